Background: an optimization exercise with open tools, aiming at small area, a short achievable clock period and few clock cycles. Do not read the settings as production practice.
Where RTL was checked, it was by simulation tests only, not by an equivalence proof against the original.
Order is by start time. A run may have started before the one above it ended, and the first run may already hold edits.
Not every run is shown, and edits may drop behaviour that the tests do not exercise.
Only the layout flow was run in runs 2 to 8, 15, 17 and 21; the RTL was not checked for function there.

**design/flow/design.v**
```verilog
module cordicMagPh
   #(parameter integer N        = 13,  
     parameter integer XY_WIDTH = 18)  
    (input  wire                           clk,
     input  wire                           reset,    
     input  wire                           st,       
     input  wire signed [XY_WIDTH - 1 : 0] xin,      
     input  wire signed [XY_WIDTH - 1 : 0] yin,      
     output reg                            rdy,      
     output wire        [XY_WIDTH - 1 : 0] mag,      
     output wire signed [XY_WIDTH + 1 : 0] ph);      
    localparam integer N_WIDTH = $clog2(N);
    reg signed [XY_WIDTH + 1 : 0] x, y, z;
    reg        [N_WIDTH  - 1 : 0] ni;       
    reg                           qrt;      
    wire signed [XY_WIDTH + 1 : 0] xShift, yShift;
    wire        [XY_WIDTH - 2 : 0] atan;
    reg  signed [XY_WIDTH + 1 : 0] zCnv;
    reg          [XY_WIDTH : 0] a;
    reg  [2 * XY_WIDTH - 1 : 0] r;
    localparam [1 : 0] ST0 = 2'd0, ST1 = 2'd1, ST2 = 2'd2, ST3 = 2'd3;
    reg [1 : 0] state;
    localparam integer PKG_WIDTH = XY_WIDTH + 1;
    function [63:0] atanLUTlong;
        input integer i;
        begin
            case (i)
                0: atanLUTlong = 64'd2305843009213693952;
                1: atanLUTlong = 64'd1361218612134873344;
                2: atanLUTlong = 64'd719230530580881024;
                3: atanLUTlong = 64'd365092647525521984;
                4: atanLUTlong = 64'd183254791493294816;
                5: atanLUTlong = 64'd91716730292036224;
                6: atanLUTlong = 64'd45869556482713136;
                7: atanLUTlong = 64'd22936177926750896;
                8: atanLUTlong = 64'd11468263948075832;
                9: atanLUTlong = 64'd5734153847876408;
                10: atanLUTlong = 64'd2867079658191484;
                11: atanLUTlong = 64'd1433540170878135;
                12: atanLUTlong = 64'd716770128161890;
                13: atanLUTlong = 64'd358385069421298;
                14: atanLUTlong = 64'd179192535378193;
                15: atanLUTlong = 64'd89596267772540;
                16: atanLUTlong = 64'd44798133896700;
                17: atanLUTlong = 64'd22399066949654;
                18: atanLUTlong = 64'd11199533474990;
                19: atanLUTlong = 64'd5599766737515;
                20: atanLUTlong = 64'd2799883368760;
                21: atanLUTlong = 64'd1399941684380;
                22: atanLUTlong = 64'd699970842190;
                23: atanLUTlong = 64'd349985421095;
                24: atanLUTlong = 64'd174992710548;
                25: atanLUTlong = 64'd87496355274;
                26: atanLUTlong = 64'd43748177637;
                27: atanLUTlong = 64'd21874088818;
                28: atanLUTlong = 64'd10937044409;
                29: atanLUTlong = 64'd5468522205;
                30: atanLUTlong = 64'd2734261102;
                31: atanLUTlong = 64'd1367130551;
                32: atanLUTlong = 64'd683565276;
                33: atanLUTlong = 64'd341782638;
                34: atanLUTlong = 64'd170891319;
                35: atanLUTlong = 64'd85445659;
                36: atanLUTlong = 64'd42722830;
                37: atanLUTlong = 64'd21361415;
                38: atanLUTlong = 64'd10680707;
                39: atanLUTlong = 64'd5340354;
                40: atanLUTlong = 64'd2670177;
                41: atanLUTlong = 64'd1335088;
                42: atanLUTlong = 64'd667544;
                43: atanLUTlong = 64'd333772;
                44: atanLUTlong = 64'd166886;
                45: atanLUTlong = 64'd83443;
                46: atanLUTlong = 64'd41722;
                47: atanLUTlong = 64'd20861;
                48: atanLUTlong = 64'd10430;
                49: atanLUTlong = 64'd5215;
                50: atanLUTlong = 64'd2608;
                51: atanLUTlong = 64'd1304;
                52: atanLUTlong = 64'd652;
                53: atanLUTlong = 64'd326;
                54: atanLUTlong = 64'd163;
                55: atanLUTlong = 64'd81;
                56: atanLUTlong = 64'd41;
                57: atanLUTlong = 64'd20;
                58: atanLUTlong = 64'd10;
                59: atanLUTlong = 64'd5;
                60: atanLUTlong = 64'd3;
                61: atanLUTlong = 64'd1;
                62: atanLUTlong = 64'd1;
                63: atanLUTlong = 64'd0;
                default: atanLUTlong = 64'd0;
            endcase
        end
    endfunction
    function [63:0] coefdLUTlong;
        input integer i;
        begin
            case (i)
                0: coefdLUTlong = 64'd3260954456333195264;
                1: coefdLUTlong = 64'd2916686334356757504;
                2: coefdLUTlong = 64'd2829601372552588288;
                3: coefdLUTlong = 64'd2807750841902562304;
                4: coefdLUTlong = 64'd2802282967498353152;
                5: coefdLUTlong = 64'd2800915666627739136;
                6: coefdLUTlong = 64'd2800573820569637376;
                7: coefdLUTlong = 64'd2800488357751430656;
                8: coefdLUTlong = 64'd2800466991965381120;
                9: coefdLUTlong = 64'd2800461650513774592;
                10: coefdLUTlong = 64'd2800460315150554624;
                11: coefdLUTlong = 64'd2800459981309729792;
                12: coefdLUTlong = 64'd2800459897849522176;
                13: coefdLUTlong = 64'd2800459876984470016;
                14: coefdLUTlong = 64'd2800459871768206848;
                15: coefdLUTlong = 64'd2800459870464141312;
                16: coefdLUTlong = 64'd2800459870138124800;
                17: coefdLUTlong = 64'd2800459870056620544;
                18: coefdLUTlong = 64'd2800459870036244480;
                19: coefdLUTlong = 64'd2800459870031150592;
                20: coefdLUTlong = 64'd2800459870029877248;
                21: coefdLUTlong = 64'd2800459870029558784;
                22: coefdLUTlong = 64'd2800459870029479424;
                23: coefdLUTlong = 64'd2800459870029459456;
                24: coefdLUTlong = 64'd2800459870029454336;
                25: coefdLUTlong = 64'd2800459870029453312;
                default: coefdLUTlong = 64'd0;
            endcase
        end
    endfunction
    localparam integer COEFD_LUT_LONG_SIZE = 26;
    function [PKG_WIDTH - 3 : 0] atanLUTshort;
        input integer i;
        reg [63 : 0] v;
        begin
            v = atanLUTlong(i);
            atanLUTshort = v[61 -: PKG_WIDTH - 2];
        end
    endfunction
    function [PKG_WIDTH - 3 : 0] coefdInit;
        input integer dummy;
        reg [63 : 0] v;
        begin
            if (N - 1 > COEFD_LUT_LONG_SIZE - 1)
                v = coefdLUTlong(COEFD_LUT_LONG_SIZE - 1);
            else
                v = coefdLUTlong(N - 1);
            coefdInit = v[61 -: PKG_WIDTH - 2];
        end
    endfunction
    localparam [PKG_WIDTH - 3 : 0] coefd = coefdInit(0);
    function [PKG_WIDTH - 1 : 0] signalSaturate;
        input [PKG_WIDTH - 1 : 0] x;
        begin
            if (x[PKG_WIDTH - 1 : PKG_WIDTH - 2] == 2'b01) begin
                signalSaturate = {2'b01, {(PKG_WIDTH - 2){1'b0}}};
            end else if (x[PKG_WIDTH - 1 : PKG_WIDTH - 2] == 2'b10) begin
                signalSaturate = {2'b11, {(PKG_WIDTH - 2){1'b0}}};
            end else begin
                signalSaturate = x;
            end
        end
    endfunction
    always @(posedge clk or posedge reset)
    if (reset) begin
        rdy   <= 1'b0;
        x     <= {(XY_WIDTH + 2){1'b0}};
        y     <= {(XY_WIDTH + 2){1'b0}};
        z     <= {(XY_WIDTH + 2){1'b0}};
        ni    <= {N_WIDTH{1'b0}};
        qrt   <= 1'b0;
        state <= ST0;
    end else begin
        if (st) begin  
            rdy <= 1'b0;
            ni  <= {N_WIDTH{1'b0}};  
            if (xin < 0) begin
                x   <= -xin;
                qrt <= 1'b1;
            end else begin  
                x   <= xin;
                qrt <= 1'b0;
            end
            y <= yin;
            state <= ST1;
        end else begin
            case (state)
                ST0: begin
                    rdy <= 1'b1;
                end
                ST1: begin
                    if (y == 0) begin  
                        rdy <= 1'b1;
                        if (~qrt) begin  
                            z <= {(XY_WIDTH + 2){1'b0}};
                        end else begin
                            z <= {2'b01, {XY_WIDTH{1'b0}}};  
                        end
                        state <= ST0;  
                    end else begin  
                        if (y < 0) begin
                            x <= x - y;
                            y <= y + x;
                            z <= -atan;
                        end else begin
                            x <= x + y;
                            y <= y - x;
                            z <= atan;
                        end
                        ni    <= ni + 1'd1;
                        state <= ST2;
                    end
                end
                ST2: begin
                    if (y < 0) begin
                        x <= x - yShift;
                        y <= y + xShift;
                        z <= z - atan;
                    end else begin  
                        x <= x + yShift;
                        y <= y - xShift;
                        z <= z + atan;
                    end
                    if (ni < N - 1) begin  
                        ni    <= ni + 1'd1;
                        state <= ST2;
                    end else begin
                        ni    <= {N_WIDTH{1'b0}};
                        state <= ST3;
                    end
                end
                ST3: begin
                    rdy   <= 1'b1;
                    x     <= {1'b0, r[2 * XY_WIDTH - 1 : XY_WIDTH - 1]};
                    z     <= zCnv;
                    state <= ST0;
                end
            endcase
        end
    end
    assign xShift = x >>> ni;
    assign yShift = y >>> ni;
    assign atan   = atanLUTshort(ni);
    always @(*) begin
        if (x >= 0) begin
            a = x[XY_WIDTH : 0];
        end else begin
            a = {(XY_WIDTH + 1){1'b0}};
        end
        r = a * coefd;
    end
    always @(*) begin
        zCnv = {z[XY_WIDTH + 1], signalSaturate(z[XY_WIDTH : 0])};
        if (~qrt) begin  
            zCnv = zCnv;
        end else begin     
            if (zCnv >= 0) begin
                zCnv = {2'b01, {XY_WIDTH{1'b0}}} - zCnv;  
            end else begin
                zCnv = {2'b11, {XY_WIDTH{1'b0}}} - zCnv;  
            end
        end
    end
    assign mag = x[XY_WIDTH - 1 : 0];
    assign ph  = z;
endmodule
```
**design/flow/run.sh**
```bash
#!/bin/bash
# synth_recipe.tcl (not shown) runs the flow's synth.tcl, then flattens the netlist and writes it again
# the make line also repeats each setting of config.mk as NAME=value (left out here)
make -C /OpenROAD-flow-scripts/flow DESIGN_CONFIG=/design/flow/config.mk WORK_HOME=/design/flow/orfs CLKGATE_MAP_FILE= SYNTH_SCRIPT=/design/flow/synth_recipe.tcl finish
```
**design/flow/config.mk**
```make
export PLATFORM = sky130hd
export DESIGN_NAME = cordicMagPh
export DESIGN_NICKNAME = cordicMagPh
export VERILOG_FILES = /design/flow/design.v
export SDC_FILE = /design/flow/constraint.sdc
export NUM_CORES = 4
export LEC_CHECK = 0
export CAP_MARGIN = 20
export CORE_MARGIN = 2
export CORE_UTILIZATION = 40
export SLEW_MARGIN = 20
```
**design/flow/constraint.sdc**
```tcl
create_clock -name core_clock -period 8.0 [get_ports {clk}]
set_input_delay 1.6000 -clock core_clock [delete_from_list [all_inputs] [get_ports {clk}]]
set_output_delay 1.6000 -clock core_clock [all_outputs]
set_load 0.01 [all_outputs]
```
==> results by group, run 1 <==
GRT
  • Met2 Use GR: between 40% and 50%
  • Grt peak-use layer: met2
  • GR Util met1: roughly 36%
  • Met3 usage: 4.944%
  • Initial antenna violation count: 1
  • Wire length of the first global-routing pass: ~110 mm
  • Number of global-route vias before repair: around 18000
  • GRT Overall Usage: between 20% and 30%
  • Total grt overflow: 0
  • Largest net degree at the start of global routing: 77

Route
  • TritonRoute pass-1 iters: 8
  • Vias per cell: between 5 and 6
  • DRC violations left: 0
  • Iter 0 DRT Violations: between 1500 and 2000
  • Drt wl/cell: around 22 um
  • Total wire length: approximately 70 mm
  • Antenna violation net count after detailed routing: 0
  • Via Count: about 19000

Synth
  • Count leader, synth: inv_1
  • Warnings from Yosys: 1
  • Yosys top cell by area: ha_1
  • Synth Instances: approximately 2500
  • Commonest cells post-synth: inv_1 (280), ha_1 (261), a21oi_1 (199)
  • Syn Std Cell Area: roughly 20000 sq um
  • Main flop type after synthesis: dfrtp_1
  • Sequential share of the synthesized area: 8.622%
  • Avg Synthesized Cell Area: between 7 and 8 sq um
  • Synth top area cells: ha_1 (17%), fa_1 (13%), dfrtp_1 (8.6%), inv_1 (5.3%), a21oi_1 (5.0%)
  • Synth Net Count: ~2900
  • Number of synthesized flops with an enable pin: 0
  • Distinct cells, synth: roughly 90
  • Yosys top cell area share: around 17%
  • Synth Register Bits: just under 70
  • Synth async-reset ratio: between 90% and 100%

Floorplanning
  • Die area: 51130 sq um
  • Die Height: between 200 and 250 um
  • Site Rows: slightly above 80
  • IO Pins: between 70 and 80
  • Total core area: around 49000 sq um
  • Starting Density: between 40% and 50%
  • Die Wd: approximately 230 um

Clock tree
  • Cts bufs inserted: 9
  • CTS root buf: clkbuf_16
  • Clock Pin Slew Worst Setup and Hold Paths: roughly 0.060 ns
  • CTS tree: yes
  • Clock tree sinks: 68
  • H-tree levels: 3
  • # hold bufs at CTS: 0
  • Clock Tree Buf Depth: 2
  • Clk latency of the worst-skew pair: 0.38 ns
  • Post-CTS Setup Bufs: 0
  • Post-CTS sizing: 0

Placement
  • DP Wirelength: roughly 54 mm
  • GP Congestion: 0.9447
  • I/O Buffers: 77

Final layout
  • FILL cells: 5000
  • Area Growth Syn to Fin: 8.000%
  • Number of nets in the layout: between 2000 and 3000
  • ANT cells: 0
  • Fin util: between 40 and 50%
  • Fraction of layout instances using a drive strength above 1: around 6.2%

STA
  • Slew margin rel.: 30.61%
  • Fmax: around 140 MHz
  • Setup TNS: 0 ns
  • Min cycle time layout: 7.222 ns
  • Final Cycle Share: between 90% and 100%
  • RSZ-0062 raised after global routing: no
  • Slew Limit Fails: 0
  • Final hold vios: 0
  • Layout Skew: between 0.01 and 0.015 ns
  • Measured slew at the worst slew-check pin: 1.041 ns
  • Final setup vio count: 0

Critical path
  • Worst Path Max Fanout: 28
  • CP Launch Type: flip-flop
  • Worst EP required: between 8 and 9 ns
  • Critical path endpoint category: flip-flop
  • Critical path arrival: between 7 and 8 ns
  • Critical path type: reg2reg

Status
  • Status: complete, no violations

Worst hold path
  • Hold Path Class: reg2reg

Flow run
  • Max cap viols: 0
==> sequential cells by signal, summed over array words and instances, names as in the netlist <==
name   cells
ni         4
qrt        1
rdy        1
state      2
x         20
y         20
z         20
==> layer usage <==
metal  vias up  routed length [um]
met2       729               31720
met5         -                   0
li1       8743                   -
met3       138                5128
met1      9198               30410
met4         0                2498
==> through the flow <==
step | setup slack [ns] | instances | cell area (sq um) | hold slack (ns)
finish | 0.7781 | 3135 | 21320 | 0.5379
global placement | 1.017 | 3118 | 20970 | 0.5222
detailed placement | 0.8608 | 3118 | 20970 | 0.5259
CTS | 0.8028 | 3134 | 21290 | 0.5407
floorplan | 0.9608 | 2477 | 19740 | 0.5513
global route | 0.3480 | 3135 | 21320 | 0.5476
==> critical path: stages, from the launching register on <==
cell and delay [ns]:
dfrtp_1 0.90, nand2b_1 0.44, inv_1 0.21, ha_1 0.36, inv_1 0.06, fa_1 0.53
inv_1 0.05, fa_1 0.46, fa_1 0.52, fa_1 0.54, inv_1 0.05, fa_1 0.52
inv_1 0.04, ha_1 0.33, nand2_1 0.10, or3_1 0.34, o21ai_0 0.17, buf_4 0.18
a21o_1 0.20, a31oi_1 0.22, o31ai_1 0.35, xnor2_1 0.16, a21oi_1 0.08, a221oi_1 0.28
==> kinds of logic after synthesis <==
| family | share of synthesized area (%) |
|---|---|
| buffers and inverters | 8.888 |
| AND/OR/NAND/NOR | 15.27 |
| flip-flops | 8.622 |
| adder cells (fa/ha/maj) | 29.43 |
| AO/OA/AOI/OAI | 23.17 |
| XOR/XNOR | 7.189 |
| multiplexers | 7.436 |
==> final cells by class <==
cell class / count / area, sq um / share of cell area [%]
well taps: 664 / 830.8 / 3.898
flip-flops and latches: 68 / 1713 / 8.036
inverters: 283 / 1064 / 4.989
clock buffers: 12 / 246.5 / 1.156
multi-input cells: 1985 / 16300 / 76.45
clock inverters: 4 / 73.82 / 0.3463
repair buffers: 119 / 1092 / 5.124
==> layout by cell type, fill, tap and decap left out, types with 27 or more instances in the layout <==
| cell | n |
|---|---|
| a21o_1 | 39 |
| mux2i_1 | 54 |
| ha_1 | 260 |
| inv_1 | 277 |
| a211oi_1 | 29 |
| nand2b_1 | 40 |
| mux4_2 | 27 |
| nor2b_1 | 30 |
| xor2_1 | 66 |
| xnor2_1 | 96 |
| fa_1 | 127 |
| o211ai_1 | 29 |
| nor3_1 | 45 |
| clkdlybuf4s50_1 | 76 |
| a21oi_1 | 198 |
| nand2_1 | 176 |
| dfrtp_1 | 63 |
| o21ai_0 | 148 |
| nand3_1 | 42 |
| nor2_1 | 191 |
| buf_4 | 40 |
==> path summary, 6_finish.rpt <==
path,startpoint,to,slack (ns),cells after the start
worst max-delay path,x[19],x[18],0.78,23
worst max register to register,x[19],x[18],0.78,23
worst min register to register,z[19],z[19],0.54,1
worst min-delay path,z[19],z[19],0.54,1
max in group asynchronous,reset,ni[0],5.68,3
min in group asynchronous,reset,z[16],1.75,3
Testbench counts, summed over its fixed seeds: cycles 240,000.
Power of run 1 is left out: the tool's default activity adds up to more than one toggle a clock period on the data nets, which glitch-free logic cannot reach.
==> run 2: changes to the inputs <==
==> design/flow/design.v (replaced) <==
module cordicMagPh
   #(parameter integer N        = 13,  
     parameter integer XY_WIDTH = 18)  
    (input  wire                           clk,
     input  wire                           reset,    
     input  wire                           st,       
     input  wire signed [XY_WIDTH - 1 : 0] xin,      
     input  wire signed [XY_WIDTH - 1 : 0] yin,      
     output reg                            rdy,      
     output wire        [XY_WIDTH - 1 : 0] mag,      
     output wire signed [XY_WIDTH + 1 : 0] ph);      
    localparam integer WW = 24;            
    localparam [16 : 0] COEFD = 17'd79593;  
    localparam [18 : 0] ATAN0 = 19'd65536;  
    reg         [18 : 0] x;      
    reg  signed [WW - 1 : 0] w;  
    reg  signed [18 : 0] z;
    reg         [3 : 0]  cnt;    
    reg                  busy;
    reg                  yzp;    
    reg                  qrt;    
    function [15 : 0] atanLUT;
        input [3 : 0] i;
        begin
            case (i)
                4'd1:  atanLUT = 16'd38688;
                4'd2:  atanLUT = 16'd20441;
                4'd3:  atanLUT = 16'd10376;
                4'd4:  atanLUT = 16'd5208;
                4'd5:  atanLUT = 16'd2606;
                4'd6:  atanLUT = 16'd1303;
                4'd7:  atanLUT = 16'd651;
                4'd8:  atanLUT = 16'd325;
                4'd9:  atanLUT = 16'd162;
                4'd10: atanLUT = 16'd81;
                4'd11: atanLUT = 16'd40;
                4'd12: atanLUT = 16'd20;
                default: atanLUT = 16'd0;
            endcase
        end
    endfunction
    wire sx = xin[XY_WIDTH - 1];
    wire sy = yin[XY_WIDTH - 1];
    wire yz = (yin == 0);
    wire [18 : 0] x1 = {1'b0, xin ^ {18{sx}}} + {1'b0, yin ^ {18{sy}}} + sx + sy;
    wire signed [18 : 0] y1 = (sx ^ sy) ? ({yin[17], yin} + {xin[17], xin})
                                        : ({yin[17], yin} - {xin[17], xin});
    wire signed [WW - 1 : 0] w1 = {{(WW - 20){y1[18]}}, y1, 1'b0};
    wire signed [18 : 0] z1 = yz ? 19'sd0 : (sy ? -ATAN0 : ATAN0);
    wire neg = w[WW - 1];                            
    wire pos = ~neg;
    wire signed [WW - 1 : 0] wsh = w >>> {cnt, 1'b0};  
    wire [18 : 0] xinc = wsh[18 : 0] ^ {19{neg}};
    wire [18 : 0] xn = x + xinc + neg;                
    wire [18 : 0] xm = x & ({19{1'b1}} << cnt);       
    wire signed [WW - 1 : 0] xmw = {{(WW - 19){1'b0}}, xm};
    wire signed [WW - 1 : 0] ws = w + (xmw ^ {WW{pos}}) + pos;  
    wire signed [WW - 1 : 0] wn = {ws[WW - 2 : 0], 1'b0};
    wire [15 : 0] at = atanLUT(cnt);
    wire signed [18 : 0] zn = z + ({3'b000, at} ^ {19{neg}}) + neg;
    wire [35 : 0] xe = {17'd0, x};
    wire [35 : 0] prod = (xe << 16) + (xe << 14) - (xe << 11) - (xe << 8) - (xe << 5)
                       + (xe << 3) + xe + (neg ? {19'd0, COEFD} : 36'd0);
    wire last = (cnt == 4'd12);
    always @(posedge clk or posedge reset)
    if (reset) begin
        rdy  <= 1'b0;
        busy <= 1'b0;
        yzp  <= 1'b0;
    end else begin
        if (st) begin
            rdy  <= 1'b0;
            busy <= ~yz;
            yzp  <= yz;
        end else begin
            yzp <= 1'b0;
            if (yzp | (busy & last))
                rdy <= 1'b1;
            if (last)
                busy <= 1'b0;
        end
    end
    always @(posedge clk) begin
        if (st) begin
            x   <= x1;
            w   <= w1;
            z   <= z1;
            cnt <= 4'd1;
            qrt <= sx;
        end else begin
            w   <= wn;
            cnt <= cnt + 4'd1;
            if (busy) begin
                z <= zn;
                x <= last ? {1'b0, prod[34 : 17]} : xn;
            end
        end
    end
    reg signed [19 : 0] zc;
    always @(*) begin
        if (z[18 : 17] == 2'b01)
            zc = {3'b001, 17'd0};
        else if (z[18 : 17] == 2'b10)
            zc = {3'b111, 17'd0};
        else
            zc = {z[18], z};
        if (qrt) begin
            if (zc >= 0)
                zc = {2'b01, 18'd0} - zc;
            else
                zc = {2'b11, 18'd0} - zc;
        end
    end
    assign mag = x[XY_WIDTH - 1 : 0];
    assign ph  = zc;
endmodule
==> run 2 against run 1 <==
Net effect: count of clock-buffer cells in the layout shrank 3; worst hold slack got worse by 0.055 ns; area after synthesis down 27%; critical path type is now in2reg.
==> results by group, run 2 <==
Clock tree
  • CTS root buf: clkbuf_16
  • Post-CTS sizing: 0 (unchanged)
  • Clock Pin Slew Worst Setup and Hold Paths: 0.07 ns (about the same)
  • Clock Tree Buf Depth: 2 (unchanged)
  • H-tree levels: 3 (unchanged)
  • Post-CTS Setup Bufs: 0 (unchanged)
  • Clock tree sinks: 85 (+25%)
  • # hold bufs at CTS: 0 (unchanged)
  • Clk latency of the worst-skew pair: 0.36 ns (-0.02 ns)
  • Cts bufs inserted: 9 (unchanged)
  • CTS tree: yes

Synth
  • Warnings from Yosys: 1 (unchanged)
  • Sequential share of the synthesized area: 14.62% (+6.0 points)
  • Yosys top cell area share: 18.93% (+2.4 points)
  • Synth async-reset ratio: 3.529% (-96 points)
  • Synth Net Count: 2049 (-29%)
  • Yosys top cell by area: ha_1
  • Count leader, synth: ha_1
  • Synth top area cells: ha_1 (19%), fa_1 (11%), edfxtp_1 (8.1%), xor2_1 (6.7%), dfxtp_1 (6.0%)
  • Syn Std Cell Area: 14410 sq um (-27%)
  • Main flop type after synthesis: dfxtp_1
  • Synth Register Bits: 85 (+25%)
  • Commonest cells post-synth: ha_1 (218), inv_1 (201), a21oi_1 (119)
  • Avg Synthesized Cell Area: 8.428 sq um (+5.8%)
  • Number of synthesized flops with an enable pin: 39 (+39)
  • Distinct cells, synth: 82 (-9.9%)
  • Synth Instances: 1710 (-31%)

Placement
  • GP Congestion: 0.9328 (-1.3%)
  • DP Wirelength: 30.69 mm (-43%)
  • I/O Buffers: 77 (unchanged)

STA
  • Slew margin rel.: 35.17% (+4.6 points)
  • Final hold vios: 0 (unchanged)
  • RSZ-0062 raised after global routing: no
  • Final Cycle Share: 74.86% (-15 points)
  • Fmax: 167.0 MHz (+21%)
  • Setup TNS: 0 ns (unchanged)
  • Slew Limit Fails: 0 (unchanged)
  • Layout Skew: 0.01579 ns (+0.005050 ns)
  • Min cycle time layout: 5.989 ns (-1.233 ns)
  • Measured slew at the worst slew-check pin: 0.9724 ns (-0.06836 ns)
  • Final setup vio count: 0 (unchanged)

Worst hold path
  • Min-Delay Endpoint: rdy
  • Hold Path Class: reg2reg
  • Hold Crit Start: yzp
  • Hold Path Stages: 2 (+1)

Route
  • DRC violations left: 0 (unchanged)
  • Antenna violation net count after detailed routing: 0 (unchanged)
  • TritonRoute pass-1 iters: 5 (-3)
  • Iter 0 DRT Violations: 694 (-61%)
  • Vias per cell: 5.448 (-9.2%)
  • Total wire length: 37.89 mm (-46%)
  • Via Count: 12000 (-36%)
  • Drt wl/cell: 17.21 um (-23%)

Critical path
  • Reg2reg setup slack: 2.25 ns (+1.47 ns)
  • Worst r2r dst: x[8]
  • Worst Path Max Fanout: 21 (-25%)
  • Worst EP required: 8.20 ns (-0.08 ns)
  • Critical path endpoint category: flip-flop
  • CP Launch Type: input port
  • Critical path arrival: 6.19 ns (-1.31 ns)
  • Worst r2r src: w[23]
  • Critical path type: in2reg
  • Reg2reg path depth: 20 (-13%)

Floorplanning
  • Die Height: 193.8 um (-14%)
  • IO Pins: 78 (unchanged)
  • Total core area: 35480 sq um (-27%)
  • Die area: 37560 sq um (-27%)
  • Die Wd: 193.8 um (-14%)
  • Starting Density: 40.61% (+0.21 points)
  • Site Rows: 69 (-15%)

Final layout
  • Area Growth Syn to Fin: 9.602%
  • Regs by FF count: w: 23 flops, x: 19 flops, z: 19 flops
  • Largest register FFs: 23
  • Most flops, register: w
  • Fraction of layout instances using a drive strength above 1: 3.676% (-2.5 points)
  • ANT cells: 0 (unchanged)
  • Most frequent cells in the layout: ha_1 (218), inv_1 (201), a21oi_1 (119), nand2_1 (116), nor2_1 (114)
  • Number of nets in the layout: 2075 (-28%)
  • Most common cell after layout, fill and taps aside: ha_1

Status
  • Status: complete, no violations

Flow run
  • Max cap viols: 0 (unchanged)

GRT
  • Wire length of the first global-routing pass: 61.13 mm (-43%)
  • Largest net degree at the start of global routing: 61 (-21%)
  • Initial antenna violation count: 0 (-1)
  • Number of global-route vias before repair: 11720 (-36%)
  • Total grt overflow: 0 (unchanged)
  • GRT Overall Usage: 20.01% (-7.3 points)
==> run 2: changes by cell type after synthesis, moves of 45 or more <==
| cell | change |
|---|---|
| nand2_1 | -60 |
| dfrtp_1 | -65 |
| inv_1 | -79 |
| o21ai_0 | -64 |
| clkbuf_1 | -51 |
| a21oi_1 | -80 |
| fa_1 | -45 |
| nor2_1 | -79 |
==> run 2: worst max-delay path, cell delays in order <==
cell and delay, ns:
clkdlybuf4s50_1 0.39, buf_4 0.23, xnor2_1 0.59, o21ai_0 0.30
fa_1 0.48, a21o_1 0.17, a21oi_1 0.22, nor2b_1 0.12
o41ai_2 0.37, o21ai_1 0.20, o41ai_2 0.33, o311a_1 0.28
mux2i_1 0.09, a311oi_1 0.61, o21ai_0 0.20
==> run 2: layout make-up <==
type / count / area [sq um]
multi-input cells: 1347 / 11180
clock inverters: 7 / 76.32
repair buffers: 90 / 863.3
inverters: 203 / 762.0
clock buffers: 9 / 225.2
flip-flops and latches: 85 / 2108
well taps: 461 / 576.8
fillers: 3493 / 19690
==> run 2: worst max path at each step <==
stage | from | to | slack [ns] | cells after the start
floorplan | w[23] | x[8] | 2.22 | 20
global placement | yin[17] | w[23] | 1.82 | 15
detailed placement | yin[17] | w[21] | 1.67 | 15
CTS | yin[17] | w[21] | 2.05 | 15
global route | yin[17] | w[21] | 1.63 | 15
finish | yin[17] | w[21] | 2.01 | 15
==> run 2: cells by family after synthesis <==
kind of cell               Yosys count  share of synthesized area [%]
AOI/OAI and AO/OA                  407                          18.27
and+or+nand+nor                    397                          13.13
adders and majority gates          300                          30.32
buffers and inverters              278                          7.779
xor gates and xnor gates           208                          12.64
DFF                                 85                          14.62
muxes                               35                          3.247
==> run 2: stage by stage <==
step / cell area [sq um] / setup slack [ns] / utilization, % / std cells / hold WS (ns)
4_1_cts: 15790 / 2.053 / 44.50 / 2201 / 0.4880
3_3_place_gp: 15490 / 1.816 / 43.65 / 2185 / 0.4577
6_report: 15800 / 2.011 / 44.52 / 2202 / 0.4832
2_1_floorplan: 14410 / 2.222 / - / 1710 / 0.4482
3_5_place_dp: 15490 / 1.675 / 43.65 / 2185 / 0.4715
5_1_grt: 15800 / 1.634 / 44.52 / 2202 / 0.5196
==> run 2: metal layers <==
layer  share of wire, %  global-route usage (%)
met3                4.0                   2.140
met4                1.9                   4.826
met2                 48                   34.38
met1                 47                   26.96
met5                  0                       0
Power of run 2 is left out for the same reason.
==> run 3: changes to the inputs <==
==> design/flow/design.v (replaced) <==
module cordicMagPh
   #(parameter integer N        = 13,  
     parameter integer XY_WIDTH = 18)  
    (input  wire                           clk,
     input  wire                           reset,    
     input  wire                           st,       
     input  wire signed [XY_WIDTH - 1 : 0] xin,      
     input  wire signed [XY_WIDTH - 1 : 0] yin,      
     output reg                            rdy,      
     output wire        [XY_WIDTH - 1 : 0] mag,      
     output wire signed [XY_WIDTH + 1 : 0] ph);      
    reg         [18 : 0] x;      
    reg         [20 : 0] w;      
    reg         [18 : 0] z;      
    reg         [3 : 0]  cnt;    
    reg                  busy;
    reg                  yzp;    
    reg                  qrt;    
    wire sx = xin[17];
    wire sy = yin[17];
    wire yz = (yin == 18'd0);
    wire [17 : 0] ax = xin ^ {18{sx}};
    wire [17 : 0] ay = yin ^ {18{sy}};
    wire [17 : 0] hs = ax ^ ay;
    wire [17 : 0] hc = ax & ay;
    wire [18 : 0] x1;
    cordicAdd #(19) addx1 (.a({1'b0, hs}), .b({hc, sx}), .cin(sy), .s(x1));
    wire sub1 = ~(sx ^ sy);
    wire [18 : 0] y1;
    cordicAdd #(19) addy1 (.a({yin[17], yin}), .b({xin[17], xin} ^ {19{sub1}}),
                           .cin(sub1), .s(y1));
    wire [18 : 0] z1 = yz ? 19'd0 : ((sx ^ sy) ? 19'h70000 : 19'h10000);
    wire neg = w[20];                       
    wire pos = ~neg;
    reg  [18 : 0] ysh;                      
    reg  [18 : 0] xmk;                      
    reg  [15 : 0] at;                       
    always @(*) begin
        case (cnt)
            4'd1: begin
                ysh = {w[20], w[19], w[18], w[17], w[16], w[15], w[14], w[13], w[12], w[11], w[10], w[9], w[8], w[7], w[6], w[5], w[4], w[3], w[2]};
                xmk = {{18{1'b1}}, 1'd0};
                at  = 16'd38688;
            end
            4'd2: begin
                ysh = {w[20], w[20], w[20], w[19], w[18], w[17], w[16], w[15], w[14], w[13], w[12], w[11], w[10], w[9], w[8], w[7], w[6], w[5], w[4]};
                xmk = {{17{1'b1}}, 2'd0};
                at  = 16'd20441;
            end
            4'd3: begin
                ysh = {w[20], w[20], w[20], w[20], w[20], w[19], w[18], w[17], w[16], w[15], w[14], w[13], w[12], w[11], w[10], w[9], w[8], w[7], w[6]};
                xmk = {{16{1'b1}}, 3'd0};
                at  = 16'd10376;
            end
            4'd4: begin
                ysh = {w[20], w[20], w[20], w[20], w[20], w[20], w[20], w[19], w[18], w[17], w[16], w[15], w[14], w[13], w[12], w[11], w[10], w[9], w[8]};
                xmk = {{15{1'b1}}, 4'd0};
                at  = 16'd5208;
            end
            4'd5: begin
                ysh = {w[20], w[20], w[20], w[20], w[20], w[20], w[20], w[20], w[20], w[19], w[18], w[17], w[16], w[15], w[14], w[13], w[12], w[11], w[10]};
                xmk = {{14{1'b1}}, 5'd0};
                at  = 16'd2606;
            end
            4'd6: begin
                ysh = {w[20], w[20], w[20], w[20], w[20], w[20], w[20], w[20], w[20], w[20], w[20], w[19], w[18], w[17], w[16], w[15], w[14], w[13], w[12]};
                xmk = {{13{1'b1}}, 6'd0};
                at  = 16'd1303;
            end
            4'd7: begin
                ysh = {w[20], w[20], w[20], w[20], w[20], w[20], w[20], w[20], w[20], w[20], w[20], w[20], w[20], w[19], w[18], w[17], w[16], w[15], w[14]};
                xmk = {{12{1'b1}}, 7'd0};
                at  = 16'd651;
            end
            4'd8: begin
                ysh = {w[20], w[20], w[20], w[20], w[20], w[20], w[20], w[20], w[20], w[20], w[20], w[20], w[20], w[20], w[20], w[19], w[18], w[17], w[16]};
                xmk = {{11{1'b1}}, 8'd0};
                at  = 16'd325;
            end
            4'd9: begin
                ysh = {w[20], w[20], w[20], w[20], w[20], w[20], w[20], w[20], w[20], w[20], w[20], w[20], w[20], w[20], w[20], w[20], w[20], w[19], w[18]};
                xmk = {{10{1'b1}}, 9'd0};
                at  = 16'd162;
            end
            default: begin
                ysh = 19'd0;
                xmk = 19'd0;
                at  = 16'd0;
            end
        endcase
    end
    wire [18 : 0] xn;
    cordicAdd #(19) addx (.a(x), .b(ysh ^ {19{neg}}), .cin(neg), .s(xn));
    wire [20 : 0] xm = {2'b00, x & xmk};
    wire [20 : 0] ws;
    cordicAdd #(21) addw (.a(w), .b(xm ^ {21{pos}}), .cin(pos), .s(ws));
    wire [20 : 0] wn = {ws[19 : 0], 1'b0};
    wire n10 = neg;
    wire [11 : 0] y10 = {w[20], w[20 : 10]};
    wire [11 : 0] a10 = {3'b000, x[18 : 10]};
    wire [11 : 0] y11;
    cordicAdd #(12) addy11 (.a(y10), .b(a10 ^ {12{~n10}}), .cin(~n10), .s(y11));
    wire n11 = y11[11];
    wire [11 : 0] a11 = {4'b0000, x[18 : 11]} + (n10 & (&x[10 : 0]));
    wire [11 : 0] y12;
    cordicAdd #(12) addy12 (.a(y11), .b(a11 ^ {12{~n11}}), .cin(~n11), .s(y12));
    wire n12 = y12[11];
    wire [1 : 0] s3 = {1'b0, n10} + {1'b0, n11} + {1'b0, n12};    
    wire [17 : 0] gmag;
    cordicGain gain (.x(x), .s(s3), .mag(gmag));
    reg [8 : 0] kt;
    always @(*) begin
        case ({qrt, n10, n11, n12})
            4'b0000: kt = 9'sd141;
            4'b0001: kt = 9'sd101;
            4'b0010: kt = 9'sd61;
            4'b0011: kt = 9'sd21;
            4'b0100: kt = -9'sd21;
            4'b0101: kt = -9'sd61;
            4'b0110: kt = -9'sd101;
            4'b0111: kt = -9'sd141;
            4'b1000: kt = -9'sd141;
            4'b1001: kt = -9'sd101;
            4'b1010: kt = -9'sd61;
            4'b1011: kt = -9'sd21;
            4'b1100: kt = 9'sd21;
            4'b1101: kt = 9'sd61;
            4'b1110: kt = 9'sd101;
            4'b1111: kt = 9'sd141;
        endcase
    end
    wire last = (cnt == 4'd10);
    wire zneg = neg ^ qrt;
    wire [18 : 0] zb = last ? {{10{kt[8]}}, kt} : ({3'b000, at} ^ {19{zneg}});
    wire [18 : 0] zn;
    cordicAdd #(19) addz (.a(z), .b(zb), .cin(~last & zneg), .s(zn));
    always @(posedge clk or posedge reset)
    if (reset) begin
        rdy  <= 1'b0;
        busy <= 1'b0;
        yzp  <= 1'b0;
    end else begin
        if (st) begin
            rdy  <= 1'b0;
            busy <= ~yz;
            yzp  <= yz;
        end else begin
            yzp <= 1'b0;
            if (yzp | (busy & last))
                rdy <= 1'b1;
            if (last)
                busy <= 1'b0;
        end
    end
    always @(posedge clk) begin
        if (st) begin
            x   <= x1;
            w   <= {y1[18], y1, 1'b0};
            z   <= z1;
            cnt <= 4'd1;
            qrt <= sx;
        end else begin
            w   <= wn;
            cnt <= cnt + 4'd1;
            if (busy) begin
                z <= zn;
                x <= last ? {1'b0, gmag} : xn;
            end
        end
    end
    wire [18 : 0] zs = (z[18 : 17] == 2'b01) ? 19'h20000 :
                       (z[18 : 17] == 2'b10) ? 19'h60000 : z;
    wire zs0 = (zs == 19'd0);
    wire [1 : 0] top = ~qrt ? {zs[18], zs[18]} : (zs0 ? 2'b01 : (zs[18] ? 2'b00 : 2'b11));
    assign ph  = {top, zs[17 : 0]};
    assign mag = x[17 : 0];
endmodule
module cordicGain (input wire [18 : 0] x, input wire [1 : 0] s, output wire [17 : 0] mag);
    wire m1 = x[16] ^ x[13];
    wire m2 = x[16] & x[13];
    wire m3 = x[17] ^ x[14] ^ ~x[12];
    wire m4 = (x[17] & x[14]) | (x[17] & ~x[12]) | (x[14] & ~x[12]);
    wire m5 = x[18] ^ x[15] ^ ~x[13];
    wire m6 = (x[18] & x[15]) | (x[18] & ~x[13]) | (x[15] & ~x[13]);
    wire m7 = x[16] ^ ~x[14];
    wire m8 = x[16] & ~x[14];
    wire m9 = x[17] ^ ~x[15];
    wire m10 = x[17] & ~x[15];
    wire m11 = x[18] ^ ~x[16];
    wire m12 = x[18] & ~x[16];
    wire m13 = x[11] ^ x[8];
    wire m14 = x[11] & x[8];
    wire m15 = x[12] ^ x[9] ^ ~x[7];
    wire m16 = (x[12] & x[9]) | (x[12] & ~x[7]) | (x[9] & ~x[7]);
    wire m17 = x[13] ^ x[10] ^ ~x[8];
    wire m18 = (x[13] & x[10]) | (x[13] & ~x[8]) | (x[10] & ~x[8]);
    wire m19 = x[14] ^ x[11] ^ ~x[9];
    wire m20 = (x[14] & x[11]) | (x[14] & ~x[9]) | (x[11] & ~x[9]);
    wire m21 = ~x[6] ^ ~x[3];
    wire m22 = ~x[6] & ~x[3];
    wire m23 = x[15] ^ x[12] ^ ~x[10];
    wire m24 = (x[15] & x[12]) | (x[15] & ~x[10]) | (x[12] & ~x[10]);
    wire m25 = ~x[7] ^ ~x[4] ^ x[1];
    wire m26 = (~x[7] & ~x[4]) | (~x[7] & x[1]) | (~x[4] & x[1]);
    wire m27 = ~x[11] ^ ~x[8] ^ ~x[5];
    wire m28 = (~x[11] & ~x[8]) | (~x[11] & ~x[5]) | (~x[8] & ~x[5]);
    wire m29 = x[2] ^ x[0] ^ m1;
    wire m30 = (x[2] & x[0]) | (x[2] & m1) | (x[0] & m1);
    wire m31 = ~x[9] ^ ~x[6] ^ x[3];
    wire m32 = (~x[9] & ~x[6]) | (~x[9] & x[3]) | (~x[6] & x[3]);
    wire m33 = x[1] ^ m3 ^ m2;
    wire m34 = (x[1] & m3) | (x[1] & m2) | (m3 & m2);
    wire m35 = ~x[10] ^ ~x[7] ^ x[4];
    wire m36 = (~x[10] & ~x[7]) | (~x[10] & x[4]) | (~x[7] & x[4]);
    wire m37 = x[2] ^ m5 ^ m4;
    wire m38 = (x[2] & m5) | (x[2] & m4) | (m5 & m4);
    wire m39 = ~x[11] ^ ~x[8] ^ x[5];
    wire m40 = (~x[11] & ~x[8]) | (~x[11] & x[5]) | (~x[8] & x[5]);
    wire m41 = x[3] ^ m7 ^ m6;
    wire m42 = (x[3] & m7) | (x[3] & m6) | (m7 & m6);
    wire m43 = ~x[12] ^ ~x[9] ^ x[6];
    wire m44 = (~x[12] & ~x[9]) | (~x[12] & x[6]) | (~x[9] & x[6]);
    wire m45 = x[4] ^ m9 ^ m8;
    wire m46 = (x[4] & m9) | (x[4] & m8) | (m9 & m8);
    wire m47 = ~x[13] ^ ~x[10] ^ x[7];
    wire m48 = (~x[13] & ~x[10]) | (~x[13] & x[7]) | (~x[10] & x[7]);
    wire m49 = x[5] ^ m11 ^ m10;
    wire m50 = (x[5] & m11) | (x[5] & m10) | (m11 & m10);
    wire m51 = ~x[17] ^ ~x[14] ^ ~x[11];
    wire m52 = (~x[17] & ~x[14]) | (~x[17] & ~x[11]) | (~x[14] & ~x[11]);
    wire m53 = x[8] ^ x[6] ^ m12;
    wire m54 = (x[8] & x[6]) | (x[8] & m12) | (x[6] & m12);
    wire m55 = ~x[18] ^ ~x[15] ^ ~x[12];
    wire m56 = (~x[18] & ~x[15]) | (~x[18] & ~x[12]) | (~x[15] & ~x[12]);
    wire m57 = x[9] ^ x[7];
    wire m58 = x[9] & x[7];
    wire m59 = ~x[16] ^ ~x[13] ^ x[10];
    wire m60 = (~x[16] & ~x[13]) | (~x[16] & x[10]) | (~x[13] & x[10]);
    wire m61 = ~x[17] ^ ~x[14];
    wire m62 = ~x[17] & ~x[14];
    wire m63 = ~x[18] ^ ~x[15];
    wire m64 = ~x[18] & ~x[15];
    wire m65 = x[8] ^ x[5];
    wire m66 = x[8] & x[5];
    wire m67 = x[9] ^ x[6] ^ ~x[4];
    wire m68 = (x[9] & x[6]) | (x[9] & ~x[4]) | (x[6] & ~x[4]);
    wire m69 = x[10] ^ x[7] ^ ~x[5];
    wire m70 = (x[10] & x[7]) | (x[10] & ~x[5]) | (x[7] & ~x[5]);
    wire m71 = ~x[6] ^ ~x[3] ^ ~x[0];
    wire m72 = (~x[6] & ~x[3]) | (~x[6] & ~x[0]) | (~x[3] & ~x[0]);
    wire m73 = ~x[4] ^ ~x[1] ^ m15;
    wire m74 = (~x[4] & ~x[1]) | (~x[4] & m15) | (~x[1] & m15);
    wire m75 = ~x[5] ^ ~x[2] ^ m17;
    wire m76 = (~x[5] & ~x[2]) | (~x[5] & m17) | (~x[2] & m17);
    wire m77 = x[0] ^ m19 ^ m21;
    wire m78 = (x[0] & m19) | (x[0] & m21) | (m19 & m21);
    wire m79 = m23 ^ m25 ^ m20;
    wire m80 = (m23 & m25) | (m23 & m20) | (m25 & m20);
    wire m81 = m27 ^ m29 ^ m24;
    wire m82 = (m27 & m29) | (m27 & m24) | (m29 & m24);
    wire m83 = m31 ^ m33 ^ m28;
    wire m84 = (m31 & m33) | (m31 & m28) | (m33 & m28);
    wire m85 = m35 ^ m37 ^ m32;
    wire m86 = (m35 & m37) | (m35 & m32) | (m37 & m32);
    wire m87 = m39 ^ m41 ^ m36;
    wire m88 = (m39 & m41) | (m39 & m36) | (m41 & m36);
    wire m89 = m43 ^ m45 ^ m40;
    wire m90 = (m43 & m45) | (m43 & m40) | (m45 & m40);
    wire m91 = m47 ^ m49 ^ m44;
    wire m92 = (m47 & m49) | (m47 & m44) | (m49 & m44);
    wire m93 = m51 ^ m53 ^ m48;
    wire m94 = (m51 & m53) | (m51 & m48) | (m53 & m48);
    wire m95 = m55 ^ m57 ^ m52;
    wire m96 = (m55 & m57) | (m55 & m52) | (m57 & m52);
    wire m97 = x[8] ^ m59 ^ m56;
    wire m98 = (x[8] & m59) | (x[8] & m56) | (m59 & m56);
    wire m99 = x[11] ^ x[9] ^ m61;
    wire m100 = (x[11] & x[9]) | (x[11] & m61) | (x[9] & m61);
    wire m101 = x[12] ^ x[10] ^ m63;
    wire m102 = (x[12] & x[10]) | (x[12] & m63) | (x[10] & m63);
    wire m103 = ~x[16] ^ x[13] ^ x[11];
    wire m104 = (~x[16] & x[13]) | (~x[16] & x[11]) | (x[13] & x[11]);
    wire m105 = ~x[17] ^ x[14];
    wire m106 = ~x[17] & x[14];
    wire m107 = ~x[18] ^ x[15];
    wire m108 = ~x[18] & x[15];
    wire m109 = x[5] ^ x[2];
    wire m110 = x[5] & x[2];
    wire m111 = x[6] ^ x[3] ^ ~x[1];
    wire m112 = (x[6] & x[3]) | (x[6] & ~x[1]) | (x[3] & ~x[1]);
    wire m113 = x[7] ^ x[4] ^ ~x[2];
    wire m114 = (x[7] & x[4]) | (x[7] & ~x[2]) | (x[4] & ~x[2]);
    wire m115 = ~x[3] ^ ~x[0] ^ m65;
    wire m116 = (~x[3] & ~x[0]) | (~x[3] & m65) | (~x[0] & m65);
    wire m117 = ~x[1] ^ m67 ^ m66;
    wire m118 = (~x[1] & m67) | (~x[1] & m66) | (m67 & m66);
    wire m119 = ~x[2] ^ m69 ^ m68;
    wire m120 = (~x[2] & m69) | (~x[2] & m68) | (m69 & m68);
    wire m121 = m13 ^ m71 ^ m70;
    wire m122 = (m13 & m71) | (m13 & m70) | (m71 & m70);
    wire m123 = m14 ^ m73 ^ m72;
    wire m124 = (m14 & m73) | (m14 & m72) | (m73 & m72);
    wire m125 = m16 ^ m75 ^ m74;
    wire m126 = (m16 & m75) | (m16 & m74) | (m75 & m74);
    wire m127 = m18 ^ m77 ^ m76;
    wire m128 = (m18 & m77) | (m18 & m76) | (m77 & m76);
    wire m129 = m22 ^ m79 ^ m78;
    wire m130 = (m22 & m79) | (m22 & m78) | (m79 & m78);
    wire m131 = m26 ^ m81 ^ m80;
    wire m132 = (m26 & m81) | (m26 & m80) | (m81 & m80);
    wire m133 = m30 ^ m83 ^ m82;
    wire m134 = (m30 & m83) | (m30 & m82) | (m83 & m82);
    wire m135 = m34 ^ m85 ^ m84;
    wire m136 = (m34 & m85) | (m34 & m84) | (m85 & m84);
    wire m137 = m38 ^ m87 ^ m86;
    wire m138 = (m38 & m87) | (m38 & m86) | (m87 & m86);
    wire m139 = m42 ^ m89 ^ m88;
    wire m140 = (m42 & m89) | (m42 & m88) | (m89 & m88);
    wire m141 = m46 ^ m91 ^ m90;
    wire m142 = (m46 & m91) | (m46 & m90) | (m91 & m90);
    wire m143 = m50 ^ m93 ^ m92;
    wire m144 = (m50 & m93) | (m50 & m92) | (m93 & m92);
    wire m145 = m54 ^ m95 ^ m94;
    wire m146 = (m54 & m95) | (m54 & m94) | (m95 & m94);
    wire m147 = m58 ^ m97 ^ m96;
    wire m148 = (m58 & m97) | (m58 & m96) | (m97 & m96);
    wire m149 = m60 ^ m99 ^ m98;
    wire m150 = (m60 & m99) | (m60 & m98) | (m99 & m98);
    wire m151 = m62 ^ m101 ^ m100;
    wire m152 = (m62 & m101) | (m62 & m100) | (m101 & m100);
    wire m153 = m64 ^ m103 ^ m102;
    wire m154 = (m64 & m103) | (m64 & m102) | (m103 & m102);
    wire m155 = x[12] ^ m105 ^ m104;
    wire m156 = (x[12] & m105) | (x[12] & m104) | (m105 & m104);
    wire m157 = x[13] ^ m107 ^ m106;
    wire m158 = (x[13] & m107) | (x[13] & m106) | (m107 & m106);
    wire m159 = x[16] ^ x[14] ^ m108;
    wire m160 = (x[16] & x[14]) | (x[16] & m108) | (x[14] & m108);
    wire m161 = x[17] ^ x[15];
    wire m162 = x[17] & x[15];
    wire m163 = x[18] ^ x[16];
    wire m164 = x[18] & x[16];
    wire m165 = (s == 2'd1) | (s == 2'd3);
    wire m166 = (s == 2'd2) | (s == 2'd3);
    wire m167 = (s == 2'd1) | (s == 2'd3);
    wire m168 = (s == 2'd2) | (s == 2'd3);
    wire m169 = (s == 2'd0) | (s == 2'd2);
    wire m170 = (s == 2'd2) | (s == 2'd3);
    wire m171 = (s == 2'd2) | (s == 2'd3);
    wire m172 = (s == 2'd0) | (s == 2'd3);
    wire m173 = (s == 2'd2);
    wire m174 = (s == 2'd2) | (s == 2'd3);
    wire m175 = (s == 2'd0) | (s == 2'd3);
    wire m176 = (s == 2'd2);
    wire m177 = (s == 2'd2) | (s == 2'd3);
    wire m178 = (s == 2'd1) | (s == 2'd2);
    wire m179 = (s == 2'd3);
    wire m180 = (s == 2'd1) | (s == 2'd3);
    wire m181 = (s == 2'd2) | (s == 2'd3);
    wire m182 = x[3] ^ x[0];
    wire m183 = x[3] & x[0];
    wire m184 = x[4] ^ x[1] ^ m168;
    wire m185 = (x[4] & x[1]) | (x[4] & m168) | (x[1] & m168);
    wire m186 = ~x[0] ^ m109 ^ m169;
    wire m187 = (~x[0] & m109) | (~x[0] & m169) | (m109 & m169);
    wire m188 = m111 ^ m110 ^ m170;
    wire m189 = (m111 & m110) | (m111 & m170) | (m110 & m170);
    wire m190 = m113 ^ m112 ^ m171;
    wire m191 = (m113 & m112) | (m113 & m171) | (m112 & m171);
    wire m192 = m115 ^ m114 ^ m172;
    wire m193 = (m115 & m114) | (m115 & m172) | (m114 & m172);
    wire m194 = m117 ^ m116 ^ m173;
    wire m195 = (m117 & m116) | (m117 & m173) | (m116 & m173);
    wire m196 = m119 ^ m118 ^ m174;
    wire m197 = (m119 & m118) | (m119 & m174) | (m118 & m174);
    wire m198 = m121 ^ m120 ^ m175;
    wire m199 = (m121 & m120) | (m121 & m175) | (m120 & m175);
    wire m200 = m123 ^ m122 ^ m176;
    wire m201 = (m123 & m122) | (m123 & m176) | (m122 & m176);
    wire m202 = m125 ^ m124 ^ m177;
    wire m203 = (m125 & m124) | (m125 & m177) | (m124 & m177);
    wire m204 = m127 ^ m126 ^ m178;
    wire m205 = (m127 & m126) | (m127 & m178) | (m126 & m178);
    wire m206 = m129 ^ m128 ^ m179;
    wire m207 = (m129 & m128) | (m129 & m179) | (m128 & m179);
    wire m208 = m131 ^ m130 ^ m180;
    wire m209 = (m131 & m130) | (m131 & m180) | (m130 & m180);
    wire m210 = m133 ^ m132 ^ m181;
    wire m211 = (m133 & m132) | (m133 & m181) | (m132 & m181);
    wire m212 = m135 ^ m134;
    wire m213 = m135 & m134;
    wire m214 = m137 ^ m136;
    wire m215 = m137 & m136;
    wire m216 = m139 ^ m138;
    wire m217 = m139 & m138;
    wire m218 = m141 ^ m140;
    wire m219 = m141 & m140;
    wire m220 = m143 ^ m142;
    wire m221 = m143 & m142;
    wire m222 = m145 ^ m144;
    wire m223 = m145 & m144;
    wire m224 = m147 ^ m146 ^ 1'b1;
    wire m225 = (m147 & m146) | (m147 & 1'b1) | (m146 & 1'b1);
    wire m226 = m149 ^ m148 ^ 1'b1;
    wire m227 = (m149 & m148) | (m149 & 1'b1) | (m148 & 1'b1);
    wire m228 = m151 ^ m150 ^ 1'b1;
    wire m229 = (m151 & m150) | (m151 & 1'b1) | (m150 & 1'b1);
    wire m230 = m153 ^ m152;
    wire m231 = m153 & m152;
    wire m232 = m155 ^ m154 ^ 1'b1;
    wire m233 = (m155 & m154) | (m155 & 1'b1) | (m154 & 1'b1);
    wire m234 = m157 ^ m156 ^ 1'b1;
    wire m235 = (m157 & m156) | (m157 & 1'b1) | (m156 & 1'b1);
    wire m236 = m159 ^ m158;
    wire m237 = m159 & m158;
    wire m238 = m161 ^ m160 ^ 1'b1;
    wire m239 = (m161 & m160) | (m161 & 1'b1) | (m160 & 1'b1);
    wire m240 = m163 ^ m162 ^ 1'b1;
    wire m241 = (m163 & m162) | (m163 & 1'b1) | (m162 & 1'b1);
    wire m242 = x[17] ^ m164 ^ 1'b1;
    wire m243 = (x[17] & m164) | (x[17] & 1'b1) | (m164 & 1'b1);
    wire m244 = x[18] ^ 1'b1;
    wire m245 = x[18] & 1'b1;
    wire [34 : 0] ra = {m244, m242, m240, m238, m236, m234, m232, m230, m228, m226, m224, m222, m220, m218, m216, m214, m212, m210, m208, m206, m204, m202, m200, m198, m196, m194, m192, m190, m188, m186, m184, m167, x[2], x[1], x[0]};
    wire [34 : 0] rb = {m243, m241, m239, m237, m235, m233, m231, m229, m227, m225, m223, m221, m219, m217, m215, m213, m211, m209, m207, m205, m203, m201, m199, m197, m195, m193, m191, m189, m187, m185, m183, m182, 1'b0, m166, m165};
    wire [34 : 0] sum;
    cordicAdd #(35) fin (.a(ra), .b(rb), .cin(1'b0), .s(sum));
    assign mag = sum[34 : 17];
endmodule
module cordicAdd #(parameter integer W = 19)
    (input wire [W - 1 : 0] a, input wire [W - 1 : 0] b, input wire cin,
     output wire [W - 1 : 0] s);
    localparam integer L = $clog2(W);
    wire [W - 1 : 0] p = a ^ b;
    wire [W - 1 : 0] g0 = a & b;
    wire [W - 1 : 0] gg [0 : L];
    wire [W - 1 : 0] pp [0 : L];
    assign gg[0] = {g0[W - 1 : 1], g0[0] | (p[0] & cin)};
    assign pp[0] = p;
    genvar l, i;
    generate
        for (l = 0; l < L; l = l + 1) begin : lv
            for (i = 0; i < W; i = i + 1) begin : bt
                if ((i >> l) & 1) begin : cmb
                    localparam integer J = ((i >> l) << l) - 1;
                    assign gg[l + 1][i] = gg[l][i] | (pp[l][i] & gg[l][J]);
                    assign pp[l + 1][i] = pp[l][i] & pp[l][J];
                end else begin : pas
                    assign gg[l + 1][i] = gg[l][i];
                    assign pp[l + 1][i] = pp[l][i];
                end
            end
        end
    endgenerate
    assign s = p ^ {gg[L][W - 2 : 0], cin};
endmodule
==> run 3 against run 2 <==
Net effect: die area decreased by 8.9%; flip-flop and latch count decreased by 19; synthesized cell count decreased by 13%; critical path type is now reg2reg; critical endpoint is now x[15]; largest cell class unchanged.
==> results by group, run 3 <==
Status
  • Status: complete, no violations

Clock tree
  • H-tree levels: 3 (unchanged)
  • CTS tree: yes
  • Clock tree sinks: 66 (-22%)
  • Clock Pin Slew Worst Setup and Hold Paths: 0.07 ns (about the same)
  • Clk latency of the worst-skew pair: 0.35 ns (about the same)
  • CTS root buf: clkbuf_16
  • Cts bufs inserted: 9 (unchanged)
  • Clock Tree Buf Depth: 2 (unchanged)
  • # hold bufs at CTS: 0 (unchanged)

Synth
  • Compound-cell area share of the yosys netlist: 16.98% (-1.3 points)
  • Synth Net Count: 1840 (-10%)
  • Main flop type after synthesis: edfxtp_1
  • Commonest cells post-synth: ha_1 (200), inv_1 (190), fa_1 (110)
  • Syn Std Cell Area: 13110 sq um (-9.1%)
  • Distinct cells, synth: 88 (+7.3%)
  • Multiplexer share of the synthesized area: 1.719% (-1.5 points)
  • Post-Synth Adder-Cell Area: 35.90% (+5.6 points)
  • Count leader, synth: ha_1
  • Synth Instances: 1491 (-13%)
  • Synth top area cells: ha_1 (19%), fa_1 (17%), edfxtp_1 (8.9%), xnor2_1 (7.2%), inv_1 (5.4%)
  • Warnings from Yosys: 5 (+4)
  • Largest family of logic cells by synthesized area: adder cells
  • Sequential share of the synthesized area: 13.18% (-1.4 points)
  • Yosys top cell by area: ha_1
  • Synth Register Bits: 66 (-22%)
  • Avg Synthesized Cell Area: 8.789 sq um (+4.3%)
  • Number of synthesized flops with an enable pin: 39 (unchanged)
  • Synth Area in XOR/XNOR: 12.50% (-0.14 points)
  • Synth async-reset ratio: 4.545% (+1.0 points)
  • Synth Area in Simple Gates: 12.12% (-1.0 points)
  • Yosys top cell area share: 19.09% (+0.17 points)

Placement
  • Cells after DPL: 1991 (-8.9%)
  • GP Congestion: 0.9090 (-2.6%)
  • I/O Buffers: 77 (unchanged)
  • DP Wirelength: 31.23 mm (+1.8%)

STA
  • Slew Limit Fails: 0 (unchanged)
  • Final setup vio count: 0 (unchanged)
  • Fmax: 131.4 MHz (-21%)
  • Final Cycle Share: 95.14% (+20 points)
  • Measured slew at the worst slew-check pin: 1.045 ns (+0.07255 ns)
  • Setup TNS: 0 ns (unchanged)
  • Layout Skew: 0.01035 ns (-0.005441 ns)
  • WHS: 0.4565 ns (-0.02669 ns)
  • Final hold vios: 0 (unchanged)
  • Slew margin rel.: 30.24% (-4.9 points)
  • Min cycle time layout: 7.611 ns (+1.622 ns)

Route
  • Drt wl/cell: 19.33 um (+12%)
  • Iter 0 DRT Violations: 857 (+23%)
  • TritonRoute pass-1 iters: 7 (+2)
  • Antenna violation net count after detailed routing: 0 (unchanged)
  • DRC violations left: 0 (unchanged)
  • Vias per cell: 5.493 (+0.82%)
  • Via Count: 11130 (-7.2%)
  • Total wire length: 39.16 mm (+3.3%)

Final layout
  • Area Growth Syn to Fin: 14.48%
  • Largest register FFs: 20 (-13%)
  • Most flops, register: w
  • Regs by FF count: w: 20 flops, x: 19 flops, z: 19 flops
  • Most common cell after layout, fill and taps aside: ha_1
  • Fraction of layout instances using a drive strength above 1: 7.891% (+4.2 points)
  • Most frequent cells in the layout: ha_1 (200), inv_1 (188), fa_1 (108), xnor2_1 (107), a21oi_1 (98)
  • Fin cells: 2026 (-8.0%)
  • Number of nets in the layout: 1928 (-7.1%)
  • ANT cells: 0 (unchanged)

Floorplanning
  • Total core area: 32370 sq um (-8.8%)
  • Starting Density: 40.48% (-0.13 points)
  • Site Rows: 66 (-4.3%)
  • Die Wd: 185.0 um (-4.5%)
  • IO Pins: 78 (unchanged)
  • Die Height: 185.0 um (-4.5%)
  • Die area: 34230 sq um (-8.9%)

GRT
  • Number of global-route vias before repair: 11100 (-5.3%)
  • Largest net degree at the start of global routing: 44 (-28%)
  • Total grt overflow: 0 (unchanged)
  • Initial antenna violation count: 0 (unchanged)
  • GRT Overall Usage: 23.49% (+3.5 points)
  • Wire length of the first global-routing pass: 61.51 mm (+0.63%)

Critical path
  • Crit path top cell by count: a21o_1
  • Worst Path Max Fanout: 6 (-71%)
  • Delay-heaviest family, CP: compound AO/OA/AOI/OAI gates
  • Worst stage delay on the critical path: 0.55 ns (-0.06 ns)
  • Buf+Inv Stages, Crit Path: 3 (+1)
  • Slowest cell on crit path: fa_2
  • CP Launch Type: flip-flop
  • Critical path endpoint category: flip-flop
  • Critical path arrival: 7.69 ns (+1.50 ns)
  • Critical path type: reg2reg
  • Worst EP required: 8.07 ns (-0.13 ns)

Flow run
  • Max cap viols: 0 (unchanged)

Worst hold path
  • Hold Path Class: reg2reg
run 3: cell types whose count changed in the layout (fill, tap and decap cells not counted), sizes merged, moves of 13 or more:
cell	before	now
buf	13	63
fa	82	110
nor3	39	21
ha	218	200
o21bai	23	8
and2	5	27
nor2	114	79
xor2	110	80
dfxtp	43	24
o21ai	87	68
inv	205	192
nand2	116	77
a21oi	119	103
run 3: layout make-up:
cell class | count | area [sq um]
Tap cell | 442 | 553.0
Clock buffer | 10 | 250.2
Timing Repair Buffer | 139 | 1245
Multi-Input combinational cell | 1170 | 10440
Clock inverter | 6 | 63.81
Sequential cell | 66 | 1727
Fill cell | 3227 | 17370
Inverter | 193 | 724.4
run 3: worst register-to-register path: cells and delay by family, from the launching register on:
family                     cells  cell delay, ns
buffers and inverters          3            0.42
DFF                            1            0.46
xor gates and xnor gates       2            0.33
and+or+nand+nor                6            0.99
adders and majority gates      6            2.45
AOI/OAI and AO/OA             16            2.69
run 3: layer usage:
| metal | routed length (um) | global-route usage, % | vias up |
|---|---|---|---|
| met3 | 2317 | 2.969 | 82 |
| li1 | - | - | 5300 |
| met1 | 17220 | 31.35 | 5357 |
| met4 | 1316 | 8.444 | 0 |
| met5 | 0 | 0 | - |
| met2 | 18310 | 39.04 | 389 |
run 3: metrics by stage:
stage	worst slack, ns	utilization [%]	area [sq um]
after floorplan	0.08977	-	13110
after global placement	0.1886	44.75	14490
after detailed placement	0.07527	44.75	14490
after CTS	0.01454	45.73	14800
after global routing	-0.05932	46.35	15000
final	0.3887	46.35	15000
run 3: cell families (layout without fill, tap and decap cells):
family | count (synthesis) | in the layout
AOI/OAI and AO/OA | 331 | 331
and+or+nand+nor | 321 | 321
adders and majority gates | 310 | 310
buffers and inverters | 255 | 348
xor gates and xnor gates | 187 | 187
DFF | 66 | 66
muxes | 21 | 21
run 3: worst paths after layout:
path,startpoint,endpoint,slack (ns),depth (start not counted)
min in group asynchronous,reset,busy,1.42,2
max in group asynchronous,reset,yzp,6.45,2
hold / removal,cnt[0],cnt[0],0.46,1
hold reg to reg,cnt[0],cnt[0],0.46,1
setup reg to reg,x[10],x[15],0.39,33
setup / recovery,x[10],x[15],0.39,33
run 3: repair_timing:
action                     CTS  global route
buffers inserted             0            17
setup endpoints to repair    0            16
gates resized for setup      0            14
Power of run 3 is left out for the same reason.
==> run 4: changes to the inputs <==
--- a/design/flow/design.v
+++ b/design/flow/design.v
@@ -84,2 +84,7 @@
             end
+            4'd11: begin  
+                ysh = {1'b0, w[17 : 0]};
+                xmk = 19'd0;
+                at  = 16'd0;
+            end
             default: begin
@@ -91,4 +96,6 @@
     end
+    wire fin = (cnt == 4'd11);
+    wire negx = neg & ~fin;
     wire [18 : 0] xn;
-    cordicAdd #(19) addx (.a(x), .b(ysh ^ {19{neg}}), .cin(neg), .s(xn));
+    cordicAdd #(19) addx (.a(x), .b(ysh ^ {19{negx}}), .cin(fin ? w[18] : neg), .s(xn));
     wire [20 : 0] xm = {2'b00, x & xmk};
@@ -99,13 +106,22 @@
     wire [11 : 0] y10 = {w[20], w[20 : 10]};
-    wire [11 : 0] a10 = {3'b000, x[18 : 10]};
+    wire [11 : 0] a10 = {3'b000, x[18 : 10]} ^ {12{~n10}};
     wire [11 : 0] y11;
-    cordicAdd #(12) addy11 (.a(y10), .b(a10 ^ {12{~n10}}), .cin(~n10), .s(y11));
+    cordicAdd #(12) addy11 (.a(y10), .b(a10), .cin(~n10), .s(y11));
     wire n11 = y11[11];
-    wire [11 : 0] a11 = {4'b0000, x[18 : 11]} + (n10 & (&x[10 : 0]));
-    wire [11 : 0] y12;
-    cordicAdd #(12) addy12 (.a(y11), .b(a11 ^ {12{~n11}}), .cin(~n11), .s(y12));
-    wire n12 = y12[11];
+    wire [11 : 0] b11 = {4'b0000, x[18 : 11]};
+    wire e11 = n10 & (&x[10 : 0]);
+    wire [11 : 0] bm = ~b11;
+    wire [11 : 0] sm = y10 ^ a10 ^ bm;
+    wire [11 : 0] cm = (y10 & a10) | (y10 & bm) | (a10 & bm);
+    wire [11 : 0] tm;
+    cordicAdd #(12) addm (.a(sm), .b({cm[10 : 0], ~n10}), .cin(~e11), .s(tm));
+    wire [11 : 0] sp = y10 ^ a10 ^ b11;
+    wire [11 : 0] cp = (y10 & a10) | (y10 & b11) | (a10 & b11);
+    wire [11 : 0] tp;
+    cordicAdd #(12) addp (.a(sp), .b({cp[10 : 0], ~n10}), .cin(e11), .s(tp));
+    wire n12 = n11 ? tp[11] : tm[11];
     wire [1 : 0] s3 = {1'b0, n10} + {1'b0, n11} + {1'b0, n12};    
-    wire [17 : 0] gmag;
-    cordicGain gain (.x(x), .s(s3), .mag(gmag));
+    wire [17 : 0] gha, ghb;
+    wire gcy;
+    cordicGain gain (.x(x), .s(s3), .ha(gha), .hb(ghb), .cy(gcy));
     reg [8 : 0] kt;
@@ -148,5 +164,5 @@
             yzp <= 1'b0;
-            if (yzp | (busy & last))
+            if (yzp | (busy & fin))
                 rdy <= 1'b1;
-            if (last)
+            if (fin)
                 busy <= 1'b0;
@@ -162,7 +178,8 @@
         end else begin
-            w   <= wn;
+            w   <= last ? {2'b00, gcy, ghb} : wn;
             cnt <= cnt + 4'd1;
             if (busy) begin
-                z <= zn;
-                x <= last ? {1'b0, gmag} : xn;
+                if (~fin)
+                    z <= zn;
+                x <= last ? {1'b0, gha} : xn;
             end
@@ -177,3 +194,4 @@
 endmodule
-module cordicGain (input wire [18 : 0] x, input wire [1 : 0] s, output wire [17 : 0] mag);
+module cordicGain (input wire [18 : 0] x, input wire [1 : 0] s,
+                   output wire [17 : 0] ha, output wire [17 : 0] hb, output wire cy);
     wire m1 = x[16] ^ x[13];
@@ -425,5 +443,7 @@
     wire [34 : 0] rb = {m243, m241, m239, m237, m235, m233, m231, m229, m227, m225, m223, m221, m219, m217, m215, m213, m211, m209, m207, m205, m203, m201, m199, m197, m195, m193, m191, m189, m187, m185, m183, m182, 1'b0, m166, m165};
-    wire [34 : 0] sum;
-    cordicAdd #(35) fin (.a(ra), .b(rb), .cin(1'b0), .s(sum));
-    assign mag = sum[34 : 17];
+    wire [17 : 0] lo;
+    cordicAdd #(18) low (.a({1'b0, ra[16 : 0]}), .b({1'b0, rb[16 : 0]}), .cin(1'b0), .s(lo));
+    assign ha = ra[34 : 17];
+    assign hb = rb[34 : 17];
+    assign cy = lo[17];
 endmodule
==> run 4 against run 3 <==
Net effect: clock skew grew 0.0034 ns; via count grew 1.1%; non-clock buffer count shrank 44; synthesized cell count grew 3.0%; still clean.
==> results by group, run 4 <==
Floorplanning
  • Die Height: 186.2 um (+0.66%)
  • Die Wd: 186.2 um (+0.66%)
  • IO Pins: 78 (unchanged)
  • Starting Density: 40.72% (+0.24 points)
  • Site Rows: 66 (unchanged)
  • Total core area: 32620 sq um (+0.77%)
  • Die area: 34680 sq um (+1.3%)

STA
  • Layout Skew: 0.01375 ns (+0.003395 ns)
  • Final Cycle Share: 81.66% (-13 points)
  • Measured slew at the worst slew-check pin: 1.011 ns (-0.03401 ns)
  • Slew margin rel.: 32.12% (+1.9 points)
  • Final worst slack: 1.467 ns (+1.078 ns)
  • WHS: 0.4504 ns (-0.006031 ns)
  • RSZ-0062 raised after global routing: no
  • Min cycle time layout: 6.533 ns (-1.078 ns)
  • Final setup vio count: 0 (unchanged)
  • Setup TNS: 0 ns (unchanged)
  • Slew Limit Fails: 0 (unchanged)
  • Fmax: 153.1 MHz (+17%)
  • Final hold vios: 0 (unchanged)

Critical path
  • CP Cell Sequence: xnor2_1 > inv_1 > fa_1 > inv_1 > ha_1 > a2111oi_0 > o31a_1 > a31oi_1 > nor3_1 > a21oi_1 > ha_1 > o311ai_0 > o21ai_0 > ha_1 > o21a_1 > o21ai_0 > a21oi_1 > a41o_1 > o41ai_4 > nor2b_1 > nor2_1 > fa_1 > xor2_1 > o21ai_0
  • Reg2reg path depth: 24 (-27%)
  • Critical path endpoint category: flip-flop
  • Critical path arrival: 6.60 ns (-1.09 ns)
  • Worst stage delay on the critical path: 0.78 ns (+0.23 ns)
  • Worst EP required: 8.07 ns (about the same)
  • Slowest cell on crit path: dfxtp_1
  • Worst Path Max Fanout: 14 (+8)
  • CP Launch Type: flip-flop
  • Critical path type: reg2reg

Synth
  • Commonest cells post-synth: inv_1 (218), ha_1 (195), fa_1 (124)
  • Sequential share of the synthesized area: 13.15% (-0.026 points)
  • Synth Area in XOR/XNOR: 10.42% (-2.1 points)
  • Avg Synthesized Cell Area: 8.648 sq um (-1.6%)
  • Distinct cells, synth: 83 (-5.7%)
  • Synth async-reset ratio: 4.478% (-0.068 points)
  • Yosys top cell area share: 18.69% (-0.41 points)
  • Count leader, synth: inv_1
  • Synth top area cells: fa_1 (19%), ha_1 (18%), edfxtp_1 (8.8%), inv_1 (6.2%), xnor2_1 (5.7%)
  • Synth Register Bits: 67 (+1.5%)
  • Compound-cell area share of the yosys netlist: 17.67% (+0.70 points)
  • Post-Synth Adder-Cell Area: 37.06% (+1.2 points)
  • Synth Area in Simple Gates: 12.22% (+0.10 points)
  • Multiplexer share of the synthesized area: 0.4616% (-1.3 points)
  • Number of synthesized flops with an enable pin: 39 (unchanged)
  • Synth Net Count: 1894 (+2.9%)
  • Warnings from Yosys: 5 (unchanged)
  • Synth Instances: 1536 (+3.0%)
  • Main flop type after synthesis: edfxtp_1
  • Largest family of logic cells by synthesized area: adder cells
  • Syn Std Cell Area: 13280 sq um (+1.4%)
  • Yosys top cell by area: fa_1

Final layout
  • Area Growth Syn to Fin: 10.57%
  • Largest register FFs: 21 (+5.0%)
  • Fin util: 45.02% (-1.3 points)
  • Regs by FF count: w: 21 flops, x: 19 flops, z: 19 flops
  • Fraction of layout instances using a drive strength above 1: 4.143% (-3.7 points)
  • ANT cells: 0 (unchanged)
  • Most flops, register: w
  • Number of nets in the layout: 1922 (-0.31%)
  • Most common cell after layout, fill and taps aside: inv_1
  • Most frequent cells in the layout: inv_1 (218), ha_1 (195), fa_1 (124), nor2_1 (105), a21oi_1 (96)
  • FILL cells: 3154 (-2.3%)

Placement
  • I/O Buffers: 77 (unchanged)
  • Pre-CTS WS: 1.514 ns (+1.439 ns)
  • DP Wirelength: 33.78 mm (+8.2%)
  • GP Congestion: 0.9488 (+4.4%)

GRT
  • Wire length of the first global-routing pass: 65.86 mm (+7.1%)
  • Largest net degree at the start of global routing: 60 (+36%)
  • Number of global-route vias before repair: 11370 (+2.4%)
  • Initial antenna violation count: 1 (+1)
  • Total grt overflow: 0 (unchanged)
  • GRT Overall Usage: 25.35% (+1.9 points)

Route
  • Iter 0 DRT Violations: 1148 (+34%)
  • Antenna violation net count after detailed routing: 0 (unchanged)
  • Total wire length: 42.27 mm (+8.0%)
  • DRC violations left: 0 (unchanged)
  • TritonRoute pass-1 iters: 7 (unchanged)
  • Drt wl/cell: 21.02 um (+8.8%)
  • Via Count: 11250 (+1.1%)
  • Vias per cell: 5.596 (+1.9%)

Clock tree
  • Post-CTS Setup Bufs: 0 (unchanged)
  • Cts bufs inserted: 9 (unchanged)
  • Clock tree sinks: 67 (+1.5%)
  • Clock Tree Buf Depth: 2 (unchanged)
  • CTS tree: yes
  • H-tree levels: 3 (unchanged)
  • CTS root buf: clkbuf_16
  • # hold bufs at CTS: 0 (unchanged)
  • Clock Pin Slew Worst Setup and Hold Paths: 0.07 ns (about the same)
  • Post-CTS sizing: 0 (unchanged)
  • Clk latency of the worst-skew pair: 0.36 ns (about the same)

Worst hold path
  • Hold Path Stages: 1 (unchanged)
  • Hold Path Class: reg2reg

Flow run
  • Max cap viols: 0 (unchanged)

Status
  • Status: complete, no violations
-- run 4: changes by cell type in the layout (fill, tap and decap cells not counted), sizes merged, moves of 12 or more --
cell	change
a22oi	+13
xnor2	-20
nor3	+17
nor2	+27
nand3	-12
buf	-43
inv	+31
fa	+14
mux2i	-13
-- run 4: per-stage QoR --
stage	std cells	area (sq um)
after floorplan	1536	13280
after global placement	1995	14390
after detailed placement	1995	14390
after CTS	2011	14690
after global routing	2011	14690
final	2011	14690
-- run 4: final cells by class --
| type | count | area (sq um) | share of cell area, % |
|---|---|---|---|
| Clock buffer | 9 | 225.2 | 1.533 |
| Timing Repair Buffer | 95 | 898.4 | 6.117 |
| Inverter | 221 | 829.5 | 5.648 |
| Multi-Input combinational cell | 1170 | 10360 | 70.52 |
| Clock inverter | 7 | 76.32 | 0.5197 |
| Tap cell | 442 | 553.0 | 3.766 |
| Sequential cell | 67 | 1747 | 11.89 |
-- run 4: final timing paths --
check | start | end | slack, ns
max in group asynchronous | reset | busy | 6.45
hold reg to reg | cnt[0] | cnt[0] | 0.45
setup / recovery | w[20] | z[17] | 1.47
setup reg to reg | w[20] | z[17] | 1.47
min in group asynchronous | reset | rdy | 1.42
hold / removal | cnt[0] | cnt[0] | 0.45
-- run 4: cell families after synthesis --
kind of cell / after synthesis
buf+inv: 299
compound gates: 344
flops: 67
xor+xnor: 158
simple gates: 343
fa+ha+maj: 319
mux: 6
-- run 4: critical path, delay by kind of cell (launching register included) --
| kind | cells | cell delay (ns) |
|---|---|---|
| AO/OA/AOI/OAI | 12 | 2.71 |
| flip-flops | 1 | 0.78 |
| adder cells (fa/ha/maj) | 5 | 1.74 |
| AND/OR/NAND/NOR | 3 | 0.45 |
| XOR/XNOR | 2 | 0.38 |
| buffers and inverters | 2 | 0.18 |
-- run 4: routing by layer --
layer,global-route usage (%),vias to the layer above,wire length (um)
met5,0,-,12
met4,10.65,2,1817
met3,4.283,103,3182
met2,40.59,460,19050
met1,33.92,5415,18200
li1,-,5273,-
Power of run 4 is left out for the same reason.
==> run 5: changes to the inputs <==
--- a/design/flow/config.mk
+++ b/design/flow/config.mk
@@ -7,2 +7,3 @@
 export LEC_CHECK = 0
+export ABC_CLOCK_PERIOD_IN_PS = 5000
 export CAP_MARGIN = 20
@@ -10,2 +11,3 @@
 export CORE_UTILIZATION = 40
+export SETUP_SLACK_MARGIN = 3.0
 export SLEW_MARGIN = 20
==> run 5 against run 4 <==
Net effect: maximum frequency is 23% higher; routed wire length rose by 6.5%; critical path depth increased by 4; worst hold slack gained 0.0092 ns; count of clock-buffer cells in the layout rose by 2; core utilization grew 4.4 points; still clean; area after synthesis unchanged; first-iteration DRC count up 6.7%.
==> results by group, run 5 <==
Floorplanning
  • IO Pins: 78 (unchanged)
  • Starting Density: 40.72% (unchanged)
  • Die area: 34680 sq um (unchanged)
  • Total core area: 32620 sq um (unchanged)
  • Site Rows: 66 (unchanged)
  • Die Wd: 186.2 um (unchanged)
  • Die Height: 186.2 um (unchanged)

Clock tree
  • CTS root buf: clkbuf_16
  • CTS tree: yes
  • Clk latency of the worst-skew pair: 0.36 ns (about the same)
  • Cts bufs inserted: 9 (unchanged)
  • H-tree levels: 3 (unchanged)
  • Clock Tree Buf Depth: 2 (unchanged)
  • Clock tree sinks: 67 (unchanged)
  • Clock Pin Slew Worst Setup and Hold Paths: 0.07 ns (about the same)
  • # hold bufs at CTS: 0 (unchanged)

STA
  • RSZ-0062 raised after global routing: yes
  • Slew margin rel.: 38.08% (+6.0 points)
  • Setup TNS: 0 ns (unchanged)
  • Final setup vio count: 0 (unchanged)
  • Layout Skew: 0.01286 ns (-0.0008868 ns)
  • Fmax: 188.9 MHz (+23%)
  • Final Cycle Share: 66.17% (-15 points)
  • Final hold vios: 0 (unchanged)
  • Measured slew at the worst slew-check pin: 0.9190 ns (-0.09194 ns)
  • Min cycle time layout: 5.294 ns (-1.239 ns)
  • WHS: 0.4596 ns (+0.009210 ns)
  • Slew Limit Fails: 0 (unchanged)

Critical path
  • Critical path arrival: 5.40 ns (-1.20 ns)
  • Critical path endpoint category: flip-flop
  • Buf+Inv Stages, Crit Path: 7 (+5)
  • Worst EP required: 8.11 ns (+0.04 ns)
  • Slowest cell on crit path: fa_1
  • CP Launch Type: flip-flop
  • Worst Path Max Fanout: 7 (-7)
  • Critical path type: reg2reg
  • Worst stage delay on the critical path: 0.57 ns (-0.21 ns)
  • Delay-heaviest family, CP: compound AO/OA/AOI/OAI gates
  • Reg2reg setup slack: 2.71 ns (+1.24 ns)

Final layout
  • Fin area: 16130 sq um (+9.8%)
  • Footprint of the multi-input gates: 10950 sq um (+5.7%)
  • ANT cells: 0 (unchanged)
  • Most common cell after layout, fill and taps aside: inv_1
  • Fin util: 49.44% (+4.4 points)
  • Most flops, register: w
  • Most frequent cells in the layout: inv_1 (200), ha_1 (184), fa_1 (116), nor2_1 (97)
  • Fraction of layout instances using a drive strength above 1: 15.92% (+12 points)
  • Register Area: 1777 sq um (+1.7%)
  • Regs by FF count: w: 21 flops, x: 19 flops, z: 19 flops
  • FILL cells: 3115 (-1.2%)
  • Area Growth Syn to Fin: 21.42%
  • Number of nets in the layout: 2011 (+4.6%)
  • Largest register FFs: 21 (unchanged)

Synth
  • Synth async-reset ratio: 4.478% (unchanged)
  • Main flop type after synthesis: edfxtp_1
  • Yosys top cell area share: 18.69% (unchanged)
  • Count leader, synth: inv_1
  • Commonest cells post-synth: inv_1 (218), ha_1 (195), fa_1 (124)
  • Number of synthesized flops with an enable pin: 39 (unchanged)
  • Synth Register Bits: 67 (unchanged)
  • Yosys top cell by area: fa_1
  • Synth top area cells: fa_1 (19%), ha_1 (18%), edfxtp_1 (8.8%), inv_1 (6.2%), xnor2_1 (5.7%)
  • Warnings from Yosys: 5 (unchanged)
  • Syn Std Cell Area: 13280 sq um (unchanged)
  • Synth Net Count: 1894 (unchanged)
  • Synth Instances: 1536 (unchanged)
  • Sequential share of the synthesized area: 13.15% (unchanged)
  • Distinct cells, synth: 83 (unchanged)
  • Avg Synthesized Cell Area: 8.648 sq um (unchanged)

Route
  • Antenna violation net count after detailed routing: 0 (unchanged)
  • TritonRoute pass-1 iters: 6 (-1)
  • Drt wl/cell: 21.44 um (+2.0%)
  • Via Count: 11920 (+6.0%)
  • Iter 0 DRT Violations: 1225 (+6.7%)
  • DRC violations left: 0 (unchanged)
  • Total wire length: 45.02 mm (+6.5%)
  • Vias per cell: 5.678 (+1.5%)

GRT
  • Number of global-route vias before repair: 11620 (+2.2%)
  • Grt peak-use layer: met2
  • Met2 Use GR: 41.95% (+1.4 points)
  • Total grt overflow: 0 (unchanged)
  • Met3 usage: 3.855% (-0.43 points)
  • GRT Overall Usage: 26.30% (+0.95 points)
  • Largest net degree at the start of global routing: 58 (-3.3%)
  • GR Util met1: 36.15% (+2.2 points)
  • Wire length of the first global-routing pass: 68.12 mm (+3.4%)
  • Initial antenna violation count: 0 (-1)

Worst hold path
  • Hold Path Class: reg2reg

Placement
  • GP Congestion: 0.9942 (+4.8%)
  • DP Wirelength: 33.79 mm (about the same)
  • I/O Buffers: 77 (unchanged)
  • Placed cell area: 14480 sq um (+0.64%)

Flow run
  • Max cap viols: 0 (unchanged)

Status
  • Status: complete, no violations
## run 5: cell counts after synthesis
No cell type changed its count.
## run 5: final cells by class
cell class	count	share of cell area, %
sequential	67	11.02
clock inverter	5	0.2172
clock buffer	11	1.505
tap	442	3.429
timing repair buffer	184	10.62
multi-input combinational	1170	67.89
inverter	221	5.322
## run 5: worst register-to-register path, delay by kind of cell, from the launching register on
| family | cells | cell delay (ns) |
|---|---|---|
| AOI/OAI and AO/OA | 12 | 1.71 |
| xor gates and xnor gates | 1 | 0.18 |
| adders and majority gates | 4 | 1.25 |
| buffers and inverters | 7 | 0.74 |
| DFF | 1 | 0.37 |
| muxes | 1 | 0.31 |
| and+or+nand+nor | 3 | 0.47 |
## run 5: timing repair
action,CTS,global route
cloned,1,2
setup buffers,48,38
pin swaps,48,46
endpoints found under the setup margin,33,17
resized for setup,108,64
## run 5: logic make-up after synthesis
| kind of cell | count (synthesis) | share of synthesized area [%] |
|---|---|---|
| AO/OA/AOI/OAI | 344 | 17.67 |
| XOR/XNOR | 158 | 10.42 |
| adder cells (fa/ha/maj) | 319 | 37.06 |
| buffers and inverters | 299 | 9.024 |
| flip-flops | 67 | 13.15 |
| multiplexers | 6 | 0.4616 |
| AND/OR/NAND/NOR | 343 | 12.22 |
## run 5: final timing paths
kind,startpoint,end,cells past startpoint
max,w[20],z[11],28
min in group asynchronous,reset,rdy,2
max reg2reg,w[20],z[11],28
min reg2reg,cnt[0],cnt[0],1
max in group asynchronous,reset,busy,2
min,cnt[0],cnt[0],1
## run 5: per-stage QoR
step                std cells  setup slack, ns
global placement         1995            1.890
floorplan                1536            2.918
CTS                      2060            2.616
finish                   2100            2.706
global route             2100            2.399
detailed placement       1995            1.862
## run 5: per-layer routing
metal	share of wire, %	up-vias	routed length (um)
met4	3.9	0	1747
met2	46	576	20530
li1	-	5443	-
met1	42	5803	19020
met5	0	-	0
met3	8.3	102	3718
Power of run 5 is left out for the same reason.
==> run 6: changes to the inputs <==
--- a/design/flow/config.mk
+++ b/design/flow/config.mk
@@ -7,3 +7,2 @@
 export LEC_CHECK = 0
-export ABC_CLOCK_PERIOD_IN_PS = 5000
 export CAP_MARGIN = 20
==> run 6 against run 5 <==
Net effect: critical path depth stayed put; still clean; worst hold slack stayed put; register-to-register slack hardly changed; design area stayed put; largest cell class unchanged; critical endpoint unchanged; count of clock-buffer cells in the layout stayed put.
==> results by group, run 6 <==
STA
  • RSZ-0062 raised after global routing: yes
  • Setup TNS: 0 ns (unchanged)
  • Slew margin rel.: 38.08% (unchanged)
  • Final setup vio count: 0 (unchanged)
  • Fmax: 188.9 MHz (unchanged)
  • Slew Limit Fails: 0 (unchanged)
  • Final Cycle Share: 66.17% (unchanged)
  • Layout Skew: 0.01286 ns (unchanged)
  • Min cycle time layout: 5.294 ns (unchanged)
  • Final hold vios: 0 (unchanged)
  • WHS: 0.4596 ns (unchanged)
  • Measured slew at the worst slew-check pin: 0.9190 ns (unchanged)

Floorplanning
  • Starting Density: 40.72% (unchanged)
  • IO Pins: 78 (unchanged)
  • Die Height: 186.2 um (unchanged)
  • Site Rows: 66 (unchanged)
  • Die area: 34680 sq um (unchanged)
  • Total core area: 32620 sq um (unchanged)
  • Die Wd: 186.2 um (unchanged)

Critical path
  • Worst Path Max Fanout: 7 (unchanged)
  • CP Launch Type: flip-flop
  • Critical path type: reg2reg
  • Worst r2r dst: z[11]
  • Reg2reg path depth: 28 (unchanged)
  • Critical path arrival: 5.40 ns (about the same)
  • Worst stage delay on the critical path: 0.57 ns (about the same)
  • Worst r2r src: w[20]
  • Reg2reg setup slack: 2.71 ns (about the same)
  • Worst EP required: 8.11 ns (about the same)
  • Slowest cell on crit path: fa_1
  • Critical path endpoint category: flip-flop

Synth
  • Yosys top cell area share: 18.69% (unchanged)
  • Count leader, synth: inv_1
  • Synth Net Count: 1894 (unchanged)
  • Avg Synthesized Cell Area: 8.648 sq um (unchanged)
  • Number of synthesized flops with an enable pin: 39 (unchanged)
  • Syn Std Cell Area: 13280 sq um (unchanged)
  • Synth Instances: 1536 (unchanged)
  • Distinct cells, synth: 83 (unchanged)
  • Main flop type after synthesis: edfxtp_1
  • Synth async-reset ratio: 4.478% (unchanged)
  • Synth Register Bits: 67 (unchanged)
  • Synth top area cells: fa_1 (19%), ha_1 (18%), edfxtp_1 (8.8%), inv_1 (6.2%), xnor2_1 (5.7%)
  • Sequential share of the synthesized area: 13.15% (unchanged)
  • Commonest cells post-synth: inv_1 (218), ha_1 (195), fa_1 (124)
  • Yosys top cell by area: fa_1
  • Warnings from Yosys: 5 (unchanged)

Route
  • Total wire length: 45.02 mm (unchanged)
  • Via Count: 11920 (unchanged)
  • DRC violations left: 0 (unchanged)
  • TritonRoute pass-1 iters: 6 (unchanged)
  • Antenna violation net count after detailed routing: 0 (unchanged)
  • Drt wl/cell: 21.44 um (unchanged)
  • Iter 0 DRT Violations: 1225 (unchanged)
  • Vias per cell: 5.678 (unchanged)

Flow run
  • Max cap viols: 0 (unchanged)

Final layout
  • ANT cells: 0 (unchanged)
  • Largest register FFs: 21 (unchanged)
  • Register Area: 1777 sq um (unchanged)
  • Most flops, register: w
  • Most frequent cells in the layout: inv_1 (200), ha_1 (184), fa_1 (116), nor2_1 (97)
  • Number of nets in the layout: 2011 (unchanged)
  • Area Growth Syn to Fin: 21.42% (unchanged)
  • FILL cells: 3115 (unchanged)
  • Most common cell after layout, fill and taps aside: inv_1
  • Regs by FF count: w: 21 flops, x: 19 flops, z: 19 flops
  • Footprint of the multi-input gates: 10950 sq um (unchanged)
  • Fraction of layout instances using a drive strength above 1: 15.92% (unchanged)

Clock tree
  • Cts bufs inserted: 9 (unchanged)
  • Clock tree sinks: 67 (unchanged)
  • Clock Pin Slew Worst Setup and Hold Paths: 0.07 ns (about the same)
  • Clock Tree Buf Depth: 2 (unchanged)
  • Clk latency of the worst-skew pair: 0.36 ns (about the same)
  • # hold bufs at CTS: 0 (unchanged)
  • CTS tree: yes
  • CTS root buf: clkbuf_16
  • H-tree levels: 3 (unchanged)

Worst hold path
  • Hold Crit Start: cnt[0]
  • Hold Path Class: reg2reg
  • Hold Path Stages: 1 (unchanged)
  • Min-Delay Endpoint: cnt[0]

GRT
  • Initial antenna violation count: 0 (unchanged)
  • Largest net degree at the start of global routing: 58 (unchanged)
  • GR Util met1: 36.15% (unchanged)
  • Number of global-route vias before repair: 11620 (unchanged)
  • GRT Overall Usage: 26.30% (unchanged)
  • Wire length of the first global-routing pass: 68.12 mm (unchanged)
  • Met2 Use GR: 41.95% (unchanged)
  • Grt peak-use layer: met2
  • Total grt overflow: 0 (unchanged)
  • Met3 usage: 3.855% (unchanged)

Placement
  • I/O Buffers: 77 (unchanged)
  • DP Wirelength: 33.79 mm (unchanged)
  • GP Congestion: 0.9942 (unchanged)

Status
  • Status: complete, no violations
-- run 6: routing by layer --
metal	share of wire, %	vias up
met1	42	5803
met5	0	-
met4	3.9	0
met2	46	576
met3	8.3	102
li1	-	5443
-- run 6: repair_timing --
item | 4_1_cts | 5_1_grt
cloned | 1 | 2
resized for setup | 108 | 64
pin swaps | 48 | 46
buffers inserted | 48 | 38
endpoints found under the setup margin | 33 | 17
-- run 6: area by class of cell --
cell class	instances	area share [%]
clock inverters	5	0.2172
flip-flops and latches	67	11.02
clock buffers	11	1.505
well taps	442	3.429
multi-input cells	1170	67.89
repair buffers	184	10.62
inverters	221	5.322
-- run 6: stage by stage --
stage	worst slack, ns	cell area (sq um)	instances	utilization, %
floorplan	2.918	13420	1536	-
finish	2.706	16130	2100	49.44
detailed placement	1.862	14480	1995	44.40
CTS	2.616	15560	2060	47.71
global route	2.399	16130	2100	49.44
global placement	1.890	14480	1995	44.39
-- run 6: how the worst max path moves through the flow --
stage | slack [ns] | cells past startpoint | start | endpoint
2_1_floorplan | 2.92 | 24 | x[15] | z[16]
3_3_place_gp | 1.89 | 17 | yin[17] | x[17]
3_5_place_dp | 1.86 | 15 | yin[17] | w[18]
4_1_cts | 2.62 | 24 | x[17] | z[16]
5_1_grt | 2.40 | 26 | x[11] | z[17]
6_report | 2.71 | 28 | w[20] | z[11]
-- run 6: kinds of logic (layout without fill, tap and decap cells) --
family,count (synthesis),count (layout),synth area share [%]
AO/OA/AOI/OAI,344,344,17.67
XOR/XNOR,158,158,10.42
buffers and inverters,299,421,9.024
multiplexers,6,6,0.4616
AND/OR/NAND/NOR,343,343,12.22
flip-flops,67,67,13.15
adder cells (fa/ha/maj),319,319,37.06
-- run 6: critical path: cells and delay by family, from the launching register on --
kind | cells | cell delay, ns
AOI/OAI and AO/OA | 12 | 1.71
DFF | 1 | 0.37
buffers and inverters | 7 | 0.74
adders and majority gates | 4 | 1.25
xor gates and xnor gates | 1 | 0.17
and+or+nand+nor | 3 | 0.46
muxes | 1 | 0.31
Power of run 6 is left out for the same reason.
==> run 7: changes to the inputs <==
--- a/design/flow/design.v
+++ b/design/flow/design.v
@@ -25,8 +25,3 @@
     wire [17 : 0] hc = ax & ay;
-    wire [18 : 0] x1;
-    cordicAdd #(19) addx1 (.a({1'b0, hs}), .b({hc, sx}), .cin(sy), .s(x1));
     wire sub1 = ~(sx ^ sy);
-    wire [18 : 0] y1;
-    cordicAdd #(19) addy1 (.a({yin[17], yin}), .b({xin[17], xin} ^ {19{sub1}}),
-                           .cin(sub1), .s(y1));
     wire [18 : 0] z1 = yz ? 19'd0 : ((sx ^ sy) ? 19'h70000 : 19'h10000);
@@ -84,2 +79,7 @@
             end
+            4'd10: begin  
+                ysh = 19'd0;
+                xmk = 19'd0;
+                at  = 16'd81;
+            end
             4'd11: begin  
@@ -99,6 +99,9 @@
     wire [18 : 0] xn;
-    cordicAdd #(19) addx (.a(x), .b(ysh ^ {19{negx}}), .cin(fin ? w[18] : neg), .s(xn));
+    cordicAdd #(19) addx (.a(st ? {1'b0, hs} : x), .b(st ? {hc, sx} : (ysh ^ {19{negx}})),
+                          .cin(st ? sy : (fin ? w[18] : neg)), .s(xn));
     wire [20 : 0] xm = {2'b00, x & xmk};
     wire [20 : 0] ws;
-    cordicAdd #(21) addw (.a(w), .b(xm ^ {21{pos}}), .cin(pos), .s(ws));
+    cordicAdd #(21) addw (.a(st ? {{3{yin[17]}}, yin} : w),
+                          .b(st ? ({{3{xin[17]}}, xin} ^ {21{sub1}}) : (xm ^ {21{pos}})),
+                          .cin(st ? sub1 : pos), .s(ws));
     wire [20 : 0] wn = {ws[19 : 0], 1'b0};
@@ -126,21 +129,13 @@
     cordicGain gain (.x(x), .s(s3), .ha(gha), .hb(ghb), .cy(gcy));
-    reg [8 : 0] kt;
+    reg [6 : 0] kt;
     always @(*) begin
-        case ({qrt, n10, n11, n12})
-            4'b0000: kt = 9'sd141;
-            4'b0001: kt = 9'sd101;
-            4'b0010: kt = 9'sd61;
-            4'b0011: kt = 9'sd21;
-            4'b0100: kt = -9'sd21;
-            4'b0101: kt = -9'sd61;
-            4'b0110: kt = -9'sd101;
-            4'b0111: kt = -9'sd141;
-            4'b1000: kt = -9'sd141;
-            4'b1001: kt = -9'sd101;
-            4'b1010: kt = -9'sd61;
-            4'b1011: kt = -9'sd21;
-            4'b1100: kt = 9'sd21;
-            4'b1101: kt = 9'sd61;
-            4'b1110: kt = 9'sd101;
-            4'b1111: kt = 9'sd141;
+        case ({qrt, w[20], w[19]})
+            3'b000: kt = 7'sd60;
+            3'b001: kt = 7'sd20;
+            3'b010: kt = -7'sd20;
+            3'b011: kt = -7'sd60;
+            3'b100: kt = -7'sd60;
+            3'b101: kt = -7'sd20;
+            3'b110: kt = 7'sd20;
+            3'b111: kt = 7'sd60;
         endcase
@@ -149,5 +144,5 @@
     wire zneg = neg ^ qrt;
-    wire [18 : 0] zb = last ? {{10{kt[8]}}, kt} : ({3'b000, at} ^ {19{zneg}});
+    wire [18 : 0] zb = fin ? {{12{kt[6]}}, kt} : ({3'b000, at} ^ {19{zneg}});
     wire [18 : 0] zn;
-    cordicAdd #(19) addz (.a(z), .b(zb), .cin(~last & zneg), .s(zn));
+    cordicAdd #(19) addz (.a(z), .b(zb), .cin(~fin & zneg), .s(zn));
     always @(posedge clk or posedge reset)
@@ -172,4 +167,4 @@
         if (st) begin
-            x   <= x1;
-            w   <= {y1[18], y1, 1'b0};
+            x   <= xn;
+            w   <= wn;
             z   <= z1;
@@ -178,7 +173,6 @@
         end else begin
-            w   <= last ? {2'b00, gcy, ghb} : wn;
+            w   <= last ? {n11, n12, gcy, ghb} : wn;
             cnt <= cnt + 4'd1;
             if (busy) begin
-                if (~fin)
-                    z <= zn;
+                z <= zn;
                 x <= last ? {1'b0, gha} : xn;
--- a/design/flow/config.mk
+++ b/design/flow/config.mk
@@ -10,3 +10,3 @@
 export CORE_UTILIZATION = 40
-export SETUP_SLACK_MARGIN = 3.0
+export SETUP_SLACK_MARGIN = 3.6
 export SLEW_MARGIN = 20
==> run 7 against run 6 <==
Net effect: sequential share of layout area increased by 0.54 points; area after synthesis fell by 7.8%; synthesized cell count is 4.4% lower; final cell count decreased by 5.3%; critical path type unchanged; clock skew decreased by 0.00088 ns; critical endpoint is now w[18]; critical path depth fell by 4; largest cell class unchanged.
==> results by group, run 7 <==
GRT
  • Met3 usage: 5.916% (+2.1 points)
  • Total grt overflow: 0 (unchanged)
  • Number of global-route vias before repair: 10960 (-5.6%)
  • Wire length of the first global-routing pass: 63.54 mm (-6.7%)
  • Grt peak-use layer: met2
  • Met2 Use GR: 41.83% (-0.12 points)
  • GRT Overall Usage: 26.50% (+0.20 points)
  • Initial antenna violation count: 0 (unchanged)
  • Largest net degree at the start of global routing: 67 (+16%)
  • GR Util met1: 35.76% (-0.38 points)

Critical path
  • Reg2reg path depth: 24 (-14%)
  • Critical path type: reg2reg
  • Critical path arrival: 5.48 ns (+0.08 ns)
  • Reg2reg setup slack: 2.80 ns (+0.09 ns)
  • CP Launch Type: flip-flop
  • Worst EP required: 8.28 ns (+0.17 ns)
  • WP depth: 24 (-14%)
  • Worst Path Max Fanout: 5 (-2)
  • Slowest cell on crit path: fa_2
  • CP Cell Sequence: buf_12 > xnor2_4 > inv_2 > fa_2 > inv_2 > ha_4 > a21oi_2 > a21oi_1 > o311a_1 > o21ai_1 > nand2_1 > o21a_4 > fa_2 > ha_4 > fa_1 > ha_4 > nand3_1 > nor2_2 > nand3_1 > o211ai_1 > nand3_1 > a31oi_1 > o21ai_1 > a31oi_1
  • Buf+Inv Stages, Crit Path: 3 (-4)
  • Worst stage delay on the critical path: 0.56 ns (about the same)
  • Delay-heaviest family, CP: adder cells
  • Critical path endpoint category: flip-flop

Synth
  • Yosys top cell by area: fa_1
  • Number of synthesized flops with an enable pin: 39 (unchanged)
  • Synth async-reset ratio: 4.478% (unchanged)
  • Yosys top cell area share: 18.63% (-0.059 points)
  • Avg Synthesized Cell Area: 8.339 sq um (-3.6%)
  • Synth top area cells: fa_1 (19%), ha_1 (16%), edfxtp_1 (9.6%), inv_1 (5.9%), xor2_1 (5.4%)
  • Main flop type after synthesis: edfxtp_1
  • Commonest cells post-synth: inv_1 (192), ha_1 (160), nand2_1 (134)
  • Synth Register Bits: 67 (unchanged)
  • Synth Net Count: 1782 (-5.9%)
  • Count leader, synth: inv_1
  • Sequential share of the synthesized area: 14.26% (+1.1 points)
  • Warnings from Yosys: 5 (unchanged)
  • Syn Std Cell Area: 12250 sq um (-7.8%)
  • Distinct cells, synth: 71 (-14%)
  • Synth Instances: 1469 (-4.4%)

Floorplanning
  • Die area: 32040 sq um (-7.6%)
  • Starting Density: 40.37% (-0.36 points)
  • Site Rows: 64 (-3.0%)
  • Die Height: 179.0 um (-3.9%)
  • Total core area: 30350 sq um (-7.0%)
  • Die Wd: 179.0 um (-3.9%)
  • IO Pins: 78 (unchanged)

STA
  • Setup TNS: 0 ns (unchanged)
  • RSZ-0062 raised after global routing: yes
  • Measured slew at the worst slew-check pin: 0.9381 ns (+0.01909 ns)
  • Min cycle time layout: 5.199 ns (-0.09425 ns)
  • Fmax: 192.3 MHz (+1.8%)
  • Layout Skew: 0.01198 ns (-0.0008763 ns)
  • Slew margin rel.: 37.01% (-1.1 points)
  • Final setup vio count: 0 (unchanged)
  • Final Cycle Share: 64.99% (-1.2 points)
  • Final hold vios: 0 (unchanged)
  • Slew Limit Fails: 0 (unchanged)

Placement
  • DP Wirelength: 30.87 mm (-8.6%)
  • GP Congestion: 0.9535 (-4.1%)
  • I/O Buffers: 77 (unchanged)

Final layout
  • Most common cell after layout, fill and taps aside: inv_1
  • Most frequent cells in the layout: inv_1 (180), ha_1 (153), nand2_1 (131), fa_1 (104), buf_4 (87)
  • Area Growth Syn to Fin: 24.34%
  • Largest register FFs: 21 (unchanged)
  • Most flops, register: w
  • Regs by FF count: w: 21 flops, x: 19 flops, z: 19 flops
  • FILL cells: 2868 (-7.9%)
  • Fraction of layout instances using a drive strength above 1: 16.52% (+0.60 points)
  • Number of nets in the layout: 1900 (-5.5%)
  • ANT cells: 0 (unchanged)

Clock tree
  • Clock tree sinks: 67 (unchanged)
  • Clock Tree Buf Depth: 2 (unchanged)
  • CTS root buf: clkbuf_16
  • CTS tree: yes
  • # hold bufs at CTS: 0 (unchanged)
  • H-tree levels: 3 (unchanged)
  • Clock Pin Slew Worst Setup and Hold Paths: 0.07 ns (about the same)
  • Clk latency of the worst-skew pair: 0.36 ns (about the same)
  • Cts bufs inserted: 9 (unchanged)

Route
  • DRC violations left: 0 (unchanged)
  • Total wire length: 41.98 mm (-6.7%)
  • Drt wl/cell: 21.12 um (-1.5%)
  • Via Count: 11170 (-6.3%)
  • Antenna violation net count after detailed routing: 0 (unchanged)
  • TritonRoute pass-1 iters: 8 (+2)
  • Vias per cell: 5.618 (-1.1%)
  • Iter 0 DRT Violations: 1168 (-4.7%)

Flow run
  • Max cap viols: 0 (unchanged)

Worst hold path
  • Hold Path Class: reg2reg
  • Hold Path Stages: 1 (unchanged)

Status
  • Status: complete, no violations
## run 7: cell count changes in the layout (fill, tap and decap cells not counted), moves of 20 or more
cell	before	now
a21oi_1	88	67
ha_1	184	153
inv_1	200	180
nand2_1	83	131
o21ai_0	47	70
o21ai_1	11	40
xnor2_1	76	56
## run 7: worst paths after layout
check,startpoint,to
min in group asynchronous,reset,busy
min,cnt[0],cnt[0]
max,w[20],w[18]
max in group asynchronous,reset,rdy
min reg2reg,cnt[0],cnt[0]
max reg2reg,w[20],w[18]
## run 7: kinds of logic after synthesis
kind of cell             count (synthesis)  synth area share [%]
AND/OR/NAND/NOR                        352                 12.97
AO/OA/AOI/OAI                          339                 17.44
buffers and inverters                  280                 8.835
adder cells (fa/ha/maj)                274                 34.97
XOR/XNOR                               140                 10.07
flip-flops                              67                 14.26
multiplexers                            17                 1.450
## run 7: what timing repair did
action | in CTS | in global routing
hold endpoints to repair | 0 | 0
gates cloned | 3 | 2
buffers inserted | 46 | 37
setup endpoints to repair | 47 | 16
pin swaps | 38 | 42
resized for setup | 147 | 60
## run 7: cell type report
cell class / instances / area [sq um] / area share, %
clock buffer: 9 / 225.2 / 1.479
multi-input combinational: 1122 / 10040 / 65.89
tap: 396 / 495.5 / 3.253
inverter: 196 / 765.7 / 5.027
sequential: 67 / 1760 / 11.56
clock inverter: 7 / 72.57 / 0.4764
timing repair inverter: 1 / 5.005 / 0.03286
timing repair buffer: 190 / 1872 / 12.29
## run 7: layer usage
metal	wire, um	up-vias
met5	0	-
met4	1682	0
met3	3568	98
met2	18910	510
met1	17820	5383
li1	-	5178
## run 7: stage by stage
stage | setup WS, ns | hold slack (ns) | util (%) | instances | area (sq um)
after global routing | 2.629 | 0.4716 | 50.19 | 1988 | 15230
after detailed placement | 1.360 | 0.4590 | 44.46 | 1884 | 13490
after floorplan | 2.941 | 0.4125 | - | 1469 | 12500
after CTS | 2.860 | 0.4681 | 48.30 | 1949 | 14660
after global placement | 1.450 | 0.4307 | 44.46 | 1884 | 13490
final | 2.801 | 0.4650 | 50.19 | 1988 | 15230
Power of run 7 is left out for the same reason.
==> run 8: changes to the inputs <==
--- a/design/flow/config.mk
+++ b/design/flow/config.mk
@@ -10,3 +10,3 @@
 export CORE_UTILIZATION = 40
-export SETUP_SLACK_MARGIN = 3.6
+export SETUP_SLACK_MARGIN = 3.0
 export SLEW_MARGIN = 20
==> run 8 against run 7 <==
Net effect: sequential share of layout area up 0.38 points; count of clock-buffer cells in the layout is 1 higher; setup slack improved by 0.031 ns; critical path depth is 1 lower; synthesized cell count unchanged; worst hold slack lost 0.015 ns; first-iteration DRC count rose by 15%; die area unchanged; routed wire length fell by 1.7%; final cell count shrank 1.1%; core utilization shrank 1.5 points; maximum frequency up 0.61%; critical path type unchanged.
==> results by group, run 8 <==
STA
  • Measured slew at the worst slew-check pin: 1.012 ns (+0.07408 ns)
  • Setup TNS: 0 ns (unchanged)
  • Final hold vios: 0 (unchanged)
  • Layout Skew: 0.008802 ns (-0.003181 ns)
  • Slew margin rel.: 32.04% (-5.0 points)
  • Fmax: 193.5 MHz (+0.61%)
  • Final setup vio count: 0 (unchanged)
  • Final Cycle Share: 64.60% (-0.39 points)
  • Min cycle time layout: 5.168 ns (-0.03129 ns)
  • Slew Limit Fails: 0 (unchanged)
  • RSZ-0062 raised after global routing: yes

Clock tree
  • Clk latency of the worst-skew pair: 0.36 ns (about the same)
  • Clock tree sinks: 67 (unchanged)
  • Clock Pin Slew Worst Setup and Hold Paths: 0.06 ns (about the same)
  • # hold bufs at CTS: 0 (unchanged)
  • Clock Tree Buf Depth: 2 (unchanged)
  • CTS tree: yes
  • CTS root buf: clkbuf_16
  • Cts bufs inserted: 9 (unchanged)
  • H-tree levels: 3 (unchanged)

Final layout
  • FILL cells: 2896 (+0.98%)
  • Fin cells: 1966 (-1.1%)
  • Fraction of layout instances using a drive strength above 1: 13.82% (-2.7 points)
  • Fin util: 48.68% (-1.5 points)
  • Most flops, register: w
  • Number of nets in the layout: 1878 (-1.2%)
  • Most common cell after layout, fill and taps aside: inv_1
  • Largest register FFs: 21 (unchanged)
  • Register Area: 1764 sq um (+0.21%)
  • Area Growth Syn to Fin: 20.61%
  • ANT cells: 0 (unchanged)
  • Regs by FF count: w: 21 flops, x: 19 flops, z: 19 flops
  • Footprint of the multi-input gates: 9889 sq um (-1.5%)
  • Most frequent cells in the layout: inv_1 (182), ha_1 (151), nand2_1 (132), fa_1 (108), nor2_1 (86)

Synth
  • Syn Std Cell Area: 12250 sq um (unchanged)
  • Synth Instances: 1469 (unchanged)
  • Number of synthesized flops with an enable pin: 39 (unchanged)
  • Sequential share of the synthesized area: 14.26% (unchanged)
  • Main flop type after synthesis: edfxtp_1
  • Yosys top cell area share: 18.63% (unchanged)
  • Warnings from Yosys: 5 (unchanged)
  • Synth Net Count: 1782 (unchanged)
  • Synth top area cells: fa_1 (19%), ha_1 (16%), edfxtp_1 (9.6%), inv_1 (5.9%), xor2_1 (5.4%)
  • Commonest cells post-synth: inv_1 (192), ha_1 (160), nand2_1 (134)
  • Distinct cells, synth: 71 (unchanged)
  • Synth Register Bits: 67 (unchanged)
  • Avg Synthesized Cell Area: 8.339 sq um (unchanged)
  • Count leader, synth: inv_1
  • Synth async-reset ratio: 4.478% (unchanged)
  • Yosys top cell by area: fa_1

GRT
  • Initial antenna violation count: 0 (unchanged)
  • Largest net degree at the start of global routing: 63 (-6.0%)
  • Number of global-route vias before repair: 10670 (-2.7%)
  • Total grt overflow: 0 (unchanged)
  • GRT Overall Usage: 26.19% (-0.31 points)
  • Wire length of the first global-routing pass: 62.67 mm (-1.4%)

Placement
  • GP Congestion: 0.9084 (-4.7%)
  • DP Wirelength: 30.66 mm (-0.67%)
  • Cells after DPL: 1880 (-0.21%)
  • I/O Buffers: 77 (unchanged)

Critical path
  • CP Cell Sequence: buf_4 > xnor2_2 > inv_2 > fa_2 > inv_1 > ha_1 > nor2b_1 > o311a_1 > o21ai_1 > nand2_1 > o21a_4 > fa_2 > ha_4 > fa_1 > ha_4 > nand3_2 > nor2_2 > nand3_1 > o211ai_1 > nand3_1 > a31oi_2 > o21ai_2 > a31oi_1
  • Reg2reg path depth: 23 (-4.2%)
  • CP endpoint: w[18]
  • Worst stage delay on the critical path: 0.57 ns (about the same)
  • Worst r2r src: w[20]
  • CP Launch Type: flip-flop
  • Crit path from: w[20]
  • Reg2reg setup slack: 2.83 ns (+0.03 ns)
  • Critical path endpoint category: flip-flop
  • Slowest cell on crit path: fa_2
  • Worst r2r dst: w[18]
  • Critical path arrival: 5.45 ns (-0.03 ns)
  • Worst Path Max Fanout: 7 (+2)
  • Critical path type: reg2reg
  • Worst EP required: 8.28 ns (about the same)

Floorplanning
  • Die Height: 179.0 um (unchanged)
  • Starting Density: 40.37% (unchanged)
  • Die Wd: 179.0 um (unchanged)
  • Die area: 32040 sq um (unchanged)
  • Total core area: 30350 sq um (unchanged)
  • Site Rows: 64 (unchanged)
  • IO Pins: 78 (unchanged)

Route
  • Iter 0 DRT Violations: 1344 (+15%)
  • TritonRoute pass-1 iters: 8 (unchanged)
  • Antenna violation net count after detailed routing: 0 (unchanged)
  • Total wire length: 41.29 mm (-1.7%)
  • Vias per cell: 5.631 (+0.22%)
  • DRC violations left: 0 (unchanged)
  • Via Count: 11070 (-0.89%)
  • Drt wl/cell: 21.00 um (-0.55%)

Worst hold path
  • Hold Path Class: reg2reg
  • Hold Crit Start: cnt[0]

Status
  • Status: complete, no violations

Flow run
  • Max cap viols: 0 (unchanged)
==> run 8: cell counts after synthesis <==
No cell type changed its count.
==> run 8: worst min path at each step <==
| stage | end | slack [ns] | cells after the start |
|---|---|---|---|
| finish | cnt[0] | 0.45 | 1 |
| CTS | cnt[0] | 0.46 | 1 |
| global placement | cnt[0] | 0.43 | 1 |
| global route | cnt[0] | 0.47 | 1 |
| detailed placement | cnt[0] | 0.44 | 1 |
| floorplan | cnt[0] | 0.41 | 1 |
==> run 8: logic make-up (layout without fill, tap and decap cells) <==
group | after synthesis | after routing | synth area share (%)
buf+inv | 280 | 381 | 8.835
simple gates | 352 | 352 | 12.97
fa+ha+maj | 274 | 274 | 34.97
mux | 17 | 17 | 1.450
compound gates | 339 | 339 | 17.44
xor+xnor | 140 | 140 | 10.07
flops | 67 | 67 | 14.26
==> run 8: stage by stage <==
step	instance area, sq um	hold slack [ns]	setup slack, ns
2_1_floorplan	12480	0.4125	2.941
3_3_place_gp	13450	0.4315	1.571
3_5_place_dp	13450	0.4430	1.475
4_1_cts	14330	0.4596	2.799
5_1_grt	14780	0.4689	2.582
6_report	14780	0.4502	2.832
==> run 8: layout make-up <==
type	count	area share (%)
inverters	196	5.123
clock buffers	10	1.550
multi-input cells	1122	66.93
repair buffers	169	10.82
clock inverters	6	0.2794
well taps	396	3.353
flip-flops and latches	67	11.94
==> run 8: per-layer routing <==
metal	routed length [um]	vias to the layer above	GRT usage (%)
met5	0	-	0
met3	3206	101	4.856
li1	-	5124	-
met2	18420	484	40.56
met1	17940	5361	36.15
met4	1722	0	10.06
==> run 8: worst max-delay path: cells and delay by family, from the launching register on <==
family | cells | cell delay (ns)
flip-flops | 1 | 0.39
buffers and inverters | 3 | 0.26
XOR/XNOR | 1 | 0.15
adder cells (fa/ha/maj) | 6 | 2.35
AO/OA/AOI/OAI | 7 | 1.33
AND/OR/NAND/NOR | 6 | 0.60
==> run 8: repair_timing <==
| action | in CTS | in global routing |
|---|---|---|
| buffers inserted | 48 | 21 |
| cloned | 0 | 1 |
| setup endpoints to repair | 35 | 12 |
| hold endpoints to repair | 0 | 0 |
| gates resized for setup | 74 | 63 |
| pin swaps | 38 | 34 |
Power of run 8 is left out for the same reason.
==> run 9: changes to the inputs <==
--- a/design/flow/design.v
+++ b/design/flow/design.v
@@ -15,3 +15,2 @@
     reg         [3 : 0]  cnt;    
-    reg                  busy;
     reg                  yzp;    
@@ -125,6 +124,5 @@
     wire n12 = n11 ? tp[11] : tm[11];
-    wire [1 : 0] s3 = {1'b0, n10} + {1'b0, n11} + {1'b0, n12};    
     wire [17 : 0] gha, ghb;
     wire gcy;
-    cordicGain gain (.x(x), .s(s3), .ha(gha), .hb(ghb), .cy(gcy));
+    cordicGain gain (.x(x), .n({n12, n11, n10}), .ha(gha), .hb(ghb), .cy(gcy));
     reg [6 : 0] kt;
@@ -149,16 +147,16 @@
     if (reset) begin
-        rdy  <= 1'b0;
-        busy <= 1'b0;
-        yzp  <= 1'b0;
+        rdy <= 1'b0;
+        yzp <= 1'b0;
+        cnt <= 4'd12;
     end else begin
         if (st) begin
-            rdy  <= 1'b0;
-            busy <= ~yz;
-            yzp  <= yz;
+            rdy <= 1'b0;
+            yzp <= yz;
+            cnt <= yz ? 4'd12 : 4'd1;
         end else begin
             yzp <= 1'b0;
-            if (yzp | (busy & fin))
+            if (yzp | fin)
                 rdy <= 1'b1;
-            if (fin)
-                busy <= 1'b0;
+            if (cnt != 4'd12)
+                cnt <= cnt + 4'd1;
         end
@@ -170,3 +168,2 @@
             z   <= z1;
-            cnt <= 4'd1;
             qrt <= sx;
@@ -174,7 +171,4 @@
             w   <= last ? {n11, n12, gcy, ghb} : wn;
-            cnt <= cnt + 4'd1;
-            if (busy) begin
-                z <= zn;
-                x <= last ? {1'b0, gha} : xn;
-            end
+            z   <= zn;
+            x   <= last ? {1'b0, gha} : xn;
         end
@@ -188,3 +182,3 @@
 endmodule
-module cordicGain (input wire [18 : 0] x, input wire [1 : 0] s,
+module cordicGain (input wire [18 : 0] x, input wire [2 : 0] n,
                    output wire [17 : 0] ha, output wire [17 : 0] hb, output wire cy);
@@ -354,19 +348,19 @@
     wire m164 = x[18] & x[16];
-    wire m165 = (s == 2'd1) | (s == 2'd3);
-    wire m166 = (s == 2'd2) | (s == 2'd3);
-    wire m167 = (s == 2'd1) | (s == 2'd3);
-    wire m168 = (s == 2'd2) | (s == 2'd3);
-    wire m169 = (s == 2'd0) | (s == 2'd2);
-    wire m170 = (s == 2'd2) | (s == 2'd3);
-    wire m171 = (s == 2'd2) | (s == 2'd3);
-    wire m172 = (s == 2'd0) | (s == 2'd3);
-    wire m173 = (s == 2'd2);
-    wire m174 = (s == 2'd2) | (s == 2'd3);
-    wire m175 = (s == 2'd0) | (s == 2'd3);
-    wire m176 = (s == 2'd2);
-    wire m177 = (s == 2'd2) | (s == 2'd3);
-    wire m178 = (s == 2'd1) | (s == 2'd2);
-    wire m179 = (s == 2'd3);
-    wire m180 = (s == 2'd1) | (s == 2'd3);
-    wire m181 = (s == 2'd2) | (s == 2'd3);
+    wire m165 = n[2] ? ((~n[0] & ~n[1]) | (n[0] & n[1])) : ((n[0] ^ n[1]));
+    wire m166 = n[2] ? ((n[0] ^ n[1]) | (n[0] & n[1])) : ((n[0] & n[1]));
+    wire m167 = n[2] ? ((~n[0] & ~n[1]) | (n[0] & n[1])) : ((n[0] ^ n[1]));
+    wire m168 = n[2] ? ((n[0] ^ n[1]) | (n[0] & n[1])) : ((n[0] & n[1]));
+    wire m169 = n[2] ? ((n[0] ^ n[1])) : ((~n[0] & ~n[1]) | (n[0] & n[1]));
+    wire m170 = n[2] ? ((n[0] ^ n[1]) | (n[0] & n[1])) : ((n[0] & n[1]));
+    wire m171 = n[2] ? ((n[0] ^ n[1]) | (n[0] & n[1])) : ((n[0] & n[1]));
+    wire m172 = n[2] ? ((n[0] & n[1])) : ((~n[0] & ~n[1]));
+    wire m173 = n[2] ? ((n[0] ^ n[1])) : ((n[0] & n[1]));
+    wire m174 = n[2] ? ((n[0] ^ n[1]) | (n[0] & n[1])) : ((n[0] & n[1]));
+    wire m175 = n[2] ? ((n[0] & n[1])) : ((~n[0] & ~n[1]));
+    wire m176 = n[2] ? ((n[0] ^ n[1])) : ((n[0] & n[1]));
+    wire m177 = n[2] ? ((n[0] ^ n[1]) | (n[0] & n[1])) : ((n[0] & n[1]));
+    wire m178 = n[2] ? ((~n[0] & ~n[1]) | (n[0] ^ n[1])) : ((n[0] ^ n[1]) | (n[0] & n[1]));
+    wire m179 = n[2] ? ((n[0] & n[1])) : (1'b0);
+    wire m180 = n[2] ? ((~n[0] & ~n[1]) | (n[0] & n[1])) : ((n[0] ^ n[1]));
+    wire m181 = n[2] ? ((n[0] ^ n[1]) | (n[0] & n[1])) : ((n[0] & n[1]));
     wire m182 = x[3] ^ x[0];
==> run 9 against run 8 <==
Net effect: clock skew decreased by 0.0041 ns; via count decreased by 3.6%; global-route usage decreased by 0.48 points; maximum frequency increased by 3.8%; flip-flop and latch count decreased by 1; first-iteration DRC count decreased by 17%; die area decreased by 2.0%; non-clock buffer count decreased by 29; design area decreased by 3.9%.
==> results by group, run 9 <==
Flow run
  • Max cap viols: 0 (unchanged)

Synth
  • Multiplexer share of the synthesized area: 2.691% (+1.2 points)
  • Avg Synthesized Cell Area: 8.121 sq um (-2.6%)
  • Number of synthesized flops with an enable pin: 1 (-97%)
  • Synth Area in XOR/XNOR: 10.66% (+0.59 points)
  • Post-Synth Adder-Cell Area: 35.65% (+0.68 points)
  • Warnings from Yosys: 5 (unchanged)
  • Syn Std Cell Area: 12000 sq um (-2.1%)
  • Main flop type after synthesis: dfxtp_1
  • Synth Register Bits: 66 (-1.5%)
  • Synth Net Count: 1790 (+0.45%)
  • Count leader, synth: inv_1
  • Commonest cells post-synth: inv_1 (202), ha_1 (161), nand2_1 (130)
  • Largest family of logic cells by synthesized area: adder cells
  • Synth Instances: 1477 (+0.54%)
  • Distinct cells, synth: 67 (-5.6%)
  • Sequential share of the synthesized area: 11.37% (-2.9 points)
  • Synth Area in Simple Gates: 13.12% (+0.15 points)
  • Compound-cell area share of the yosys netlist: 17.14% (-0.31 points)
  • Yosys top cell by area: fa_1
  • Synth async-reset ratio: 9.091% (+4.6 points)
  • Synth top area cells: fa_1 (19%), ha_1 (17%), dfxtp_1 (9.8%), inv_1 (6.3%), xnor2_1 (5.8%)
  • Yosys top cell area share: 18.86% (+0.23 points)

Floorplanning
  • Die area: 31390 sq um (-2.0%)
  • IO Pins: 78 (unchanged)
  • Die Height: 177.2 um (-1.0%)
  • Die Wd: 177.2 um (-1.0%)
  • Starting Density: 40.58% (+0.21 points)
  • Site Rows: 63 (-1.6%)
  • Total core area: 29560 sq um (-2.6%)

GRT
  • Number of global-route vias before repair: 10310 (-3.4%)
  • Total grt overflow: 0 (unchanged)
  • Largest net degree at the start of global routing: 97 (+54%)
  • Initial antenna violation count: 1 (+1)
  • Wire length of the first global-routing pass: 60.64 mm (-3.2%)
  • GRT Overall Usage: 25.70% (-0.48 points)

Final layout
  • Most frequent cells in the layout: inv_1 (186), ha_1 (153), nand2_1 (129), fa_1 (109), o21ai_0 (104)
  • Footprint of the multi-input gates: 9858 sq um (-0.32%)
  • FILL cells: 2843 (-1.8%)
  • Regs by FF count: w: 21 flops, x: 19 flops, z: 19 flops
  • Fraction of layout instances using a drive strength above 1: 11.36% (-2.5 points)
  • Register Area: 1408 sq um (-20%)
  • Area Growth Syn to Fin: 18.32%
  • Most common cell after layout, fill and taps aside: inv_1
  • Fin cells: 1940 (-1.3%)
  • Number of nets in the layout: 1857 (-1.1%)
  • Largest register FFs: 21 (unchanged)
  • Most flops, register: w

Critical path
  • Worst Path Max Fanout: 7 (unchanged)
  • Critical path endpoint category: flip-flop
  • Critical path type: reg2reg
  • CP Launch Type: flip-flop
  • Reg2reg path depth: 22 (-4.3%)
  • Critical path arrival: 5.22 ns (-0.23 ns)
  • Reg2reg setup slack: 3.02 ns (+0.19 ns)
  • Worst EP required: 8.24 ns (-0.04 ns)

STA
  • Min cycle time layout: 4.981 ns (-0.1870 ns)
  • Setup TNS: 0 ns (unchanged)
  • RSZ-0062 raised after global routing: yes
  • Final worst slack: 3.019 ns (+0.1870 ns)
  • Slew Limit Fails: 0 (unchanged)
  • Layout Skew: 0.004736 ns (-0.004065 ns)
  • Fmax: 200.8 MHz (+3.8%)
  • Final Cycle Share: 62.26% (-2.3 points)
  • Slew margin rel.: 45.87% (+14 points)
  • Measured slew at the worst slew-check pin: 0.8108 ns (-0.2014 ns)
  • Final setup vio count: 0 (unchanged)
  • Final hold vios: 0 (unchanged)

Clock tree
  • CTS root buf: clkbuf_16
  • Clock Tree Buf Depth: 2 (unchanged)
  • Clk latency of the worst-skew pair: 0.36 ns (about the same)
  • CTS tree: yes
  • H-tree levels: 3 (unchanged)
  • Cts bufs inserted: 9 (unchanged)
  • Clock Pin Slew Worst Setup and Hold Paths: 0.07 ns (about the same)
  • # hold bufs at CTS: 0 (unchanged)
  • Clock tree sinks: 66 (-1.5%)

Placement
  • I/O Buffers: 77 (unchanged)
  • Cells after DPL: 1882 (+0.11%)
  • GP Congestion: 0.9267 (+2.0%)
  • DP Wirelength: 30.70 mm (+0.13%)
  • Pre-CTS WS: 1.803 ns (+0.3278 ns)

Worst hold path
  • Hold Path Class: reg2reg
  • Hold Path Stages: 2 (+1)

Route
  • Drt wl/cell: 20.76 um (-1.2%)
  • Total wire length: 40.27 mm (-2.5%)
  • Vias per cell: 5.501 (-2.3%)
  • DRC violations left: 0 (unchanged)
  • Via Count: 10670 (-3.6%)
  • TritonRoute pass-1 iters: 6 (-2)
  • Iter 0 DRT Violations: 1115 (-17%)
  • Antenna violation net count after detailed routing: 0 (unchanged)

Status
  • Status: complete, no violations
[run 9: worst max-delay path: stages (launching register included)]
cell and delay (ns):
dfxtp_4 0.36, buf_12 0.16, buf_12 0.14, xor2_4 0.18, fa_1 0.52, ha_1 0.32
o31a_1 0.11, o2111ai_1 0.21, a21oi_1 0.10, o21ai_1 0.15, mux2_4 0.26, mux2i_4 0.29
inv_2 0.06, fa_1 0.44, ha_1 0.33, a21o_1 0.19, a21o_1 0.15, a21o_1 0.15
a21o_1 0.16, a21oi_2 0.13, o21ai_2 0.07, nor4_1 0.29, a21oi_1 0.09
[run 9: cell families (layout without fill, tap and decap cells)]
group / count (synthesis) / count (layout)
other: 0 / 1
flip-flops: 66 / 66
AO/OA/AOI/OAI: 328 / 328
AND/OR/NAND/NOR: 347 / 347
XOR/XNOR: 146 / 146
buffers and inverters: 288 / 360
adder cells (fa/ha/maj): 274 / 274
multiplexers: 28 / 28
[run 9: area by class of cell]
cell class,count,area share [%]
repair buffers,140,9.292
diodes,1,0.01763
clock buffers,10,1.763
multi-input cells,1123,69.46
inverters,204,5.607
well taps,390,3.438
clock inverters,6,0.5025
flip-flops and latches,66,9.918
[run 9: final timing paths]
path	startpoint	to
worst max-delay path	w[20]	w[18]
worst min-delay path	yzp	rdy
worst max register to register	w[20]	w[18]
worst min register to register	yzp	rdy
max in group asynchronous	reset	cnt[2]
min in group asynchronous	reset	cnt[1]
[run 9: repair_timing]
action	CTS	global route
resized for setup	40	72
pin swaps	2	41
buffers inserted	9	32
endpoints found under the setup margin	23	6
[run 9: per-stage QoR]
stage / hold slack, ns / cell area [sq um] / utilization, %
global placement: 0.5034 / 13110 / 44.36
finish: 0.5237 / 14190 / 48.01
CTS: 0.5372 / 13590 / 45.98
floorplan: 0.4893 / 12120 / -
detailed placement: 0.5215 / 13110 / 44.36
global route: 0.5533 / 14190 / 48.01
[run 9: routing by layer]
| layer | routed length [um] | up-vias | share of wire (%) | global-route usage (%) |
|---|---|---|---|---|
| met2 | 18070 | 447 | 45 | 39.64 |
| li1 | - | 5032 | - | - |
| met4 | 1274 | 0 | 3.2 | 8.437 |
| met5 | 0 | - | 0 | 0 |
| met3 | 3172 | 77 | 7.9 | 4.768 |
| met1 | 17750 | 5115 | 44 | 36.09 |
Testbench counts for the RTL of run 9, summed over its fixed seeds: cycles 192,000.
Power of run 9 is left out for the same reason.
==> run 10: changes to the inputs <==
--- a/design/flow/config.mk
+++ b/design/flow/config.mk
@@ -7,2 +7,3 @@
 export LEC_CHECK = 0
+export ABC_AREA = 1
 export CAP_MARGIN = 20
==> run 10 against run 9 <==
Net effect: still clean; final cell count rose by 8.1%; non-clock buffer count rose by 40; core utilization is 1.8 points higher; design area up 1.3%.
==> results by group, run 10 <==
Status
  • Status: complete, no violations

Route
  • Drt wl/cell: 19.01 um (-8.4%)
  • Via Count: 11070 (+3.8%)
  • Antenna violation net count after detailed routing: 0 (unchanged)
  • Iter 0 DRT Violations: 1058 (-5.1%)
  • Total wire length: 39.86 mm (-1.0%)
  • DRC violations left: 0 (unchanged)
  • Vias per cell: 5.280 (-4.0%)
  • TritonRoute pass-1 iters: 6 (unchanged)

Synth
  • Avg Synthesized Cell Area: 7.523 sq um (-7.4%)
  • Warnings from Yosys: 5 (unchanged)
  • Distinct cells, synth: 57 (-15%)
  • Commonest cells post-synth: inv_1 (290), nand2_1 (221), ha_1 (161)
  • Yosys top cell area share: 19.15% (+0.29 points)
  • Count leader, synth: inv_1
  • Synth Instances: 1570 (+6.3%)
  • Syn Std Cell Area: 11810 sq um (-1.5%)
  • Synth top area cells: fa_1 (19%), ha_1 (17%), dfxtp_1 (10%), inv_1 (9.2%), nand2_1 (7.0%)
  • Synth Net Count: 1883 (+5.2%)
  • Synth Register Bits: 66 (unchanged)
  • Main flop type after synthesis: dfxtp_1
  • Yosys top cell by area: fa_1
  • Number of synthesized flops with an enable pin: 1 (unchanged)
  • Synth async-reset ratio: 9.091% (unchanged)
  • Sequential share of the synthesized area: 11.55% (+0.18 points)

Worst hold path
  • Hold Crit Start: yzp
  • Hold Path Class: reg2reg
  • Hold Path Stages: 2 (unchanged)
  • Min-Delay Endpoint: rdy

STA
  • Final setup vio count: 0 (unchanged)
  • Slew Limit Fails: 0 (unchanged)
  • Final hold vios: 0 (unchanged)
  • Layout Skew: 0.01089 ns (+0.006150 ns)
  • RSZ-0062 raised after global routing: yes
  • Min cycle time layout: 4.879 ns (-0.1018 ns)
  • Measured slew at the worst slew-check pin: 0.7542 ns (-0.05658 ns)
  • Slew margin rel.: 49.65% (+3.8 points)
  • Setup TNS: 0 ns (unchanged)
  • Fmax: 205.0 MHz (+2.1%)
  • Final Cycle Share: 60.99% (-1.3 points)

Floorplanning
  • Total core area: 28860 sq um (-2.4%)
  • Site Rows: 62 (-1.6%)
  • IO Pins: 78 (unchanged)
  • Die Height: 175.8 um (-0.75%)
  • Starting Density: 40.93% (+0.35 points)
  • Die Wd: 175.8 um (-0.75%)
  • Die area: 30920 sq um (-1.5%)

Critical path
  • Critical path arrival: 5.14 ns (-0.08 ns)
  • Slowest cell on crit path: fa_2
  • CP Launch Type: input port
  • Worst stage delay on the critical path: 0.38 ns (-0.14 ns)
  • Crit path top cell by count: nand2_2
  • Reg2reg path depth: 29 (+32%)
  • Critical path type: in2reg
  • Critical path endpoint category: flip-flop
  • Worst Path Max Fanout: 5 (-2)
  • Worst r2r src: cnt[0]
  • Worst EP required: 8.26 ns (+0.02 ns)
  • Worst r2r dst: x[17]
  • Reg2reg setup slack: 3.13 ns (+0.11 ns)

Placement
  • DP Wirelength: 30.60 mm (-0.34%)
  • GP Congestion: 0.9619 (+3.8%)
  • I/O Buffers: 77 (unchanged)

Clock tree
  • H-tree levels: 3 (unchanged)
  • CTS root buf: clkbuf_16
  • Clock tree sinks: 66 (unchanged)
  • Cts bufs inserted: 9 (unchanged)
  • Clock Pin Slew Worst Setup and Hold Paths: 0.07 ns (about the same)
  • Clock Tree Buf Depth: 2 (unchanged)
  • Clk latency of the worst-skew pair: 0.36 ns (about the same)
  • CTS tree: yes

Flow run
  • Max cap viols: 0 (unchanged)

Final layout
  • Area Growth Syn to Fin: 21.74%
  • Most common cell after layout, fill and taps aside: inv_1
  • Most flops, register: w
  • ANT cells: 0 (-1)
  • Largest register FFs: 21 (unchanged)
  • Most frequent cells in the layout: inv_1 (275), nand2_1 (214), ha_1 (161), nor2_1 (135), fa_1 (107)
  • Fraction of layout instances using a drive strength above 1: 15.24% (+3.9 points)
  • Regs by FF count: w: 21 flops, x: 19 flops, z: 19 flops
  • Number of nets in the layout: 2021 (+8.8%)

GRT
  • GRT Overall Usage: 25.80% (+0.097 points)
  • Number of global-route vias before repair: 10690 (+3.8%)
  • Initial antenna violation count: 0 (-1)
  • Wire length of the first global-routing pass: 60.84 mm (+0.34%)
  • Total grt overflow: 0 (unchanged)
  • Largest net degree at the start of global routing: 73 (-25%)
## run 10: worst max path at each step
stage / start / to / slack, ns / cells past startpoint
detailed placement: xin[17] / w[18] / 1.40 / 26
global route: cnt[3] / x[17] / 2.92 / 31
finish: yin[17] / x[17] / 3.12 / 26
floorplan: st / x[17] / 2.90 / 25
CTS: x[18] / w[18] / 2.82 / 24
global placement: xin[17] / w[18] / 1.52 / 26
## run 10: kinds of logic (layout without fill, tap and decap cells)
| family | count (synthesis) | in the layout | share of synthesized area [%] |
|---|---|---|---|
| simple gates | 466 | 466 | 16.79 |
| buf+inv | 359 | 502 | 12.04 |
| compound gates | 294 | 294 | 15.11 |
| fa+ha+maj | 274 | 274 | 36.21 |
| xor+xnor | 104 | 104 | 7.712 |
| flops | 66 | 66 | 11.55 |
| mux | 7 | 7 | 0.5932 |
## run 10: cell type report
class / count / area (sq um)
Clock inverter: 3 / 43.79
Tap cell: 384 / 480.5
Multi-Input combinational cell: 1145 / 9261
Inverter: 305 / 1195
Timing Repair inverter: 1 / 5.005
Sequential cell: 66 / 1386
Timing Repair Buffer: 180 / 1725
Fill cell: 2887 / 14480
Clock buffer: 13 / 281.5
## run 10: layer usage
layer | GRT usage (%) | vias up | routed length (um)
li1 | - | 5281 | -
met1 | 35.10 | 5275 | 17620
met3 | 5.065 | 89 | 2958
met5 | 2.244 | - | 90
met4 | 8.264 | 2 | 1255
met2 | 41.01 | 426 | 17940
## run 10: timing repair
| action | 4_1_cts | 5_1_grt |
|---|---|---|
| cloned | 1 | 3 |
| hold endpoints to repair | 0 | 0 |
| setup buffers | 24 | 56 |
| setup endpoints to repair | 29 | 15 |
| hold buffers | 0 | 0 |
| pin swaps | 3 | 27 |
| resized for setup | 43 | 95 |
## run 10: stage by stage
| step | setup WS, ns | hold slack (ns) | instance area (sq um) | std cells | util, % |
|---|---|---|---|---|---|
| floorplan | 2.902 | 0.4893 | 11840 | 1570 | - |
| global placement | 1.518 | 0.5038 | 12930 | 1996 | 44.81 |
| detailed placement | 1.398 | 0.5193 | 12930 | 1996 | 44.81 |
| CTS | 2.818 | 0.5322 | 13560 | 2037 | 47.00 |
| global route | 2.917 | 0.5925 | 14380 | 2097 | 49.83 |
| finish | 3.121 | 0.5303 | 14380 | 2097 | 49.83 |
## run 10: worst max-delay path: cells and delay by family
| family | cells | cell delay, ns |
|---|---|---|
| xor gates and xnor gates | 2 | 0.29 |
| AOI/OAI and AO/OA | 6 | 0.72 |
| buffers and inverters | 3 | 0.28 |
| adders and majority gates | 4 | 1.42 |
| and+or+nand+nor | 11 | 0.82 |
Power of run 10 is left out for the same reason.
==> run 11: changes to the inputs <==
--- a/design/flow/config.mk
+++ b/design/flow/config.mk
@@ -11,3 +11,3 @@
 export CORE_UTILIZATION = 40
-export SETUP_SLACK_MARGIN = 3.0
+export SETUP_SLACK_MARGIN = 2.5
 export SLEW_MARGIN = 20
==> run 11 against run 10 <==
Net effect: maximum frequency decreased by 8.0%; worst hold slack got worse by 0.0060 ns; highest routed layer is now met4; die area did not move; core utilization decreased by 3.1 points.
==> results by group, run 11 <==
Status
  • Status: complete, no violations

Final layout
  • Fin util: 46.77% (-3.1 points)
  • Most flops, register: w
  • Area Growth Syn to Fin: 14.26%
  • ANT cells: 0 (unchanged)
  • Fraction of layout instances using a drive strength above 1: 8.952% (-6.3 points)
  • Largest register FFs: 21 (unchanged)
  • Number of nets in the layout: 1950 (-3.5%)
  • Register Area: 1374 sq um (-0.90%)
  • Regs by FF count: w: 21 flops, x: 19 flops, z: 19 flops
  • FILL cells: 2958 (+2.5%)
  • Most frequent cells in the layout: inv_1 (280), nand2_1 (221), ha_1 (161), nor2_1 (140), fa_1 (111)
  • Most common cell after layout, fill and taps aside: inv_1
  • Fin area: 13500 sq um (-6.1%)
  • Footprint of the multi-input gates: 9055 sq um (-2.2%)

STA
  • Final hold vios: 0 (unchanged)
  • Measured slew at the worst slew-check pin: 1.015 ns (+0.2603 ns)
  • Fmax: 188.5 MHz (-8.0%)
  • WHS: 0.5243 ns (-0.006043 ns)
  • Slew Limit Fails: 0 (unchanged)
  • Final setup vio count: 0 (unchanged)
  • Min cycle time layout: 5.304 ns (+0.4245 ns)
  • Layout Skew: 0.01011 ns (-0.0007783 ns)
  • RSZ-0062 raised after global routing: yes
  • Final Cycle Share: 66.30% (+5.3 points)
  • Slew margin rel.: 32.11% (-18 points)
  • Setup TNS: 0 ns (unchanged)

Synth
  • Yosys top cell area share: 19.15% (unchanged)
  • Warnings from Yosys: 5 (unchanged)
  • Yosys top cell by area: fa_1
  • Synth top area cells: fa_1 (19%), ha_1 (17%), dfxtp_1 (10%), inv_1 (9.2%), nand2_1 (7.0%)
  • Synth Instances: 1570 (unchanged)
  • Synth Net Count: 1883 (unchanged)
  • Avg Synthesized Cell Area: 7.523 sq um (unchanged)
  • Syn Std Cell Area: 11810 sq um (unchanged)
  • Synth Register Bits: 66 (unchanged)
  • Commonest cells post-synth: inv_1 (290), nand2_1 (221), ha_1 (161)
  • Count leader, synth: inv_1
  • Distinct cells, synth: 57 (unchanged)
  • Main flop type after synthesis: dfxtp_1
  • Synth async-reset ratio: 9.091% (unchanged)
  • Number of synthesized flops with an enable pin: 1 (unchanged)
  • Sequential share of the synthesized area: 11.55% (unchanged)

Placement
  • DP Wirelength: 31.50 mm (+3.0%)
  • GP Congestion: 0.9666 (+0.49%)
  • Placed cell area: 12920 sq um (about the same)
  • I/O Buffers: 77 (unchanged)

Critical path
  • Critical path arrival: 5.54 ns (+0.40 ns)
  • Critical path type: reg2reg
  • Worst stage delay on the critical path: 0.56 ns (+0.18 ns)
  • Worst r2r src: x[16]
  • Crit path top cell by count: nand2_1
  • Slowest cell on crit path: dfxtp_2
  • Worst r2r dst: w[18]
  • WP depth: 26 (unchanged)
  • Reg2reg path depth: 26 (-10%)
  • Worst EP required: 8.23 ns (-0.03 ns)
  • Crit path from: x[16]
  • Delay-heaviest family, CP: adder cells
  • Reg2reg setup slack: 2.70 ns (-0.43 ns)
  • Buf+Inv Stages, Crit Path: 5 (+2)
  • Worst Path Max Fanout: 9 (+4)
  • CP endpoint: w[18]
  • CP Launch Type: flip-flop
  • Critical path endpoint category: flip-flop

Flow run
  • Max cap viols: 0 (unchanged)

GRT
  • Initial antenna violation count: 0 (unchanged)
  • Grt peak-use layer: met2
  • Wire length of the first global-routing pass: 61.69 mm (+1.4%)
  • GR Util met1: 36.19% (+1.1 points)
  • Largest net degree at the start of global routing: 53 (-27%)
  • Total grt overflow: 0 (unchanged)
  • GRT Overall Usage: 26.14% (+0.34 points)
  • Met3 usage: 4.307% (-0.76 points)
  • Met2 Use GR: 42.55% (+1.5 points)
  • Number of global-route vias before repair: 10810 (+1.1%)

Route
  • Antenna violation net count after detailed routing: 0 (unchanged)
  • Iter 0 DRT Violations: 873 (-17%)
  • Vias per cell: 5.338 (+1.1%)
  • Drt wl/cell: 19.62 um (+3.2%)
  • DRC violations left: 0 (unchanged)
  • Total wire length: 39.75 mm (-0.27%)
  • Via Count: 10820 (-2.3%)
  • TritonRoute pass-1 iters: 5 (-1)

Floorplanning
  • Die Wd: 175.8 um (unchanged)
  • Starting Density: 40.93% (unchanged)
  • Total core area: 28860 sq um (unchanged)
  • Die Height: 175.8 um (unchanged)
  • Die area: 30920 sq um (unchanged)
  • IO Pins: 78 (unchanged)
  • Site Rows: 62 (unchanged)

Clock tree
  • Clock Tree Buf Depth: 2 (unchanged)
  • Cts bufs inserted: 9 (unchanged)
  • CTS tree: yes
  • # hold bufs at CTS: 0 (unchanged)
  • H-tree levels: 3 (unchanged)
  • CTS root buf: clkbuf_16
  • Clk latency of the worst-skew pair: 0.36 ns (about the same)
  • Clock tree sinks: 66 (unchanged)
  • Clock Pin Slew Worst Setup and Hold Paths: 0.06 ns (about the same)

Worst hold path
  • Hold Path Class: reg2reg
==> run 11: final cells by class <==
| type | count | share of cell area [%] |
|---|---|---|
| inverter | 305 | 8.771 |
| sequential | 66 | 10.18 |
| multi-input combinational | 1145 | 67.10 |
| tap | 384 | 3.560 |
| clock buffer | 10 | 1.771 |
| clock inverter | 6 | 0.8344 |
| timing repair buffer | 110 | 7.788 |
==> run 11: logic make-up after synthesis <==
kind of cell	count (synthesis)	share of synthesized area [%]
simple gates	466	16.79
buf+inv	359	12.04
compound gates	294	15.11
fa+ha+maj	274	36.21
xor+xnor	104	7.712
flops	66	11.55
mux	7	0.5932
==> run 11: repair_timing <==
item | 4_1_cts | 5_1_grt
resized for setup | 9 | 36
setup buffers | 2 | 12
cloned | 0 | 1
setup endpoints to repair | 9 | 9
endpoints found under the hold margin | 0 | 0
==> run 11: worst reg2reg max path: cells and delay by family (launching register included) <==
family / cells / cell delay, ns
AO/OA/AOI/OAI: 5 / 1.05
adder cells (fa/ha/maj): 4 / 1.62
buffers and inverters: 5 / 0.62
flip-flops: 1 / 0.56
AND/OR/NAND/NOR: 12 / 1.33
==> run 11: stage by stage <==
step           cells  setup slack, ns
3_3_place_gp    1995            1.738
5_1_grt         2026            2.461
3_5_place_dp    1995            1.658
4_1_cts         2013            2.489
6_report        2026            2.696
2_1_floorplan   1570            2.555
==> run 11: worst min path at each step <==
stage               start   to  slack [ns]  cells past startpoint
finish                yzp  rdy        0.52                      2
global route          yzp  rdy        0.59                      2
CTS                   yzp  rdy        0.53                      2
detailed placement    yzp  rdy        0.51                      2
global placement      yzp  rdy        0.51                      2
floorplan             yzp  rdy        0.49                      2
==> run 11: per-layer routing <==
| metal | wire length (um) | share of wire, % |
|---|---|---|
| met2 | 18030 | 45 |
| met5 | 0 | 0 |
| met3 | 2859 | 7.2 |
| met4 | 845 | 2.1 |
| met1 | 18020 | 45 |
Power of run 11 is left out for the same reason.
==> run 12: changes to the inputs <==
==> design/flow/flow/run.sh (new file) <==
#!/bin/bash
# The standard layout, with one change to synthesis: no adder cells are
# extracted (ADDER_MAP_FILE empty), so ABC maps the adders and carry-save
# trees from plain gates. Registers are mapped as in the standard synthesis.
set -euo pipefail
bash standard.sh ADDER_MAP_FILE= synth > synth.log 2>&1
bash standard.sh > layout.log 2>&1
==> design/flow/standard.sh (new file) <==
#!/bin/bash
# synth_recipe.tcl (not shown) runs the flow's synth.tcl, then flattens the netlist and writes it again
# the make line also repeats each setting of config.mk as NAME=value (left out here)
make -C /OpenROAD-flow-scripts/flow DESIGN_CONFIG=/design/flow/config.mk WORK_HOME=/design/flow/orfs CLKGATE_MAP_FILE= SYNTH_SCRIPT=/design/flow/synth_recipe.tcl "${@:-finish}"
--- a/design/flow/config.mk
+++ b/design/flow/config.mk
@@ -11,3 +11,3 @@
 export CORE_UTILIZATION = 40
-export SETUP_SLACK_MARGIN = 2.5
+export SETUP_SLACK_MARGIN = 3.0
 export SLEW_MARGIN = 20
removed: design/flow/run.sh
==> run 12 against run 11 <==
Net effect: via count grew 35%; critical path depth decreased by 3; area after synthesis is 4.2% higher; flip-flop and latch count stayed put; critical path type is now in2reg; critical endpoint is now w[20]; largest cell class unchanged.
==> results by group, run 12 <==
Clock tree
  • Clock Tree Buf Depth: 2 (unchanged)
  • H-tree levels: 3 (unchanged)
  • Clock tree sinks: 66 (unchanged)
  • CTS root buf: clkbuf_16
  • # hold bufs at CTS: 0 (unchanged)
  • Cts bufs inserted: 9 (unchanged)
  • Clock Pin Slew Worst Setup and Hold Paths: 0.06 ns (about the same)
  • CTS tree: yes
  • Clk latency of the worst-skew pair: 0.36 ns (about the same)

Route
  • TritonRoute pass-1 iters: 6 (+1)
  • Iter 0 DRT Violations: 1303 (+49%)
  • Total wire length: 45.40 mm (+14%)
  • Vias per cell: 5.336 (about the same)
  • DRC violations left: 0 (unchanged)
  • Drt wl/cell: 16.60 um (-15%)
  • Via Count: 14590 (+35%)
  • Antenna violation net count after detailed routing: 0 (unchanged)

Synth
  • Synth async-reset ratio: 9.091% (unchanged)
  • Commonest cells post-synth: nand2_1 (728), inv_1 (288), nor2_1 (264)
  • Compound-cell area share of the yosys netlist: 18.02% (+2.9 points)
  • Synth Area in XOR/XNOR: 10.59% (+2.9 points)
  • Yosys top cell by area: nand2_1
  • Multiplexer share of the synthesized area: 0.08137% (-0.51 points)
  • Number of synthesized flops with an enable pin: 1 (unchanged)
  • Count leader, synth: nand2_1
  • Synth Instances: 2311 (+47%)
  • Avg Synthesized Cell Area: 5.323 sq um (-29%)
  • Yosys top cell area share: 22.21% (+3.1 points)
  • Synth top area cells: nand2_1 (22%), dfxtp_1 (9.6%), inv_1 (8.8%), nor2_1 (8.1%), xor2_1 (7.3%)
  • Sequential share of the synthesized area: 11.09% (-0.46 points)
  • Post-Synth Adder-Cell Area: 0% (-36 points)
  • Synth Register Bits: 66 (unchanged)
  • Synth Net Count: 2350 (+25%)
  • Distinct cells, synth: 70 (+23%)
  • Syn Std Cell Area: 12300 sq um (+4.2%)
  • Synth Area in Simple Gates: 46.57% (+30 points)
  • Warnings from Yosys: 5 (unchanged)
  • Main flop type after synthesis: dfxtp_1
  • Largest family of logic cells by synthesized area: simple AND/OR/NAND/NOR gates

Placement
  • DP Wirelength: 36.17 mm (+15%)
  • I/O Buffers: 77 (unchanged)
  • GP Congestion: 0.9590 (-0.79%)

Critical path
  • Critical path type: in2reg
  • Slowest cell on crit path: buf_4
  • Worst stage delay on the critical path: 0.52 ns (-0.04 ns)
  • Delay-heaviest family, CP: simple AND/OR/NAND/NOR gates
  • Critical path arrival: 4.85 ns (-0.69 ns)
  • Crit path from: st
  • Crit path top cell by count: nand2_1
  • CP Launch Type: input port
  • CP Cell Sequence: buf_2 > buf_4 > nor2_2 > inv_1 > nand2_1 > nand2_1 > o21ai_0 > or2_2 > nand3_1 > a21o_1 > nand2_1 > a21boi_2 > a21boi_4 > nand3b_1 > nand2_2 > nand2_1 > nand3_1 > nand2_1 > nand3_1 > nand3_1 > nand2_1 > nand2_1 > nand2_1
  • Worst r2r src: w[20]
  • Worst EP required: 8.25 ns (+0.02 ns)
  • Worst Path Max Fanout: 54 (+45)
  • Buf+Inv Stages, Crit Path: 3 (-2)
  • Critical path endpoint category: flip-flop

Floorplanning
  • Site Rows: 64 (+3.2%)
  • Die area: 32170 sq um (+4.1%)
  • Total core area: 30430 sq um (+5.4%)
  • Die Height: 179.4 um (+2.0%)
  • Die Wd: 179.4 um (+2.0%)
  • Starting Density: 40.43% (-0.50 points)
  • IO Pins: 78 (unchanged)

GRT
  • Largest net degree at the start of global routing: 55 (+3.8%)
  • Initial antenna violation count: 0 (unchanged)
  • GRT Overall Usage: 28.06% (+1.9 points)
  • Wire length of the first global-routing pass: 69.52 mm (+13%)
  • Number of global-route vias before repair: 12680 (+17%)
  • Total grt overflow: 0 (unchanged)

Worst hold path
  • Hold Path Class: reg2reg
  • Hold Crit Start: yzp

STA
  • Slew margin rel.: 36.94% (+4.8 points)
  • Final hold vios: 0 (unchanged)
  • Final Cycle Share: 57.49% (-8.8 points)
  • RSZ-0062 raised after global routing: no
  • Slew Limit Fails: 0 (unchanged)
  • Fmax: 217.4 MHz (+15%)
  • Min cycle time layout: 4.599 ns (-0.7047 ns)
  • Layout Skew: 0.007281 ns (-0.002827 ns)
  • Final setup vio count: 0 (unchanged)
  • Setup TNS: 0 ns (unchanged)
  • Measured slew at the worst slew-check pin: 0.9459 ns (-0.06865 ns)

Final layout
  • Regs by FF count: w: 21 flops, x: 19 flops, z: 19 flops
  • Most frequent cells in the layout: nand2_1 (728), inv_1 (287), nor2_1 (261), a21oi_1 (137), nand3_1 (136)
  • ANT cells: 0 (unchanged)
  • Most common cell after layout, fill and taps aside: nand2_1
  • Largest register FFs: 21 (unchanged)
  • Number of nets in the layout: 2374 (+22%)
  • Area Growth Syn to Fin: 9.581%
  • Fraction of layout instances using a drive strength above 1: 8.251% (-0.70 points)
  • Most flops, register: w

Flow run
  • Max cap viols: 0 (unchanged)

Status
  • Status: complete, no violations
[run 12: cell count changes in the layout (fill, tap and decap cells not counted), sizes merged, moves of 41 or more]
| cell | delta |
|---|---|
| nand2 | +524 |
| ha | -161 |
| nor2 | +133 |
| fa | -113 |
| nand3 | +111 |
| a21oi | +41 |
[run 12: repair_timing]
action	in CTS	in global routing
buffers inserted	0	2
endpoints found under the setup margin	4	19
gates resized for setup	1	5
[run 12: worst paths after layout]
kind,slack [ns],endpoint,cells past startpoint
setup reg to reg,3.75,w[18],28
max in group asynchronous,6.29,cnt[3],2
setup / recovery,3.40,w[20],23
hold / removal,0.53,rdy,2
hold reg to reg,0.53,rdy,2
min in group asynchronous,1.45,rdy,2
[run 12: metrics by stage]
step / worst slack, ns / instances / hold slack (ns) / area (sq um) / util (%)
floorplan: 4.063 / 2311 / 0.4890 / 12300 / -
global placement: 2.646 / 2718 / 0.5038 / 13200 / 43.36
detailed placement: 2.560 / 2718 / 0.5253 / 13200 / 43.36
CTS: 3.018 / 2733 / 0.5390 / 13460 / 44.23
global route: 3.022 / 2735 / 0.5793 / 13480 / 44.30
finish: 3.401 / 2735 / 0.5286 / 13480 / 44.30
[run 12: cell type report]
type / count / area [sq um]
sequential: 66 / 1364
fill: 3352 / 16950
tap: 396 / 495.5
clock inverter: 3 / 17.52
clock buffer: 12 / 246.5
inverter: 330 / 1252
multi-input combinational: 1840 / 9266
timing repair buffer: 88 / 838.3
[run 12: routing by layer]
| layer | global-route usage [%] | vias to the layer above | routed length [um] |
|---|---|---|---|
| met2 | 44.00 | 563 | 19460 |
| met4 | 9.610 | 0 | 1505 |
| met3 | 3.903 | 81 | 3549 |
| li1 | - | 7390 | - |
| met5 | 0 | - | 0 |
| met1 | 39.32 | 6560 | 20880 |
[run 12: kinds of logic after synthesis]
group,Yosys count
buffers and inverters,405
multiplexers,1
AO/OA/AOI/OAI,378
flip-flops,66
XOR/XNOR,147
AND/OR/NAND/NOR,1314
[run 12: worst register-to-register path: cells and delay by family, from the launching register on]
| family | cells | cell delay, ns |
|---|---|---|
| and+or+nand+nor | 24 | 2.83 |
| buffers and inverters | 2 | 0.77 |
| AOI/OAI and AO/OA | 2 | 0.29 |
| DFF | 1 | 0.29 |
Power of run 12 is left out for the same reason.
==> run 13: changes to the inputs <==
--- a/design/flow/config.mk
+++ b/design/flow/config.mk
@@ -7,3 +7,2 @@
 export LEC_CHECK = 0
-export ABC_AREA = 1
 export CAP_MARGIN = 20
==> run 13 against run 12 <==
Net effect: still clean on timing, DRC and antenna; clock skew is 0.0024 ns higher; synthesized cell count is 7.3% lower; first-iteration DRC count is 22% higher; largest cell class unchanged; highest routed layer unchanged.
==> results by group, run 13 <==
Synth
  • Yosys top cell by area: xnor2_1
  • Warnings from Yosys: 5 (unchanged)
  • Sequential share of the synthesized area: 9.409% (-1.7 points)
  • Synth Register Bits: 66 (unchanged)
  • Main flop type after synthesis: dfxtp_1
  • Synth Net Count: 2181 (-7.2%)
  • Avg Synthesized Cell Area: 6.767 sq um (+27%)
  • Number of synthesized flops with an enable pin: 1 (unchanged)
  • Synth async-reset ratio: 9.091% (unchanged)
  • Commonest cells post-synth: xnor2_1 (257), nand2_1 (225), nor2_1 (181)
  • Synth Instances: 2142 (-7.3%)
  • Count leader, synth: xnor2_1
  • Distinct cells, synth: 102 (+46%)
  • Yosys top cell area share: 15.53% (-6.7 points)
  • Syn Std Cell Area: 14500 sq um (+18%)
  • Synth top area cells: xnor2_1 (16%), dfxtp_1 (8.1%), a21oi_1 (5.8%), nand2_1 (5.8%), xor2_1 (5.4%)

Flow run
  • Max cap viols: 0 (unchanged)

STA
  • Min cycle time layout: 4.906 ns (+0.3068 ns)
  • Measured slew at the worst slew-check pin: 1.067 ns (+0.1212 ns)
  • Final worst slack: 3.094 ns (-0.3068 ns)
  • Setup TNS: 0 ns (unchanged)
  • Final hold vios: 0 (unchanged)
  • Final Cycle Share: 61.32% (+3.8 points)
  • RSZ-0062 raised after global routing: no
  • Layout Skew: 0.009677 ns (+0.002396 ns)
  • Slew Limit Fails: 0 (unchanged)
  • Final setup vio count: 0 (unchanged)
  • Slew margin rel.: 28.76% (-8.2 points)
  • Fmax: 203.8 MHz (-6.3%)

Critical path
  • Critical path type: in2reg
  • Reg2reg path depth: 16 (-43%)
  • Critical path arrival: 5.14 ns (+0.29 ns)
  • Crit path from: xin[17]
  • Worst r2r dst: w[18]
  • CP Launch Type: input port
  • Worst Path Max Fanout: 29 (-46%)
  • Worst EP required: 8.23 ns (-0.02 ns)
  • Reg2reg setup slack: 3.16 ns (-0.59 ns)
  • Worst r2r src: x[14]
  • Critical path endpoint category: flip-flop

Clock tree
  • Clock Pin Slew Worst Setup and Hold Paths: 0.06 ns (about the same)
  • Clock tree sinks: 66 (unchanged)
  • Clock Tree Buf Depth: 2 (unchanged)
  • H-tree levels: 3 (unchanged)
  • CTS tree: yes
  • Clk latency of the worst-skew pair: 0.36 ns (about the same)
  • Cts bufs inserted: 9 (unchanged)
  • # hold bufs at CTS: 0 (unchanged)
  • CTS root buf: clkbuf_16

Placement
  • DP Wirelength: 37.45 mm (+3.5%)
  • Cells after DPL: 2528 (-7.0%)
  • Pre-CTS WS: 1.711 ns (-0.8488 ns)
  • GP Congestion: 0.9409 (-1.9%)
  • I/O Buffers: 77 (unchanged)

Final layout
  • Regs by FF count: w: 21 flops, x: 19 flops, z: 19 flops
  • ANT cells: 0 (unchanged)
  • Area Growth Syn to Fin: 13.44%
  • Fin cells: 2578 (-5.7%)
  • Most frequent cells in the layout: xnor2_1 (245), nand2_1 (222), nor2_1 (180), a21oi_1 (164), o21ai_0 (137)
  • Fin util: 46.12% (+1.8 points)
  • Largest register FFs: 21 (unchanged)
  • Fraction of layout instances using a drive strength above 1: 11.29% (+3.0 points)
  • Number of nets in the layout: 2151 (-9.4%)
  • Most flops, register: w
  • FILL cells: 3641 (+8.6%)
  • Most common cell after layout, fill and taps aside: xnor2_1

GRT
  • Largest net degree at the start of global routing: 85 (+55%)
  • Total grt overflow: 0 (unchanged)
  • Wire length of the first global-routing pass: 81.96 mm (+18%)
  • Initial antenna violation count: 0 (unchanged)
  • GRT Overall Usage: 26.89% (-1.2 points)
  • Number of global-route vias before repair: 14410 (+14%)

Worst hold path
  • Hold Path Class: reg2reg
  • Min-Delay Endpoint: rdy
  • Hold Crit Start: yzp
  • Hold Path Stages: 2 (unchanged)

Route
  • Via Count: 15930 (+9.1%)
  • Total wire length: 52.93 mm (+17%)
  • TritonRoute pass-1 iters: 24 (+18)
  • Iter 0 DRT Violations: 1585 (+22%)
  • Drt wl/cell: 20.53 um (+24%)
  • DRC violations left: 0 (unchanged)
  • Vias per cell: 6.177 (+16%)
  • Antenna violation net count after detailed routing: 0 (unchanged)

Status
  • Status: complete, no violations

Floorplanning
  • Starting Density: 40.65% (+0.23 points)
  • IO Pins: 78 (unchanged)
  • Die area: 37780 sq um (+17%)
  • Site Rows: 69 (+7.8%)
  • Die Wd: 194.4 um (+8.4%)
  • Total core area: 35660 sq um (+17%)
  • Die Height: 194.4 um (+8.4%)
[run 13: cell count changes in the layout (fill, tap and decap cells not counted), moves of 28 or more]
cell      previous run  this run
nand3_1            136        59
mux2i_1              1        37
inv_2               36         2
nand2_1            728       222
nand2b_1             0        28
inv_1              287        38
buf_4               11        55
and2_1               1        35
xnor2_1             43       245
nor2b_1              0        30
maj3_1               0        42
nand2_2             33         3
nor2_1             261       180
[run 13: how the worst max path moves through the flow]
stage | endpoint | slack (ns)
global placement | w[20] | 1.80
finish | x[18] | 3.09
global route | z[17] | 2.94
detailed placement | w[20] | 1.71
floorplan | x[15] | 2.97
CTS | w[20] | 2.99
[run 13: layer usage]
layer  vias up  GRT usage, %  part of all wire, %
li1       7608             -                    -
met1      7568         37.85                   46
met2       662         41.66                   44
met3        87         3.974                  7.4
met4         0         9.487                  3.2
met5         -             0                    0
[run 13: cell families (layout without fill, tap and decap cells)]
| family | Yosys count | in the layout | synth area share, % |
|---|---|---|---|
| simple gates | 742 | 742 | 24.84 |
| compound gates | 637 | 637 | 28.85 |
| xor+xnor | 356 | 356 | 22.29 |
| buf+inv | 237 | 212 | 7.044 |
| flops | 66 | 66 | 9.409 |
| mux | 54 | 54 | 4.048 |
| fa+ha+maj | 50 | 50 | 3.522 |
[run 13: cell type report]
cell class / instances / area [sq um] / area share (%)
multi-input cells: 1839 / 12520 / 76.15
clock inverters: 6 / 66.31 / 0.4033
inverters: 49 / 214.0 / 1.301
well taps: 461 / 576.8 / 3.508
clock buffers: 10 / 229.0 / 1.392
flip-flops and latches: 66 / 1395 / 8.484
repair buffers: 147 / 1441 / 8.766
[run 13: critical path, cell delays in order]
cell and delay (ns):
buf_12 0.21, xor2_4 0.27, buf_4 0.19, xnor2_1 0.19
xor2_1 0.23, a21oi_2 0.11, nand3_2 0.12, o21ai_0 0.09
a21boi_0 0.25, o21ai_0 0.21, o21ai_4 0.24, a21oi_2 0.11
maj3_2 0.39, a221o_1 0.38, and2_1 0.17, o221a_1 0.25
mux2i_1 0.13
[run 13: timing repair]
action | in CTS | in global routing
setup buffers | 13 | 21
endpoints found under the setup margin | 20 | 12
pin swaps | 4 | 18
resized for setup | 64 | 72
[run 13: stage by stage]
step / area (sq um) / hold WS, ns
after floorplan: 14510 / 0.4895
after global placement: 15300 / 0.5079
after detailed placement: 15300 / 0.5417
after CTS: 15970 / 0.5557
after global routing: 16440 / 0.6281
final: 16440 / 0.5611
Power of run 13 is left out for the same reason.
==> run 14: changes to the inputs <==
--- a/design/flow/config.mk
+++ b/design/flow/config.mk
@@ -7,2 +7,3 @@
 export LEC_CHECK = 0
+export ABC_AREA = 1
 export CAP_MARGIN = 20
@@ -10,3 +11,3 @@
 export CORE_UTILIZATION = 40
-export SETUP_SLACK_MARGIN = 3.0
+export SETUP_SLACK_MARGIN = 3.5
 export SLEW_MARGIN = 20
==> run 14 against run 13 <==
Net effect: still clean; final cell count increased by 6.0%; sequential share of layout area is 1.6 points higher; worst hold slack lost 0.032 ns; non-clock buffer count shrank 61; clock skew shrank 0.0026 ns; maximum frequency rose by 15%; critical endpoint is now ph[19].
==> results by group, run 14 <==
Route
  • TritonRoute pass-1 iters: 6 (-75%)
  • Met2 WL: 19.45 mm (-16%)
  • Top layer in use: met4
  • Iter 0 DRT Violations: 1318 (-17%)
  • DRC violations left: 0 (unchanged)
  • Antenna violation net count after detailed routing: 0 (unchanged)
  • Vias per cell: 5.326 (-14%)
  • Via Count: 14560 (-8.6%)
  • Drt wl/cell: 16.61 um (-19%)
  • Total wire length: 45.41 mm (-14%)
  • Metal3 WL: 3.170 mm (-19%)
  • Met1 wire length: 21.23 mm (-12%)

Clock tree
  • Clock tree sinks: 66 (unchanged)
  • Cts bufs inserted: 9 (unchanged)
  • Clk latency of the worst-skew pair: 0.36 ns (about the same)
  • H-tree levels: 3 (unchanged)
  • Clock Tree Buf Depth: 2 (unchanged)
  • Clock Pin Slew Worst Setup and Hold Paths: 0.06 ns (about the same)
  • CTS tree: yes
  • CTS root buf: clkbuf_16
  • # hold bufs at CTS: 0 (unchanged)

STA
  • Fmax: 234.5 MHz (+15%)
  • Layout Skew: 0.007118 ns (-0.002559 ns)
  • Final Cycle Share: 53.31% (-8.0 points)
  • Setup TNS: 0 ns (unchanged)
  • Min cycle time layout: 4.265 ns (-0.6406 ns)
  • Measured slew at the worst slew-check pin: 0.7909 ns (-0.2762 ns)
  • WHS: 0.5292 ns (-0.03185 ns)
  • RSZ-0062 raised after global routing: yes
  • Final hold vios: 0 (unchanged)
  • Slew margin rel.: 46.72% (+18 points)
  • Final setup vio count: 0 (unchanged)
  • Slew Limit Fails: 0 (unchanged)

Synth
  • Count leader, synth: nand2_1
  • Synth Net Count: 2350 (+7.7%)
  • Avg Synthesized Cell Area: 5.323 sq um (-21%)
  • Commonest cells post-synth: nand2_1 (728), inv_1 (288), nor2_1 (264)
  • Yosys top cell area share: 22.21% (+6.7 points)
  • Sequential share of the synthesized area: 11.09% (+1.7 points)
  • Distinct cells, synth: 70 (-31%)
  • Main flop type after synthesis: dfxtp_1
  • Warnings from Yosys: 5 (unchanged)
  • Syn Std Cell Area: 12300 sq um (-15%)
  • Yosys top cell by area: nand2_1
  • Synth async-reset ratio: 9.091% (unchanged)
  • Synth Register Bits: 66 (unchanged)
  • Synth top area cells: nand2_1 (22%), dfxtp_1 (9.6%), inv_1 (8.8%), nor2_1 (8.1%), xor2_1 (7.3%)
  • Number of synthesized flops with an enable pin: 1 (unchanged)
  • Synth Instances: 2311 (+7.9%)

Floorplanning
  • Die area: 32170 sq um (-15%)
  • Die Wd: 179.4 um (-7.7%)
  • Die Height: 179.4 um (-7.7%)
  • Starting Density: 40.43% (-0.23 points)
  • IO Pins: 78 (unchanged)
  • Total core area: 30430 sq um (-15%)
  • Site Rows: 64 (-7.2%)

GRT
  • GRT Overall Usage: 28.07% (+1.2 points)
  • Total grt overflow: 0 (unchanged)
  • Largest net degree at the start of global routing: 55 (-35%)
  • Initial antenna violation count: 0 (unchanged)
  • Wire length of the first global-routing pass: 69.54 mm (-15%)
  • Number of global-route vias before repair: 12670 (-12%)

Critical path
  • Buf+Inv Stages, Crit Path: 2 (unchanged)
  • Critical path arrival: 2.67 ns (-2.47 ns)
  • Worst EP required: 6.40 ns (-1.83 ns)
  • Critical path endpoint category: primary output
  • Crit path top cell by count: nor3_1
  • Worst stage delay on the critical path: 0.53 ns (+0.14 ns)
  • CP Cell Sequence: inv_1 > nor2_4 > nor3_1 > or4_1 > nor3_1 > a21oi_1 > clkdlybuf4s50_1
  • Critical path type: reg2out
  • Slowest cell on crit path: or4_1
  • Worst Path Max Fanout: 17 (-41%)
  • Delay-heaviest family, CP: simple AND/OR/NAND/NOR gates
  • CP Launch Type: flip-flop

Final layout
  • Fin area: 13510 sq um (-18%)
  • Fin util: 44.40% (-1.7 points)
  • Area Growth Syn to Fin: 9.815%
  • Most flops, register: w
  • Most frequent cells in the layout: nand2_1 (728), inv_1 (287), nor2_1 (261), a21oi_1 (137), nand3_1 (136)
  • Register Area: 1364 sq um (-2.2%)
  • Most common cell after layout, fill and taps aside: nand2_1
  • Largest register FFs: 21 (unchanged)
  • FILL cells: 3345 (-8.1%)
  • Footprint of the multi-input gates: 9281 sq um (-26%)
  • Fraction of layout instances using a drive strength above 1: 8.173% (-3.1 points)
  • ANT cells: 0 (unchanged)
  • Number of nets in the layout: 2372 (+10%)
  • Regs by FF count: w: 21 flops, x: 19 flops, z: 19 flops

Placement
  • DP Wirelength: 36.17 mm (-3.4%)
  • GP Congestion: 0.9590 (+1.9%)
  • I/O Buffers: 77 (unchanged)
  • Placed cell area: 13200 sq um (-14%)

Status
  • Status: complete, no violations

Flow run
  • Max cap viols: 0 (unchanged)

Worst hold path
  • Hold Path Class: reg2reg
[run 14: kinds of logic (layout without fill, tap and decap cells)]
group                     Yosys count  after routing  share of synthesized area, %
buffers and inverters             405            431                         13.65
AOI/OAI and AO/OA                 378            378                         18.02
and+or+nand+nor                  1314           1314                         46.57
muxes                               1              1                       0.08137
xor gates and xnor gates          147            147                         10.59
DFF                                66             66                         11.09
[run 14: final cells by class]
cell class	count	share of cell area, %
multi-input combinational	1840	68.70
sequential	66	10.10
inverter	330	9.299
timing repair buffer	86	6.280
tap	396	3.668
clock buffer	12	1.825
clock inverter	3	0.1297
[run 14: path summary, 6_finish.rpt]
path / from / end / slack, ns / cells after the start
max: z[18] / ph[19] / 3.73 / 7
min: yzp / rdy / 0.53 / 2
max reg2reg: x[11] / w[18] / 3.96 / 26
min reg2reg: yzp / rdy / 0.53 / 2
max in group asynchronous: reset / cnt[3] / 6.30 / 2
min in group asynchronous: reset / rdy / 1.45 / 2
[run 14: through the flow]
step	setup slack [ns]	cells
after floorplan	4.063	2311
after global placement	2.646	2718
after detailed placement	2.560	2718
after CTS	3.457	2733
after global routing	3.373	2733
final	3.735	2733
[run 14: worst register-to-register path, cell delays in order (launching register included)]
cell and delay [ns]:
dfxtp_1 0.74, inv_2 0.23, nand2_1 0.17, nand3_2 0.19, nand2_1 0.16, o21ai_1 0.08
nand2_1 0.08, nand2_1 0.06, nand2_1 0.06, nand2_1 0.06, nand2_1 0.08, nand2_2 0.09
nand2_2 0.28, inv_2 0.06, nor2_1 0.15, nand3_1 0.25, nand2_2 0.22, nand2_1 0.06
o21ai_0 0.08, nand2_1 0.08, a21oi_1 0.16, nand3_1 0.09, nand2_1 0.13, nand2_1 0.07
nand2_1 0.08, nand2_1 0.14, a21oi_2 0.14
[run 14: per-layer routing]
layer  vias up  track usage (%)
met1      6569            39.35
li1       7380                -
met4         0            9.610
met2       518            43.98
met3        88            3.903
met5         -                0
[run 14: what timing repair did]
| action | 4_1_cts | 5_1_grt |
|---|---|---|
| setup endpoints to repair | 29 | 24 |
| setup buffers | 0 | 0 |
| gates resized for setup | 9 | 15 |
Power of run 14 is left out for the same reason.
==> run 15: changes to the inputs <==
--- a/design/flow/design.v
+++ b/design/flow/design.v
@@ -78,12 +78,2 @@
             end
-            4'd10: begin  
-                ysh = 19'd0;
-                xmk = 19'd0;
-                at  = 16'd81;
-            end
-            4'd11: begin  
-                ysh = {1'b0, w[17 : 0]};
-                xmk = 19'd0;
-                at  = 16'd0;
-            end
             default: begin
@@ -95,7 +85,5 @@
     end
-    wire fin = (cnt == 4'd11);
-    wire negx = neg & ~fin;
     wire [18 : 0] xn;
-    cordicAdd #(19) addx (.a(st ? {1'b0, hs} : x), .b(st ? {hc, sx} : (ysh ^ {19{negx}})),
-                          .cin(st ? sy : (fin ? w[18] : neg)), .s(xn));
+    cordicAdd #(19) addx (.a(st ? {1'b0, hs} : x), .b(st ? {hc, sx} : (ysh ^ {19{neg}})),
+                          .cin(st ? sy : neg), .s(xn));
     wire [20 : 0] xm = {2'b00, x & xmk};
@@ -127,13 +115,21 @@
     cordicGain gain (.x(x), .n({n12, n11, n10}), .ha(gha), .hb(ghb), .cy(gcy));
-    reg [6 : 0] kt;
+    reg [8 : 0] kt;
     always @(*) begin
-        case ({qrt, w[20], w[19]})
-            3'b000: kt = 7'sd60;
-            3'b001: kt = 7'sd20;
-            3'b010: kt = -7'sd20;
-            3'b011: kt = -7'sd60;
-            3'b100: kt = -7'sd60;
-            3'b101: kt = -7'sd20;
-            3'b110: kt = 7'sd20;
-            3'b111: kt = 7'sd60;
+        case ({qrt, n10, n11, n12})
+            4'b0000: kt = 9'sd141;
+            4'b0001: kt = 9'sd101;
+            4'b0010: kt = 9'sd61;
+            4'b0011: kt = 9'sd21;
+            4'b0100: kt = -9'sd21;
+            4'b0101: kt = -9'sd61;
+            4'b0110: kt = -9'sd101;
+            4'b0111: kt = -9'sd141;
+            4'b1000: kt = -9'sd141;
+            4'b1001: kt = -9'sd101;
+            4'b1010: kt = -9'sd61;
+            4'b1011: kt = -9'sd21;
+            4'b1100: kt = 9'sd21;
+            4'b1101: kt = 9'sd61;
+            4'b1110: kt = 9'sd101;
+            4'b1111: kt = 9'sd141;
         endcase
@@ -142,5 +138,5 @@
     wire zneg = neg ^ qrt;
-    wire [18 : 0] zb = fin ? {{12{kt[6]}}, kt} : ({3'b000, at} ^ {19{zneg}});
+    wire [18 : 0] zb = last ? {{10{kt[8]}}, kt} : ({3'b000, at} ^ {19{zneg}});
     wire [18 : 0] zn;
-    cordicAdd #(19) addz (.a(z), .b(zb), .cin(~fin & zneg), .s(zn));
+    cordicAdd #(19) addz (.a(z), .b(zb), .cin(~last & zneg), .s(zn));
     always @(posedge clk or posedge reset)
@@ -154,8 +150,10 @@
             yzp <= yz;
-            cnt <= yz ? 4'd12 : 4'd1;
+            cnt <= yz ? 4'd11 : 4'd1;
         end else begin
             yzp <= 1'b0;
-            if (yzp | fin)
+            if (yzp | last)
                 rdy <= 1'b1;
-            if (cnt != 4'd12)
+            if (last)
+                cnt <= 4'd12;
+            else if (cnt != 4'd12)
                 cnt <= cnt + 4'd1;
@@ -170,3 +168,8 @@
         end else begin
-            w   <= last ? {n11, n12, gcy, ghb} : wn;
+            if (last)
+                w <= {2'b00, gcy, ghb};
+            else if (cnt == 4'd11)
+                w <= 21'd0;
+            else if (cnt != 4'd12)
+                w <= wn;
             z   <= zn;
@@ -175,2 +178,4 @@
     end
+    wire [17 : 0] magv;
+    cordicAdd #(18) addmag (.a(x[17 : 0]), .b(w[17 : 0]), .cin(w[18]), .s(magv));
     wire [18 : 0] zs = (z[18 : 17] == 2'b01) ? 19'h20000 :
@@ -180,3 +185,3 @@
     assign ph  = {top, zs[17 : 0]};
-    assign mag = x[17 : 0];
+    assign mag = magv;
 endmodule
--- a/design/flow/config.mk
+++ b/design/flow/config.mk
@@ -11,3 +11,3 @@
 export CORE_UTILIZATION = 40
-export SETUP_SLACK_MARGIN = 3.5
+export SETUP_SLACK_MARGIN = 3.0
 export SLEW_MARGIN = 20
==> run 15 against run 14 <==
Net effect: still clean on timing, DRC and antenna; register-to-register slack lost 0.52 ns; worst hold slack worse by 0.0035 ns; critical path depth grew 9; via count rose by 3.2%; core utilization is 0.78 points higher; die area increased by 2.6%; critical path type unchanged.
==> results by group, run 15 <==
Critical path
  • Worst Path Max Fanout: 9 (-8)
  • Reg2reg setup slack: 3.44 ns (-0.52 ns)
  • Worst EP required: 6.40 ns (about the same)
  • WP depth: 16 (+9)
  • CP Cell Sequence: inv_2 > nand2_1 > nand2_1 > o21ai_2 > nand2_1 > o21ai_2 > a21oi_2 > a21oi_2 > a21oi_2 > a21oi_2 > a21oi_4 > o21ai_4 > buf_4 > a21oi_1 > xnor2_1 > clkdlybuf4s50_1
  • CP endpoint: mag[13]
  • Worst stage delay on the critical path: 0.56 ns (+0.03 ns)
  • Delay-heaviest family, CP: compound AO/OA/AOI/OAI gates
  • Reg2reg path depth: 24 (-7.7%)
  • Slowest cell on crit path: clkdlybuf4s50_1
  • CP Launch Type: flip-flop
  • Buf+Inv Stages, Crit Path: 3 (+1)
  • Crit path from: x[0]
  • Crit path top cell by count: a21oi_2
  • Worst r2r dst: w[18]
  • Worst r2r src: x[14]
  • Critical path type: reg2out
  • Critical path arrival: 3.19 ns (+0.52 ns)
  • Critical path endpoint category: primary output

Worst hold path
  • Hold Path Class: reg2reg
  • Hold Path Stages: 2 (unchanged)

Synth
  • Synth top area cells: nand2_1 (20%), inv_1 (9.6%), nor2_1 (8.5%), xor2_1 (8.0%), dfxtp_1 (6.2%)
  • Commonest cells post-synth: nand2_1 (678), inv_1 (323), nor2_1 (287)
  • Sequential share of the synthesized area: 12.38% (+1.3 points)
  • Count leader, synth: nand2_1
  • Synth Register Bits: 66 (unchanged)
  • Warnings from Yosys: 5 (unchanged)
  • Synth Instances: 2349 (+1.6%)
  • Main flop type after synthesis: dfxtp_1
  • Number of synthesized flops with an enable pin: 21 (+20)
  • Yosys top cell area share: 20.15% (-2.1 points)
  • Synth Net Count: 2388 (+1.6%)
  • Syn Std Cell Area: 12630 sq um (+2.7%)
  • Distinct cells, synth: 69 (-1.4%)
  • Avg Synthesized Cell Area: 5.376 sq um (+0.99%)
  • Yosys top cell by area: nand2_1
  • Synth async-reset ratio: 9.091% (unchanged)

Final layout
  • Area Growth Syn to Fin: 12.02%
  • Regs by FF count: w: 21 flops, x: 19 flops, z: 19 flops
  • Register Area: 1570 sq um (+15%)
  • Fraction of layout instances using a drive strength above 1: 8.100% (-0.073 points)
  • Most common cell after layout, fill and taps aside: nand2_1
  • Largest register FFs: 21 (unchanged)
  • Footprint of the multi-input gates: 9419 sq um (+1.5%)
  • Most flops, register: w
  • FILL cells: 3466 (+3.6%)
  • Number of nets in the layout: 2429 (+2.4%)
  • ANT cells: 0 (unchanged)
  • Fin util: 45.18% (+0.78 points)
  • Most frequent cells in the layout: nand2_1 (677), inv_1 (320), nor2_1 (287), a21oi_1 (145), nand3_1 (143)

STA
  • Final setup vio count: 0 (unchanged)
  • Slew margin rel.: 28.13% (-19 points)
  • Final hold vios: 0 (unchanged)
  • Final worst slack: 3.207 ns (-0.5275 ns)
  • Slew Limit Fails: 0 (unchanged)
  • Fmax: 208.7 MHz (-11%)
  • Min cycle time layout: 4.793 ns (+0.5275 ns)
  • RSZ-0062 raised after global routing: no
  • Layout Skew: 0.005642 ns (-0.001476 ns)
  • Final Cycle Share: 59.91% (+6.6 points)
  • Measured slew at the worst slew-check pin: 1.051 ns (+0.2599 ns)
  • Setup TNS: 0 ns (unchanged)

Clock tree
  • CTS root buf: clkbuf_16
  • H-tree levels: 3 (unchanged)
  • CTS tree: yes
  • Clock Tree Buf Depth: 2 (unchanged)
  • Clock Pin Slew Worst Setup and Hold Paths: 0.07 ns (about the same)
  • Cts bufs inserted: 9 (unchanged)
  • # hold bufs at CTS: 0 (unchanged)
  • Clk latency of the worst-skew pair: 0.36 ns (about the same)
  • Clock tree sinks: 66 (unchanged)

Floorplanning
  • Site Rows: 65 (+1.6%)
  • IO Pins: 78 (unchanged)
  • Die area: 33010 sq um (+2.6%)
  • Total core area: 31310 sq um (+2.9%)
  • Die Wd: 181.7 um (+1.3%)
  • Starting Density: 40.33% (-0.096 points)
  • Die Height: 181.7 um (+1.3%)

GRT
  • Number of global-route vias before repair: 13210 (+4.3%)
  • Wire length of the first global-routing pass: 73.55 mm (+5.8%)
  • Total grt overflow: 0 (unchanged)
  • GRT Overall Usage: 28.63% (+0.56 points)
  • Largest net degree at the start of global routing: 78 (+42%)
  • Initial antenna violation count: 0 (unchanged)

Placement
  • DP Wirelength: 37.57 mm (+3.9%)
  • GP Congestion: 0.9295 (-3.1%)
  • Pre-CTS WS: 2.214 ns (-0.3462 ns)
  • I/O Buffers: 77 (unchanged)

Status
  • Status: complete, no violations

Route
  • Iter 0 DRT Violations: 1364 (+3.5%)
  • TritonRoute pass-1 iters: 8 (+2)
  • Antenna violation net count after detailed routing: 0 (unchanged)
  • Via Count: 15010 (+3.2%)
  • DRC violations left: 0 (unchanged)
  • Drt wl/cell: 17.19 um (+3.5%)
  • Vias per cell: 5.368 (+0.79%)
  • Total wire length: 48.08 mm (+5.9%)

Flow run
  • Max cap viols: 0 (unchanged)
-- run 15: what timing repair did --
action,4_1_cts,5_1_grt
gates resized for setup,17,19
setup buffers,7,4
endpoints found under the setup margin,16,31
pin swaps,4,3
cloned,0,1
-- run 15: worst min path at each step --
| stage | slack [ns] | to | from |
|---|---|---|---|
| 3_5_place_dp | 0.52 | rdy | yzp |
| 6_report | 0.53 | rdy | yzp |
| 3_3_place_gp | 0.50 | rdy | yzp |
| 5_1_grt | 0.54 | rdy | yzp |
| 2_1_floorplan | 0.49 | rdy | yzp |
| 4_1_cts | 0.52 | rdy | yzp |
-- run 15: routing by layer --
| metal | track usage (%) | routed length [um] | up-vias |
|---|---|---|---|
| li1 | - | - | 7582 |
| met2 | 46.85 | 21310 | 579 |
| met4 | 11.90 | 2037 | 0 |
| met3 | 3.831 | 3569 | 92 |
| met1 | 37.88 | 21170 | 6761 |
| met5 | 0 | 0 | - |
-- run 15: worst min-delay path: stages, from the launching register on --
cell and delay (ns):
dfrtp_1 0.32, nor2_1 0.04, a21oi_1 0.13
-- run 15: cell families (layout without fill, tap and decap cells) --
group	Yosys count	count (layout)	synth area share [%]
buf+inv	426	472	13.62
mux	1	1	0.07927
xor+xnor	165	165	11.50
compound gates	411	411	18.84
simple gates	1280	1280	43.57
flops	66	66	12.38
-- run 15: per-stage QoR --
stage                     cell area [sq um]  hold slack (ns)  instances
after detailed placement              13610           0.5156       2769
after global routing                  14150           0.5440       2797
after floorplan                       12630           0.4890       2349
final                                 14150           0.5258       2797
after CTS                             14030           0.5239       2792
after global placement                13610           0.4972       2769
-- run 15: layout make-up --
type	count	share of cell area, %
clock buffer	10	1.769
clock inverter	6	0.4865
inverter	352	9.429
multi-input combinational	1857	66.58
sequential	66	11.10
tap	402	3.556
timing repair buffer	104	7.076
Power of run 15 is left out for the same reason.
==> run 16: changes to the inputs <==
==> design/flow/design.v: back to that of run 9 <==
--- a/design/flow/config.mk
+++ b/design/flow/config.mk
@@ -11,3 +11,3 @@
 export CORE_UTILIZATION = 40
-export SETUP_SLACK_MARGIN = 3.0
+export SETUP_SLACK_MARGIN = 4.2
 export SLEW_MARGIN = 20
==> run 16 against run 15 <==
Net effect: setup slack better by 0.99 ns; global-route usage down 0.17 points; critical endpoint is now w[14]; still clean; first-iteration DRC count up 6.5%; non-clock buffer count up 30; largest cell class unchanged; maximum frequency up 26%; critical path depth up 2.
==> results by group, run 16 <==
Status
  • Status: complete, no violations

Final layout
  • Most flops, register: w
  • Most common cell after layout, fill and taps aside: nand2_1
  • Most frequent cells in the layout: nand2_1 (705), inv_1 (280), nor2_1 (244), a21oi_1 (131), nand3_1 (131)
  • ANT cells: 0 (unchanged)
  • Footprint of the multi-input gates: 9932 sq um (+5.4%)
  • Largest register FFs: 21 (unchanged)
  • Register Area: 1388 sq um (-12%)
  • Fin cells: 2781 (-0.57%)
  • Fin area: 14890 sq um (+5.3%)
  • Fraction of layout instances using a drive strength above 1: 14.55% (+6.4 points)
  • Area Growth Syn to Fin: 21.05%
  • Regs by FF count: w: 21 flops, x: 19 flops, z: 19 flops
  • FILL cells: 3217 (-7.2%)
  • Number of nets in the layout: 2420 (-0.37%)

Synth
  • Compound-cell area share of the yosys netlist: 18.02% (-0.81 points)
  • Distinct cells, synth: 70 (+1.4%)
  • Count leader, synth: nand2_1
  • Synth Register Bits: 66 (unchanged)
  • Syn Std Cell Area: 12300 sq um (-2.6%)
  • Sequential share of the synthesized area: 11.09% (-1.3 points)
  • Synth Area in Simple Gates: 46.57% (+3.0 points)
  • Commonest cells post-synth: nand2_1 (728), inv_1 (288), nor2_1 (264)
  • Avg Synthesized Cell Area: 5.323 sq um (-0.98%)
  • Main flop type after synthesis: dfxtp_1
  • Largest family of logic cells by synthesized area: simple AND/OR/NAND/NOR gates
  • Synth Area in XOR/XNOR: 10.59% (-0.92 points)
  • Multiplexer share of the synthesized area: 0.08137% (+0.0021 points)
  • Warnings from Yosys: 5 (unchanged)
  • Post-Synth Adder-Cell Area: 0% (unchanged)
  • Number of synthesized flops with an enable pin: 1 (-95%)
  • Yosys top cell area share: 22.21% (+2.1 points)
  • Yosys top cell by area: nand2_1
  • Synth Instances: 2311 (-1.6%)
  • Synth async-reset ratio: 9.091% (unchanged)
  • Synth top area cells: nand2_1 (22%), dfxtp_1 (9.6%), inv_1 (8.8%), nor2_1 (8.1%), xor2_1 (7.3%)
  • Synth Net Count: 2350 (-1.6%)

Floorplanning
  • Starting Density: 40.43% (+0.096 points)
  • Die Wd: 179.4 um (-1.3%)
  • IO Pins: 78 (unchanged)
  • Total core area: 30430 sq um (-2.8%)
  • Die area: 32170 sq um (-2.5%)
  • Die Height: 179.4 um (-1.3%)
  • Site Rows: 64 (-1.5%)

STA
  • Slew margin rel.: 46.88% (+19 points)
  • Slew Limit Fails: 0 (unchanged)
  • Fmax: 263.0 MHz (+26%)
  • Layout Skew: 0.007518 ns (+0.001876 ns)
  • Min cycle time layout: 3.802 ns (-0.9903 ns)
  • RSZ-0062 raised after global routing: yes
  • Final Cycle Share: 47.53% (-12 points)
  • Final worst slack: 4.198 ns (+0.9903 ns)
  • Measured slew at the worst slew-check pin: 0.7885 ns (-0.2623 ns)
  • Setup TNS: 0 ns (unchanged)
  • Final setup vio count: 0 (unchanged)
  • Final hold vios: 0 (unchanged)

GRT
  • GRT Overall Usage: 28.45% (-0.17 points)
  • Wire length of the first global-routing pass: 70.93 mm (-3.6%)
  • Number of global-route vias before repair: 13300 (+0.68%)
  • Largest net degree at the start of global routing: 36 (-54%)
  • Total grt overflow: 0 (unchanged)
  • Initial antenna violation count: 1 (+1)

Clock tree
  • Clock tree sinks: 66 (unchanged)
  • CTS tree: yes
  • Clock Tree Buf Depth: 2 (unchanged)
  • H-tree levels: 3 (unchanged)
  • Cts bufs inserted: 9 (unchanged)
  • Clk latency of the worst-skew pair: 0.35 ns (about the same)
  • CTS root buf: clkbuf_16
  • Clock Pin Slew Worst Setup and Hold Paths: 0.06 ns (about the same)

Route
  • DRC violations left: 0 (unchanged)
  • Iter 0 DRT Violations: 1453 (+6.5%)
  • Total wire length: 46.98 mm (-2.3%)
  • Vias per cell: 5.355 (-0.25%)
  • Drt wl/cell: 16.89 um (-1.7%)
  • Antenna violation net count after detailed routing: 0 (unchanged)
  • TritonRoute pass-1 iters: 6 (-2)
  • Via Count: 14890 (-0.82%)

Critical path
  • Worst Path Max Fanout: 4 (-5)
  • CP Launch Type: input port
  • Worst EP required: 8.26 ns (+1.86 ns)
  • Critical path arrival: 4.06 ns (+0.87 ns)
  • Critical path type: in2reg
  • Critical path endpoint category: flip-flop

Flow run
  • Max cap viols: 0 (unchanged)

Placement
  • DP Wirelength: 35.73 mm (-4.9%)
  • Placed cell area: 13230 sq um (-2.8%)
  • I/O Buffers: 77 (unchanged)
  • Pre-CTS WS: 2.963 ns (+0.7489 ns)
  • GP Congestion: 0.9420 (+1.3%)
  • Cells after DPL: 2720 (-1.8%)

Worst hold path
  • Hold Path Class: reg2reg
==> run 16: cell count changes after synthesis, sizes merged, moves of 8 or more <==
| cell | delta |
|---|---|
| nand2 | +59 |
| inv | -22 |
| dfxtp | +20 |
| edfxtp | -20 |
| nor2 | -19 |
| o211ai | -15 |
| buf | +11 |
| nand3b | +11 |
| o21ai | -11 |
| xor2 | -11 |
| clkbuf | -10 |
| a2111oi | -8 |
| a21oi | -8 |
| o311ai | -8 |
==> run 16: cell families after synthesis <==
logic type             Yosys count
AO/OA/AOI/OAI                  378
XOR/XNOR                       147
buffers and inverters          405
flip-flops                      66
multiplexers                     1
AND/OR/NAND/NOR               1314
==> run 16: worst paths after layout <==
path	from	end	slack [ns]	cells after the start
max in group asynchronous	reset	cnt[2]	6.27	2
hold reg to reg	yzp	rdy	0.52	2
hold / removal	yzp	rdy	0.52	2
setup reg to reg	w[20]	w[18]	4.36	27
setup / recovery	yin[1]	w[14]	4.20	18
min in group asynchronous	reset	cnt[0]	1.47	2
==> run 16: critical path, cell delays in order <==
cell and delay, ns:
clkdlybuf4s50_1 0.55, nand2_1 0.11, o21ai_0 0.19, xor2_1 0.25
a21o_1 0.14, nand2_2 0.08, a21boi_4 0.20, a21boi_4 0.07
nand3b_1 0.13, nand2_4 0.11, a21oi_4 0.17, inv_2 0.05
nand3_1 0.10, nand2_1 0.06, nand2_1 0.05, nand3_1 0.07
nand2_1 0.07, inv_1 0.03
==> run 16: repair_timing <==
action	CTS	global route
pin swaps	13	41
gates resized for setup	83	143
endpoints found under the setup margin	52	39
cloned	4	5
hold buffers	0	0
setup buffers	11	26
==> run 16: metrics by stage <==
| step | hold slack, ns | utilization [%] |
|---|---|---|
| after global placement | 0.5044 | 43.48 |
| after global routing | 0.5685 | 48.94 |
| after detailed placement | 0.5168 | 43.48 |
| after CTS | 0.5297 | 45.97 |
| after floorplan | 0.4890 | - |
| final | 0.5238 | 48.94 |
==> run 16: final cells by class <==
class,instances,share of cell area [%]
Multi-Input combinational cell,1840,66.69
Clock inverter,4,0.3025
Timing Repair Buffer,134,10.27
Tap cell,396,3.327
Inverter,330,8.528
Clock buffer,11,1.563
Sequential cell,66,9.318
==> run 16: routing by layer <==
metal	part of all wire (%)	global-route usage, %
met3	7.4	4.325
met2	44	45.56
met5	0	0
met1	45	39.16
met4	3.4	9.039
Testbench counts for the RTL of run 16, summed over its fixed seeds: cycles 192,000.
Power of run 16 is left out for the same reason.
==> run 17: changes to the inputs <==
==> design/flow/design.v: back to that of run 15 <==
--- a/design/flow/config.mk
+++ b/design/flow/config.mk
@@ -11,3 +11,3 @@
 export CORE_UTILIZATION = 40
-export SETUP_SLACK_MARGIN = 4.2
+export SETUP_SLACK_MARGIN = 4.0
 export SLEW_MARGIN = 20
==> run 17 against run 16 <==
Net effect: still clean on timing, DRC and antenna; first-iteration DRC count is 5.4% lower; flip-flop and latch count stayed put; via count is 8.2% higher.
==> results by group, run 17 <==
Route
  • Via Count: 16110 (+8.2%)
  • TritonRoute pass-1 iters: 6 (unchanged)
  • Vias per cell: 5.510 (+2.9%)
  • DRC violations left: 0 (unchanged)
  • Antenna violation net count after detailed routing: 0 (unchanged)
  • Iter 0 DRT Violations: 1374 (-5.4%)
  • Total wire length: 54.61 mm (+16%)
  • Drt wl/cell: 18.68 um (+11%)

Synth
  • Synth top area cells: nand2_1 (20%), inv_1 (9.6%), nor2_1 (8.5%), xor2_1 (8.0%), dfxtp_1 (6.2%)
  • Synth async-reset ratio: 9.091% (unchanged)
  • Synth Net Count: 2388 (+1.6%)
  • Commonest cells post-synth: nand2_1 (678), inv_1 (323), nor2_1 (287)
  • Distinct cells, synth: 69 (-1.4%)
  • Number of synthesized flops with an enable pin: 21 (+20)
  • Count leader, synth: nand2_1
  • Main flop type after synthesis: dfxtp_1
  • Yosys top cell by area: nand2_1
  • Synth Instances: 2349 (+1.6%)
  • Sequential share of the synthesized area: 12.38% (+1.3 points)
  • Yosys top cell area share: 20.15% (-2.1 points)
  • Synth Register Bits: 66 (unchanged)
  • Warnings from Yosys: 5 (unchanged)
  • Avg Synthesized Cell Area: 5.376 sq um (+0.99%)
  • Syn Std Cell Area: 12630 sq um (+2.7%)

Critical path
  • Worst Path Max Fanout: 12 (+8)
  • Delay-heaviest family, CP: compound AO/OA/AOI/OAI gates
  • Worst EP required: 6.40 ns (-1.86 ns)
  • Critical path type: reg2out
  • Worst stage delay on the critical path: 0.44 ns (-0.11 ns)
  • CP Launch Type: flip-flop
  • Critical path endpoint category: primary output
  • Buf+Inv Stages, Crit Path: 2 (-1)
  • Slowest cell on crit path: dfxtp_4
  • CP Cell Sequence: inv_1 > o21ai_2 > a21oi_2 > a21oi_2 > a21oi_2 > a21oi_2 > a21oi_4 > o21ai_4 > a31oi_4 > o21ai_2 > nand2_1 > nand2_2 > nand2_2 > o21ai_2 > xor2_1 > buf_2
  • Critical path arrival: 3.05 ns (-1.01 ns)
  • Crit path top cell by count: a21oi_2

Clock tree
  • CTS root buf: clkbuf_16
  • Cts bufs inserted: 9 (unchanged)
  • CTS tree: yes
  • H-tree levels: 3 (unchanged)
  • Clk latency of the worst-skew pair: 0.37 ns (+0.02 ns)
  • Clock tree sinks: 66 (unchanged)
  • Clock Pin Slew Worst Setup and Hold Paths: 0.07 ns (about the same)
  • Clock Tree Buf Depth: 2 (unchanged)

Final layout
  • Footprint of the multi-input gates: 10210 sq um (+2.8%)
  • Largest register FFs: 21 (unchanged)
  • FILL cells: 3214 (-0.093%)
  • Fraction of layout instances using a drive strength above 1: 19.90% (+5.4 points)
  • Most frequent cells in the layout: nand2_1 (635), inv_1 (306), nor2_1 (271), a21oi_1 (133), nand3_1 (128)
  • Most flops, register: w
  • Register Area: 1614 sq um (+16%)
  • ANT cells: 0 (unchanged)
  • Area Growth Syn to Fin: 28.83%
  • Fin cells: 2924 (+5.1%)
  • Most common cell after layout, fill and taps aside: nand2_1
  • Number of nets in the layout: 2556 (+5.6%)
  • Regs by FF count: w: 21 flops, x: 19 flops, z: 19 flops

Floorplanning
  • Die Wd: 181.7 um (+1.3%)
  • Die Height: 181.7 um (+1.3%)
  • IO Pins: 78 (unchanged)
  • Starting Density: 40.33% (-0.096 points)
  • Total core area: 31310 sq um (+2.9%)
  • Die area: 33010 sq um (+2.6%)
  • Site Rows: 65 (+1.6%)

Placement
  • Cells after DPL: 2765 (+1.7%)
  • GP Congestion: 0.9407 (-0.14%)
  • I/O Buffers: 77 (unchanged)
  • DP Wirelength: 39.34 mm (+10%)

Flow run
  • Max cap viols: 0 (unchanged)

GRT
  • Initial antenna violation count: 0 (-1)
  • Largest net degree at the start of global routing: 40 (+11%)
  • GRT Overall Usage: 31.02% (+2.6 points)
  • Total grt overflow: 0 (unchanged)
  • Wire length of the first global-routing pass: 79.42 mm (+12%)
  • Number of global-route vias before repair: 14040 (+5.5%)

Worst hold path
  • Hold Path Class: reg2reg

STA
  • Setup TNS: 0 ns (unchanged)
  • Measured slew at the worst slew-check pin: 1.078 ns (+0.2897 ns)
  • Layout Skew: 0.01329 ns (+0.005769 ns)
  • Min cycle time layout: 4.647 ns (+0.8452 ns)
  • Slew margin rel.: 28.04% (-19 points)
  • Final Cycle Share: 58.09% (+11 points)
  • Slew Limit Fails: 0 (unchanged)
  • Final setup vio count: 0 (unchanged)
  • Final hold vios: 0 (unchanged)
  • RSZ-0062 raised after global routing: yes
  • Fmax: 215.2 MHz (-18%)

Status
  • Status: complete, no violations
==> run 17: cell count changes after synthesis, moves of 15 or more <==
cell	delta
dfxtp_1	-20
edfxtp_1	+20
inv_1	+35
nand2_1	-50
nor2_1	+23
o211ai_1	+15
==> run 17: worst reg2reg max path: cells and delay by family (launching register included) <==
family                 cells  cell delay, ns
AO/OA/AOI/OAI              1            0.16
AND/OR/NAND/NOR           16            2.33
flip-flops                 1            0.52
buffers and inverters      6            0.73
==> run 17: kinds of logic (layout without fill, tap and decap cells) <==
| group | after synthesis | in the layout | share of synthesized area (%) |
|---|---|---|---|
| DFF | 66 | 66 | 12.38 |
| muxes | 1 | 1 | 0.07927 |
| buffers and inverters | 426 | 597 | 13.62 |
| xor gates and xnor gates | 165 | 165 | 11.50 |
| AOI/OAI and AO/OA | 411 | 411 | 18.84 |
| and+or+nand+nor | 1280 | 1282 | 43.57 |
==> run 17: final timing paths <==
| kind | start | endpoint | slack (ns) | cells after the start |
|---|---|---|---|---|
| max | x[1] | mag[17] | 3.35 | 16 |
| min | yzp | rdy | 0.54 | 2 |
| max reg2reg | cnt[1] | w[18] | 4.02 | 23 |
| min reg2reg | yzp | rdy | 0.54 | 2 |
| max in group asynchronous | reset | cnt[3] | 6.28 | 2 |
| min in group asynchronous | reset | yzp | 1.45 | 2 |
==> run 17: area by class of cell <==
class                      count  area share, %
timing repair buffer         228          13.90
inverter                     352          8.483
tap                          402          3.092
timing repair inverter         1        0.03076
clock buffer                  12          1.646
sequential                    66          9.921
clock inverter                 4         0.1461
multi-input combinational   1859          62.79
==> run 17: routing by layer <==
metal	track usage, %	up-vias	routed length, um
li1	-	7838	-
met1	41.77	7351	23340
met2	50.18	792	24250
met3	4.613	129	4817
met4	11.54	0	2212
met5	0	-	0
==> run 17: what timing repair did <==
| action | 4_1_cts | 5_1_grt |
|---|---|---|
| pin swaps | 30 | 60 |
| hold buffers | 0 | 0 |
| cloned | 8 | 2 |
| endpoints found under the setup margin | 58 | 52 |
| setup buffers | 82 | 51 |
| gates resized for setup | 165 | 215 |
==> run 17: stage by stage <==
stage / area, sq um / utilization [%] / worst slack (ns) / hold WS (ns)
after floorplan: 12780 / - / 3.808 / 0.4890
after global placement: 13700 / 43.77 / 2.811 / 0.5032
after detailed placement: 13700 / 43.77 / 2.748 / 0.5105
after CTS: 15080 / 48.18 / 3.425 / 0.5367
after global routing: 16270 / 51.96 / 3.205 / 0.5779
final: 16270 / 51.96 / 3.353 / 0.5378
Power of run 17 is left out for the same reason.
==> run 18: changes to the inputs <==
==> design/flow/design.v: back to that of run 9 <==
--- a/design/flow/config.mk
+++ b/design/flow/config.mk
@@ -11,3 +11,3 @@
 export CORE_UTILIZATION = 40
-export SETUP_SLACK_MARGIN = 4.0
+export SETUP_SLACK_MARGIN = 3.85
 export SLEW_MARGIN = 20
==> run 18 against run 17 <==
Net effect: area after synthesis fell by 2.6%; count of clock-buffer cells in the layout did not move; flip-flop and latch count did not move; sequential share of layout area barely moved; routed wire length fell by 15%; core utilization fell by 6.3 points; clock skew fell by 0.0061 ns; first-iteration DRC count fell by 4.3%; synthesized cell count fell by 1.6%; final cell count fell by 5.7%; critical endpoint is now ph[19]; highest routed layer unchanged.
==> results by group, run 18 <==
Critical path
  • CP Launch Type: flip-flop
  • Critical path type: reg2out
  • Slowest cell on crit path: clkdlybuf4s50_1
  • Critical path arrival: 2.44 ns (-0.61 ns)
  • CP Cell Sequence: clkinvlp_4 > nor2_4 > buf_4 > nor3_1 > nor2_1 > nand4_1 > nor3_2 > a21oi_1 > clkdlybuf4s50_1
  • Worst Path Max Fanout: 8 (-4)
  • Delay-heaviest family, CP: buffers and inverters
  • Buf+Inv Stages, Crit Path: 3 (+1)
  • Reg2reg setup slack: 4.19 ns (+0.17 ns)
  • Critical path endpoint category: primary output
  • Worst EP required: 6.40 ns (about the same)
  • Worst stage delay on the critical path: 0.48 ns (+0.04 ns)

Floorplanning
  • Die area: 32170 sq um (-2.5%)
  • Die Wd: 179.4 um (-1.3%)
  • Starting Density: 40.43% (+0.096 points)
  • IO Pins: 78 (unchanged)
  • Total core area: 30430 sq um (-2.8%)
  • Die Height: 179.4 um (-1.3%)
  • Site Rows: 64 (-1.5%)

Final layout
  • Largest register FFs: 21 (unchanged)
  • Most common cell after layout, fill and taps aside: nand2_1
  • Number of nets in the layout: 2395 (-6.3%)
  • Most flops, register: w
  • Regs by FF count: w: 21 flops, x: 19 flops, z: 19 flops
  • Fraction of layout instances using a drive strength above 1: 10.04% (-9.9 points)
  • Most frequent cells in the layout: nand2_1 (727), inv_1 (284), nor2_1 (259), a21oi_1 (137), nand3_1 (135)
  • Area Growth Syn to Fin: 13.00%
  • ANT cells: 0 (unchanged)

Clock tree
  • CTS tree: yes
  • Cts bufs inserted: 9 (unchanged)
  • H-tree levels: 3 (unchanged)
  • Clock Tree Buf Depth: 2 (unchanged)
  • Clock tree sinks: 66 (unchanged)
  • CTS root buf: clkbuf_16
  • Clock Pin Slew Worst Setup and Hold Paths: 0.06 ns (about the same)
  • Clk latency of the worst-skew pair: 0.36 ns (about the same)

STA
  • Measured slew at the worst slew-check pin: 0.7420 ns (-0.3362 ns)
  • Final Cycle Share: 50.51% (-7.6 points)
  • Setup TNS: 0 ns (unchanged)
  • Final hold vios: 0 (unchanged)
  • Fmax: 247.5 MHz (+15%)
  • Slew margin rel.: 50.41% (+22 points)
  • Final setup vio count: 0 (unchanged)
  • Slew Limit Fails: 0 (unchanged)
  • Layout Skew: 0.007186 ns (-0.006102 ns)
  • RSZ-0062 raised after global routing: yes
  • Min cycle time layout: 4.041 ns (-0.6063 ns)

Route
  • Drt wl/cell: 16.80 um (-10%)
  • TritonRoute pass-1 iters: 8 (+2)
  • Antenna violation net count after detailed routing: 0 (unchanged)
  • DRC violations left: 0 (unchanged)
  • Vias per cell: 5.359 (-2.7%)
  • Total wire length: 46.29 mm (-15%)
  • Iter 0 DRT Violations: 1315 (-4.3%)
  • Via Count: 14770 (-8.3%)

GRT
  • Wire length of the first global-routing pass: 69.58 mm (-12%)
  • Total grt overflow: 0 (unchanged)
  • GRT Overall Usage: 28.09% (-2.9 points)
  • Number of global-route vias before repair: 12690 (-9.6%)
  • Initial antenna violation count: 0 (unchanged)
  • Largest net degree at the start of global routing: 55 (+38%)

Worst hold path
  • Hold Path Class: reg2reg

Synth
  • Commonest cells post-synth: nand2_1 (728), inv_1 (288), nor2_1 (264)
  • Avg Synthesized Cell Area: 5.323 sq um (-0.98%)
  • Syn Std Cell Area: 12300 sq um (-2.6%)
  • Number of synthesized flops with an enable pin: 1 (-95%)
  • Distinct cells, synth: 70 (+1.4%)
  • Main flop type after synthesis: dfxtp_1
  • Synth Instances: 2311 (-1.6%)
  • Sequential share of the synthesized area: 11.09% (-1.3 points)
  • Warnings from Yosys: 5 (unchanged)
  • Synth async-reset ratio: 9.091% (unchanged)
  • Yosys top cell area share: 22.21% (+2.1 points)
  • Count leader, synth: nand2_1
  • Synth Net Count: 2350 (-1.6%)
  • Yosys top cell by area: nand2_1
  • Synth Register Bits: 66 (unchanged)
  • Synth top area cells: nand2_1 (22%), dfxtp_1 (9.6%), inv_1 (8.8%), nor2_1 (8.1%), xor2_1 (7.3%)

Placement
  • DP Wirelength: 36.17 mm (-8.1%)
  • GP Congestion: 0.9590 (+1.9%)
  • I/O Buffers: 77 (unchanged)

Status
  • Status: complete, no violations

Flow run
  • Max cap viols: 0 (unchanged)
[run 18: layout make-up]
class | instances | area [sq um]
well taps | 396 | 495.5
inverters | 330 | 1272
fillers | 3314 | 16530
flip-flops and latches | 66 | 1376
clock inverters | 3 | 17.52
repair buffers | 107 | 1106
clock buffers | 12 | 246.5
multi-input cells | 1842 | 9387
[run 18: repair_timing]
action / CTS / global route
gates resized for setup: 24 / 49
hold buffers: 0 / 0
setup endpoints to repair: 35 / 27
setup buffers: 5 / 13
gates cloned: 0 / 5
pin swaps: 3 / 7
[run 18: logic make-up after synthesis]
logic type / Yosys count / share of synthesized area [%]
AOI/OAI and AO/OA: 378 / 18.02
xor gates and xnor gates: 147 / 10.59
buffers and inverters: 405 / 13.65
DFF: 66 / 11.09
muxes: 1 / 0.08137
and+or+nand+nor: 1314 / 46.57
[run 18: final timing paths]
check	from	endpoint	cells past startpoint
worst max-delay path	z[17]	ph[19]	9
min in group asynchronous	reset	rdy	2
worst max register to register	x[10]	w[18]	26
worst min register to register	yzp	rdy	2
worst min-delay path	yzp	rdy	2
max in group asynchronous	reset	cnt[3]	2
[run 18: worst min-delay path, delay by kind of cell (launching register included)]
kind | cells | cell delay (ns)
flip-flops | 1 | 0.33
AND/OR/NAND/NOR | 1 | 0.04
AO/OA/AOI/OAI | 1 | 0.12
[run 18: metrics by stage]
stage | utilization, % | instance area [sq um] | hold slack, ns | worst slack, ns | instances
floorplan | - | 12300 | 0.4890 | 4.063 | 2311
global placement | 43.36 | 13200 | 0.5038 | 2.646 | 2718
detailed placement | 43.36 | 13200 | 0.5253 | 2.560 | 2718
CTS | 44.56 | 13560 | 0.5390 | 3.852 | 2738
global route | 45.68 | 13900 | 0.5793 | 3.790 | 2756
finish | 45.68 | 13900 | 0.5285 | 3.959 | 2756
[run 18: per-layer routing]
metal | vias up | track usage [%] | routed length, um
li1 | 7432 | - | -
met1 | 6726 | 39.33 | 21280
met2 | 533 | 44.08 | 20120
met3 | 79 | 3.966 | 3487
met4 | 0 | 9.509 | 1395
met5 | - | 0 | 0
Testbench counts for the RTL of run 18, summed over its fixed seeds: cycles 192,000.
Power of run 18 is left out for the same reason.
==> run 19: changes to the inputs <==
--- a/design/flow/config.mk
+++ b/design/flow/config.mk
@@ -10,3 +10,3 @@
 export CORE_MARGIN = 2
-export CORE_UTILIZATION = 40
+export CORE_UTILIZATION = 55
 export SETUP_SLACK_MARGIN = 3.85
==> run 19 against run 18 <==
Net effect: critical endpoint unchanged; largest cell class unchanged; critical path type unchanged; setup slack better by 0.039 ns; non-clock buffer count is 3 lower; sequential share of layout area hardly changed; global-route usage is 8.5 points higher; routed wire length is 3.2% lower; via count is 1.4% higher.
==> results by group, run 19 <==
STA
  • Final worst slack: 3.998 ns (+0.03868 ns)
  • RSZ-0062 raised after global routing: yes
  • Final Cycle Share: 50.03% (-0.48 points)
  • Min cycle time layout: 4.002 ns (-0.03868 ns)
  • Measured slew at the worst slew-check pin: 0.7551 ns (+0.01309 ns)
  • Layout Skew: 0.01430 ns (+0.007110 ns)
  • Setup TNS: 0 ns (unchanged)
  • Fmax: 249.8 MHz (+0.97%)
  • Final setup vio count: 0 (unchanged)
  • Slew margin rel.: 49.59% (-0.82 points)
  • Slew Limit Fails: 0 (unchanged)
  • Final hold vios: 0 (unchanged)

Clock tree
  • H-tree levels: 3 (unchanged)
  • Clock Pin Slew Worst Setup and Hold Paths: 0.06 ns (about the same)
  • # hold bufs at CTS: 0 (unchanged)
  • Clock tree sinks: 66 (unchanged)
  • Clock Tree Buf Depth: 2 (unchanged)
  • CTS tree: yes
  • Clk latency of the worst-skew pair: 0.36 ns (about the same)
  • Cts bufs inserted: 9 (unchanged)
  • CTS root buf: clkbuf_16

GRT
  • Total grt overflow: 0 (unchanged)
  • Initial antenna violation count: 0 (unchanged)
  • Grt peak-use layer: met2
  • Met2 Use GR: 56.70% (+13 points)
  • Met3 usage: 5.524% (+1.6 points)
  • Wire length of the first global-routing pass: 69.19 mm (-0.56%)
  • Largest net degree at the start of global routing: 55 (unchanged)
  • GRT Overall Usage: 36.55% (+8.5 points)
  • GR Util met1: 51.17% (+12 points)
  • Number of global-route vias before repair: 13180 (+3.8%)

Final layout
  • Number of nets in the layout: 2390 (-0.21%)
  • Fin cells: 2636 (-4.4%)
  • Most common cell after layout, fill and taps aside: nand2_1
  • Most flops, register: w
  • Regs by FF count: w: 21 flops, x: 19 flops, z: 19 flops
  • Largest register FFs: 21 (unchanged)
  • FILL cells: 2270 (-32%)
  • Area Growth Syn to Fin: 12.03%
  • Fraction of layout instances using a drive strength above 1: 9.890% (-0.15 points)
  • Fin area: 13780 sq um (-0.85%)
  • ANT cells: 0 (unchanged)
  • Most frequent cells in the layout: nand2_1 (725), inv_1 (286), nor2_1 (259), a21oi_1 (136), nand3_1 (135)

Synth
  • Main flop type after synthesis: dfxtp_1
  • Yosys top cell by area: nand2_1
  • Synth Register Bits: 66 (unchanged)
  • Avg Synthesized Cell Area: 5.323 sq um (unchanged)
  • Syn Std Cell Area: 12300 sq um (unchanged)
  • Distinct cells, synth: 70 (unchanged)
  • Number of synthesized flops with an enable pin: 1 (unchanged)
  • Synth top area cells: nand2_1 (22%), dfxtp_1 (9.6%), inv_1 (8.8%), nor2_1 (8.1%), xor2_1 (7.3%)
  • Warnings from Yosys: 5 (unchanged)
  • Yosys top cell area share: 22.21% (unchanged)
  • Sequential share of the synthesized area: 11.09% (unchanged)
  • Count leader, synth: nand2_1
  • Synth async-reset ratio: 9.091% (unchanged)
  • Synth Net Count: 2350 (unchanged)
  • Synth Instances: 2311 (unchanged)
  • Commonest cells post-synth: nand2_1 (728), inv_1 (288), nor2_1 (264)

Floorplanning
  • Die Height: 153.6 um (-14%)
  • IO Pins: 78 (unchanged)
  • Die Wd: 153.6 um (-14%)
  • Die area: 23580 sq um (-27%)
  • Site Rows: 54 (-16%)
  • Starting Density: 56.20% (+16 points)
  • Total core area: 21890 sq um (-28%)

Route
  • TritonRoute pass-1 iters: 9 (+1)
  • Antenna violation net count after detailed routing: 0 (unchanged)
  • Drt wl/cell: 17.01 um (+1.2%)
  • Via Count: 14970 (+1.4%)
  • DRC violations left: 0 (unchanged)
  • Total wire length: 44.83 mm (-3.2%)
  • Iter 0 DRT Violations: 1627 (+24%)
  • Vias per cell: 5.681 (+6.0%)

Flow run
  • Max cap viols: 0 (unchanged)

Critical path
  • Slowest cell on crit path: or4_1
  • Worst EP required: 6.40 ns (about the same)
  • Buf+Inv Stages, Crit Path: 2 (-1)
  • Crit path top cell by count: nor3_1
  • Delay-heaviest family, CP: simple AND/OR/NAND/NOR gates
  • Critical path arrival: 2.40 ns (-0.04 ns)
  • Critical path type: reg2out
  • Worst stage delay on the critical path: 0.52 ns (+0.04 ns)
  • CP Cell Sequence: inv_1 > nor2_4 > nor3_1 > or4_1 > nor3_1 > a21oi_1 > clkdlybuf4s50_1
  • CP Launch Type: flip-flop
  • Worst Path Max Fanout: 8 (unchanged)
  • Critical path endpoint category: primary output

Worst hold path
  • Hold Path Class: reg2reg

Placement
  • Placed cell area: 13070 sq um (-0.99%)
  • I/O Buffers: 77 (unchanged)
  • Pre-CTS WS: 2.678 ns (+0.1183 ns)
  • Cells after DPL: 2603 (-4.2%)
  • DP Wirelength: 34.77 mm (-3.9%)
  • GP Congestion: 1.035 (+7.9%)

Status
  • Status: complete, no violations
[run 19: cell counts after synthesis]
Identical to the previous run, type by type.
[run 19: cell type report]
class / instances / area [sq um] / share of cell area (%)
Clock buffer: 11 / 264.0 / 1.916
Clock inverter: 5 / 60.06 / 0.4358
Inverter: 330 / 1266 / 9.187
Multi-Input combinational cell: 1840 / 9374 / 68.02
Sequential cell: 66 / 1371 / 9.950
Tap cell: 280 / 350.3 / 2.542
Timing Repair Buffer: 104 / 1096 / 7.953
[run 19: metrics by stage]
stage | util (%) | hold WS (ns)
2_1_floorplan | - | 0.4890
3_3_place_gp | 59.61 | 0.5015
4_1_cts | 61.75 | 0.5183
6_report | 62.96 | 0.5169
3_5_place_dp | 59.68 | 0.5053
5_1_grt | 62.96 | 0.5616
[run 19: final timing paths]
check / start / endpoint / slack, ns / depth (start not counted)
max: z[17] / ph[19] / 4.00 / 7
min: yzp / rdy / 0.52 / 2
max reg2reg: w[20] / w[18] / 4.21 / 30
min reg2reg: yzp / rdy / 0.52 / 2
max in group asynchronous: reset / cnt[2] / 6.30 / 2
min in group asynchronous: reset / yzp / 1.45 / 2
[run 19: routing by layer]
metal  vias to the layer above  share of wire, %
met4                         0               4.5
li1                       7423                 -
met1                      6667                44
met3                       122               9.7
met5                         -                 0
met2                       762                42
[run 19: cells by family after synthesis]
family	count (synthesis)	synth area share, %
mux	1	0.08137
xor+xnor	147	10.59
simple gates	1314	46.57
buf+inv	405	13.65
flops	66	11.09
compound gates	378	18.02
[run 19: timing repair]
action | 4_1_cts | 5_1_grt
pin swaps | 3 | 7
cloned | 1 | 3
endpoints found under the setup margin | 35 | 32
hold endpoints to repair | 0 | 0
buffers inserted | 3 | 10
resized for setup | 22 | 37
[run 19: tightest hold or removal path, stage by stage, from the launching register on]
cell	delay [ns]
dfrtp_1	0.32
nor2_1	0.04
a21oi_1	0.12
Power of run 19 is left out for the same reason.
==> run 20: changes to the inputs <==
==> design/flow/flow/run.sh (replaced) <==
#!/bin/bash
# The standard layout, with two changes to synthesis only: no adder cells are
# extracted (ADDER_MAP_FILE empty), so ABC maps the adders and carry-save
# trees from plain gates, and ABC's area script maps for area (map -a).
# Registers are mapped exactly as in the standard synthesis.
set -euo pipefail
rm -rf scripts_x
cp -r "$FLOW_HOME/scripts" scripts_x
printf 'strash\ndch\nmap -a\ntopo\nstime -c\nbuffer -c\nupsize -c\ndnsize -c\n' > scripts_x/abc_area.script
bash standard.sh SCRIPTS_DIR="$PWD/scripts_x" ADDER_MAP_FILE= synth > synth.log 2>&1
bash standard.sh > layout.log 2>&1
--- a/design/flow/config.mk
+++ b/design/flow/config.mk
@@ -10,3 +10,3 @@
 export CORE_MARGIN = 2
-export CORE_UTILIZATION = 55
+export CORE_UTILIZATION = 40
 export SETUP_SLACK_MARGIN = 3.85
==> run 20 against run 19 <==
Net effect: design area grew 7.6%; critical path depth grew 15; highest routed layer unchanged; worst hold slack gained 0.0049 ns; die area grew 23%; setup slack lost 0.76 ns; clock skew shrank 0.0017 ns; synthesized cell count shrank 14%; area after synthesis shrank 9.9%; maximum frequency shrank 16%; global-route usage shrank 6.1 points; final cell count shrank 2.1%.
==> results by group, run 20 <==
Status
  • Status: complete, no violations

Synth
  • Synth Register Bits: 66 (unchanged)
  • Syn Std Cell Area: 11080 sq um (-9.9%)
  • Commonest cells post-synth: nor2_1 (412), inv_1 (313), nand2_1 (276)
  • Yosys top cell by area: nor2_1
  • Main flop type after synthesis: dfxtp_1
  • Synth Net Count: 2037 (-13%)
  • Sequential share of the synthesized area: 12.31% (+1.2 points)
  • Count leader, synth: nor2_1
  • Yosys top cell area share: 13.96% (-8.3 points)
  • Avg Synthesized Cell Area: 5.545 sq um (+4.2%)
  • Synth top area cells: nor2_1 (14%), dfxtp_1 (11%), inv_1 (11%), nand2_1 (9.4%), xor2_1 (9.3%)
  • Synth async-reset ratio: 9.091% (unchanged)
  • Distinct cells, synth: 69 (-1.4%)
  • Synth Instances: 1998 (-14%)
  • Warnings from Yosys: 5 (unchanged)
  • Number of synthesized flops with an enable pin: 1 (unchanged)

Critical path
  • Critical path endpoint category: flip-flop
  • Worst Path Max Fanout: 38 (+30)
  • Critical path type: in2reg
  • Reg2reg setup slack: 3.40 ns (-0.81 ns)
  • CP Launch Type: input port
  • Worst EP required: 8.24 ns (+1.84 ns)
  • Critical path arrival: 5.00 ns (+2.60 ns)

Final layout
  • Fraction of layout instances using a drive strength above 1: 21.06% (+11 points)
  • Largest register FFs: 21 (unchanged)
  • Regs by FF count: w: 21 flops, x: 19 flops, z: 19 flops
  • Number of nets in the layout: 2243 (-6.2%)
  • ANT cells: 0 (unchanged)
  • Area Growth Syn to Fin: 33.87%
  • Most frequent cells in the layout: nor2_1 (380), inv_1 (291), nand2_1 (264), a21oi_1 (167), buf_4 (136)
  • Most flops, register: w
  • Most common cell after layout, fill and taps aside: nor2_1

Floorplanning
  • Die Height: 170.4 um (+11%)
  • Site Rows: 60 (+11%)
  • Die Wd: 170.4 um (+11%)
  • Total core area: 27100 sq um (+24%)
  • Die area: 29050 sq um (+23%)
  • IO Pins: 78 (unchanged)
  • Starting Density: 40.88% (-15 points)

Flow run
  • Max cap viols: 0 (unchanged)

GRT
  • Total grt overflow: 0 (unchanged)
  • Wire length of the first global-routing pass: 68.46 mm (-1.0%)
  • Initial antenna violation count: 1 (+1)
  • Largest net degree at the start of global routing: 45 (-18%)
  • Number of global-route vias before repair: 12480 (-5.3%)
  • GRT Overall Usage: 30.45% (-6.1 points)

Clock tree
  • # hold bufs at CTS: 0 (unchanged)
  • Clock Tree Buf Depth: 2 (unchanged)
  • Cts bufs inserted: 9 (unchanged)
  • Clk latency of the worst-skew pair: 0.35 ns (about the same)
  • CTS root buf: clkbuf_16
  • CTS tree: yes
  • Clock tree sinks: 66 (unchanged)
  • Clock Pin Slew Worst Setup and Hold Paths: 0.06 ns (about the same)
  • H-tree levels: 3 (unchanged)

Worst hold path
  • Hold Path Class: reg2reg

Route
  • Metal3 WL: 4.443 mm (+2.4%)
  • Vias per cell: 5.439 (-4.3%)
  • Top layer in use: met4
  • Via Count: 14030 (-6.3%)
  • Met1 wire length: 19.69 mm (+0.92%)
  • Total wire length: 46.97 mm (+4.8%)
  • TritonRoute pass-1 iters: 7 (-2)
  • Iter 0 DRT Violations: 1744 (+7.2%)
  • Drt wl/cell: 18.21 um (+7.1%)
  • DRC violations left: 0 (unchanged)
  • Antenna violation net count after detailed routing: 0 (unchanged)
  • Met2 WL: 20.40 mm (+7.5%)

STA
  • RSZ-0062 raised after global routing: yes
  • Final Cycle Share: 59.59% (+9.6 points)
  • Fmax: 209.8 MHz (-16%)
  • Measured slew at the worst slew-check pin: 0.7153 ns (-0.03978 ns)
  • Final setup vio count: 0 (unchanged)
  • Setup TNS: 0 ns (unchanged)
  • Slew margin rel.: 51.87% (+2.3 points)
  • Min cycle time layout: 4.767 ns (+0.7644 ns)
  • Slew Limit Fails: 0 (unchanged)
  • Final hold vios: 0 (unchanged)
  • Layout Skew: 0.01257 ns (-0.001726 ns)

Placement
  • I/O Buffers: 77 (unchanged)
  • DP Wirelength: 33.03 mm (-5.0%)
  • GP Congestion: 1.005 (-2.9%)
==> run 20: cell count changes after synthesis, sizes merged, moves of 12 or more <==
| cell | change |
|---|---|
| nand2 | -481 |
| nor2 | +151 |
| nand3 | -119 |
| a21oi | +46 |
| o21ai | +34 |
| xnor2 | +30 |
| or2 | -28 |
| inv | +18 |
| buf | -17 |
| a22oi | +15 |
| nand3b | -14 |
| xor2 | +14 |
| nor4 | +12 |
==> run 20: kinds of logic (layout without fill, tap and decap cells) <==
kind of cell / Yosys count / in the layout / synth area share, %
buffers and inverters: 419 / 629 / 15.20
AO/OA/AOI/OAI: 484 / 484 / 25.57
AND/OR/NAND/NOR: 835 / 835 / 31.54
adder cells (fa/ha/maj): 2 / 2 / 0.1920
flip-flops: 66 / 66 / 12.31
multiplexers: 1 / 1 / 0.09035
XOR/XNOR: 191 / 191 / 15.10
==> run 20: worst paths after layout <==
| kind | endpoint | depth (start not counted) | from |
|---|---|---|---|
| worst max-delay path | w[18] | 22 | st |
| max in group asynchronous | cnt[3] | 2 | reset |
| worst min register to register | rdy | 2 | yzp |
| worst min-delay path | rdy | 2 | yzp |
| min in group asynchronous | rdy | 2 | reset |
| worst max register to register | w[19] | 26 | cnt[3] |
==> run 20: repair_timing <==
item / 4_1_cts / 5_1_grt
setup endpoints to repair: 31 / 36
resized for setup: 121 / 187
setup buffers: 89 / 82
gates cloned: 3 / 1
pin swaps: 57 / 96
==> run 20: area by class of cell <==
cell class                      count  area [sq um]
Clock buffer                       11         232.7
Clock inverter                      4         45.04
Fill cell                        2720         12270
Inverter                          351          1400
Multi-Input combinational cell   1513          8776
Sequential cell                    66          1411
Tap cell                          372         465.4
Timing Repair Buffer              262          2492
Timing Repair inverter              1         8.758
==> run 20: metal layers <==
layer	global-route usage (%)	vias up
met5	0	-
met4	14.23	0
met3	5.721	160
met2	46.59	772
met1	41.22	6299
li1	-	6801
==> run 20: critical path, cell delays in order <==
cell and delay, ns:
buf_8 0.26, mux2i_1 0.48, xor2_2 0.17, nor2_2 0.20, nor2_2 0.09, o21ai_2 0.18
nand3_2 0.09, nand2_2 0.10, o21bai_4 0.07, o21ai_2 0.17, nor2_2 0.05, a21oi_2 0.14
maj3_2 0.24, a21oi_4 0.07, o21ai_4 0.21, a31oi_4 0.13, inv_2 0.12, nand3_2 0.09
nand2_2 0.12, o21ai_2 0.08, a21oi_4 0.25, a21oi_2 0.05
==> run 20: per-stage QoR <==
step | cell area, sq um | std cells | hold slack [ns] | setup WS [ns] | util [%]
final | 14830 | 2580 | 0.5218 | 3.233 | 54.73
after detailed placement | 12060 | 2390 | 0.5076 | 1.889 | 44.51
after floorplan | 11120 | 1998 | 0.4892 | 3.314 | -
after global routing | 14830 | 2580 | 0.5345 | 3.140 | 54.73
after global placement | 12060 | 2390 | 0.4973 | 1.942 | 44.51
after CTS | 13510 | 2497 | 0.5157 | 3.328 | 49.86
Power of run 20 is left out for the same reason.
==> run 21: changes to the inputs <==
--- a/design/flow/design.v
+++ b/design/flow/design.v
@@ -177,3 +177,3 @@
                        (z[18 : 17] == 2'b10) ? 19'h60000 : z;
-    wire zs0 = (zs == 19'd0);
+    wire zs0 = (z == 19'd0);        
     wire [1 : 0] top = ~qrt ? {zs[18], zs[18]} : (zs0 ? 2'b01 : (zs[18] ? 2'b00 : 2'b11));
==> design/flow/flow/run.sh (replaced) <==
#!/bin/bash
# The standard layout, with one change to synthesis: no adder cells are
# extracted (ADDER_MAP_FILE empty), so ABC maps the adders and carry-save
# trees from plain gates. Registers are mapped as in the standard synthesis.
set -euo pipefail
bash standard.sh ADDER_MAP_FILE= synth > synth.log 2>&1
bash standard.sh > layout.log 2>&1
--- a/design/flow/config.mk
+++ b/design/flow/config.mk
@@ -10,3 +10,3 @@
 export CORE_MARGIN = 2
-export CORE_UTILIZATION = 40
+export CORE_UTILIZATION = 55
 export SETUP_SLACK_MARGIN = 3.85
==> run 21 against run 20 <==
Net effect: still clean; first-iteration DRC count down 6.8%; critical endpoint is now w[12]; sequential share of layout area increased by 0.31 points; worst hold slack improved by 0.012 ns; non-clock buffer count shrank 170; highest routed layer unchanged; count of clock-buffer cells in the layout decreased by 2; via count up 7.5%.
==> results by group, run 21 <==
Clock tree
  • H-tree levels: 3 (unchanged)
  • Clock Tree Buf Depth: 2 (unchanged)
  • CTS root buf: clkbuf_16
  • Clk latency of the worst-skew pair: 0.36 ns (about the same)
  • Clock tree sinks: 66 (unchanged)
  • Clock Pin Slew Worst Setup and Hold Paths: 0.07 ns (about the same)
  • Cts bufs inserted: 9 (unchanged)
  • CTS tree: yes

Route
  • Total wire length: 45.75 mm (-2.6%)
  • Antenna violation net count after detailed routing: 0 (unchanged)
  • DRC violations left: 0 (unchanged)
  • TritonRoute pass-1 iters: 10 (+3)
  • Via Count: 15080 (+7.5%)
  • Iter 0 DRT Violations: 1626 (-6.8%)
  • Vias per cell: 5.647 (+3.8%)
  • Drt wl/cell: 17.13 um (-5.9%)

GRT
  • Total grt overflow: 0 (unchanged)
  • Initial antenna violation count: 0 (-1)
  • GRT Overall Usage: 37.30% (+6.9 points)
  • Largest net degree at the start of global routing: 58 (+29%)
  • Number of global-route vias before repair: 13250 (+6.1%)
  • Wire length of the first global-routing pass: 70.99 mm (+3.7%)

Critical path
  • Worst Path Max Fanout: 10 (-74%)
  • Delay-heaviest family, CP: simple AND/OR/NAND/NOR gates
  • Critical path arrival: 4.26 ns (-0.74 ns)
  • Critical path endpoint category: flip-flop
  • Critical path type: in2reg
  • CP Launch Type: input port
  • Reg2reg path depth: 21 (-19%)
  • Worst EP required: 8.25 ns (about the same)
  • WP depth: 26 (+18%)
  • Crit path top cell by count: nand2_1
  • Slowest cell on crit path: or2_1
  • Worst stage delay on the critical path: 0.27 ns (-0.21 ns)
  • Buf+Inv Stages, Crit Path: 3 (+1)

STA
  • Slew Limit Fails: 0 (unchanged)
  • Fmax: 249.6 MHz (+19%)
  • Measured slew at the worst slew-check pin: 0.8186 ns (+0.1033 ns)
  • Final Cycle Share: 50.07% (-9.5 points)
  • Setup TNS: 0 ns (unchanged)
  • Final setup vio count: 0 (unchanged)
  • Final hold vios: 0 (unchanged)
  • RSZ-0062 raised after global routing: yes
  • Min cycle time layout: 4.006 ns (-0.7610 ns)
  • Layout Skew: 0.01428 ns (+0.001712 ns)
  • Slew margin rel.: 45.23% (-6.6 points)

Floorplanning
  • Starting Density: 56.13% (+15 points)
  • IO Pins: 78 (unchanged)
  • Total core area: 22710 sq um (-16%)
  • Die area: 24410 sq um (-16%)
  • Die Wd: 156.2 um (-8.3%)
  • Die Height: 156.2 um (-8.3%)
  • Site Rows: 55 (-8.3%)

Synth
  • Main flop type after synthesis: dfxtp_1
  • Synth async-reset ratio: 9.091% (unchanged)
  • Synth Instances: 2355 (+18%)
  • Count leader, synth: nand2_1
  • Commonest cells post-synth: nand2_1 (743), inv_1 (282), nor2_1 (251)
  • Yosys top cell area share: 21.88% (+7.9 points)
  • Synth Register Bits: 66 (unchanged)
  • Yosys top cell by area: nand2_1
  • Warnings from Yosys: 5 (unchanged)
  • Syn Std Cell Area: 12750 sq um (+15%)
  • Synth Net Count: 2394 (+18%)
  • Number of synthesized flops with an enable pin: 1 (unchanged)
  • Distinct cells, synth: 72 (+4.3%)
  • Sequential share of the synthesized area: 10.70% (-1.6 points)
  • Synth top area cells: nand2_1 (22%), dfxtp_1 (9.3%), inv_1 (8.3%), nor2_1 (7.4%), xor2_1 (7.2%)
  • Avg Synthesized Cell Area: 5.412 sq um (-2.4%)

Final layout
  • Most frequent cells in the layout: nand2_1 (736), inv_1 (282), nor2_1 (247), a21oi_1 (138), nand3_1 (138)
  • Area Growth Syn to Fin: 10.12%
  • Most common cell after layout, fill and taps aside: nand2_1
  • Most flops, register: w
  • ANT cells: 0 (unchanged)
  • Number of nets in the layout: 2420 (+7.9%)
  • Regs by FF count: w: 21 flops, x: 19 flops, z: 19 flops
  • Fraction of layout instances using a drive strength above 1: 11.82% (-9.2 points)
  • Largest register FFs: 21 (unchanged)

Worst hold path
  • Hold Path Stages: 2 (unchanged)
  • Hold Path Class: reg2reg

Placement
  • I/O Buffers: 77 (unchanged)
  • GP Congestion: 0.9947 (-1.0%)
  • DP Wirelength: 35.60 mm (+7.8%)

Flow run
  • Max cap viols: 0 (unchanged)

Status
  • Status: complete, no violations
[run 21: cell count changes after synthesis, moves of 28 or more]
cell     previous run  this run
nand2_1           276       743
nor2_1            412       251
nand3_1            29       140
a21oi_1           182       138
nand2_2             8        50
o21ai_0           149       112
inv_1             313       282
xnor2_1            73        45
[run 21: what timing repair did]
item | 4_1_cts | 5_1_grt
cloned | 2 | 1
resized for setup | 17 | 39
hold endpoints to repair | 0 | 0
setup endpoints to repair | 28 | 21
pin swaps | 2 | 9
buffers inserted | 1 | 4
hold buffers | 0 | 0
[run 21: worst register-to-register path, cell delays in order, from the launching register on]
cell and delay [ns]:
dfxtp_1 0.74, inv_1 0.39, nand2_1 0.19, nand2_1 0.11, xor2_1 0.36, xor2_1 0.14, or2_2 0.31, nand2_1 0.07
nand2_1 0.06, or2_2 0.31, nand2_1 0.09, inv_1 0.05, nand3_2 0.05, nand2_1 0.07, nor2_1 0.17, o21ai_0 0.11
nand2_1 0.07, nand2_1 0.04, a21oi_1 0.11, nand2_1 0.11, nand2_1 0.11, a21oi_1 0.06
[run 21: worst paths after layout]
kind | start | slack, ns | to
worst max-delay path | xin[17] | 3.99 | w[12]
worst min-delay path | yzp | 0.53 | rdy
worst max register to register | x[9] | 4.17 | w[18]
worst min register to register | yzp | 0.53 | rdy
max in group asynchronous | reset | 6.30 | cnt[3]
min in group asynchronous | reset | 1.44 | rdy
[run 21: layout make-up]
class                   instances  area (sq um)
clock buffers                   9         225.2
clock inverters                 7         83.83
fillers                      2257          8673
inverters                     326          1244
multi-input cells            1886          9752
flip-flops and latches         66          1379
well taps                     285         356.6
repair buffers                 92         996.0
[run 21: routing by layer]
layer,wire [um],GRT usage [%],vias up
met5,0,0,-
met3,4259,5.428,136
met2,19500,58.32,734
li1,-,-,7501
met4,2516,16.64,0
met1,19480,50.87,6712
[run 21: cells by family after synthesis]
family / share of synthesized area, %
compound gates: 16.52
simple gates: 48.66
fa+ha+maj: 0.07853
mux: 0.1571
xor+xnor: 10.31
flops: 10.70
buf+inv: 13.58
[run 21: stage by stage]
step | hold slack [ns] | utilization, % | setup WS [ns] | instances | instance area, sq um
CTS | 0.5377 | 61.03 | 3.853 | 2666 | 13860
global route | 0.5633 | 61.81 | 3.810 | 2671 | 14040
detailed placement | 0.5215 | 59.10 | 2.779 | 2647 | 13420
finish | 0.5334 | 61.81 | 3.994 | 2671 | 14040
global placement | 0.5011 | 59.10 | 2.842 | 2647 | 13420
floorplan | 0.4890 | - | 4.063 | 2355 | 12750
Power of run 21 is left out for the same reason.
==> run 22: changes to the inputs <==
--- a/design/flow/design.v
+++ b/design/flow/design.v
@@ -177,3 +177,3 @@
                        (z[18 : 17] == 2'b10) ? 19'h60000 : z;
-    wire zs0 = (z == 19'd0);        
+    wire zs0 = (zs == 19'd0);
     wire [1 : 0] top = ~qrt ? {zs[18], zs[18]} : (zs0 ? 2'b01 : (zs[18] ? 2'b00 : 2'b11));
--- a/design/flow/config.mk
+++ b/design/flow/config.mk
@@ -11,2 +11,3 @@
 export CORE_UTILIZATION = 55
+export CTS_BUF_LIST = sky130_fd_sc_hd__clkbuf_4 sky130_fd_sc_hd__clkbuf_8
 export SETUP_SLACK_MARGIN = 3.85
==> run 22 against run 21 <==
Net effect: still clean on timing, DRC and antenna; flip-flop and latch count stayed put; die area decreased by 3.4%; routed wire length decreased by 2.4%; final cell count is 1.4% lower; synthesized cell count shrank 1.9%; count of clock-buffer cells in the layout is 1 higher; maximum frequency is 1.0% higher; highest routed layer unchanged; via count is 0.82% lower.
==> results by group, run 22 <==
Critical path
  • Worst EP required: 6.40 ns (-1.85 ns)
  • Critical path type: reg2out
  • Critical path endpoint category: primary output
  • Critical path arrival: 2.37 ns (-1.89 ns)
  • Worst Path Max Fanout: 8 (-2)
  • CP Launch Type: flip-flop

Worst hold path
  • Hold Path Class: reg2reg

Flow run
  • Max cap viols: 0 (unchanged)

Final layout
  • FILL cells: 2294 (+1.6%)
  • Most common cell after layout, fill and taps aside: nand2_1
  • Most frequent cells in the layout: nand2_1 (726), inv_1 (286), nor2_1 (259), a21oi_1 (137), nand3_1 (135)
  • Most flops, register: w
  • Largest register FFs: 21 (unchanged)
  • Regs by FF count: w: 21 flops, x: 19 flops, z: 19 flops
  • Area Growth Syn to Fin: 10.63%
  • Fin cells: 2633 (-1.4%)
  • Number of nets in the layout: 2386 (-1.4%)
  • Fraction of layout instances using a drive strength above 1: 9.609% (-2.2 points)
  • Fin area: 13610 sq um (-3.0%)

Clock tree
  • CTS tree: yes
  • Cts bufs inserted: 9 (unchanged)
  • Clk latency of the worst-skew pair: 0.38 ns (+0.02 ns)
  • Clock Pin Slew Worst Setup and Hold Paths: 0.09 ns (+0.02 ns)
  • Clock tree sinks: 66 (unchanged)
  • H-tree levels: 3 (unchanged)
  • Clock Tree Buf Depth: 2 (unchanged)
  • CTS root buf: clkbuf_8
  • # hold bufs at CTS: 0 (unchanged)

Synth
  • Yosys top cell by area: nand2_1
  • Syn Std Cell Area: 12300 sq um (-3.5%)
  • Main flop type after synthesis: dfxtp_1
  • Yosys top cell area share: 22.21% (+0.33 points)
  • Synth Register Bits: 66 (unchanged)
  • Synth Instances: 2311 (-1.9%)
  • Sequential share of the synthesized area: 11.09% (+0.39 points)
  • Synth async-reset ratio: 9.091% (unchanged)
  • Synth top area cells: nand2_1 (22%), dfxtp_1 (9.6%), inv_1 (8.8%), nor2_1 (8.1%), xor2_1 (7.3%)
  • Avg Synthesized Cell Area: 5.323 sq um (-1.6%)
  • Number of synthesized flops with an enable pin: 1 (unchanged)
  • Distinct cells, synth: 70 (-2.8%)
  • Warnings from Yosys: 5 (unchanged)
  • Synth Net Count: 2350 (-1.8%)
  • Count leader, synth: nand2_1
  • Commonest cells post-synth: nand2_1 (728), inv_1 (288), nor2_1 (264)

Route
  • DRC violations left: 0 (unchanged)
  • TritonRoute pass-1 iters: 6 (-4)
  • Vias per cell: 5.681 (+0.61%)
  • Drt wl/cell: 16.97 um (-0.94%)
  • Iter 0 DRT Violations: 1589 (-2.3%)
  • Total wire length: 44.68 mm (-2.4%)
  • Via Count: 14960 (-0.82%)
  • Antenna violation net count after detailed routing: 0 (unchanged)

STA
  • Measured slew at the worst slew-check pin: 0.7453 ns (-0.07326 ns)
  • Final hold vios: 0 (unchanged)
  • RSZ-0062 raised after global routing: yes
  • Fmax: 252.1 MHz (+1.0%)
  • Final worst slack: 4.034 ns (+0.03959 ns)
  • Slew margin rel.: 50.24% (+5.0 points)
  • Layout Skew: 0.01560 ns (+0.001315 ns)
  • Min cycle time layout: 3.966 ns (-0.03959 ns)
  • Setup TNS: 0 ns (unchanged)
  • Final Cycle Share: 49.58% (-0.49 points)
  • Slew Limit Fails: 0 (unchanged)
  • Final setup vio count: 0 (unchanged)

Floorplanning
  • Starting Density: 56.20% (+0.069 points)
  • Die area: 23580 sq um (-3.4%)
  • Total core area: 21890 sq um (-3.6%)
  • IO Pins: 78 (unchanged)
  • Die Wd: 153.6 um (-1.7%)
  • Site Rows: 54 (-1.8%)
  • Die Height: 153.6 um (-1.7%)

GRT
  • Largest net degree at the start of global routing: 55 (-5.2%)
  • Total grt overflow: 0 (unchanged)
  • Number of global-route vias before repair: 13120 (-0.95%)
  • Initial antenna violation count: 1 (+1)
  • GRT Overall Usage: 36.52% (-0.79 points)
  • Wire length of the first global-routing pass: 69.13 mm (-2.6%)

Placement
  • Cells after DPL: 2603 (-1.7%)
  • I/O Buffers: 77 (unchanged)
  • Placed cell area: 13070 sq um (-2.7%)
  • Pre-CTS WS: 2.678 ns (-0.1007 ns)
  • DP Wirelength: 34.77 mm (-2.3%)
  • GP Congestion: 1.035 (+4.0%)

Status
  • Status: complete, no violations
## run 22: stage by stage
stage	utilization, %	hold WS [ns]
2_1_floorplan	-	0.4890
3_3_place_gp	59.61	0.5015
3_5_place_dp	59.68	0.5053
4_1_cts	61.28	0.5228
5_1_grt	62.16	0.5663
6_report	62.17	0.5202
## run 22: final timing paths
kind                       start     end  slack [ns]  cells past startpoint
setup / recovery           z[17]  ph[19]        4.03                      7
hold / removal               yzp     rdy        0.52                      2
setup reg to reg           x[10]   w[18]        4.20                     28
hold reg to reg              yzp     rdy        0.52                      2
max in group asynchronous  reset  cnt[2]        6.33                      2
min in group asynchronous  reset     yzp        1.42                      2
## run 22: layer usage
layer | vias up | wire [um] | track usage [%]
met3 | 138 | 4854 | 5.637
met1 | 6644 | 19000 | 51.13
li1 | 7410 | - | -
met4 | 0 | 1977 | 14.11
met5 | - | 0 | 0
met2 | 767 | 18840 | 56.40
## run 22: cell families (layout without fill, tap and decap cells)
family | Yosys count | after routing | share of synthesized area [%]
AO/OA/AOI/OAI | 378 | 378 | 18.02
XOR/XNOR | 147 | 147 | 10.59
buffers and inverters | 405 | 446 | 13.65
flip-flops | 66 | 66 | 11.09
multiplexers | 1 | 1 | 0.08137
other | 0 | 1 | 0
AND/OR/NAND/NOR | 1314 | 1314 | 46.57
## run 22: cell type report
cell class | count | area, sq um | area share, %
clock buffer | 10 | 137.6 | 1.011
inverter | 330 | 1264 | 9.286
antenna | 1 | 2.502 | 0.01839
tap | 280 | 350.3 | 2.574
clock inverter | 6 | 90.09 | 0.6619
multi-input combinational | 1840 | 9343 | 68.65
timing repair buffer | 100 | 1049 | 7.704
sequential | 66 | 1374 | 10.09
## run 22: worst max-delay path: stages (launching register included)
cell and delay [ns]:
dfxtp_2 0.36, inv_1 0.11, nor2_4 0.19, nor3_1 0.10, or4_1 0.52, nor3_1 0.17, a21oi_1 0.06, clkdlybuf4s50_1 0.47
## run 22: timing repair
item / in CTS / in global routing
setup endpoints to repair: 35 / 34
gates resized for setup: 20 / 32
pin swaps: 4 / 8
gates cloned: 1 / 2
hold endpoints to repair: 0 / 0
buffers inserted: 3 / 7
Testbench counts for the RTL of run 22, summed over its fixed seeds: cycles 192,000.
Power of run 22 is left out for the same reason.
==> run 23: changes to the inputs <==
--- a/design/flow/config.mk
+++ b/design/flow/config.mk
@@ -10,5 +10,5 @@
 export CORE_MARGIN = 2
-export CORE_UTILIZATION = 55
+export CORE_UTILIZATION = 60
 export CTS_BUF_LIST = sky130_fd_sc_hd__clkbuf_4 sky130_fd_sc_hd__clkbuf_8
-export SETUP_SLACK_MARGIN = 3.85
+export SETUP_SLACK_MARGIN = 4.05
 export SLEW_MARGIN = 20
==> run 23 against run 22 <==
Net effect: die area decreased by 8.1%; via count up 2.4%; flip-flop and latch count did not move; critical path depth is 16 higher; critical path type is now in2reg.
==> results by group, run 23 <==
Route
  • Vias per cell: 5.822 (+2.5%)
  • DRC violations left: 0 (unchanged)
  • Iter 0 DRT Violations: 1644 (+3.5%)
  • Total wire length: 45.26 mm (+1.3%)
  • Via Count: 15320 (+2.4%)
  • Drt wl/cell: 17.20 um (+1.4%)
  • Antenna violation net count after detailed routing: 0 (unchanged)
  • TritonRoute pass-1 iters: 9 (+3)

Final layout
  • Most frequent cells in the layout: nand2_1 (718), inv_1 (283), nor2_1 (256), nand3_1 (134), a21oi_1 (132)
  • Most flops, register: w
  • Regs by FF count: w: 21 flops, x: 19 flops, z: 19 flops
  • Fin cells: 2631 (-0.076%)
  • Largest register FFs: 21 (unchanged)
  • Number of nets in the layout: 2394 (+0.34%)
  • Most common cell after layout, fill and taps aside: nand2_1
  • Fraction of layout instances using a drive strength above 1: 11.69% (+2.1 points)
  • Area Growth Syn to Fin: 13.14%

Synth
  • Synth top area cells: nand2_1 (22%), dfxtp_1 (9.6%), inv_1 (8.8%), nor2_1 (8.1%), xor2_1 (7.3%)
  • Yosys top cell area share: 22.21% (unchanged)
  • Synth async-reset ratio: 9.091% (unchanged)
  • Synth Instances: 2311 (unchanged)
  • Yosys top cell by area: nand2_1
  • Syn Std Cell Area: 12300 sq um (unchanged)
  • Distinct cells, synth: 70 (unchanged)
  • Synth Net Count: 2350 (unchanged)
  • Warnings from Yosys: 5 (unchanged)
  • Synth Register Bits: 66 (unchanged)
  • Count leader, synth: nand2_1
  • Number of synthesized flops with an enable pin: 1 (unchanged)
  • Sequential share of the synthesized area: 11.09% (unchanged)
  • Commonest cells post-synth: nand2_1 (728), inv_1 (288), nor2_1 (264)
  • Main flop type after synthesis: dfxtp_1
  • Avg Synthesized Cell Area: 5.323 sq um (unchanged)

Flow run
  • Max cap viols: 0 (unchanged)

GRT
  • Total grt overflow: 0 (unchanged)
  • Number of global-route vias before repair: 13490 (+2.8%)
  • GRT Overall Usage: 39.94% (+3.4 points)
  • Wire length of the first global-routing pass: 69.21 mm (+0.11%)
  • Initial antenna violation count: 1 (unchanged)
  • Largest net degree at the start of global routing: 57 (+3.6%)

Worst hold path
  • Hold Path Class: reg2reg

Clock tree
  • Cts bufs inserted: 9 (unchanged)
  • CTS tree: yes
  • Clock tree sinks: 66 (unchanged)
  • CTS root buf: clkbuf_8
  • Clk latency of the worst-skew pair: 0.38 ns (about the same)
  • Clock Tree Buf Depth: 2 (unchanged)
  • H-tree levels: 3 (unchanged)
  • Clock Pin Slew Worst Setup and Hold Paths: 0.08 ns (about the same)

Critical path
  • Delay-heaviest family, CP: simple AND/OR/NAND/NOR gates
  • Worst Path Max Fanout: 10 (+2)
  • Critical path type: in2reg
  • Critical path arrival: 4.12 ns (+1.75 ns)
  • Worst stage delay on the critical path: 0.21 ns (-0.31 ns)
  • Crit path top cell by count: nand2_1
  • CP Launch Type: input port
  • Critical path endpoint category: flip-flop
  • Worst EP required: 8.26 ns (+1.86 ns)
  • Slowest cell on crit path: xor2_1
  • Buf+Inv Stages, Crit Path: 3 (+1)
  • CP Cell Sequence: clkbuf_4 > buf_12 > nor2_2 > inv_2 > nor2_1 > nand3b_1 > xor2_1 > a21o_1 > nand2_2 > a21boi_4 > a21boi_4 > nand3b_1 > nand2_4 > nand2_2 > nand2_1 > nand2_2 > nand2_1 > nand2_2 > nand2_1 > nand2_1 > nand2_1 > nand2_1 > nand2_1

Floorplanning
  • Total core area: 20170 sq um (-7.9%)
  • Die area: 21660 sq um (-8.1%)
  • IO Pins: 78 (unchanged)
  • Starting Density: 60.99% (+4.8 points)
  • Die Wd: 147.2 um (-4.1%)
  • Die Height: 147.2 um (-4.1%)
  • Site Rows: 52 (-3.7%)

Placement
  • DP Wirelength: 34.34 mm (-1.2%)
  • GP Congestion: 1.028 (-0.61%)
  • Pre-CTS WS: 2.640 ns (-0.03800 ns)
  • I/O Buffers: 77 (unchanged)
  • Cells after DPL: 2592 (-0.42%)

STA
  • Layout Skew: 0.01578 ns (+0.0001846 ns)
  • Setup TNS: 0 ns (unchanged)
  • Final worst slack: 4.142 ns (+0.1084 ns)
  • Slew margin rel.: 46.58% (-3.7 points)
  • Slew Limit Fails: 0 (unchanged)
  • Fmax: 259.2 MHz (+2.8%)
  • Final Cycle Share: 48.22% (-1.4 points)
  • Final setup vio count: 0 (unchanged)
  • WHS: 0.5249 ns (+0.004736 ns)
  • RSZ-0062 raised after global routing: yes
  • Min cycle time layout: 3.858 ns (-0.1084 ns)
  • Measured slew at the worst slew-check pin: 0.7930 ns (+0.04766 ns)
  • Final hold vios: 0 (unchanged)

Status
  • Status: complete, no violations
==> run 23: cell counts after synthesis <==
Identical to the previous run, type by type.
==> run 23: what timing repair did <==
item | CTS | global route
resized for setup | 36 | 78
setup buffers | 6 | 10
hold buffers | 0 | 0
pin swaps | 7 | 14
setup endpoints to repair | 37 | 34
gates cloned | 2 | 4
==> run 23: layer usage <==
metal	part of all wire (%)	routed length, um	track usage, %
met5	0	0	0
met4	5.0	2241	17.12
met3	12	5323	7.391
met2	43	19310	62.52
met1	41	18380	53.83
==> run 23: worst paths after layout <==
check	start	end	slack, ns	depth (start not counted)
max	st	w[12]	4.14	23
min	yzp	rdy	0.52	2
max reg2reg	w[20]	w[18]	4.18	30
min reg2reg	yzp	rdy	0.52	2
max in group asynchronous	reset	cnt[2]	6.31	2
min in group asynchronous	reset	yzp	1.43	2
==> run 23: layout make-up <==
class | instances | area [sq um]
Multi-Input combinational cell | 1841 | 9593
Clock inverter | 5 | 53.80
Clock buffer | 11 | 145.1
Tap cell | 270 | 337.8
Fill cell | 1915 | 6251
Sequential cell | 66 | 1376
Timing Repair Buffer | 107 | 1140
Antenna cell | 1 | 2.502
Inverter | 330 | 1270
==> run 23: cells by family after synthesis <==
group                  after synthesis  share of synthesized area, %
XOR/XNOR                           147                         10.59
AND/OR/NAND/NOR                   1314                         46.57
flip-flops                          66                         11.09
multiplexers                         1                       0.08137
buffers and inverters              405                         13.65
AO/OA/AOI/OAI                      378                         18.02
==> run 23: worst reg2reg max path, delay by kind of cell, from the launching register on <==
family | cells | cell delay, ns
simple gates | 25 | 2.67
buf+inv | 4 | 0.63
flops | 1 | 0.32
compound gates | 1 | 0.12
==> run 23: stage by stage <==
stage,area [sq um],util (%)
5_1_grt,13920,68.99
3_3_place_gp,13040,64.64
2_1_floorplan,12300,-
3_5_place_dp,13040,64.64
6_report,13920,69.01
4_1_cts,13430,66.59
Power of run 23 is left out for the same reason.
==> run 24: changes to the inputs <==
==> design/flow/flow/run.sh (replaced) <==
#!/bin/bash
# The standard layout with two changes:
#  * synthesis extracts no adder cells (ADDER_MAP_FILE empty), so ABC maps the
#    adders and carry-save trees from plain gates; registers are mapped exactly
#    as in the standard synthesis
#  * the port buffers are sky130_fd_sc_hd__buf_1 (the placer's repair still
#    resizes them where timing needs it); every port keeps its buffer
set -euo pipefail
bash standard.sh ADDER_MAP_FILE= synth > synth.log 2>&1
bash standard.sh "BUFFER_PORTS_ARGS=-buffer_cell sky130_fd_sc_hd__buf_1" > layout.log 2>&1
--- a/design/flow/config.mk
+++ b/design/flow/config.mk
@@ -10,5 +10,5 @@
 export CORE_MARGIN = 2
-export CORE_UTILIZATION = 60
+export CORE_UTILIZATION = 55
 export CTS_BUF_LIST = sky130_fd_sc_hd__clkbuf_4 sky130_fd_sc_hd__clkbuf_8
-export SETUP_SLACK_MARGIN = 4.05
+export SETUP_SLACK_MARGIN = 3.85
 export SLEW_MARGIN = 20
==> run 24 against run 23 <==
Net effect: final cell count is 0.30% lower; via count down 2.6%; worst hold slack gained 0.013 ns; critical endpoint is now w[20]; routed wire length decreased by 0.87%; area after synthesis unchanged; global-route usage fell by 2.4 points; still clean; count of clock-buffer cells in the layout decreased by 1.
==> results by group, run 24 <==
Clock tree
  • CTS root buf: clkbuf_8
  • Clock Tree Buf Depth: 2 (unchanged)
  • # hold bufs at CTS: 0 (unchanged)
  • Clk latency of the worst-skew pair: 0.39 ns (about the same)
  • Clock Pin Slew Worst Setup and Hold Paths: 0.08 ns (about the same)
  • Clock tree sinks: 66 (unchanged)
  • H-tree levels: 3 (unchanged)
  • Cts bufs inserted: 9 (unchanged)
  • CTS tree: yes

Floorplanning
  • Total core area: 21890 sq um (+8.5%)
  • Starting Density: 56.20% (-4.8 points)
  • Die Wd: 153.6 um (+4.3%)
  • Die Height: 153.6 um (+4.3%)
  • IO Pins: 78 (unchanged)
  • Site Rows: 54 (+3.8%)
  • Die area: 23580 sq um (+8.8%)

Placement
  • DP Wirelength: 35.27 mm (+2.7%)
  • GP Congestion: 0.9845 (-4.3%)
  • I/O Buffers: 77 (unchanged)
  • Cells after DPL: 2601 (+0.35%)

Synth
  • Commonest cells post-synth: nand2_1 (728), inv_1 (288), nor2_1 (264)
  • Synth Register Bits: 66 (unchanged)
  • Sequential share of the synthesized area: 11.09% (unchanged)
  • Synth Instances: 2311 (unchanged)
  • Main flop type after synthesis: dfxtp_1
  • Yosys top cell area share: 22.21% (unchanged)
  • Syn Std Cell Area: 12300 sq um (unchanged)
  • Count leader, synth: nand2_1
  • Distinct cells, synth: 70 (unchanged)
  • Number of synthesized flops with an enable pin: 1 (unchanged)
  • Avg Synthesized Cell Area: 5.323 sq um (unchanged)
  • Synth Net Count: 2350 (unchanged)
  • Synth async-reset ratio: 9.091% (unchanged)
  • Yosys top cell by area: nand2_1
  • Warnings from Yosys: 5 (unchanged)
  • Synth top area cells: nand2_1 (22%), dfxtp_1 (9.6%), inv_1 (8.8%), nor2_1 (8.1%), xor2_1 (7.3%)

Critical path
  • Slowest cell on crit path: or2_4
  • CP Cell Sequence: clkbuf_2 > buf_12 > xor2_4 > nand2_1 > nand2_1 > o21ai_0 > or2_4 > nand3_2 > a21o_1 > nand2_1 > a21boi_2 > a21boi_4 > nand3b_1 > nand2_2 > nand2_1 > nand3_1 > nand2_1 > nand3_1 > nand3_1 > nand2_1 > nand2_1 > nand2_1
  • Worst stage delay on the critical path: 0.28 ns (+0.07 ns)
  • Critical path type: in2reg
  • Crit path top cell by count: nand2_1
  • Buf+Inv Stages, Crit Path: 2 (-1)
  • Worst EP required: 8.28 ns (+0.02 ns)
  • Worst Path Max Fanout: 9 (-1)
  • Delay-heaviest family, CP: simple AND/OR/NAND/NOR gates
  • CP Launch Type: input port
  • Critical path endpoint category: flip-flop
  • Critical path arrival: 4.21 ns (+0.09 ns)

STA
  • Final hold vios: 0 (unchanged)
  • Slew margin rel.: 47.61% (+1.0 points)
  • Setup TNS: 0 ns (unchanged)
  • Slew Limit Fails: 0 (unchanged)
  • Min cycle time layout: 3.930 ns (+0.07248 ns)
  • Fmax: 254.4 MHz (-1.8%)
  • Measured slew at the worst slew-check pin: 0.7848 ns (-0.008177 ns)
  • Final setup vio count: 0 (unchanged)
  • Layout Skew: 0.01563 ns (-0.0001482 ns)
  • Final Cycle Share: 49.13% (+0.91 points)
  • RSZ-0062 raised after global routing: yes

GRT
  • GRT Overall Usage: 37.55% (-2.4 points)
  • Largest net degree at the start of global routing: 60 (+5.3%)
  • Number of global-route vias before repair: 13420 (-0.53%)
  • Initial antenna violation count: 1 (unchanged)
  • Total grt overflow: 0 (unchanged)
  • Wire length of the first global-routing pass: 71.10 mm (+2.7%)

Final layout
  • Most frequent cells in the layout: nand2_1 (727), inv_1 (285), nor2_1 (259), a21oi_1 (137), nand3_1 (135)
  • Regs by FF count: w: 21 flops, x: 19 flops, z: 19 flops
  • Fin cells: 2623 (-0.30%)
  • FILL cells: 2280 (+19%)
  • Register Area: 1371 sq um (-0.36%)
  • Largest register FFs: 21 (unchanged)
  • Number of nets in the layout: 2377 (-0.71%)
  • Area Growth Syn to Fin: 6.285%
  • Fraction of layout instances using a drive strength above 1: 9.091% (-2.6 points)
  • Footprint of the multi-input gates: 9328 sq um (-2.8%)
  • Most common cell after layout, fill and taps aside: nand2_1
  • Most flops, register: w
  • ANT cells: 0 (-1)

Status
  • Status: complete, no violations

Route
  • Total wire length: 44.86 mm (-0.87%)
  • DRC violations left: 0 (unchanged)
  • Vias per cell: 5.690 (-2.3%)
  • Iter 0 DRT Violations: 1697 (+3.2%)
  • Antenna violation net count after detailed routing: 0 (unchanged)
  • TritonRoute pass-1 iters: 6 (-3)
  • Via Count: 14930 (-2.6%)
  • Drt wl/cell: 17.10 um (-0.57%)

Flow run
  • Max cap viols: 0 (unchanged)

Worst hold path
  • Hold Path Class: reg2reg
-- run 24: cell counts after synthesis --
No cell type changed its count.
-- run 24: cell families (layout without fill, tap and decap cells) --
logic type / count (synthesis) / count (layout) / synth area share (%)
simple gates: 1314 / 1314 / 46.57
buf+inv: 405 / 437 / 13.65
compound gates: 378 / 378 / 18.02
xor+xnor: 147 / 147 / 10.59
flops: 66 / 66 / 11.09
mux: 1 / 1 / 0.08137
-- run 24: timing repair --
item	4_1_cts	5_1_grt
cloned	0	2
gates resized for setup	14	31
hold endpoints to repair	0	0
setup endpoints to repair	34	27
setup buffers	0	4
pin swaps	0	2
-- run 24: final cells by class --
| class | count | share of cell area [%] |
|---|---|---|
| inverter | 330 | 9.627 |
| clock buffer | 10 | 1.053 |
| timing repair buffer | 91 | 3.770 |
| sequential | 66 | 10.49 |
| tap | 280 | 2.679 |
| multi-input combinational | 1840 | 71.34 |
| clock inverter | 6 | 1.043 |
-- run 24: worst min-delay path: stages (launching register included) --
cell	delay, ns
dfrtp_1	0.33
nor2_1	0.04
a21oi_1	0.13
-- run 24: path summary, 6_finish.rpt --
| check | start | end | slack, ns | cells after the start |
|---|---|---|---|---|
| setup / recovery | xin[17] | w[20] | 4.07 | 22 |
| hold / removal | yzp | rdy | 0.54 | 2 |
| setup reg to reg | cnt[3] | w[20] | 4.24 | 18 |
| hold reg to reg | yzp | rdy | 0.54 | 2 |
| max in group asynchronous | reset | cnt[3] | 6.67 | 2 |
| min in group asynchronous | reset | rdy | 1.08 | 2 |
-- run 24: per-stage QoR --
stage / instance area (sq um) / setup WS, ns / utilization (%) / hold WS (ns)
2_1_floorplan: 12300 / 4.063 / - / 0.4890
3_3_place_gp: 12570 / 2.654 / 57.44 / 0.5083
3_5_place_dp: 12570 / 2.501 / 57.44 / 0.5266
4_1_cts: 12900 / 3.797 / 58.93 / 0.5449
5_1_grt: 13080 / 3.793 / 59.73 / 0.5802
6_report: 13080 / 4.070 / 59.73 / 0.5374
-- run 24: layer usage --
| metal | track usage (%) | up-vias | routed length [um] |
|---|---|---|---|
| met3 | 6.003 | 105 | 4507 |
| met5 | 0 | - | 13 |
| met4 | 13.32 | 2 | 1682 |
| li1 | - | 7385 | - |
| met1 | 52.19 | 6722 | 19570 |
| met2 | 58.88 | 712 | 19090 |
Power of run 24 is left out for the same reason.
==> run 25: changes to the inputs <==
--- a/design/flow/config.mk
+++ b/design/flow/config.mk
@@ -10,5 +10,5 @@
 export CORE_MARGIN = 2
-export CORE_UTILIZATION = 55
+export CORE_UTILIZATION = 60
 export CTS_BUF_LIST = sky130_fd_sc_hd__clkbuf_4 sky130_fd_sc_hd__clkbuf_8
-export SETUP_SLACK_MARGIN = 3.85
+export SETUP_SLACK_MARGIN = 4.1
 export SLEW_MARGIN = 20
==> run 25 against run 24 <==
Net effect: still clean on timing, DRC and antenna; first-iteration DRC count down 14%; setup slack gained 0.12 ns; flip-flop and latch count unchanged; routed wire length down 2.1%; core utilization increased by 6.0 points; count of clock-buffer cells in the layout up 3; non-clock buffer count rose by 7; critical endpoint is now w[18].
==> results by group, run 25 <==
Status
  • Status: complete, no violations

GRT
  • Met3 usage: 7.329% (+1.3 points)
  • Met2 Use GR: 62.22% (+3.3 points)
  • Largest net degree at the start of global routing: 50 (-17%)
  • GRT Overall Usage: 39.60% (+2.1 points)
  • Total grt overflow: 0 (unchanged)
  • Number of global-route vias before repair: 13180 (-1.7%)
  • GR Util met1: 53.40% (+1.2 points)
  • Grt peak-use layer: met2
  • Initial antenna violation count: 1 (unchanged)
  • Wire length of the first global-routing pass: 68.16 mm (-4.1%)

Clock tree
  • # hold bufs at CTS: 0 (unchanged)
  • Clock Pin Slew Worst Setup and Hold Paths: 0.07 ns (about the same)
  • Clock tree sinks: 66 (unchanged)
  • Cts bufs inserted: 9 (unchanged)
  • CTS root buf: clkbuf_8
  • CTS tree: yes
  • Clk latency of the worst-skew pair: 0.39 ns (about the same)
  • Clock Tree Buf Depth: 2 (unchanged)
  • H-tree levels: 3 (unchanged)

Route
  • DRC violations left: 0 (unchanged)
  • Vias per cell: 5.741 (+0.89%)
  • Antenna violation net count after detailed routing: 0 (unchanged)
  • Via Count: 15040 (+0.77%)
  • TritonRoute pass-1 iters: 6 (unchanged)
  • Total wire length: 43.93 mm (-2.1%)
  • Drt wl/cell: 16.77 um (-2.0%)
  • Iter 0 DRT Violations: 1453 (-14%)

Final layout
  • Area Growth Syn to Fin: 7.689%
  • Regs by FF count: w: 21 flops, x: 19 flops, z: 19 flops
  • Fin cells: 2620 (-0.11%)
  • Most common cell after layout, fill and taps aside: nand2_1
  • Fin area: 13250 sq um (+1.3%)
  • Fraction of layout instances using a drive strength above 1: 10.73% (+1.6 points)
  • FILL cells: 2074 (-9.0%)
  • Most flops, register: w
  • Number of nets in the layout: 2384 (+0.29%)
  • Most frequent cells in the layout: nand2_1 (719), inv_1 (286), nor2_1 (258), a21oi_1 (136), nand3_1 (134)
  • Largest register FFs: 21 (unchanged)
  • Fin util: 65.68% (+6.0 points)

Placement
  • DP Wirelength: 33.86 mm (-4.0%)
  • GP Congestion: 1.025 (+4.1%)
  • Placed cell area: 12580 sq um (about the same)
  • Cells after DPL: 2592 (-0.35%)
  • I/O Buffers: 77 (unchanged)

Floorplanning
  • Starting Density: 60.99% (+4.8 points)
  • Die Wd: 147.2 um (-4.1%)
  • Die Height: 147.2 um (-4.1%)
  • Die area: 21660 sq um (-8.1%)
  • IO Pins: 78 (unchanged)
  • Total core area: 20170 sq um (-7.9%)
  • Site Rows: 52 (-3.7%)

Synth
  • Synth top area cells: nand2_1 (22%), dfxtp_1 (9.6%), inv_1 (8.8%), nor2_1 (8.1%), xor2_1 (7.3%)
  • Number of synthesized flops with an enable pin: 1 (unchanged)
  • Commonest cells post-synth: nand2_1 (728), inv_1 (288), nor2_1 (264)
  • Avg Synthesized Cell Area: 5.323 sq um (unchanged)
  • Main flop type after synthesis: dfxtp_1
  • Yosys top cell area share: 22.21% (unchanged)
  • Yosys top cell by area: nand2_1
  • Warnings from Yosys: 5 (unchanged)
  • Synth Instances: 2311 (unchanged)
  • Synth Net Count: 2350 (unchanged)
  • Syn Std Cell Area: 12300 sq um (unchanged)
  • Synth Register Bits: 66 (unchanged)
  • Sequential share of the synthesized area: 11.09% (unchanged)
  • Count leader, synth: nand2_1
  • Synth async-reset ratio: 9.091% (unchanged)
  • Distinct cells, synth: 70 (unchanged)

STA
  • Layout Skew: 0.01975 ns (+0.004113 ns)
  • Final setup vio count: 0 (unchanged)
  • Slew Limit Fails: 0 (unchanged)
  • Slew margin rel.: 56.14% (+8.5 points)
  • Min cycle time layout: 3.809 ns (-0.1215 ns)
  • Measured slew at the worst slew-check pin: 0.6570 ns (-0.1278 ns)
  • Final Cycle Share: 47.61% (-1.5 points)
  • Fmax: 262.5 MHz (+3.2%)
  • Final hold vios: 0 (unchanged)
  • RSZ-0062 raised after global routing: yes
  • Setup TNS: 0 ns (unchanged)

Worst hold path
  • Hold Path Class: reg2reg
  • Min-Delay Endpoint: rdy
  • Hold Crit Start: yzp
  • Hold Path Stages: 2 (unchanged)

Flow run
  • Max cap viols: 0 (unchanged)

Critical path
  • Critical path type: in2reg
  • Worst EP required: 8.27 ns (about the same)
  • Worst Path Max Fanout: 10 (+1)
  • Worst r2r dst: w[18]
  • Reg2reg path depth: 26 (+8)
  • Worst r2r src: x[1]
  • CP Launch Type: input port
  • Reg2reg setup slack: 4.27 ns (+0.03 ns)
  • Critical path arrival: 4.08 ns (-0.13 ns)
  • Critical path endpoint category: flip-flop
[run 25: cell counts after synthesis]
Identical to the previous run, type by type.
[run 25: logic make-up (layout without fill, tap and decap cells)]
| family | Yosys count | in the layout | share of synthesized area (%) |
|---|---|---|---|
| and+or+nand+nor | 1314 | 1314 | 46.57 |
| buffers and inverters | 405 | 443 | 13.65 |
| AOI/OAI and AO/OA | 378 | 378 | 18.02 |
| xor gates and xnor gates | 147 | 147 | 10.59 |
| DFF | 66 | 66 | 11.09 |
| muxes | 1 | 1 | 0.08137 |
| other | 0 | 1 | 0 |
[run 25: worst max path at each step]
| stage | start | end | slack, ns | cells after the start |
|---|---|---|---|---|
| global placement | yin[17] | w[12] | 2.73 | 19 |
| CTS | x[16] | w[18] | 4.02 | 28 |
| detailed placement | yin[17] | w[12] | 2.62 | 19 |
| floorplan | xin[17] | w[12] | 4.10 | 23 |
| finish | xin[17] | w[18] | 4.19 | 17 |
| global route | x[1] | w[18] | 3.99 | 26 |
[run 25: layout make-up]
type / count / area, sq um / area share, %
diodes: 1 / 2.502 / 0.01889
clock buffers: 13 / 166.4 / 1.256
clock inverters: 2 / 12.51 / 0.09445
inverters: 330 / 1264 / 9.539
multi-input cells: 1840 / 9517 / 71.84
flip-flops and latches: 66 / 1381 / 10.43
well taps: 270 / 337.8 / 2.550
repair buffers: 98 / 566.8 / 4.278
[run 25: per-layer routing]
metal  wire [um]  part of all wire (%)
met4        1931                   4.4
met1       18470                    42
met3        4769                    11
met5          26                 0.059
met2       18740                    43
[run 25: worst max-delay path, stage by stage]
cell and delay (ns):
clkbuf_4 0.16, bufbuf_16 0.32, xnor2_2 0.19, inv_1 0.09, nor2_1 0.11, o221ai_1 0.16
or2_2 0.34, o21ai_1 0.16, nand2_1 0.07, o211ai_1 0.21, nand2_1 0.12, nand3_2 0.14
nand2_1 0.10, nand3_1 0.08, nand2_1 0.05, nor2_1 0.14, a21oi_2 0.04
[run 25: stage by stage]
| step | setup WS, ns | hold WS [ns] |
|---|---|---|
| finish | 4.191 | 0.5432 |
| global route | 3.994 | 0.6238 |
| CTS | 4.015 | 0.5465 |
| detailed placement | 2.621 | 0.5296 |
| global placement | 2.735 | 0.5021 |
| floorplan | 4.101 | 0.4890 |
[run 25: what timing repair did]
action | in CTS | in global routing
gates cloned | 1 | 1
resized for setup | 24 | 68
pin swaps | 3 | 12
setup buffers | 2 | 8
setup endpoints to repair | 51 | 35
Power of run 25 is left out for the same reason.

[port drivers added, routing unchanged]
In the flow no input, the clock included, has a driving cell. The finished layouts below were timed again as built, in two steps.
Step 1 assumes that a clkbuf_16 drives the clock port and a buf_2 every other input.
Step 2 times the ports against the registers' clock, not the clock port: input delays grow and output delays shrink by t, the midpoint of the rising clock arrivals with the driver on.
a / b / c = ideal ports / drivers / drivers and shift; a / b = the first two.
run | t (ns) | setup slack, ns | latest minus earliest clock arrival (ns) | worst slew at a driven data input, ns
run 1 | 0.428 | 0.778 / 0.778 / 0.778 | 0.012 / 0.012 | 0.08
run 2 | 0.396 | 2.011 / 2.036 / 1.640 | 0.016 / 0.016 | 0.04
run 3 | 0.395 | 0.389 / 0.389 / 0.389 | 0.010 / 0.010 | 0.04
run 4 | 0.400 | 1.467 / 1.467 / 1.467 | 0.014 / 0.014 | 0.04
run 5 | 0.400 | 2.706 / 2.706 / 2.706 | 0.013 / 0.013 | 0.05
run 6 | 0.400 | 2.706 / 2.706 / 2.706 | 0.013 / 0.013 | 0.05
run 7 | 0.399 | 2.801 / 2.801 / 2.777 | 0.012 / 0.012 | 0.14
run 8 | 0.401 | 2.832 / 2.832 / 2.647 | 0.009 / 0.009 | 0.07
run 9 | 0.408 | 3.019 / 3.019 / 2.746 | 0.005 / 0.005 | 0.10
run 10 | 0.400 | 3.121 / 3.112 / 2.711 | 0.013 / 0.013 | 0.07
run 11 | 0.400 | 2.696 / 2.696 / 2.407 | 0.010 / 0.010 | 0.04
run 12 | 0.403 | 3.401 / 3.427 / 3.023 | 0.008 / 0.007 | 0.04
run 13 | 0.397 | 3.094 / 3.074 / 2.677 | 0.012 / 0.012 | 0.09
run 14 | 0.408 | 3.735 / 3.685 / 3.362 | 0.007 / 0.007 | 0.04
run 15 | 0.408 | 3.207 / 3.154 / 2.859 | 0.006 / 0.006 | 0.08
run 16 | 0.398 | 4.198 / 4.149 / 3.751 | 0.008 / 0.008 | 0.20
run 17 | 0.404 | 3.353 / 3.307 / 3.304 | 0.013 / 0.013 | 0.23
run 18 | 0.406 | 3.959 / 3.909 / 3.670 | 0.007 / 0.008 | 0.05
run 19 | 0.398 | 3.998 / 3.947 / 3.671 | 0.014 / 0.014 | 0.04
run 20 | 0.392 | 3.233 / 3.223 / 2.832 | 0.013 / 0.013 | 0.07
run 21 | 0.404 | 3.994 / 4.023 / 3.618 | 0.014 / 0.015 | 0.05
run 22 | 0.419 | 4.034 / 3.988 / 3.662 | 0.016 / 0.016 | 0.04
run 23 | 0.415 | 4.142 / 4.114 / 3.748 | 0.016 / 0.015 | 0.05
run 24 | 0.433 | 4.070 / 4.071 / 3.638 | 0.016 / 0.015 | 0.08
run 25 | 0.428 | 4.191 / 4.215 / 3.787 | 0.019 / 0.019 | 0.06
After both steps setup and hold are still met in every run listed. The setup slack of run 16, which loses most, moves by -0.049 ns with the drivers and by -0.447 ns with both steps.
